From an optimization exercise on the open Yosys and OpenROAD flow, aimed at small area, a short achievable clock period and few clock cycles per item; shortcuts taken in it are not production practice.
Where RTL was checked, it was by simulation tests only, not by an equivalence proof against the original.
Order is by start time. A run may have started before the one above it ended, and the first run may already hold edits.
The series may have gaps, and a smaller design here may also do less where the tests do not look.
Function not checked in runs 8 and 9: the RTL went through the layout flow alone.

==> design/flow/design.v <==
module bitcoin_hash (
  input  logic        clk, reset_n, start,
  input  logic [15:0] message_addr, output_addr,
  output logic        done, mem_clk, mem_we,
  output logic [15:0] mem_addr,
  output logic [31:0] mem_write_data,
  input  logic [31:0] mem_read_data
);
parameter int NUM_NONCES = 16;
assign mem_clk = 1'b0;
localparam logic [2047:0] KTAB = {
  32'h428a2f98,32'h71374491,32'hb5c0fbcf,32'he9b5dba5,32'h3956c25b,32'h59f111f1,32'h923f82a4,32'hab1c5ed5,
  32'hd807aa98,32'h12835b01,32'h243185be,32'h550c7dc3,32'h72be5d74,32'h80deb1fe,32'h9bdc06a7,32'hc19bf174,
  32'he49b69c1,32'hefbe4786,32'h0fc19dc6,32'h240ca1cc,32'h2de92c6f,32'h4a7484aa,32'h5cb0a9dc,32'h76f988da,
  32'h983e5152,32'ha831c66d,32'hb00327c8,32'hbf597fc7,32'hc6e00bf3,32'hd5a79147,32'h06ca6351,32'h14292967,
  32'h27b70a85,32'h2e1b2138,32'h4d2c6dfc,32'h53380d13,32'h650a7354,32'h766a0abb,32'h81c2c92e,32'h92722c85,
  32'ha2bfe8a1,32'ha81a664b,32'hc24b8b70,32'hc76c51a3,32'hd192e819,32'hd6990624,32'hf40e3585,32'h106aa070,
  32'h19a4c116,32'h1e376c08,32'h2748774c,32'h34b0bcb5,32'h391c0cb3,32'h4ed8aa4a,32'h5b9cca4f,32'h682e6ff3,
  32'h748f82ee,32'h78a5636f,32'h84c87814,32'h8cc70208,32'h90befffa,32'ha4506ceb,32'hbef9a3f7,32'hc67178f2
};
function automatic logic [31:0] kc(input logic [6:0] i);
  kc = KTAB[(7'd63 - i)*32 +: 32];
endfunction
localparam logic [31:0] H0C=32'h6a09e667, H1C=32'hbb67ae85, H2C=32'h3c6ef372, H3C=32'ha54ff53a,
                        H4C=32'h510e527f, H5C=32'h9b05688c, H6C=32'h1f83d9ab, H7C=32'h5be0cd19;
function automatic logic [31:0] ror(input logic [31:0] x, input logic [7:0] r);
  ror = (x >> r) | (x << (32-r));
endfunction
function automatic logic [255:0] sha256_op(
  input logic [31:0] a,b,c,d,e,f,g,h,
  input logic [31:0] w, kk
);
  logic [31:0] S1, S0, ch, maj, t1, t2;
  S1 = ror(e,6) ^ ror(e,11) ^ ror(e,25);
  ch = (e & f) ^ ((~e) & g);
  t1 = h + S1 + ch + kk + w;
  S0 = ror(a,2) ^ ror(a,13) ^ ror(a,22);
  maj = (a & b) ^ (a & c) ^ (b & c);
  t2 = S0 + maj;
  sha256_op = {t1 + t2, a, b, c, d + t1, e, f, g};
endfunction
function automatic logic [31:0] wt_next(
  input logic [31:0] w0,  
  input logic [31:0] w1,
  input logic [31:0] w9,  
  input logic [31:0] w14 
);
  logic [31:0] s0, s1;
  s0 = ror(w1,7)  ^ ror(w1,18) ^ (w1 >> 3);
  s1 = ror(w14,17)^ ror(w14,19)^ (w14 >> 10);
  wt_next = w0 + s0 + w9 + s1;
endfunction
typedef enum logic [3:0] {
  S_IDLE, S_READ,
  S_P1_LOAD, S_P1_RUN,
  S_P2_LOAD, S_P2_RUN,
  S_P3_LOAD, S_P3_RUN,
  S_WSET, S_WCOMMIT
} state_t;
state_t state;
logic cur_we;
logic [15:0] cur_addr;
logic [31:0] cur_wdata;
logic [15:0] offset;
assign mem_addr = cur_addr + offset;
assign mem_we = cur_we;
assign mem_write_data = cur_wdata;
logic [31:0] header[0:18];
logic [31:0] wwin[0:15];
logic [31:0] a,b,c,d,e,f,g,h;
logic [31:0] h0,h1,h2,h3,h4,h5,h6,h7;
logic [31:0] p1_0,p1_1,p1_2,p1_3,p1_4,p1_5,p1_6,p1_7;
logic [6:0]  t;
logic [4:0]  nonce;
assign done = (state == S_IDLE);
always_ff @(posedge clk, negedge reset_n) 
	begin
	  if (!reset_n) begin
		 state <= S_IDLE;
		 cur_we <= 1'b0;
		 cur_addr <= '0;
		 cur_wdata <= '0;
		 offset <= '0;
		 nonce <= '0;
		 t <= '0;
		 a<=0; b<=0; c<=0; d<=0; e<=0; f<=0; g<=0; h<=0;
		 h0<=0; h1<=0; h2<=0; h3<=0; h4<=0; h5<=0; h6<=0; h7<=0;
		 p1_0<=0; p1_1<=0; p1_2<=0; p1_3<=0; p1_4<=0; p1_5<=0; p1_6<=0; p1_7<=0;
	  end else begin
		 unique case (state)
			S_IDLE: begin
			  cur_we <= 1'b0;
			  if (start) begin
				 cur_addr <= message_addr;
				 offset <= 16'd0;
				 nonce <= 5'd0;
				 state <= S_READ;
			  end
			end
			S_READ: begin
			  cur_we <= 1'b0;
			  if (offset <= 16'd19) 
			  begin
					 if (offset != 0) header[offset-1] <= mem_read_data;
					 offset <= offset + 16'd1;
			  end else 
			  begin
					 offset <= 16'd0;
					 h0<=H0C; h1<=H1C; h2<=H2C; h3<=H3C; h4<=H4C; h5<=H5C; h6<=H6C; h7<=H7C;
					 a<=H0C; b<=H1C; c<=H2C; d<=H3C; e<=H4C; f<=H5C; g<=H6C; h<=H7C;
					 state <= S_P1_LOAD;
			  end
      end
      S_P1_LOAD: 
		begin
			  for (int i=0;i<16;i++) wwin[i] <= header[i];
			  t <= 7'd0;
			  state <= S_P1_RUN;
      end
      S_P1_RUN: 
		begin
			  logic [31:0] wt;
			  logic [31:0] na,nb,nc,nd,ne,nf,ng,nh;
			  if (t < 7'd16) wt = wwin[t];
			  else begin
				 wt = wt_next(wwin[0], wwin[1], wwin[9], wwin[14]);
				 for (int i=0;i<15;i++) wwin[i] <= wwin[i+1];
				 wwin[15] <= wt;
        end
        {na,nb,nc,nd,ne,nf,ng,nh} = sha256_op(a,b,c,d,e,f,g,h, wt, kc(t));
        if (t == 7'd63) 
		  begin
				 h0 <= h0 + na; h1 <= h1 + nb; h2 <= h2 + nc; h3 <= h3 + nd;
				 h4 <= h4 + ne; h5 <= h5 + nf; h6 <= h6 + ng; h7 <= h7 + nh;
				 p1_0 <= h0 + na; p1_1 <= h1 + nb; p1_2 <= h2 + nc; p1_3 <= h3 + nd;
				 p1_4 <= h4 + ne; p1_5 <= h5 + nf; p1_6 <= h6 + ng; p1_7 <= h7 + nh;
				 state <= S_P2_LOAD;
        end else 
		  begin
				 a<=na; b<=nb; c<=nc; d<=nd; e<=ne; f<=nf; g<=ng; h<=nh;
				 t <= t + 7'd1;
        end
      end
      S_P2_LOAD: begin
        wwin[0] <= header[16];
        wwin[1] <= header[17];
        wwin[2] <= header[18];
        wwin[3] <= {27'd0, nonce};
        wwin[4] <= 32'h80000000;
        for (int i=5;i<15;i++) wwin[i] <= 32'h00000000;
        wwin[15] <= 32'd640;
        h0<=p1_0; h1<=p1_1; h2<=p1_2; h3<=p1_3; h4<=p1_4; h5<=p1_5; h6<=p1_6; h7<=p1_7;
        a <=p1_0; b <=p1_1; c <=p1_2; d <=p1_3; e <=p1_4; f <=p1_5; g <=p1_6; h <=p1_7;
        t <= 7'd0;
        state <= S_P2_RUN;
      end
      S_P2_RUN: 
		begin
				  logic [31:0] wt;
				  logic [31:0] na,nb,nc,nd,ne,nf,ng,nh;
				  if (t < 7'd16) wt = wwin[t];
				  else begin
						 wt = wt_next(wwin[0], wwin[1], wwin[9], wwin[14]);
						 for (int i=0;i<15;i++) wwin[i] <= wwin[i+1];
						 wwin[15] <= wt;
				  end
				  {na,nb,nc,nd,ne,nf,ng,nh} = sha256_op(a,b,c,d,e,f,g,h, wt, kc(t));
				  if (t == 7'd63) 
				  begin
						 h0 <= h0 + na; h1 <= h1 + nb; h2 <= h2 + nc; h3 <= h3 + nd;
						 h4 <= h4 + ne; h5 <= h5 + nf; h6 <= h6 + ng; h7 <= h7 + nh;
						 state <= S_P3_LOAD;
				  end else 
				  begin
						 a<=na; b<=nb; c<=nc; d<=nd; e<=ne; f<=nf; g<=ng; h<=nh;
						 t <= t + 7'd1;
				  end
				end
				S_P3_LOAD: 
				begin
					  wwin[0]<=h0; wwin[1]<=h1; wwin[2]<=h2; wwin[3]<=h3;
					  wwin[4]<=h4; wwin[5]<=h5; wwin[6]<=h6; wwin[7]<=h7;
					  wwin[8]<=32'h80000000;
					  for (int i=9;i<15;i++) wwin[i] <= 32'h00000000;
					  wwin[15] <= 32'd256;
					  h0<=H0C; h1<=H1C; h2<=H2C; h3<=H3C; h4<=H4C; h5<=H5C; h6<=H6C; h7<=H7C;
					  a <=H0C; b <=H1C; c <=H2C; d <=H3C; e <=H4C; f <=H5C; g <=H6C; h <=H7C;
					  t <= 7'd0;
					  state <= S_P3_RUN;
				end
				S_P3_RUN: 
				begin
				  logic [31:0] wt;
				  logic [31:0] na,nb,nc,nd,ne,nf,ng,nh;
				  if (t < 7'd16) wt = wwin[t];
				  else 
				  begin
						 wt = wt_next(wwin[0], wwin[1], wwin[9], wwin[14]);
						 for (int i=0;i<15;i++) wwin[i] <= wwin[i+1];
						 wwin[15] <= wt;
				  end
				  {na,nb,nc,nd,ne,nf,ng,nh} = sha256_op(a,b,c,d,e,f,g,h, wt, kc(t));
				  if (t == 7'd63) 
				  begin
						 cur_we   <= 1'b0;
						 cur_addr <= output_addr;
						 offset   <= nonce;
						 cur_wdata<= H0C + na;
						 state    <= S_WSET;
				  end else 
				  begin
						 a<=na; b<=nb; c<=nc; d<=nd; e<=ne; f<=nf; g<=ng; h<=nh;
						 t <= t + 7'd1;
				  end
      end
      S_WSET: 
		begin
			  cur_we <= 1'b1;
			  state  <= S_WCOMMIT;
      end
      S_WCOMMIT: 
		begin
			  cur_we <= 1'b0;
			  if (nonce + 5'd1 < NUM_NONCES) 
			  begin
				 nonce <= nonce + 5'd1;
				 state <= S_P2_LOAD;
			  end else 
			  begin
				 state <= S_IDLE;
			  end
      end
      default: state <= S_IDLE;
    endcase
  end
end
endmodule
==> design/flow/run.sh <==
#!/bin/bash
# synth_recipe.tcl (not shown) runs the flow's synth.tcl, then flattens the netlist and writes it again
# the make line also repeats each setting of config.mk as NAME=value (left out here)
make -C /OpenROAD-flow-scripts/flow DESIGN_CONFIG=/design/flow/config.mk WORK_HOME=/design/flow/orfs CLKGATE_MAP_FILE= SYNTH_SCRIPT=/design/flow/synth_recipe.tcl finish
==> design/flow/config.mk <==
export PLATFORM = sky130hd
export DESIGN_NAME = bitcoin_hash
export DESIGN_NICKNAME = bitcoin_hash
export VERILOG_FILES = /design/flow/design.v
export SDC_FILE = /design/flow/constraint.sdc
export NUM_CORES = 4
export LEC_CHECK = 0
export CAP_MARGIN = 30
export CORE_MARGIN = 2
export CORE_UTILIZATION = 40
export PLACE_DENSITY = 0.55
export SLEW_MARGIN = 40
==> design/flow/constraint.sdc <==
create_clock -name core_clock -period 12.0 [get_ports {clk}]
set_input_delay 2.4000 -clock core_clock [delete_from_list [all_inputs] [get_ports {clk}]]
set_output_delay 2.4000 -clock core_clock [all_outputs]
set_load 0.01 [all_outputs]
==> flow_summary.yaml, run 1 <==
status:
  outcome: "complete, no violations"
yosys:
  synth_nets: 10600
  yosysWarnings: 3
  synth.distinct_cells: 99
  synth_edf_count: 1120
  yosysSeqAreaShare_pct: 50.8
  synthCells: 9975
  async_flop_share_pct: 43.1
  ys.flop_type: "edfxtp_1"
  syn_avg_cell_area_um2: 10.8
  ys_ff_latch: 1969
  netlist_area_um2: 108000
clock_tree:
  cts_root_buffer: "clkbuf_16"
  cts_tree: "done"
  htreeDepth: 4
  hold_buffers: 0
  clkSlewWorstSetupHoldPaths_ps: 60
  cts_buffers: 225
  clock_latency_ps: 960
  clockBufferDepth: 4
  clock-sinks: 1969
floorplan:
  initial_utilization_pct: 40.3
  core_um2: 268000
  rows: 190
  die_h_um: 524
  die_w_um: 524
  dieArea_um2: 274000
  io_pins: 118
placement:
  port-buffer-count: 116
  dp_hpwl_um: 354000
  place.gp.congestion: 1.03
  dp_cells: 13300
timing:
  tns_ps: 0
  hold_viol: 0
  setup_viol: 0
  fmax_mhz: 87.9
  slew_headroom_pct: 33.6
  whs_ps: 482
  worst_pin_slew_ps: 987
  fin_crit_sh_pct: 94.8
  rsz0062_at_grt: "no"
  fin_skew_ps: 81.6
  slew_violations: 0
  min_period_ps: 11380
worst_setup_path:
  required_ps: 12860
  critPathKind: "register to register"
  critPathArrivalTime_ps: 12240
  r2r_setup_slack_ps: 620
  cp_slowest_cell: "a2111oi_4"
  start_kind: "register"
  endpoint_kind: "register"
  cp_max_fo: 19
  worst_path_largest_cell_delay_ps: 520
final_layout:
  largest_reg_flops: 608
  reg.largest.list: "header (608), wwin (512)"
  final_cell_mix: "edfxtp_1 (1120), nor2_1 (892), dfrtp_1 (844)"
  regMostFlops: "header"
  synthToLayoutAreaGrowth_pct: 12.9
  fin_cells: 13700
  final_common_cell: "edfxtp_1"
  fin_nets: 10600
  drive_gt1_share_pct: 9.84
route:
  drt_iter0_markers: 13500
  detail_route.wl_per_cell_um: 35.9
  drc: 0
  vias: 89200
  drtPass1Iterations: 10
  detail-route-antenna-nets: 0
  vias_per_cell: 6.50
  wirelength_um: 493000
global_routing:
  grt_overflow: 0
  antenna_found_initial: 37
  gr-usage-all-layers_pct: 35.2
  grt_max_degree: 144
  grt_pass1_wl_um: 680000
  grt_pass1_vias: 83400
job:
  max_cap_violations: 0
worst_hold_path:
  min_path_type: "register to register"
## final timing paths
| check | end | depth (start not counted) | start |
|---|---|---|---|
| setup / recovery | h0[31]$_DFFE_PN0P_ | 48 | t[4]$_DFFE_PN0P_ |
| hold / removal | p1_3[31]$_DFFE_PN0P_ | 2 | p1_3[31]$_DFFE_PN0P_ |
| setup reg to reg | h0[31]$_DFFE_PN0P_ | 48 | t[4]$_DFFE_PN0P_ |
| hold reg to reg | p1_3[31]$_DFFE_PN0P_ | 2 | p1_3[31]$_DFFE_PN0P_ |
| max in group asynchronous | f[16]$_DFFE_PN0P_ | 6 | reset_n |
| min in group asynchronous | offset[8]$_DFFE_PN0P_ | 1 | reset_n |
## layout make-up
cell class / count / area [µm²]
Sequential cell: 1969 / 54900
Multi-Input combinational cell: 6921 / 49800
Clock inverter: 116 / 1280
Tap cell: 3552 / 4440
Antenna cell: 17 / 42.5
Inverter: 392 / 1470
Clock buffer: 303 / 6020
Timing Repair Buffer: 448 / 4170
Fill cell: 24700 / 146000
## layer usage
layer	share of wire (%)	global-route usage (%)	vias to the layer above
li1	-	-	37500
met1	40	48.4	45300
met2	42	50.6	5317
met3	10	6.97	1066
met4	7.7	22.4	18
met5	0.046	0	-
## worst max-delay path, delay by kind of cell (launching register included)
family | cells | cell delay [ps]
AO/OA/AOI/OAI | 20 | 4750
XOR/XNOR | 4 | 780
adder cells (fa/ha/maj) | 6 | 2370
buffers and inverters | 6 | 1090
flip-flops | 1 | 420
multiplexers | 1 | 210
AND/OR/NAND/NOR | 11 | 1660
## metrics by stage
stage | instance area, µm² | utilization [%] | setup slack (ps)
2_1_floorplan | 108000 | - | 313
3_3_place_gp | 114000 | 42.5 | 378
3_5_place_dp | 115000 | 42.7 | 400
4_1_cts | 122000 | 45.4 | 350
5_1_grt | 122000 | 45.5 | 7.68
6_report | 122000 | 45.5 | 621
## synthesized netlist by cell type (137+ instances only)
master | n | area share (%)
edfxtp_1 | 1120 | 31
nor2_1 | 919 | 3.2
dfrtp_1 | 849 | 20
nand2_1 | 788 | 2.7
clkbuf_1 | 665 | 2.3
o21ai_0 | 586 | 2.7
xnor2_1 | 526 | 4.3
a21oi_1 | 524 | 2.4
ha_1 | 465 | 5.4
inv_1 | 390 | 1.4
a22o_1 | 332 | 2.7
a22oi_1 | 283 | 2.0
a221oi_1 | 260 | 2.1
a222oi_1 | 198 | 1.8
mux2_2 | 188 | 2.0
a31oi_1 | 180 | 1.0
a21o_1 | 153 | 1.1
xor2_1 | 149 | 1.2
fa_1 | 137 | 2.5
## cell families (layout without fill, tap and decap cells)
logic type / Yosys count / in the layout / share of synthesized area [%]
AO/OA/AOI/OAI: 3182 / 3182 / 20.7
AND/OR/NAND/NOR: 2197 / 2197 / 8.67
flip-flops: 1969 / 1969 / 50.8
buffers and inverters: 1085 / 1259 / 3.77
XOR/XNOR: 677 / 677 / 5.50
adder cells (fa/ha/maj): 635 / 635 / 8.22
multiplexers: 229 / 229 / 2.34
other: 1 / 18 / 0.00347
## what timing repair did
item                       CTS  global route
setup endpoints to repair    0            15
gates resized for setup      0             9
buffers inserted             0             1
Testbench counts, summed over its fixed seeds: cycles 70,368, items 512.
Power of run 1 is left out: the tool's default activity adds up to more than one toggle a clock period on the data nets, which glitch-free logic cannot reach.
==> inputs of run 2 (changes only) <==
==> design/flow/design.v (replaced) <==
module bitcoin_hash (
  input  logic        clk, reset_n, start,
  input  logic [15:0] message_addr, output_addr,
  output logic        done, mem_clk, mem_we,
  output logic [15:0] mem_addr,
  output logic [31:0] mem_write_data,
  input  logic [31:0] mem_read_data
);
assign mem_clk = 1'b0;
localparam logic [2047:0] KTAB = {
  32'h428a2f98,32'h71374491,32'hb5c0fbcf,32'he9b5dba5,32'h3956c25b,32'h59f111f1,32'h923f82a4,32'hab1c5ed5,
  32'hd807aa98,32'h12835b01,32'h243185be,32'h550c7dc3,32'h72be5d74,32'h80deb1fe,32'h9bdc06a7,32'hc19bf174,
  32'he49b69c1,32'hefbe4786,32'h0fc19dc6,32'h240ca1cc,32'h2de92c6f,32'h4a7484aa,32'h5cb0a9dc,32'h76f988da,
  32'h983e5152,32'ha831c66d,32'hb00327c8,32'hbf597fc7,32'hc6e00bf3,32'hd5a79147,32'h06ca6351,32'h14292967,
  32'h27b70a85,32'h2e1b2138,32'h4d2c6dfc,32'h53380d13,32'h650a7354,32'h766a0abb,32'h81c2c92e,32'h92722c85,
  32'ha2bfe8a1,32'ha81a664b,32'hc24b8b70,32'hc76c51a3,32'hd192e819,32'hd6990624,32'hf40e3585,32'h106aa070,
  32'h19a4c116,32'h1e376c08,32'h2748774c,32'h34b0bcb5,32'h391c0cb3,32'h4ed8aa4a,32'h5b9cca4f,32'h682e6ff3,
  32'h748f82ee,32'h78a5636f,32'h84c87814,32'h8cc70208,32'h90befffa,32'ha4506ceb,32'hbef9a3f7,32'hc67178f2
};
localparam logic [255:0] IVTAB = {
  32'h6a09e667, 32'hbb67ae85, 32'h3c6ef372, 32'ha54ff53a,
  32'h510e527f, 32'h9b05688c, 32'h1f83d9ab, 32'h5be0cd19
};
function automatic logic [31:0] kc(input logic [5:0] i);
  kc = KTAB[(6'd63 - i)*32 +: 32];
endfunction
function automatic logic [31:0] ivc(input logic [2:0] i);
  ivc = IVTAB[(3'd7 - i)*32 +: 32];
endfunction
function automatic logic [31:0] ror(input logic [31:0] x, input int r);
  ror = (x >> r) | (x << (32-r));
endfunction
function automatic logic [63:0] csa(input logic [31:0] x, y, z);
  logic [31:0] s, c;
  s = x ^ y ^ z;
  c = ((x & y) | (x & z) | (y & z)) << 1;
  csa = {s, c};
endfunction
localparam logic [1:0] B_P1 = 2'd0, B_P2 = 2'd1, B_P3 = 2'd2;
localparam logic [2:0] PH_IDLE = 3'd0, PH_PRE = 3'd1, PH_RND = 3'd2,
                       PH_XFER = 3'd3, PH_FIN = 3'd4;
logic [2:0]  ph;
logic [1:0]  blk;
logic [6:0]  t;
logic [3:0]  nonce;
logic [31:0] a, b, c, d, e, f, g, hk;
logic [15:0][31:0] win;
logic [3:0][31:0] rp, rq;       
logic [15:0] ma;
logic        we;
assign done = (ph == PH_IDLE);
assign mem_addr = ma;
assign mem_we = we;
assign mem_write_data = a + ivc(3'd0);
wire rnd   = (ph == PH_RND);
wire init  = rnd && (t == 7'd0);
wire last  = rnd && (t == 7'd64);
wire is_p2 = (blk == B_P2);
wire is_p3 = (blk == B_P3);
logic [31:0] S0, S1, ch, maj, new_a, new_e;
logic [31:0] s1, c1, s2a, c2a, s3a, c3a, s2e, c2e;
always_comb begin
  S1  = ror(e,6) ^ ror(e,11) ^ ror(e,25);
  ch  = (e & f) ^ (~e & g);
  S0  = ror(a,2) ^ ror(a,13) ^ ror(a,22);
  maj = (a & b) | (a & c) | (b & c);
  {s1, c1}   = csa(hk, S1, ch);
  {s2e, c2e} = csa(s1, c1, d);
  {s2a, c2a} = csa(s1, c1, S0);
  {s3a, c3a} = csa(s2a, c2a, maj);
  new_e = s2e + c2e;
  new_a = s3a + c3a;
end
logic [31:0] fixop, wf;
always_comb begin
  fixop = 32'd0;
  if (ph == PH_XFER) fixop = ivc(t[2:0]);
  else if (rnd && is_p3 && t <= 7'd7) fixop = rq[t[2:1]];
  wf = win[8] + fixop;
end
logic [31:0] gsel, hk_next;
logic [31:0] hs, hc;
always_comb begin
  if (init) gsel = is_p2 ? rq[3] : ivc(3'd7);
  else      gsel = g;
  {hs, hc} = csa(gsel, kc(t[5:0]), wf);
  hk_next = hs + hc;
end
logic [31:0] sg0, sg1, sched, ss, sc;
always_comb begin
  sg0 = ror(win[1],7) ^ ror(win[1],18) ^ (win[1] >> 3);
  sg1 = ror(win[14],17) ^ ror(win[14],19) ^ (win[14] >> 10);
  {ss, sc} = csa(sg1, win[9], sg0);
  sched = ss + sc + win[0];
end
logic [31:0] ins;
logic [3:0]  nn;
always_comb begin
  nn  = (ph == PH_XFER) ? 4'd0 : nonce + 4'd1;
  ins = sched;
  case (ph)
    PH_PRE:  ins = mem_read_data;
    PH_XFER: case (t[2:0])
               3'd0, 3'd1, 3'd2: ins = mem_read_data;
               3'd3: ins = {28'd0, nn};
               3'd4: ins = 32'h80000000;
               default: ins = 32'd0;
             endcase
    PH_RND: begin
      if (t <= 7'd7) begin
        case (blk)
          B_P1: ins = mem_read_data;
          B_P2: ins = (t == 7'd7) ? 32'd640 : 32'd0;
          default: ins = (t == 7'd0) ? 32'h80000000 : (t == 7'd7) ? 32'd256 : 32'd0;
        endcase
      end else if (is_p3 && t >= 7'd57) begin
        case (t[2:0])
          3'd1, 3'd2, 3'd3: ins = mem_read_data;    
          3'd4: ins = {28'd0, nn};                   
          3'd5: ins = 32'h80000000;                  
          default: ins = 32'd0;
        endcase
      end
    end
    default: ;
  endcase
end
logic        ma_wr;
logic [4:0]  ma_off;
always_comb begin
  ma_wr  = 1'b0;
  ma_off = 5'd16;
  case (ph)
    PH_IDLE: ma_off = 5'd0;
    PH_PRE:  ma_off = t[4:0] + 5'd1;
    PH_XFER: ma_off = 5'd18;
    PH_RND: begin
      if (blk == B_P1) begin
        if (t <= 7'd5)       ma_off = t[4:0] + 5'd10;
        else if (t == 7'd64) ma_off = 5'd17;
        else                 ma_off = 5'd16;
      end else begin
        if (t == 7'd56)      ma_off = 5'd17;
        else if (t == 7'd57) ma_off = 5'd18;
        else                 ma_off = 5'd16;
        if (last) begin ma_wr = 1'b1; ma_off = {1'b0, nonce}; end
      end
    end
    default: ;
  endcase
end
always_ff @(posedge clk) begin
  if (init) begin
    if (is_p2) begin
      a <= rp[0]; b <= rq[0]; c <= rp[1]; d <= rq[1];
      e <= rp[2]; f <= rq[2]; g <= rp[3];
    end else begin
      a <= ivc(3'd0); b <= ivc(3'd1); c <= ivc(3'd2); d <= ivc(3'd3);
      e <= ivc(3'd4); f <= ivc(3'd5); g <= ivc(3'd6);
    end
  end else begin
    a <= new_a; b <= a; c <= b; d <= c;
    e <= new_e; f <= e; g <= f;
  end
  hk <= hk_next;
  for (int i = 0; i < 7; i++) win[i] <= win[i+1];
  win[7] <= wf;
  if (last && !is_p3) begin
    win[8]  <= new_a; win[9]  <= a; win[10] <= b; win[11] <= c;
    win[12] <= new_e; win[13] <= e; win[14] <= f; win[15] <= g;
  end else begin
    for (int i = 8; i < 15; i++) win[i] <= win[i+1];
    win[15] <= ins;
  end
  for (int j = 0; j < 4; j++) rp[j] <= rq[j];
  if (ph == PH_XFER) begin
    for (int j = 0; j < 3; j++) rq[j] <= rp[j+1];
    rq[3] <= wf;
  end else begin
    for (int j = 0; j < 4; j++) rq[j] <= rp[j];
  end
  ma <= (ma_wr ? output_addr : message_addr) + {11'd0, ma_off};
end
always_ff @(posedge clk, negedge reset_n) begin
  if (!reset_n) begin
    ph    <= PH_IDLE;
    blk   <= B_P1;
    t     <= 7'd0;
    nonce <= 4'd0;
    we    <= 1'b0;
  end else begin
    we <= rnd && is_p3 && (t == 7'd64);
    case (ph)
      PH_IDLE: if (start) begin
        ph <= PH_PRE; t <= 7'd0; blk <= B_P1; nonce <= 4'd0;
      end
      PH_PRE: begin
        if (t == 7'd8) begin ph <= PH_RND; t <= 7'd0; end
        else t <= t + 7'd1;
      end
      PH_XFER: begin
        if (t == 7'd7) begin ph <= PH_RND; blk <= B_P2; t <= 7'd0; end
        else t <= t + 7'd1;
      end
      PH_RND: begin
        if (t == 7'd64) begin
          t <= 7'd0;
          case (blk)
            B_P1: begin ph <= PH_XFER; end
            B_P2: begin blk <= B_P3; end
            default: begin
              nonce <= nonce + 4'd1;
              if (nonce == 4'd15) ph <= PH_FIN;
              else blk <= B_P2;
            end
          endcase
        end else t <= t + 7'd1;
      end
      PH_FIN: ph <= PH_IDLE;
      default: ph <= PH_IDLE;
    endcase
  end
end
endmodule
==> run 2 against run 1 <==
Net effect:
- count of clock-buffer cells in the layout down 157
- register-to-register slack improved by 2100 ps
- design area fell by 53%
- setup slack gained 2100 ps
- first-iteration DRC count decreased by 71%
- flip-flop and latch count shrank 912
- global-route usage is 3.8 points lower
- hold slack worse by 200 ps
- critical path depth down 16
- die area decreased by 53%
- critical path type unchanged
- cell count decreased by 47%
==> flow_summary.yaml, run 2 <==
timing:
  hold_viol: 0
  tns_ps: 0
  worst_slack_ps: 2750
  setup_viol: 0
  rsz0062_at_grt: "no"
  slew_headroom_pct: 34.1
  fmax_mhz: 108
  worst_pin_slew_ps: 984
  fin_crit_sh_pct: 77.0
  min_period_ps: 9250
  fin_skew_ps: 65.8
  slew_violations: 0
clock_tree:
  cts_root_buffer: "clkbuf_16"
  ctsResizeCount: 0
  post-cts-setup-buffer-count: 0
  clkSlewWorstSetupHoldPaths_ps: 70
  cts_tree: "done"
  clock-sinks: 1057
  htreeDepth: 3
  clock_latency_ps: 760
  hold_buffers: 0
  clockBufferDepth: 3
  cts_buffers: 110
route:
  drc: 0
  vias_per_cell: 5.65
  wirelength_um: 207000
  drt_iter0_markers: 3925
  detail_route.wl_per_cell_um: 28.6
  detail-route-antenna-nets: 0
  vias: 41000
  drtPass1Iterations: 6
yosys:
  ys_ff_latch: 1057
  yosysSeqAreaShare_pct: 41.7
  syn_avg_cell_area_um2: 9.25
  synth.distinct_cells: 94
  yosysWarnings: 1
  ys.flop_type: "dfxtp_1"
  synthTopCellsByArea: "dfxtp_1 (41%), fa_1 (8.6%), nand2_1 (8.2%)"
  synth_top_area_cell: "dfxtp_1"
  synth_top_area_share_pct: 40.9
  netlist_area_um2: 50900
  synth_nets: 5965
  synth_edf_count: 0
  synth_common_cells: "nand2_1 (1108), dfxtp_1 (1040), inv_1 (326)"
  synthCells: 5500
  async_flop_share_pct: 1.61
  synth_most_common_cell: "nand2_1"
floorplan:
  die_w_um: 361
  initial_utilization_pct: 40.4
  dieArea_um2: 130000
  core_um2: 126000
  rows: 130
  io_pins: 118
  die_h_um: 361
global_routing:
  grt_overflow: 0
  grt_pass1_wl_um: 293000
  antenna_found_initial: 3
  grt_pass1_vias: 39300
  gr-usage-all-layers_pct: 31.3
  grt_max_degree: 149
final_layout:
  design_area_um2: 57800
  regMostFlops: "win"
  final_common_cell: "nand2_1"
  fin_cells: 7254
  nFillCells: 12300
  final_cell_mix: "nand2_1 (1106), dfxtp_1 (1038), inv_1 (326)"
  reg.largest.list: "win (512), rp (128), rq (128)"
  synthToLayoutAreaGrowth_pct: 13.5
  seq_area_um2: 21300
  largest_reg_flops: 512
  drive_gt1_share_pct: 7.48
  fin_nets: 5968
  multi_input_area_um2: 27400
worst_setup_path:
  endpoint_kind: "register"
  path_common_cell: "buf_4"
  rr_endpoint: "hk[31]$_DFF_P_"
  critPathArrivalTime_ps: 9830
  reg2reg_depth: 32
  critPathKind: "register to register"
  required_ps: 12580
  r2r-start: "t[1]$_DFFE_PN0P_"
  start_kind: "register"
  worst_path_largest_cell_delay_ps: 640
  r2r_setup_slack_ps: 2750
  cp_slowest_cell: "dfrtp_4"
  cp_max_fo: 37
placement:
  place.gp.congestion: 1.01
  placed_cell_area_um2: 53800
  dp_hpwl_um: 160000
  dp_cells: 7040
  port-buffer-count: 116
  pre_cts_slack_ps: 3030
worst_hold_path:
  holdPathStages: 0
  min_from: "win[208]$_DFF_P_"
  min_path_type: "register to register"
  hold_path_end: "win[176]$_DFF_P_"
job:
  max_cap_violations: 0
status:
  outcome: "complete, no violations"
[run 2: cell count changes in the layout (fill, tap and decap cells not counted), moves of 233 or more]
cell	before	now
dfrtp_1	844	12
a22o_1	332	99
o21ai_0	584	181
edfxtp_1	1120	0
a21oi_1	521	276
ha_1	465	179
nor2_1	892	203
nand2_1	779	1106
a221oi_1	255	9
a22oi_1	282	20
dfxtp_1	0	1038
xnor2_1	519	271
[run 2: cell type report]
type | count | share of cell area, %
Clock inverter | 64 | 1.31
Tap cell | 1650 | 3.57
Sequential cell | 1057 | 36.8
Multi-Input combinational cell | 3801 | 47.4
Antenna cell | 3 | 0.0130
Inverter | 329 | 2.14
Timing Repair Buffer | 204 | 3.34
Clock buffer | 146 | 5.40
[run 2: layer usage]
layer  global-route usage [%]  vias up  part of all wire (%)
met4                     16.4        0                   5.9
met1                     42.0    20400                    43
met5                        0        -                     0
li1                         -    18600                     -
met2                     48.7     1604                    44
met3                     4.95      323                   6.8
[run 2: worst max path at each step]
stage                                end  slack [ps]  cells past startpoint        startpoint
after detailed placement  hk[31]$_DFF_P_        3030                     32  t[1]$_DFFE_PN0P_
after global placement    hk[31]$_DFF_P_        3110                     32  t[1]$_DFFE_PN0P_
final                     hk[31]$_DFF_P_        2750                     32  t[1]$_DFFE_PN0P_
after CTS                 hk[31]$_DFF_P_        2910                     32  t[1]$_DFFE_PN0P_
after floorplan           hk[31]$_DFF_P_        4790                     28  t[2]$_DFFE_PN0P_
after global routing      hk[31]$_DFF_P_        2290                     32  t[1]$_DFFE_PN0P_
[run 2: cell families (layout without fill, tap and decap cells)]
family	count (synthesis)	in the layout	synth area share, %
other	1	4	0.00737
and+or+nand+nor	1647	1647	13.6
buffers and inverters	642	743	4.75
muxes	116	116	3.21
AOI/OAI and AO/OA	1180	1180	15.7
DFF	1057	1057	41.7
xor gates and xnor gates	427	427	7.38
adders and majority gates	430	430	13.6
[run 2: critical path, delay by kind of cell (launching register included)]
kind            cells  cell delay (ps)
fa+ha+maj           4             1520
xor+xnor            2              770
compound gates     13             2880
simple gates        7             1380
flops               1              640
buf+inv             6             1720
[run 2: metrics by stage]
step	util (%)	hold WS [ps]
2_1_floorplan	-	310
3_3_place_gp	42.6	310
3_5_place_dp	42.7	312
4_1_cts	45.8	278
5_1_grt	45.9	295
6_report	45.9	278
Testbench counts for the RTL of run 2, summed over its fixed seeds: cycles 69,248, items 512.
Power of run 2 is left out for the same reason.
==> inputs of run 3 (changes only) <==
==> design/flow/design.v (replaced) <==
module bitcoin_hash (
  input  logic        clk, reset_n, start,
  input  logic [15:0] message_addr, output_addr,
  output logic        done, mem_clk, mem_we,
  output logic [15:0] mem_addr,
  output logic [31:0] mem_write_data,
  input  logic [31:0] mem_read_data
);
assign mem_clk = 1'b0;
localparam logic [2047:0] KTAB = {
  32'h428a2f98,32'h71374491,32'hb5c0fbcf,32'he9b5dba5,32'h3956c25b,32'h59f111f1,32'h923f82a4,32'hab1c5ed5,
  32'hd807aa98,32'h12835b01,32'h243185be,32'h550c7dc3,32'h72be5d74,32'h80deb1fe,32'h9bdc06a7,32'hc19bf174,
  32'he49b69c1,32'hefbe4786,32'h0fc19dc6,32'h240ca1cc,32'h2de92c6f,32'h4a7484aa,32'h5cb0a9dc,32'h76f988da,
  32'h983e5152,32'ha831c66d,32'hb00327c8,32'hbf597fc7,32'hc6e00bf3,32'hd5a79147,32'h06ca6351,32'h14292967,
  32'h27b70a85,32'h2e1b2138,32'h4d2c6dfc,32'h53380d13,32'h650a7354,32'h766a0abb,32'h81c2c92e,32'h92722c85,
  32'ha2bfe8a1,32'ha81a664b,32'hc24b8b70,32'hc76c51a3,32'hd192e819,32'hd6990624,32'hf40e3585,32'h106aa070,
  32'h19a4c116,32'h1e376c08,32'h2748774c,32'h34b0bcb5,32'h391c0cb3,32'h4ed8aa4a,32'h5b9cca4f,32'h682e6ff3,
  32'h748f82ee,32'h78a5636f,32'h84c87814,32'h8cc70208,32'h90befffa,32'ha4506ceb,32'hbef9a3f7,32'hc67178f2
};
localparam logic [255:0] IVTAB = {
  32'h6a09e667, 32'hbb67ae85, 32'h3c6ef372, 32'ha54ff53a,
  32'h510e527f, 32'h9b05688c, 32'h1f83d9ab, 32'h5be0cd19
};
function automatic logic [31:0] kc(input logic [5:0] i);
  kc = KTAB[(6'd63 - i)*32 +: 32];
endfunction
function automatic logic [31:0] ivc(input logic [2:0] i);
  ivc = IVTAB[(3'd7 - i)*32 +: 32];
endfunction
function automatic logic [31:0] ror(input logic [31:0] x, input int r);
  ror = (x >> r) | (x << (32-r));
endfunction
function automatic logic [63:0] csa(input logic [31:0] x, y, z);
  logic [31:0] s, c;
  s = x ^ y ^ z;
  c = ((x & y) | (x & z) | (y & z)) << 1;
  csa = {s, c};
endfunction
localparam logic [1:0] B_P1 = 2'd0, B_P2 = 2'd1, B_P3 = 2'd2;
localparam logic [2:0] PH_IDLE = 3'd0, PH_PRE = 3'd1, PH_RND = 3'd2,
                       PH_XFER = 3'd3, PH_FIN = 3'd4;
logic [2:0]  ph, ph_n;
logic [1:0]  blk, blk_n;
logic [6:0]  t, t_n;
logic [3:0]  nonce, nonce_n;
logic [31:0] a, b, c, d, e, f, g, hk;
logic [15:0][31:0] win;
logic [3:0][31:0] rp, rq;       
logic [15:0] ma;
logic        we;
logic [31:0] kr;                
logic        c_init, c_initp2, c_load, c_xfer;
logic [3:0]  c_fix;
logic        c_sched, c_mem, c_k80, c_k640, c_k256;
logic [3:0]  c_nn;
logic        c_wr;
logic [4:0]  c_off;
assign done = (ph == PH_IDLE);
assign mem_addr = ma;
assign mem_we = we;
assign mem_write_data = a + ivc(3'd0);
always_comb begin
  ph_n = ph; blk_n = blk; t_n = t + 7'd1; nonce_n = nonce;
  case (ph)
    PH_IDLE: begin
      t_n = 7'd0;
      if (start) begin ph_n = PH_PRE; blk_n = B_P1; nonce_n = 4'd0; end
    end
    PH_PRE:  if (t == 7'd8) begin ph_n = PH_RND; t_n = 7'd0; end
    PH_XFER: if (t == 7'd7) begin ph_n = PH_RND; blk_n = B_P2; t_n = 7'd0; end
    PH_RND:  if (t == 7'd64) begin
      t_n = 7'd0;
      case (blk)
        B_P1: ph_n = PH_XFER;
        B_P2: blk_n = B_P3;
        default: begin
          nonce_n = nonce + 4'd1;
          if (nonce == 4'd15) ph_n = PH_FIN;
          else blk_n = B_P2;
        end
      endcase
    end
    default: begin ph_n = PH_IDLE; t_n = 7'd0; end
  endcase
end
logic        d_init, d_initp2, d_load, d_xfer;
logic [3:0]  d_fix;
logic        d_sched, d_mem, d_k80, d_k640, d_k256;
logic [3:0]  d_nn;
logic        d_wr;
logic [4:0]  d_off;
always_comb begin
  logic rn;
  rn       = (ph_n == PH_RND);
  d_init   = rn && (t_n == 7'd0);
  d_initp2 = d_init && (blk_n == B_P2);
  d_load   = rn && (t_n == 7'd64) && (blk_n != B_P3);
  d_xfer   = (ph_n == PH_XFER);
  d_fix    = 4'd0;
  if (rn && blk_n == B_P3 && t_n <= 7'd7) d_fix[t_n[2:1]] = 1'b1;
  d_sched = 1'b0; d_mem = 1'b0; d_k80 = 1'b0; d_k640 = 1'b0; d_k256 = 1'b0;
  d_nn = 4'd0;
  case (ph_n)
    PH_PRE:  d_mem = 1'b1;
    PH_XFER: case (t_n[2:0])
               3'd0, 3'd1, 3'd2: d_mem = 1'b1;
               3'd3: d_nn = 4'd0;
               3'd4: d_k80 = 1'b1;
               default: ;
             endcase
    PH_RND: begin
      if (t_n <= 7'd7) begin
        case (blk_n)
          B_P1: d_mem = 1'b1;
          B_P2: d_k640 = (t_n == 7'd7);
          default: begin d_k80 = (t_n == 7'd0); d_k256 = (t_n == 7'd7); end
        endcase
      end else if (blk_n == B_P3 && t_n >= 7'd57) begin
        case (t_n[2:0])
          3'd1, 3'd2, 3'd3: d_mem = 1'b1;          
          3'd4: d_nn = nonce_n + 4'd1;              
          3'd5: d_k80 = 1'b1;                       
          default: ;
        endcase
      end else d_sched = 1'b1;
    end
    default: ;
  endcase
  d_wr  = 1'b0;
  d_off = 5'd16;
  case (ph_n)
    PH_IDLE: d_off = 5'd0;
    PH_PRE:  d_off = t_n[4:0] + 5'd1;
    PH_XFER: d_off = 5'd18;
    PH_RND: begin
      if (blk_n == B_P1) begin
        if (t_n <= 7'd5)       d_off = t_n[4:0] + 5'd10;
        else if (t_n == 7'd64) d_off = 5'd17;
        else                   d_off = 5'd16;
      end else begin
        if (t_n == 7'd56)      d_off = 5'd17;
        else if (t_n == 7'd57) d_off = 5'd18;
        else                   d_off = 5'd16;
        if (blk_n == B_P3 && t_n == 7'd64) begin d_wr = 1'b1; d_off = {1'b0, nonce_n}; end
      end
    end
    default: ;
  endcase
end
logic [31:0] S0, S1, ch, maj, new_a, new_e;
logic [31:0] s1, c1, s2a, c2a, s3a, c3a, s2e, c2e;
always_comb begin
  S1  = ror(e,6) ^ ror(e,11) ^ ror(e,25);
  ch  = (e & f) ^ (~e & g);
  S0  = ror(a,2) ^ ror(a,13) ^ ror(a,22);
  maj = (a & b) | (a & c) | (b & c);
  {s1, c1}   = csa(hk, S1, ch);
  {s2e, c2e} = csa(s1, c1, d);
  {s2a, c2a} = csa(s1, c1, S0);
  {s3a, c3a} = csa(s2a, c2a, maj);
  new_e = s2e + c2e;
  new_a = s3a + c3a;
end
logic [31:0] fixop, wf;
always_comb begin
  fixop = c_xfer ? ivc(t[2:0]) : 32'd0;
  for (int j = 0; j < 4; j++) fixop = fixop | (rq[j] & {32{c_fix[j]}});
  wf = win[8] + fixop;
end
logic [31:0] gsel, hk_next;
logic [31:0] hs, hc, hs2, hc2;
always_comb begin
  if (c_init) gsel = c_initp2 ? rq[3] : ivc(3'd7);
  else        gsel = g;
  {hs, hc}   = csa(gsel, kr, win[8]);
  {hs2, hc2} = csa(hs, hc, fixop);
  hk_next = hs2 + hc2;
end
logic [31:0] sg0, sg1, sched, ss, sc, ins;
always_comb begin
  sg0 = ror(win[1],7) ^ ror(win[1],18) ^ (win[1] >> 3);
  sg1 = ror(win[14],17) ^ ror(win[14],19) ^ (win[14] >> 10);
  {ss, sc} = csa(sg1, win[9], sg0);
  sched = ss + sc + win[0];
  if (c_sched)    ins = sched;
  else if (c_mem) ins = mem_read_data;
  else            ins = {c_k80, 21'd0, c_k640, c_k256, c_k640, 3'd0, c_nn};
end
always_ff @(posedge clk) begin
  if (c_init) begin
    if (c_initp2) begin
      a <= rp[0]; b <= rq[0]; c <= rp[1]; d <= rq[1];
      e <= rp[2]; f <= rq[2]; g <= rp[3];
    end else begin
      a <= ivc(3'd0); b <= ivc(3'd1); c <= ivc(3'd2); d <= ivc(3'd3);
      e <= ivc(3'd4); f <= ivc(3'd5); g <= ivc(3'd6);
    end
  end else begin
    a <= new_a; b <= a; c <= b; d <= c;
    e <= new_e; f <= e; g <= f;
  end
  hk <= hk_next;
  kr <= kc(t_n[5:0]);
  for (int i = 0; i < 7; i++) win[i] <= win[i+1];
  win[7] <= wf;
  if (c_load) begin
    win[8]  <= new_a; win[9]  <= a; win[10] <= b; win[11] <= c;
    win[12] <= new_e; win[13] <= e; win[14] <= f; win[15] <= g;
  end else begin
    for (int i = 8; i < 15; i++) win[i] <= win[i+1];
    win[15] <= ins;
  end
  for (int j = 0; j < 4; j++) rp[j] <= rq[j];
  if (c_xfer) begin
    for (int j = 0; j < 3; j++) rq[j] <= rp[j+1];
    rq[3] <= wf;
  end else begin
    for (int j = 0; j < 4; j++) rq[j] <= rp[j];
  end
  ma <= (c_wr ? output_addr : message_addr) + {11'd0, c_off};
end
always_ff @(posedge clk, negedge reset_n) begin
  if (!reset_n) begin
    ph <= PH_IDLE; blk <= B_P1; t <= 7'd0; nonce <= 4'd0; we <= 1'b0;
    c_init <= 1'b0; c_initp2 <= 1'b0; c_load <= 1'b0; c_xfer <= 1'b0; c_fix <= 4'd0;
    c_sched <= 1'b0; c_mem <= 1'b0; c_k80 <= 1'b0; c_k640 <= 1'b0; c_k256 <= 1'b0;
    c_nn <= 4'd0; c_wr <= 1'b0; c_off <= 5'd0;
  end else begin
    ph <= ph_n; blk <= blk_n; t <= t_n; nonce <= nonce_n;
    we <= (ph == PH_RND) && (blk == B_P3) && (t == 7'd64);
    c_init <= d_init; c_initp2 <= d_initp2; c_load <= d_load; c_xfer <= d_xfer; c_fix <= d_fix;
    c_sched <= d_sched; c_mem <= d_mem; c_k80 <= d_k80; c_k640 <= d_k640; c_k256 <= d_k256;
    c_nn <= d_nn; c_wr <= d_wr; c_off <= d_off;
  end
end
endmodule
==> run 3 against run 2 <==
Net effect:
- still clean
- core utilization shrank 0.38 points
- via count shrank 0.21%
- flip-flop and latch count grew 55
- cell count shrank 0.51%
- largest cell class unchanged
==> flow_summary.yaml, run 3 <==
final_layout:
  fin_nets: 5851
  drive_gt1_share_pct: 12.4
  design_area_um2: 60800
  final_common_cell: "dfxtp_1"
  final_cell_mix: "dfxtp_1 (1071), inv_1 (604), mux2_2 (329)"
  fin_cells: 7217
  regMostFlops: "win"
  synthToLayoutAreaGrowth_pct: 12.9
  largest_reg_flops: 512
  reg.largest.list: "win (512), rp (128), rq (128)"
clock_tree:
  clock_latency_ps: 770
  cts_buffers: 118
  clkSlewWorstSetupHoldPaths_ps: 60
  clockBufferDepth: 3
  hold_buffers: 0
  post-cts-setup-buffer-count: 0
  htreeDepth: 3
  ctsResizeCount: 0
  cts_tree: "done"
  clock-sinks: 1112
  cts_root_buffer: "clkbuf_16"
worst_setup_path:
  endpoint_kind: "output port"
  critPathKind: "register to output port"
  cp_max_fo: 7
  r2r_setup_slack_ps: 5600
  start_kind: "register"
  critPathArrivalTime_ps: 4530
  required_ps: 9600
global_routing:
  grt_busiest_layer: "met2"
  use_met2_pct: 45.7
  grt_overflow: 0
  grt_max_degree: 96
  antenna_found_initial: 19
  met1_usage_pct: 42.8
  met3_usage_pct: 5.13
  grt_pass1_vias: 39400
  gr-usage-all-layers_pct: 30.1
  grt_pass1_wl_um: 295000
yosys:
  yosysWarnings: 1
  synth.distinct_cells: 103
  synth_top_area_share_pct: 39.8
  synthCells: 5327
  syn_avg_cell_area_um2: 10.1
  async_flop_share_pct: 3.60
  synth_top_area_cell: "dfxtp_1"
  netlist_area_um2: 53900
  synth_nets: 5831
  ys.flop_type: "dfxtp_1"
  synth_edf_count: 0
  ys_ff_latch: 1112
  synth_most_common_cell: "dfxtp_1"
  synthTopCellsByArea: "dfxtp_1 (40%), fa_1 (9.3%), mux2_2 (6.9%)"
  yosysSeqAreaShare_pct: 41.7
  synth_common_cells: "dfxtp_1 (1072), inv_1 (606), mux2_2 (329)"
route:
  vias_per_cell: 5.67
  vias: 40900
  wirelength_um: 210000
  drt_iter0_markers: 4425
  detail-route-antenna-nets: 0
  detail_route.wl_per_cell_um: 29.1
  drc: 0
  drtPass1Iterations: 6
timing:
  worst_pin_slew_ps: 943
  tns_ps: 0
  slew_violations: 0
  fmax_mhz: 144
  hold_viol: 0
  rsz0062_at_grt: "no"
  fin_skew_ps: 61.4
  slew_headroom_pct: 37.1
  fin_crit_sh_pct: 57.7
  setup_viol: 0
  min_period_ps: 6930
placement:
  place.gp.congestion: 0.992
  dp_cells: 6995
  dp_hpwl_um: 163000
  placed_cell_area_um2: 56700
  port-buffer-count: 116
floorplan:
  die_h_um: 371
  rows: 134
  io_pins: 118
  dieArea_um2: 138000
  die_w_um: 371
  initial_utilization_pct: 40.3
  core_um2: 134000
worst_hold_path:
  min_path_type: "register to register"
job:
  max_cap_violations: 0
status:
  outcome: "complete, no violations"
-- run 3: per-stage QoR --
| step | setup slack [ps] | utilization [%] | hold slack [ps] |
|---|---|---|---|
| finish | 5070 | 45.5 | 309 |
| global route | 4790 | 45.5 | 311 |
| CTS | 4960 | 45.5 | 305 |
| detailed placement | 5700 | 42.5 | 312 |
| global placement | 5740 | 42.4 | 310 |
| floorplan | 6990 | - | 310 |
-- run 3: logic make-up (layout without fill, tap and decap cells) --
logic type / count (synthesis) / count (layout) / share of synthesized area (%)
buffers and inverters: 900 / 1017 / 6.41
AOI/OAI and AO/OA: 1272 / 1272 / 16.3
other: 1 / 6 / 0.00696
adders and majority gates: 467 / 467 / 14.2
DFF: 1112 / 1112 / 41.7
and+or+nand+nor: 774 / 774 / 6.76
xor gates and xnor gates: 435 / 435 / 7.10
muxes: 366 / 366 / 7.56
-- run 3: critical path, cell delays in order, from the launching register on --
cell and delay, ps:
dfxtp_1 460, inv_1 180, ha_1 200, nor2b_1 470, o21ai_1 230, a311oi_2 390, o21bai_1 170, a31o_2 320
a41oi_1 290, o21bai_1 130, a21oi_1 210, xor2_1 160, clkdlybuf4s50_1 550
-- run 3: final timing paths --
check	startpoint	to	cells after the start
max	a[1]$_DFF_P_	mem_write_data[30]	12
min	win[201]$_DFF_P_	win[169]$_DFF_P_	0
max reg2reg	c_init$_DFF_PN0_	hk[30]$_DFF_P_	18
min reg2reg	win[201]$_DFF_P_	win[169]$_DFF_P_	0
max in group asynchronous	reset_n	c_init$_DFF_PN0_	2
min in group asynchronous	reset_n	t[2]$_DFF_PN0_	2
-- run 3: layer usage --
| layer | part of all wire [%] | vias to the layer above |
|---|---|---|
| li1 | - | 18200 |
| met1 | 45 | 20400 |
| met2 | 43 | 1987 |
| met3 | 8.2 | 344 |
| met4 | 3.9 | 10 |
| met5 | 0.031 | - |
-- run 3: final cells by class --
type                       count  area (µm²)
inverter                     611        2300
clock buffer                 159        3320
timing repair buffer         189        1740
clock inverter                58         741
fill                       12700       72800
tap                         1768        2210
sequential                  1112       22500
antenna                        5        12.5
multi-input combinational   3315       28000
Testbench counts for the RTL of run 3, summed over its fixed seeds: cycles 69,248, items 512.
Power of run 3 is left out for the same reason.
==> inputs of run 4 (changes only) <==
--- a/design/flow/config.mk
+++ b/design/flow/config.mk
@@ -8,5 +8,6 @@
 export CAP_MARGIN = 30
 export CORE_MARGIN = 2
-export CORE_UTILIZATION = 40
-export PLACE_DENSITY = 0.55
+export CORE_UTILIZATION = 50
+export PLACE_DENSITY = 0.65
+export SETUP_SLACK_MARGIN = 5
 export SLEW_MARGIN = 40
==> run 4 against run 3 <==
Net effect:
- count of clock-buffer cells in the layout shrank 8
- register-to-register slack gained 90 ps
- global-route usage grew 4.9 points
- critical path depth is the same
- synthesized cell count is the same
- core utilization grew 11 points
- highest routed layer unchanged
==> flow_summary.yaml, run 4 <==
clock_tree:
  clkSlewWorstSetupHoldPaths_ps: 60
  cts_root_buffer: "clkbuf_16"
  cts_tree: "done"
  clock_latency_ps: 750
  cts_buffers: 110
  clockBufferDepth: 3
  htreeDepth: 3
  clock-sinks: 1112
  post-cts-setup-buffer-count: 0
route:
  wl_met3_um: 18700
  met2_length_um: 84200
  routed.top_layer: "met5"
  drt_iter0_markers: 4876
  wl_met1_um: 82800
  wirelength_um: 197000
  detail_route.wl_per_cell_um: 28.8
  drtPass1Iterations: 6
  drc: 0
  vias_per_cell: 6.01
  vias: 41100
  detail-route-antenna-nets: 0
timing:
  hold_viol: 0
  fin_crit_sh_pct: 55.5
  whs_ps: 293
  fin_skew_ps: 58.9
  slew_headroom_pct: 37.8
  tns_ps: 0
  rsz0062_at_grt: "no"
  min_period_ps: 6660
  worst_pin_slew_ps: 924
  slew_violations: 0
  fmax_mhz: 150
  setup_viol: 0
final_layout:
  drive_gt1_share_pct: 12.3
  largest_reg_flops: 512
  fin_nets: 5840
  regMostFlops: "win"
  final_common_cell: "dfxtp_1"
  reg.largest.list: "win (512), rp (128), rq (128)"
  synthToLayoutAreaGrowth_pct: 11.7
  final_cell_mix: "dfxtp_1 (1067), inv_1 (605), mux2_2 (329)"
  fin_util_pct: 56.3
floorplan:
  rows: 120
  die_w_um: 332
  initial_utilization_pct: 50.4
  dieArea_um2: 110000
  die_h_um: 332
  io_pins: 118
  core_um2: 107000
worst_setup_path:
  r2r-start: "e[26]$_DFF_P_"
  critPathKind: "register to output port"
  rr_endpoint: "a[31]$_DFF_P_"
  critPathArrivalTime_ps: 4260
  r2r_setup_slack_ps: 5690
  endpoint_kind: "output port"
  reg2reg_depth: 19
  crit_start: "a[0]$_DFF_P_"
  start_kind: "register"
  cp-endpoint: "mem_write_data[30]"
  required_ps: 9600
  cp_max_fo: 8
global_routing:
  grt_pass1_wl_um: 280000
  grt_overflow: 0
  grt_max_degree: 145
  antenna_found_initial: 13
  gr-usage-all-layers_pct: 35.1
  grt_pass1_vias: 39500
job:
  max_cap_violations: 0
yosys:
  netlist_area_um2: 53900
  synth_edf_count: 0
  synthCells: 5327
  synthTopCellsByArea: "dfxtp_1 (40%), fa_1 (9.3%), mux2_2 (6.9%)"
  ys_ff_latch: 1112
  yosysSeqAreaShare_pct: 41.7
  syn_avg_cell_area_um2: 10.1
  synth_top_area_cell: "dfxtp_1"
  synth.distinct_cells: 103
  yosysWarnings: 1
  synth_common_cells: "dfxtp_1 (1072), inv_1 (606), mux2_2 (329)"
  ys.flop_type: "dfxtp_1"
  async_flop_share_pct: 3.60
  synth_nets: 5831
  synth_most_common_cell: "dfxtp_1"
  synth_top_area_share_pct: 39.8
placement:
  place.gp.congestion: 1.02
  dp_hpwl_um: 150000
  port-buffer-count: 116
status:
  outcome: "complete, no violations"
worst_hold_path:
  min_path_type: "register to register"
-- run 4: cell count changes in the layout (fill, tap and decap cells not counted), sizes merged --
cell | previous run | this run
bufinv | 12 | 13
clkinv | 30 | 28
diode | 5 | 7
clkinvlp | 7 | 5
clkbuf | 159 | 151
buf | 74 | 71
inv | 620 | 618
-- run 4: final cells by class --
cell class / count / area [µm²]
repair buffers: 186 / 1700
inverters: 611 / 2300
clock inverters: 53 / 738
well taps: 1403 / 1760
multi-input cells: 3315 / 28000
diodes: 7 / 17.5
flip-flops and latches: 1112 / 22500
fillers: 9379 / 46700
clock buffers: 151 / 3160
-- run 4: cell families after synthesis --
group | count (synthesis) | synth area share [%]
AO/OA/AOI/OAI | 1272 | 16.3
XOR/XNOR | 435 | 7.10
adder cells (fa/ha/maj) | 467 | 14.2
buffers and inverters | 900 | 6.41
flip-flops | 1112 | 41.7
multiplexers | 366 | 7.56
other | 1 | 0.00696
AND/OR/NAND/NOR | 774 | 6.76
-- run 4: per-layer routing --
metal | vias up | GRT usage (%)
met5 | - | 0
met4 | 8 | 17.1
met3 | 443 | 6.77
met2 | 2175 | 52.7
met1 | 20200 | 48.4
li1 | 18200 | -
-- run 4: what timing repair did --
| action | CTS | global route |
|---|---|---|
| hold buffers | 0 | 0 |
| resized for setup | 0 | 3 |
| setup endpoints to repair | 0 | 2 |
-- run 4: critical path, stage by stage, from the launching register on --
cell,delay (ps)
dfxtp_2,410
inv_1,140
ha_1,220
nor2b_2,310
o21ai_1,200
a311oi_2,380
o21bai_1,210
a31o_2,320
a41oi_1,290
o21bai_1,130
a21oi_1,210
xor2_1,160
clkdlybuf4s50_1,550
-- run 4: how the worst min path moves through the flow --
stage          cells past startpoint  slack, ps          endpoint        startpoint
3_5_place_dp                       0        310  win[119]$_DFF_P_  win[151]$_DFF_P_
4_1_cts                            0        290  win[146]$_DFF_P_  win[178]$_DFF_P_
6_report                           0        290  win[146]$_DFF_P_  win[178]$_DFF_P_
3_3_place_gp                       0        310   win[69]$_DFF_P_  win[101]$_DFF_P_
5_1_grt                            0        290  win[146]$_DFF_P_  win[178]$_DFF_P_
2_1_floorplan                      0        310  win[100]$_DFF_P_  win[132]$_DFF_P_
-- run 4: stage by stage --
step | setup WS [ps] | instances | area, µm²
after floorplan | 6990 | 5327 | 53900
after global placement | 5820 | 6625 | 56200
after detailed placement | 5770 | 6626 | 56200
after CTS | 5000 | 6830 | 60100
after global routing | 5040 | 6831 | 60200
final | 5340 | 6838 | 60200
Power of run 4 is left out for the same reason.
==> inputs of run 5 (changes only) <==
--- a/design/flow/design.v
+++ b/design/flow/design.v
@@ -50,5 +50,5 @@
 logic        we;
 logic [31:0] kr;                
-logic        c_init, c_initp2, c_load, c_xfer;
+logic        c_init, c_initp2, c_load, c_xfer, c_iv0;
 logic [3:0]  c_fix;
 logic        c_sched, c_mem, c_k80, c_k640, c_k256;
@@ -59,5 +59,5 @@
 assign mem_addr = ma;
 assign mem_we = we;
-assign mem_write_data = a + ivc(3'd0);
+assign mem_write_data = a;    
 always_comb begin
   ph_n = ph; blk_n = blk; t_n = t + 7'd1; nonce_n = nonce;
@@ -84,5 +84,5 @@
   endcase
 end
-logic        d_init, d_initp2, d_load, d_xfer;
+logic        d_init, d_initp2, d_load, d_xfer, d_iv0;
 logic [3:0]  d_fix;
 logic        d_sched, d_mem, d_k80, d_k640, d_k256;
@@ -97,4 +97,5 @@
   d_load   = rn && (t_n == 7'd64) && (blk_n != B_P3);
   d_xfer   = (ph_n == PH_XFER);
+  d_iv0    = rn && (blk_n == B_P3) && (t_n == 7'd63);    
   d_fix    = 4'd0;
   if (rn && blk_n == B_P3 && t_n <= 7'd7) d_fix[t_n[2:1]] = 1'b1;
@@ -164,5 +165,5 @@
 logic [31:0] fixop, wf;
 always_comb begin
-  fixop = c_xfer ? ivc(t[2:0]) : 32'd0;
+  fixop = c_xfer ? ivc(t[2:0]) : c_iv0 ? ivc(3'd0) : 32'd0;
   for (int j = 0; j < 4; j++) fixop = fixop | (rq[j] & {32{c_fix[j]}});
   wf = win[8] + fixop;
@@ -177,10 +178,11 @@
   hk_next = hs2 + hc2;
 end
-logic [31:0] sg0, sg1, sched, ss, sc, ins;
+logic [31:0] sg0, sg1, sched, ss, sc, ss2, sc2, ins;
 always_comb begin
   sg0 = ror(win[1],7) ^ ror(win[1],18) ^ (win[1] >> 3);
   sg1 = ror(win[14],17) ^ ror(win[14],19) ^ (win[14] >> 10);
-  {ss, sc} = csa(sg1, win[9], sg0);
-  sched = ss + sc + win[0];
+  {ss, sc}   = csa(sg1, win[9], sg0);
+  {ss2, sc2} = csa(ss, sc, win[0]);
+  sched = ss2 + sc2;
   if (c_sched)    ins = sched;
   else if (c_mem) ins = mem_read_data;
@@ -223,5 +225,5 @@
   if (!reset_n) begin
     ph <= PH_IDLE; blk <= B_P1; t <= 7'd0; nonce <= 4'd0; we <= 1'b0;
-    c_init <= 1'b0; c_initp2 <= 1'b0; c_load <= 1'b0; c_xfer <= 1'b0; c_fix <= 4'd0;
+    c_init <= 1'b0; c_initp2 <= 1'b0; c_load <= 1'b0; c_xfer <= 1'b0; c_iv0 <= 1'b0; c_fix <= 4'd0;
     c_sched <= 1'b0; c_mem <= 1'b0; c_k80 <= 1'b0; c_k640 <= 1'b0; c_k256 <= 1'b0;
     c_nn <= 4'd0; c_wr <= 1'b0; c_off <= 5'd0;
@@ -229,5 +231,5 @@
     ph <= ph_n; blk <= blk_n; t <= t_n; nonce <= nonce_n;
     we <= (ph == PH_RND) && (blk == B_P3) && (t == 7'd64);
-    c_init <= d_init; c_initp2 <= d_initp2; c_load <= d_load; c_xfer <= d_xfer; c_fix <= d_fix;
+    c_init <= d_init; c_initp2 <= d_initp2; c_load <= d_load; c_xfer <= d_xfer; c_iv0 <= d_iv0; c_fix <= d_fix;
     c_sched <= d_sched; c_mem <= d_mem; c_k80 <= d_k80; c_k640 <= d_k640; c_k256 <= d_k256;
     c_nn <= d_nn; c_wr <= d_wr; c_off <= d_off;
--- a/design/flow/config.mk
+++ b/design/flow/config.mk
@@ -8,6 +8,5 @@
 export CAP_MARGIN = 30
 export CORE_MARGIN = 2
-export CORE_UTILIZATION = 50
-export PLACE_DENSITY = 0.65
-export SETUP_SLACK_MARGIN = 5
+export CORE_UTILIZATION = 40
+export PLACE_DENSITY = 0.55
 export SLEW_MARGIN = 40
==> run 5 against run 4 <==
Net effect:
- clock skew decreased by 13 ps
- highest routed layer unchanged
- first-iteration DRC count fell by 25%
- design area down 0.64%
- area after synthesis is 2.0% lower
- synthesized cell count decreased by 3.1%
- routed wire length increased by 5.7%
- hold slack better by 24 ps
- setup slack better by 52 ps
- via count shrank 3.5%
- sequential share of layout area up 0.27 points
- core utilization shrank 11 points
==> flow_summary.yaml, run 5 <==
status:
  outcome: "complete, no violations"
route:
  drt_iter0_markers: 3655
  detail_route.wl_per_cell_um: 29.6
  wirelength_um: 208000
  met2_length_um: 97100
  detail-route-antenna-nets: 0
  drc: 0
  routed.top_layer: "met5"
  vias_per_cell: 5.65
  wl_met1_um: 83700
  vias: 39700
  wl_met3_um: 14300
  drtPass1Iterations: 6
clock_tree:
  ctsResizeCount: 0
  clock-sinks: 1113
  post-cts-setup-buffer-count: 0
  cts_tree: "done"
  htreeDepth: 3
  hold_buffers: 0
  cts_buffers: 117
  clock_latency_ps: 780
  clkSlewWorstSetupHoldPaths_ps: 70
  clockBufferDepth: 3
  cts_root_buffer: "clkbuf_16"
final_layout:
  nFillCells: 12600
  synthToLayoutAreaGrowth_pct: 13.3
  drive_gt1_share_pct: 12.3
  largest_reg_flops: 512
  reg.largest.list: "win (512), rp (128), rq (128)"
  regMostFlops: "win"
  final_cell_mix: "dfxtp_1 (1072), inv_1 (482), mux2_2 (334)"
  final_common_cell: "dfxtp_1"
  fin_nets: 5675
  fin_cells: 7023
yosys:
  netlist_area_um2: 52800
  ys.flop_type: "dfxtp_1"
  synth.distinct_cells: 91
  synthTopCellsByArea: "dfxtp_1 (41%), fa_1 (9.4%), mux2_2 (7.1%)"
  synth_top_area_cell: "dfxtp_1"
  synth_common_cells: "dfxtp_1 (1072), inv_1 (484), mux2_2 (334)"
  synth_edf_count: 0
  yosysSeqAreaShare_pct: 42.6
  synth_most_common_cell: "dfxtp_1"
  syn_avg_cell_area_um2: 10.2
  synthCells: 5161
  yosysWarnings: 1
  synth_nets: 5664
  async_flop_share_pct: 3.68
  synth_top_area_share_pct: 40.7
  ys_ff_latch: 1113
placement:
  dp_cells: 6808
  port-buffer-count: 116
  dp_hpwl_um: 162000
  place.gp.congestion: 0.998
timing:
  slew_headroom_pct: 37.2
  slew_violations: 0
  fin_skew_ps: 46.3
  tns_ps: 0
  fmax_mhz: 151
  worst_pin_slew_ps: 932
  setup_viol: 0
  hold_viol: 0
  rsz0062_at_grt: "no"
  fin_crit_sh_pct: 55.1
  min_period_ps: 6610
global_routing:
  grt_pass1_wl_um: 293000
  antenna_found_initial: 7
  gr-usage-all-layers_pct: 30.3
  grt_max_degree: 70
  grt_overflow: 0
  grt_pass1_vias: 39200
worst_setup_path:
  start_kind: "register"
  endpoint_kind: "register"
  critPathArrivalTime_ps: 7270
  critPathKind: "register to register"
  cp_max_fo: 18
  required_ps: 12660
floorplan:
  initial_utilization_pct: 40.2
  io_pins: 118
  core_um2: 131000
  die_h_um: 367
  dieArea_um2: 135000
  die_w_um: 367
  rows: 133
job:
  max_cap_violations: 0
worst_hold_path:
  min_path_type: "register to register"
[run 5: cell count changes in the layout (fill, tap and decap cells not counted), sizes merged, moves of 18 or more]
cell / before / now
a21o: 104 / 73
a21oi: 240 / 261
inv: 618 / 491
nand2: 263 / 310
nor2: 190 / 171
xnor2: 305 / 287
[run 5: kinds of logic (layout without fill, tap and decap cells)]
kind of cell	count (synthesis)	after routing	synth area share [%]
xor gates and xnor gates	411	411	6.84
other	1	5	0.00711
DFF	1113	1113	42.6
muxes	358	358	7.58
adders and majority gates	466	466	14.4
buffers and inverters	781	884	5.63
AOI/OAI and AO/OA	1241	1241	16.0
and+or+nand+nor	790	790	6.93
[run 5: metal layers]
| metal | track usage [%] | up-vias |
|---|---|---|
| li1 | - | 17800 |
| met1 | 38.0 | 19900 |
| met2 | 49.7 | 1628 |
| met3 | 5.10 | 387 |
| met4 | 16.6 | 6 |
| met5 | 0 | - |
[run 5: path summary, 6_finish.rpt]
kind / start / end / slack (ps) / cells past startpoint
worst max-delay path: t[0]$_DFF_PN0_ / rq[124]$_DFF_P_ / 5390 / 14
worst min-delay path: win[184]$_DFF_P_ / win[152]$_DFF_P_ / 320 / 0
worst max register to register: t[0]$_DFF_PN0_ / rq[124]$_DFF_P_ / 5390 / 14
worst min register to register: win[184]$_DFF_P_ / win[152]$_DFF_P_ / 320 / 0
max in group asynchronous: reset_n / c_load$_DFF_PN0_ / 9760 / 2
min in group asynchronous: reset_n / c_off[3]$_DFF_PN0_ / 1750 / 2
[run 5: area by class of cell]
type	instances	area, µm²	share of cell area, %
multi-input combinational	3267	27400	45.8
sequential	1113	22500	37.6
clock buffer	163	3340	5.59
tap	1755	2200	3.67
inverter	489	1840	3.07
timing repair buffer	184	1700	2.84
clock inverter	48	806	1.35
antenna	4	10.0	0.0167
[run 5: worst max-delay path, cell delays in order, from the launching register on]
cell and delay (ps):
dfrtp_1 800, inv_1 510, ha_1 440, o311ai_2 770, nand3_1 310, fa_1 490
a21o_1 170, a21oi_1 270, o21ai_0 190, a211oi_1 720, o21ai_0 500, o31ai_1 640
a21oi_1 180, o21a_1 230, o31ai_1 260
[run 5: per-stage QoR]
stage,area (µm²),setup slack (ps),hold slack [ps],utilization (%)
finish,59800,5390,317,45.6
global route,59800,5250,318,45.6
CTS,59800,5760,317,45.6
detailed placement,55600,5800,312,42.4
global placement,55600,5590,310,42.4
floorplan,52800,6870,310,-
Testbench counts for the RTL of run 5, summed over its fixed seeds: cycles 69,248, items 512.
Power of run 5 is left out for the same reason.
==> inputs of run 6 (changes only) <==
==> design/flow/flow/run.sh (new file) <==
#!/bin/bash
set -euo pipefail
cd "$(dirname "$0")/.."
export SETUP_SLACK_MARGIN=${MARGIN:-6.5}
bash standard.sh > make.log 2>&1
==> design/flow/standard.sh (new file) <==
#!/bin/bash
# synth_recipe.tcl (not shown) runs the flow's synth.tcl, then flattens the netlist and writes it again
# the make line also repeats each setting of config.mk as NAME=value (left out here)
make -C /OpenROAD-flow-scripts/flow DESIGN_CONFIG=/design/flow/config.mk WORK_HOME=/design/flow/orfs CLKGATE_MAP_FILE= SYNTH_SCRIPT=/design/flow/synth_recipe.tcl "${@:-finish}"
removed: design/flow/run.sh
==> run 6 against run 5 <==
Net effect:
- hold slack is essentially flat
- synthesized cell count is the same
- clock skew fell by 1.3 ps
- global-route usage about the same
- critical path depth rose by 2
- area after synthesis did not move
- flip-flop and latch count stayed put
- count of clock-buffer cells in the layout stayed put
- critical endpoint is now win[287]$_DFF_P_
==> flow_summary.yaml, run 6 <==
timing:
  fin_skew_ps: 45.0
  slew_headroom_pct: 41.4
  whs_ps: 317
  tns_ps: 0
  hold_viol: 0
  slew_violations: 0
  fin_crit_sh_pct: 44.8
  min_period_ps: 5380
  fmax_mhz: 186
  worst_pin_slew_ps: 870
  rsz0062_at_grt: "no"
  setup_viol: 0
  worst_slack_ps: 6620
yosys:
  synth_top_family_by_area: "compound AO/OA/AOI/OAI gates"
  synth_compound_area_share_pct: 16.0
  synthCells: 5161
  syn_avg_cell_area_um2: 10.2
  ys.flop_type: "dfxtp_1"
  yosysWarnings: 1
  async_flop_share_pct: 3.68
  muxShareOfSynthArea_pct: 7.58
  synth_top_area_cell: "dfxtp_1"
  synth_edf_count: 0
  synthXorXnorAreaFrac_pct: 6.84
  synth_top_area_share_pct: 40.7
  netlist_area_um2: 52800
  synthTopCellsByArea: "dfxtp_1 (41%), fa_1 (9.4%), mux2_2 (7.1%)"
  synthAdderAreaFrac_pct: 14.4
  synth_common_cells: "dfxtp_1 (1072), inv_1 (484), mux2_2 (334)"
  synthSimpleGateAreaFrac_pct: 6.93
  synth.distinct_cells: 91
  synth_nets: 5664
  yosysSeqAreaShare_pct: 42.6
  ys_ff_latch: 1113
  synth_most_common_cell: "dfxtp_1"
floorplan:
  dieArea_um2: 135000
  initial_utilization_pct: 40.2
  io_pins: 118
  die_w_um: 367
  core_um2: 131000
  die_h_um: 367
  rows: 133
route:
  vias: 39800
  drtPass1Iterations: 5
  detail-route-antenna-nets: 0
  detail_route.wl_per_cell_um: 29.7
  drt_iter0_markers: 3588
  wirelength_um: 209000
  drc: 0
  vias_per_cell: 5.66
global_routing:
  grt_pass1_wl_um: 293000
  grt_busiest_layer: "met2"
  use_met2_pct: 49.4
  met3_usage_pct: 5.22
  grt_max_degree: 70
  grt_pass1_vias: 39200
  met1_usage_pct: 38.1
  gr-usage-all-layers_pct: 30.4
  grt_overflow: 0
  antenna_found_initial: 9
clock_tree:
  cts_buffers: 117
  clock_latency_ps: 780
  clockBufferDepth: 3
  htreeDepth: 3
  cts_tree: "done"
  cts_root_buffer: "clkbuf_16"
  clock-sinks: 1113
  hold_buffers: 0
  clkSlewWorstSetupHoldPaths_ps: 70
worst_setup_path:
  cp_slowest_cell: "dfxtp_1"
  cp_max_fo: 9
  start_kind: "register"
  critPathArrivalTime_ps: 6030
  crit_chain: "xnor2_1 -> xnor2_1 -> fa_1 -> inv_1 -> fa_1 -> inv_1 -> fa_1 -> ha_1 -> a21o_1 -> a21o_1 -> a21oi_1 -> a21bo_2 -> a221o_1 -> a31oi_1 -> xnor2_1 -> mux2_2"
  endpoint_kind: "register"
  reg2reg_depth: 16
  required_ps: 12650
  r2r_setup_slack_ps: 6620
  critPathKind: "register to register"
  worst_path_largest_cell_delay_ps: 710
final_layout:
  largest_reg_flops: 512
  final_common_cell: "dfxtp_1"
  multi_input_area_um2: 27600
  seq_area_um2: 22500
  reg.largest.list: "win (512), rp (128), rq (128)"
  nFillCells: 12600
  regMostFlops: "win"
  synthToLayoutAreaGrowth_pct: 14.1
  fin_nets: 5694
  fin_cells: 7041
  final_cell_mix: "dfxtp_1 (1055), inv_1 (478), mux2_2 (334)"
  drive_gt1_share_pct: 13.6
placement:
  port-buffer-count: 116
  dp_cells: 6808
  place.gp.congestion: 0.998
  dp_hpwl_um: 162000
  pre_cts_slack_ps: 5800
job:
  max_cap_violations: 0
status:
  outcome: "complete, no violations"
worst_hold_path:
  min_path_type: "register to register"
  holdPathStages: 0
## run 6: timing repair
action / in CTS / in global routing
setup endpoints to repair: 93 / 70
pin swaps: 1 / 4
resized for setup: 24 / 49
setup buffers: 5 / 14
## run 6: cell families (layout without fill, tap and decap cells)
group | Yosys count | count (layout)
XOR/XNOR | 411 | 411
multiplexers | 358 | 358
adder cells (fa/ha/maj) | 466 | 466
flip-flops | 1113 | 1113
AND/OR/NAND/NOR | 790 | 790
buffers and inverters | 781 | 903
AO/OA/AOI/OAI | 1241 | 1241
other | 1 | 4
## run 6: final timing paths
path | from | to
hold reg to reg | win[184]$_DFF_P_ | win[152]$_DFF_P_
max in group asynchronous | reset_n | c_load$_DFF_PN0_
hold / removal | win[184]$_DFF_P_ | win[152]$_DFF_P_
setup / recovery | e[30]$_DFF_P_ | win[287]$_DFF_P_
min in group asynchronous | reset_n | c_off[4]$_DFF_PN0_
setup reg to reg | e[30]$_DFF_P_ | win[287]$_DFF_P_
## run 6: critical path, delay by kind of cell (launching register included)
family,cells,cell delay (ps)
buffers and inverters,2,220
multiplexers,1,290
AO/OA/AOI/OAI,6,1480
flip-flops,1,710
adder cells (fa/ha/maj),4,1840
XOR/XNOR,3,730
## run 6: area by class of cell
class	instances	area share, %
Timing Repair Buffer	203	3.12
Clock inverter	48	1.34
Multi-Input combinational cell	3267	45.8
Antenna cell	3	0.0125
Tap cell	1755	3.65
Clock buffer	163	5.55
Inverter	489	3.11
Sequential cell	1113	37.4
## run 6: per-stage QoR
step	util (%)	area, µm²
3_3_place_gp	42.4	55600
5_1_grt	45.9	60200
2_1_floorplan	-	52800
4_1_cts	45.7	59900
3_5_place_dp	42.4	55600
6_report	45.9	60200
## run 6: metal layers
metal / share of wire (%) / up-vias
li1: - / 17800
met1: 40 / 19900
met2: 46 / 1659
met3: 6.7 / 399
met4: 6.5 / 8
met5: 0.025 / -
Power of run 6 is left out for the same reason.
==> inputs of run 7 (changes only) <==
--- a/design/flow/design.v
+++ b/design/flow/design.v
@@ -51,4 +51,5 @@
 logic [31:0] kr;                
 logic        c_init, c_initp2, c_load, c_xfer, c_iv0;
+logic        c_ginit, c_gp2, c_ring;    
 logic [3:0]  c_fix;
 logic        c_sched, c_mem, c_k80, c_k640, c_k256;
@@ -85,4 +86,5 @@
 end
 logic        d_init, d_initp2, d_load, d_xfer, d_iv0;
+logic        d_ginit, d_gp2, d_ring;
 logic [3:0]  d_fix;
 logic        d_sched, d_mem, d_k80, d_k640, d_k256;
@@ -97,4 +99,7 @@
   d_load   = rn && (t_n == 7'd64) && (blk_n != B_P3);
   d_xfer   = (ph_n == PH_XFER);
+  d_ginit  = d_init || d_xfer;
+  d_gp2    = d_initp2 || d_xfer;
+  d_ring   = d_xfer || (ph_n == PH_PRE) || (rn && blk_n == B_P1);
   d_iv0    = rn && (blk_n == B_P3) && (t_n == 7'd63);    
   d_fix    = 4'd0;
@@ -150,5 +155,5 @@
 end
 logic [31:0] S0, S1, ch, maj, new_a, new_e;
-logic [31:0] s1, c1, s2a, c2a, s3a, c3a, s2e, c2e;
+logic [31:0] s1, c1, s2a, c2a, s3a, c3a, s4a, c4a, s2e, c2e;
 always_comb begin
   S1  = ror(e,6) ^ ror(e,11) ^ ror(e,25);
@@ -156,10 +161,11 @@
   S0  = ror(a,2) ^ ror(a,13) ^ ror(a,22);
   maj = (a & b) | (a & c) | (b & c);
-  {s1, c1}   = csa(hk, S1, ch);
-  {s2e, c2e} = csa(s1, c1, d);
-  {s2a, c2a} = csa(s1, c1, S0);
-  {s3a, c3a} = csa(s2a, c2a, maj);
+  {s1, c1}   = csa(hk, ch, d);
+  {s2e, c2e} = csa(s1, c1, S1);
+  {s2a, c2a} = csa(hk, ch, maj);
+  {s3a, c3a} = csa(s2a, c2a, S1);
+  {s4a, c4a} = csa(s3a, c3a, S0);
   new_e = s2e + c2e;
-  new_a = s3a + c3a;
+  new_a = s4a + c4a;
 end
 logic [31:0] fixop, wf;
@@ -172,5 +178,5 @@
 logic [31:0] hs, hc, hs2, hc2;
 always_comb begin
-  if (c_init) gsel = c_initp2 ? rq[3] : ivc(3'd7);
+  if (c_ginit) gsel = c_gp2 ? rq[3] : ivc(3'd7);
   else        gsel = g;
   {hs, hc}   = csa(gsel, kr, win[8]);
@@ -214,5 +220,5 @@
   end
   for (int j = 0; j < 4; j++) rp[j] <= rq[j];
-  if (c_xfer) begin
+  if (c_ring) begin
     for (int j = 0; j < 3; j++) rq[j] <= rp[j+1];
     rq[3] <= wf;
@@ -226,4 +232,5 @@
     ph <= PH_IDLE; blk <= B_P1; t <= 7'd0; nonce <= 4'd0; we <= 1'b0;
     c_init <= 1'b0; c_initp2 <= 1'b0; c_load <= 1'b0; c_xfer <= 1'b0; c_iv0 <= 1'b0; c_fix <= 4'd0;
+    c_ginit <= 1'b0; c_gp2 <= 1'b0; c_ring <= 1'b0;
     c_sched <= 1'b0; c_mem <= 1'b0; c_k80 <= 1'b0; c_k640 <= 1'b0; c_k256 <= 1'b0;
     c_nn <= 4'd0; c_wr <= 1'b0; c_off <= 5'd0;
@@ -232,4 +239,5 @@
     we <= (ph == PH_RND) && (blk == B_P3) && (t == 7'd64);
     c_init <= d_init; c_initp2 <= d_initp2; c_load <= d_load; c_xfer <= d_xfer; c_iv0 <= d_iv0; c_fix <= d_fix;
+    c_ginit <= d_ginit; c_gp2 <= d_gp2; c_ring <= d_ring;
     c_sched <= d_sched; c_mem <= d_mem; c_k80 <= d_k80; c_k640 <= d_k640; c_k256 <= d_k256;
     c_nn <= d_nn; c_wr <= d_wr; c_off <= d_off;
==> design/flow/run.sh (new file) <==
#!/bin/bash
# synth_recipe.tcl (not shown) runs the flow's synth.tcl, then flattens the netlist and writes it again
# the make line also repeats each setting of config.mk as NAME=value (left out here)
make -C /OpenROAD-flow-scripts/flow DESIGN_CONFIG=/design/flow/config.mk WORK_HOME=/design/flow/orfs CLKGATE_MAP_FILE= SYNTH_SCRIPT=/design/flow/synth_recipe.tcl finish
--- a/design/flow/config.mk
+++ b/design/flow/config.mk
@@ -8,5 +8,6 @@
 export CAP_MARGIN = 30
 export CORE_MARGIN = 2
-export CORE_UTILIZATION = 40
-export PLACE_DENSITY = 0.55
+export CORE_UTILIZATION = 50
+export PLACE_DENSITY = 0.65
+export SETUP_SLACK_MARGIN = 5
 export SLEW_MARGIN = 40
removed: design/flow/flow/run.sh
removed: design/flow/standard.sh
==> run 7 against run 6 <==
Net effect:
- die area decreased by 18%
- design area increased by 0.65%
- cell count decreased by 1.6%
- core utilization increased by 11 points
- via count increased by 6.2%
- sequential share of layout area decreased by 0.18 points
- setup slack got worse by 1100 ps
- non-clock buffer count increased by 3
- synthesized cell count increased by 4.3%
- first-iteration DRC count increased by 34%
- flip-flop and latch count increased by 3
==> flow_summary.yaml, run 7 <==
worst_setup_path:
  start_kind: "register"
  reg2reg_depth: 20
  r2r-start: "t[1]$_DFF_PN0_"
  endpoint_kind: "register"
  r2r_setup_slack_ps: 5490
  path_common_cell: "inv_1"
  cp_max_fo: 12
  required_ps: 12590
  critPathArrivalTime_ps: 7100
  crit_chain: "inv_1 -> ha_1 -> o311ai_0 -> buf_4 -> nand3_1 -> inv_1 -> fa_1 -> inv_1 -> ha_1 -> inv_1 -> fa_1 -> nor2b_1 -> o31ai_1 -> a211oi_1 -> o211ai_1 -> a21oi_1 -> o41ai_1 -> a31oi_1 -> a21oi_1 -> xnor2_1"
  critPathKind: "register to register"
  worst_path_largest_cell_delay_ps: 780
  cp_slowest_cell: "o311ai_0"
  rr_endpoint: "hk[27]$_DFF_P_"
yosys:
  synth_edf_count: 0
  yosysWarnings: 1
  synth_top_area_share_pct: 39.9
  synthCells: 5383
  netlist_area_um2: 53800
  ys.flop_type: "dfxtp_1"
  yosysSeqAreaShare_pct: 41.9
  async_flop_share_pct: 3.94
  ys_ff_latch: 1116
  synth_top_area_cell: "dfxtp_1"
  syn_avg_cell_area_um2: 10.0
  synth.distinct_cells: 85
  synth_common_cells: "dfxtp_1 (1072), inv_1 (581), o21ai_0 (391)"
  synth_most_common_cell: "dfxtp_1"
  synthTopCellsByArea: "dfxtp_1 (40%), fa_1 (10%), mux2_2 (7.0%)"
  synth_nets: 5916
route:
  detail_route.wl_per_cell_um: 30.8
  vias: 42300
  detail-route-antenna-nets: 0
  vias_per_cell: 6.10
  drc: 0
  wirelength_um: 213000
  drt_iter0_markers: 4813
  drtPass1Iterations: 9
worst_hold_path:
  holdPathStages: 0
  min_path_type: "register to register"
  hold_path_end: "win[86]$_DFF_P_"
  min_from: "win[118]$_DFF_P_"
clock_tree:
  clockBufferDepth: 3
  htreeDepth: 3
  cts_buffers: 114
  post-cts-setup-buffer-count: 0
  hold_buffers: 0
  clock_latency_ps: 740
  cts_root_buffer: "clkbuf_16"
  clkSlewWorstSetupHoldPaths_ps: 70
  ctsResizeCount: 0
  clock-sinks: 1116
  cts_tree: "done"
timing:
  worst_slack_ps: 5490
  tns_ps: 0
  min_period_ps: 6510
  slew_headroom_pct: 38.1
  fin_crit_sh_pct: 54.3
  rsz0062_at_grt: "no"
  setup_viol: 0
  fin_skew_ps: 59.1
  hold_viol: 0
  worst_pin_slew_ps: 922
  slew_violations: 0
  fmax_mhz: 154
final_layout:
  regMostFlops: "win"
  drive_gt1_share_pct: 12.3
  largest_reg_flops: 512
  fin_util_pct: 56.7
  final_common_cell: "dfxtp_1"
  fin_nets: 5961
  synthToLayoutAreaGrowth_pct: 12.6
  reg.largest.list: "win (512), rp (128), rq (128)"
  final_cell_mix: "dfxtp_1 (1072), inv_1 (580), o21ai_0 (391)"
floorplan:
  core_um2: 107000
  die_h_um: 332
  die_w_um: 332
  io_pins: 118
  initial_utilization_pct: 50.4
  rows: 120
  dieArea_um2: 110000
placement:
  port-buffer-count: 116
  pre_cts_slack_ps: 5690
  dp_hpwl_um: 165000
  place.gp.congestion: 1.02
status:
  outcome: "complete, no violations"
global_routing:
  grt_overflow: 0
  grt_pass1_vias: 40700
  grt_max_degree: 201
  gr-usage-all-layers_pct: 38.0
  antenna_found_initial: 13
  grt_pass1_wl_um: 301000
job:
  max_cap_violations: 0
==> run 7: changes by cell type after synthesis, sizes merged, moves of 12 or more <==
cell and delta:
o21ai +134, inv +99, xnor2 +56, xor2 -55, o22a -52, a22o -46
nor2 +33, nand3 +32, fa +31, a21oi +23, nor3 +13, a21o -12
maj3 -12, o21a +12
==> run 7: how the worst max path moves through the flow <==
stage	slack [ps]	startpoint	end	cells past startpoint
floorplan	7350	a[14]$_DFF_P_	a[29]$_DFF_P_	17
global placement	5860	t[1]$_DFF_PN0_	hk[27]$_DFF_P_	20
detailed placement	5690	t[1]$_DFF_PN0_	hk[27]$_DFF_P_	20
CTS	5650	t[1]$_DFF_PN0_	hk[27]$_DFF_P_	20
global route	5320	t[1]$_DFF_PN0_	hk[27]$_DFF_P_	20
finish	5490	t[1]$_DFF_PN0_	hk[27]$_DFF_P_	20
==> run 7: area by class of cell <==
class | count | area [µm²]
clock buffers | 163 | 3350
multi-input cells | 3403 | 28200
clock inverters | 48 | 629
well taps | 1403 | 1760
diodes | 5 | 12.5
flip-flops and latches | 1116 | 22600
inverters | 587 | 2200
fillers | 9443 | 46300
repair buffers | 206 | 1900
==> run 7: layer usage <==
layer	track usage [%]	share of wire, %	up-vias
met5	0	0.030	-
met4	22.6	7.1	10
met3	8.35	9.6	532
li1	-	-	18500
met2	57.6	43	2277
met1	49.7	40	21000
==> run 7: metrics by stage <==
stage / area [µm²] / instances / hold WS [ps]
4_1_cts: 60500 / 6924 / 321
3_3_place_gp: 56400 / 6709 / 310
5_1_grt: 60600 / 6926 / 321
3_5_place_dp: 56600 / 6713 / 312
6_report: 60600 / 6931 / 319
2_1_floorplan: 53800 / 5383 / 310
==> run 7: critical path: cells and delay by family, from the launching register on <==
family / cells / cell delay, ps
compound gates: 8 / 2910
xor+xnor: 1 / 150
fa+ha+maj: 4 / 1410
buf+inv: 5 / 850
flops: 1 / 620
simple gates: 2 / 430
==> run 7: cells by family after synthesis <==
family / after synthesis / share of synthesized area, %
muxes: 354 / 7.40
other: 1 / 0.00697
DFF: 1116 / 41.9
adders and majority gates: 484 / 15.1
AOI/OAI and AO/OA: 1305 / 15.6
buffers and inverters: 864 / 6.07
and+or+nand+nor: 847 / 7.21
xor gates and xnor gates: 412 / 6.70
Testbench counts for the RTL of run 7, summed over its fixed seeds: cycles 69,248, items 512.
Power of run 7 is left out for the same reason.
==> inputs of run 8 (changes only) <==
--- a/design/flow/design.v
+++ b/design/flow/design.v
@@ -53,4 +53,5 @@
 logic        c_ginit, c_gp2, c_ring;    
 logic [3:0]  c_fix;
+logic [7:0]  c_iv;                
 logic        c_sched, c_mem, c_k80, c_k640, c_k256;
 logic [3:0]  c_nn;
@@ -85,7 +86,10 @@
   endcase
 end
+wire kz = (ph == PH_IDLE) || (ph == PH_FIN) || ((ph == PH_PRE) && (t == 7'd8)) ||
+          ((ph == PH_XFER) && (t == 7'd7)) || ((ph == PH_RND) && (t == 7'd64));
 logic        d_init, d_initp2, d_load, d_xfer, d_iv0;
 logic        d_ginit, d_gp2, d_ring;
 logic [3:0]  d_fix;
+logic [7:0]  d_iv;
 logic        d_sched, d_mem, d_k80, d_k640, d_k256;
 logic [3:0]  d_nn;
@@ -103,4 +107,7 @@
   d_ring   = d_xfer || (ph_n == PH_PRE) || (rn && blk_n == B_P1);
   d_iv0    = rn && (blk_n == B_P3) && (t_n == 7'd63);    
+  d_iv     = 8'd0;
+  if (d_xfer) d_iv[t_n[2:0]] = 1'b1;
+  if (d_iv0)  d_iv[0] = 1'b1;
   d_fix    = 4'd0;
   if (rn && blk_n == B_P3 && t_n <= 7'd7) d_fix[t_n[2:1]] = 1'b1;
@@ -125,5 +132,5 @@
         case (t_n[2:0])
           3'd1, 3'd2, 3'd3: d_mem = 1'b1;          
-          3'd4: d_nn = nonce_n + 4'd1;              
+          3'd4: d_nn = nonce + 4'd1;                
           3'd5: d_k80 = 1'b1;                       
           default: ;
@@ -171,5 +178,6 @@
 logic [31:0] fixop, wf;
 always_comb begin
-  fixop = c_xfer ? ivc(t[2:0]) : c_iv0 ? ivc(3'd0) : 32'd0;
+  fixop = 32'd0;
+  for (int k = 0; k < 8; k++) fixop = fixop | (ivc(3'(k)) & {32{c_iv[k]}});
   for (int j = 0; j < 4; j++) fixop = fixop | (rq[j] & {32{c_fix[j]}});
   wf = win[8] + fixop;
@@ -209,5 +217,5 @@
   end
   hk <= hk_next;
-  kr <= kc(t_n[5:0]);
+  kr <= kz ? kc(6'd0) : kc(t[5:0] + 6'd1);    
   for (int i = 0; i < 7; i++) win[i] <= win[i+1];
   win[7] <= wf;
@@ -231,5 +239,5 @@
   if (!reset_n) begin
     ph <= PH_IDLE; blk <= B_P1; t <= 7'd0; nonce <= 4'd0; we <= 1'b0;
-    c_init <= 1'b0; c_initp2 <= 1'b0; c_load <= 1'b0; c_xfer <= 1'b0; c_iv0 <= 1'b0; c_fix <= 4'd0;
+    c_init <= 1'b0; c_initp2 <= 1'b0; c_load <= 1'b0; c_xfer <= 1'b0; c_iv0 <= 1'b0; c_fix <= 4'd0; c_iv <= 8'd0;
     c_ginit <= 1'b0; c_gp2 <= 1'b0; c_ring <= 1'b0;
     c_sched <= 1'b0; c_mem <= 1'b0; c_k80 <= 1'b0; c_k640 <= 1'b0; c_k256 <= 1'b0;
@@ -238,5 +246,5 @@
     ph <= ph_n; blk <= blk_n; t <= t_n; nonce <= nonce_n;
     we <= (ph == PH_RND) && (blk == B_P3) && (t == 7'd64);
-    c_init <= d_init; c_initp2 <= d_initp2; c_load <= d_load; c_xfer <= d_xfer; c_iv0 <= d_iv0; c_fix <= d_fix;
+    c_init <= d_init; c_initp2 <= d_initp2; c_load <= d_load; c_xfer <= d_xfer; c_iv0 <= d_iv0; c_fix <= d_fix; c_iv <= d_iv;
     c_ginit <= d_ginit; c_gp2 <= d_gp2; c_ring <= d_ring;
     c_sched <= d_sched; c_mem <= d_mem; c_k80 <= d_k80; c_k640 <= d_k640; c_k256 <= d_k256;
==> design/flow/flow/run.sh (new file) <==
#!/bin/bash
set -euo pipefail
cd "$(dirname "$0")/.."
export SETUP_SLACK_MARGIN=8
bash standard.sh > make.log 2>&1
==> design/flow/standard.sh (new file) <==
#!/bin/bash
# synth_recipe.tcl (not shown) runs the flow's synth.tcl, then flattens the netlist and writes it again
# the make line also repeats each setting of config.mk as NAME=value (left out here)
make -C /OpenROAD-flow-scripts/flow DESIGN_CONFIG=/design/flow/config.mk WORK_HOME=/design/flow/orfs CLKGATE_MAP_FILE= SYNTH_SCRIPT=/design/flow/synth_recipe.tcl "${@:-finish}"
--- a/design/flow/config.mk
+++ b/design/flow/config.mk
@@ -8,6 +8,5 @@
 export CAP_MARGIN = 30
 export CORE_MARGIN = 2
-export CORE_UTILIZATION = 50
-export PLACE_DENSITY = 0.65
-export SETUP_SLACK_MARGIN = 5
+export CORE_UTILIZATION = 40
+export PLACE_DENSITY = 0.55
 export SLEW_MARGIN = 40
removed: design/flow/run.sh
==> run 8 against run 7 <==
Net effect:
- still clean
- register-to-register slack better by 1600 ps
- via count up 0.87%
- non-clock buffer count increased by 237
==> flow_summary.yaml, run 8 <==
worst_setup_path:
  endpoint_kind: "register"
  start_kind: "register"
  reg2reg_depth: 18
  rr_endpoint: "win[284]$_DFF_P_"
  cp_max_fo: 4
  required_ps: 12640
  crit_start: "e[11]$_DFF_P_"
  cp-endpoint: "win[284]$_DFF_P_"
  critPathKind: "register to register"
  r2r-start: "e[11]$_DFF_P_"
  critPathArrivalTime_ps: 5530
  r2r_setup_slack_ps: 7110
yosys:
  muxShareOfSynthArea_pct: 8.11
  ys.flop_type: "dfxtp_1"
  ys_ff_latch: 1122
  syn_avg_cell_area_um2: 10.1
  synthXorXnorAreaFrac_pct: 6.88
  synthSimpleGateAreaFrac_pct: 7.42
  synth_compound_area_share_pct: 14.3
  synth_top_area_cell: "dfxtp_1"
  synth_most_common_cell: "dfxtp_1"
  synthCells: 5356
  async_flop_share_pct: 4.46
  synthAdderAreaFrac_pct: 15.1
  synth_edf_count: 0
  synth_top_area_share_pct: 39.8
  yosysWarnings: 1
  synth_top_family_by_area: "adder cells"
  yosysSeqAreaShare_pct: 42.1
  netlist_area_um2: 54000
  synthTopCellsByArea: "dfxtp_1 (40%), fa_1 (10%), mux2_2 (7.2%)"
  synth_common_cells: "dfxtp_1 (1072), inv_1 (594), o21ai_0 (357)"
  synth.distinct_cells: 90
  synth_nets: 5894
final_layout:
  regMostFlops: "win"
  largest_reg_flops: 512
  synthToLayoutAreaGrowth_pct: 24.8
  fin_nets: 6183
  final_cell_mix: "dfxtp_1 (986), inv_1 (573), mux2_2 (322)"
  reg.largest.list: "win (512), rp (128), rq (128)"
  drive_gt1_share_pct: 25.8
  final_common_cell: "dfxtp_1"
floorplan:
  core_um2: 134000
  dieArea_um2: 138000
  die_h_um: 371
  io_pins: 118
  rows: 134
  die_w_um: 371
  initial_utilization_pct: 40.4
timing:
  slew_headroom_pct: 36.8
  fin_crit_sh_pct: 40.8
  rsz0062_at_grt: "yes"
  tns_ps: 0
  hold_viol: 0
  min_period_ps: 4890
  worst_slack_ps: 7110
  setup_viol: 0
  fin_skew_ps: 66.8
  slew_violations: 0
  worst_pin_slew_ps: 947
  fmax_mhz: 204
worst_hold_path:
  min_path_type: "register to register"
  holdPathStages: 0
  min_from: "win[144]$_DFF_P_"
job:
  max_cap_violations: 0
placement:
  dp_hpwl_um: 161000
  port-buffer-count: 116
  pre_cts_slack_ps: 5950
  place.gp.congestion: 1.02
route:
  detail_route.wl_per_cell_um: 29.0
  detail-route-antenna-nets: 0
  wirelength_um: 218000
  drtPass1Iterations: 9
  drt_iter0_markers: 4642
  vias: 42700
  vias_per_cell: 5.68
  drc: 0
clock_tree:
  cts_root_buffer: "clkbuf_16"
  cts_tree: "done"
  hold_buffers: 0
  htreeDepth: 3
  clock-sinks: 1122
  clkSlewWorstSetupHoldPaths_ps: 70
  clock_latency_ps: 770
  clockBufferDepth: 3
  cts_buffers: 118
global_routing:
  gr-usage-all-layers_pct: 30.9
  grt_pass1_vias: 41300
  grt_overflow: 0
  grt_max_degree: 124
  grt_pass1_wl_um: 304000
  antenna_found_initial: 14
status:
  outcome: "complete, no violations"
run 8: timing repair:
action | CTS | global route
gates resized for setup | 622 | 297
pin swaps | 184 | 171
setup buffers | 152 | 95
cloned | 4 | 0
setup endpoints to repair | 282 | 199
run 8: how the worst min path moves through the flow:
stage | to
after floorplan | win[40]$_DFF_P_
final | win[112]$_DFF_P_
after global placement | win[186]$_DFF_P_
after detailed placement | win[40]$_DFF_P_
after CTS | win[112]$_DFF_P_
after global routing | win[112]$_DFF_P_
run 8: cells by family after synthesis:
logic type | count (synthesis)
buffers and inverters | 873
AOI/OAI and AO/OA | 1193
DFF | 1122
other | 1
and+or+nand+nor | 861
adders and majority gates | 488
xor gates and xnor gates | 424
muxes | 394
run 8: metal layers:
metal	routed length, µm	global-route usage [%]
met1	90100	41.7
met4	14000	15.9
met3	19600	6.15
met2	94000	47.0
met5	54	0
run 8: layout make-up:
| type | instances | area (µm²) |
|---|---|---|
| Fill cell | 12000 | 66300 |
| Multi-Input combinational cell | 3361 | 31600 |
| Sequential cell | 1122 | 23000 |
| Timing Repair Buffer | 443 | 4230 |
| Clock buffer | 162 | 3420 |
| Inverter | 599 | 2270 |
| Tap cell | 1768 | 2210 |
| Clock inverter | 47 | 609 |
| Antenna cell | 6 | 15.0 |
run 8: metrics by stage:
step	hold slack (ps)	area [µm²]	utilization, %	cells
after floorplan	310	54500	-	5356
after global placement	310	57400	42.9	7038
after detailed placement	312	57500	43.0	7040
after CTS	297	65200	48.8	7405
after global routing	301	67300	50.4	7504
final	283	67400	50.4	7508
run 8: critical path: stages (launching register included):
cell and delay, ps:
dfxtp_4 370, mux2_4 320, fa_1 500, inv_1 50, fa_1 470, inv_1 50
fa_1 530, ha_4 220, a211o_1 310, a21oi_4 260, or2_4 150, a21o_1 100
o211ai_1 80, buf_4 170, o31a_1 380, a211o_1 320, a21oi_2 160, xor2_1 240
mux2i_1 110
Power of run 8 is left out for the same reason.
==> inputs of run 9 (changes only) <==
==> design/flow/flow/run.sh (replaced) <==
#!/bin/bash
set -euo pipefail
cd "$(dirname "$0")/.."
export SETUP_SLACK_MARGIN=7
bash standard.sh > make.log 2>&1
==> run 9 against run 8 <==
Net effect:
- still clean
- via count fell by 2.6%
- critical path type unchanged
- register-to-register slack worse by 240 ps
- core utilization fell by 3.9 points
- critical endpoint unchanged
- largest cell class unchanged
==> flow_summary.yaml, run 9 <==
yosys:
  synth.distinct_cells: 90
  synthTopCellsByArea: "dfxtp_1 (40%), fa_1 (10%), mux2_2 (7.2%)"
  synth_top_area_cell: "dfxtp_1"
  yosysWarnings: 1
  syn_avg_cell_area_um2: 10.1
  ys.flop_type: "dfxtp_1"
  synth_edf_count: 0
  netlist_area_um2: 54000
  synthCells: 5356
  async_flop_share_pct: 4.46
  synth_common_cells: "dfxtp_1 (1072), inv_1 (594), o21ai_0 (357)"
  yosysSeqAreaShare_pct: 42.1
  synth_nets: 5894
  synth_most_common_cell: "dfxtp_1"
  synth_top_area_share_pct: 39.8
  ys_ff_latch: 1122
final_layout:
  synthToLayoutAreaGrowth_pct: 15.0
  final_cell_mix: "dfxtp_1 (1025), inv_1 (588), o21ai_0 (344)"
  largest_reg_flops: 512
  regMostFlops: "win"
  drive_gt1_share_pct: 15.4
  nFillCells: 12500
  fin_nets: 5957
  design_area_um2: 62100
  reg.largest.list: "win (512), rp (128), rq (128)"
  final_common_cell: "dfxtp_1"
floorplan:
  die_w_um: 371
  initial_utilization_pct: 40.4
  dieArea_um2: 138000
  die_h_um: 371
  io_pins: 118
  rows: 134
  core_um2: 134000
worst_hold_path:
  holdPathStages: 0
  min_path_type: "register to register"
timing:
  fmax_mhz: 195
  min_period_ps: 5130
  setup_viol: 0
  worst_pin_slew_ps: 888
  rsz0062_at_grt: "yes"
  fin_crit_sh_pct: 42.8
  slew_headroom_pct: 40.4
  fin_skew_ps: 47.8
  hold_viol: 0
  tns_ps: 0
  slew_violations: 0
clock_tree:
  clock-sinks: 1122
  clkSlewWorstSetupHoldPaths_ps: 70
  hold_buffers: 0
  cts_buffers: 115
  cts_tree: "done"
  htreeDepth: 3
  clockBufferDepth: 3
  cts_root_buffer: "clkbuf_16"
  clock_latency_ps: 770
job:
  max_cap_violations: 0
worst_setup_path:
  reg2reg_depth: 18
  start_kind: "register"
  critPathArrivalTime_ps: 5720
  required_ps: 12590
  cp_max_fo: 5
  critPathKind: "register to register"
  endpoint_kind: "register"
global_routing:
  grt_pass1_wl_um: 295000
  grt_pass1_vias: 39700
  grt_max_degree: 100
  grt_overflow: 0
  gr-usage-all-layers_pct: 30.1
  antenna_found_initial: 17
route:
  detail_route.wl_per_cell_um: 28.8
  vias: 41600
  wirelength_um: 210000
  vias_per_cell: 5.70
  detail-route-antenna-nets: 0
  drt_iter0_markers: 4707
  drtPass1Iterations: 8
  drc: 0
placement:
  dp_hpwl_um: 163000
  placed_cell_area_um2: 57200
  port-buffer-count: 116
  place.gp.congestion: 1.03
status:
  outcome: "complete, no violations"
==> run 9: cell counts after synthesis <==
No cell type changed its count.
==> run 9: kinds of logic (layout without fill, tap and decap cells) <==
family / after synthesis / count (layout) / synth area share [%]
compound gates: 1193 / 1193 / 14.3
xor+xnor: 424 / 424 / 6.88
fa+ha+maj: 488 / 488 / 15.1
buf+inv: 873 / 1036 / 6.10
flops: 1122 / 1122 / 42.1
mux: 394 / 394 / 8.11
other cells: 1 / 7 / 0.00695
simple gates: 861 / 861 / 7.42
==> run 9: stage by stage <==
stage          utilization [%]  setup slack, ps  cells  hold WS, ps
6_report                  46.5             6870   7293          311
5_1_grt                   46.5             6810   7287          315
3_3_place_gp              42.7             6290   7048          310
2_1_floorplan                -             7300   5356          310
4_1_cts                   46.2             6990   7276          309
3_5_place_dp              42.8             6240   7051          312
==> run 9: repair_timing <==
item / 4_1_cts / 5_1_grt
endpoints found under the setup margin: 62 / 67
setup buffers: 8 / 11
gates resized for setup: 128 / 80
pin swaps: 23 / 44
==> run 9: critical path, cell delays in order (launching register included) <==
cell and delay (ps):
dfxtp_1 510, inv_1 160, xnor2_1 620, fa_1 510
inv_1 90, fa_1 460, ha_4 280, o21a_1 190
o211ai_1 250, nand2_1 150, nand2_2 160, o211ai_1 120
buf_4 180, o31a_1 250, buf_6 140, a211o_1 270
a21oi_2 190, xor2_2 300, mux2i_1 120
==> run 9: final cells by class <==
type	count	area, µm²	share of cell area, %
Antenna cell	6	15.0	0.0242
Clock buffer	161	3280	5.29
Clock inverter	56	723	1.16
Inverter	599	2250	3.63
Multi-Input combinational cell	3361	28800	46.3
Sequential cell	1122	22800	36.8
Tap cell	1768	2210	3.56
Timing Repair Buffer	220	2020	3.25
==> run 9: final timing paths <==
path                                   from  slack (ps)                to
setup reg to reg              e[31]$_DFF_P_        6870  win[284]$_DFF_P_
setup / recovery              e[31]$_DFF_P_        6870  win[284]$_DFF_P_
min in group asynchronous           reset_n        1670    c_wr$_DFF_PN0_
hold reg to reg            win[145]$_DFF_P_         310  win[113]$_DFF_P_
hold / removal             win[145]$_DFF_P_         310  win[113]$_DFF_P_
max in group asynchronous           reset_n        9730  c_ring$_DFF_PN0_
==> run 9: metal layers <==
metal	share of wire (%)	GRT usage [%]
met5	0.012	0
met4	6.0	15.1
met3	8.4	4.71
met2	43	45.3
met1	43	42.0
Power of run 9 is left out for the same reason.
==> inputs of run 10 (changes only) <==
==> design/flow/design.v: back to that of run 5 <==
--- a/design/flow/config.mk
+++ b/design/flow/config.mk
@@ -9,4 +9,6 @@
 export CORE_MARGIN = 2
 export CORE_UTILIZATION = 40
+export CTS_BUF_LIST = sky130_fd_sc_hd__clkbuf_8
+export CTS_CLUSTER_SIZE = 30
 export PLACE_DENSITY = 0.55
 export SLEW_MARGIN = 40
==> run 10 against run 9 <==
Net effect:
- still clean
- clock skew grew 16 ps
- synthesized cell count shrank 3.6%
- design area shrank 1.7%
- die area shrank 2.2%
- via count shrank 1.4%
- core utilization grew 0.094 points
- critical path depth shrank 2
- sequential share of layout area grew 0.25 points
- non-clock buffer count grew 14
- flip-flop and latch count shrank 9
- hold slack lost 0.51 ps
- count of clock-buffer cells in the layout grew 78
- largest cell class unchanged
==> flow_summary.yaml, run 10 <==
status:
  outcome: "complete, no violations"
route:
  drt_iter0_markers: 4053
  detail_route.wl_per_cell_um: 29.7
  detail-route-antenna-nets: 0
  drtPass1Iterations: 6
  wirelength_um: 214000
  vias: 41000
  drc: 0
  vias_per_cell: 5.69
timing:
  min_period_ps: 5050
  worst_pin_slew_ps: 940
  setup_viol: 0
  rsz0062_at_grt: "yes"
  fmax_mhz: 198
  slew_violations: 0
  hold_viol: 0
  fin_crit_sh_pct: 42.1
  tns_ps: 0
  fin_skew_ps: 63.8
  slew_headroom_pct: 36.9
worst_setup_path:
  required_ps: 12830
  crit_chain: "buf_4 -> buf_4 -> nand2_1 -> nand4_1 -> inv_1 -> fa_1 -> inv_1 -> ha_1 -> o21ai_0 -> a21oi_1 -> nand4_1 -> a31o_4 -> o311ai_1 -> a31o_2 -> a21oi_2 -> xnor2_1"
  rr_endpoint: "hk[31]$_DFF_P_"
  r2r-start: "c_xfer$_DFF_PN0_"
  critPathKind: "register to register"
  cp_top_family: "compound AO/OA/AOI/OAI gates"
  cp_max_fo: 38
  start_kind: "register"
  endpoint_kind: "register"
  r2r_setup_slack_ps: 6950
  critPathBufInv: 4
  worst_path_largest_cell_delay_ps: 540
  cp_slowest_cell: "buf_4"
  reg2reg_depth: 16
  crit_start: "c_xfer$_DFF_PN0_"
  critPathArrivalTime_ps: 5880
floorplan:
  die_w_um: 367
  initial_utilization_pct: 40.2
  die_h_um: 367
  dieArea_um2: 135000
  rows: 133
  io_pins: 118
  core_um2: 131000
yosys:
  synth.distinct_cells: 91
  yosysSeqAreaShare_pct: 42.6
  synth_edf_count: 0
  async_flop_share_pct: 3.68
  synth_top_area_share_pct: 40.7
  netlist_area_um2: 52800
  synth_common_cells: "dfxtp_1 (1072), inv_1 (484), mux2_2 (334)"
  synthCells: 5161
  ys_ff_latch: 1113
  synth_most_common_cell: "dfxtp_1"
  ys.flop_type: "dfxtp_1"
  syn_avg_cell_area_um2: 10.2
  synthTopCellsByArea: "dfxtp_1 (41%), fa_1 (9.4%), mux2_2 (7.1%)"
  yosysWarnings: 1
  synth_nets: 5664
  synth_top_area_cell: "dfxtp_1"
final_layout:
  fin_nets: 5798
  regMostFlops: "win"
  largest_reg_flops: 512
  drive_gt1_share_pct: 17.0
  reg.largest.list: "win (512), rp (128), rq (128)"
  final_cell_mix: "dfxtp_1 (1035), inv_1 (532), mux2_2 (334)"
  synthToLayoutAreaGrowth_pct: 15.7
  final_common_cell: "dfxtp_1"
clock_tree:
  htreeDepth: 4
  hold_buffers: 0
  cts_tree: "done"
  cts_buffers: 189
  cts_root_buffer: "clkbuf_8"
  clkSlewWorstSetupHoldPaths_ps: 60
  clock-sinks: 1113
  clockBufferDepth: 3
  clock_latency_ps: 970
worst_hold_path:
  min_from: "win[116]$_DFF_P_"
  hold_path_end: "win[84]$_DFF_P_"
  holdPathStages: 0
  min_path_type: "register to register"
job:
  max_cap_violations: 0
placement:
  dp_hpwl_um: 163000
  place.gp.congestion: 1.01
  port-buffer-count: 116
global_routing:
  grt_overflow: 0
  grt_max_degree: 71
  grt_pass1_wl_um: 297000
  antenna_found_initial: 8
  gr-usage-all-layers_pct: 31.0
  grt_pass1_vias: 40200
run 10: cell count changes after synthesis, moves of 40 or more:
cell | before | now
nor2_1 | 224 | 170
xor2_1 | 74 | 124
o21ai_0 | 357 | 262
nand3_1 | 121 | 81
xnor2_1 | 350 | 286
a22o_1 | 26 | 76
inv_1 | 594 | 484
nand2_1 | 262 | 310
o22a_1 | 63 | 113
run 10: metal layers:
metal	global-route usage, %	wire [µm]
met2	49.4	96600
met5	0	28
met1	37.5	83200
met4	21.4	17300
met3	6.60	16900
run 10: final cells by class:
| type | count | area [µm²] |
|---|---|---|
| Tap cell | 1755 | 2200 |
| Clock inverter | 97 | 769 |
| Clock buffer | 239 | 3290 |
| Sequential cell | 1113 | 22600 |
| Fill cell | 12600 | 70100 |
| Multi-Input combinational cell | 3268 | 28100 |
| Antenna cell | 7 | 17.5 |
| Timing Repair Buffer | 234 | 2250 |
| Inverter | 489 | 1870 |
run 10: kinds of logic (layout without fill, tap and decap cells):
family	Yosys count	in the layout	synth area share (%)
xor gates and xnor gates	411	411	6.84
other	1	8	0.00711
buffers and inverters	781	1059	5.63
and+or+nand+nor	790	791	6.93
DFF	1113	1113	42.6
AOI/OAI and AO/OA	1241	1241	16.0
muxes	358	358	7.58
adders and majority gates	466	466	14.4
run 10: worst max path at each step:
| stage | end | depth (start not counted) |
|---|---|---|
| floorplan | a[25]$_DFF_P_ | 19 |
| global placement | hk[30]$_DFF_P_ | 17 |
| detailed placement | hk[31]$_DFF_P_ | 17 |
| CTS | hk[31]$_DFF_P_ | 21 |
| finish | hk[31]$_DFF_P_ | 16 |
| global route | hk[31]$_DFF_P_ | 21 |
run 10: timing repair:
action | in CTS | in global routing
gates cloned | 0 | 2
setup buffers | 22 | 22
endpoints found under the setup margin | 146 | 112
pin swaps | 8 | 36
gates resized for setup | 93 | 119
run 10: through the flow:
stage	utilization, %	setup WS [ps]	hold slack (ps)	area, µm²	cells
global route	46.6	6840	313	61100	7200
CTS	46.0	6790	311	60300	7170
global placement	42.4	6030	310	55600	6811
detailed placement	42.4	6040	312	55600	6812
finish	46.6	6950	311	61100	7202
floorplan	-	7010	310	52800	5161
run 10: worst reg2reg max path: stages, from the launching register on:
cell,delay (ps)
dfrtp_4,440
buf_4,240
buf_4,540
nand2_1,380
nand4_1,220
inv_1,80
fa_1,540
inv_1,50
ha_1,370
o21ai_0,130
a21oi_1,400
nand4_1,370
a31o_4,370
o311ai_1,380
a31o_2,230
a21oi_2,60
xnor2_1,120
Testbench counts for the RTL of run 10, summed over its fixed seeds: cycles 69,248, items 512.
Power of run 10 is left out for the same reason.
==> inputs of run 11 (changes only) <==
==> design/flow/flow/run.sh (replaced) <==
#!/bin/bash
set -euo pipefail
cd "$(dirname "$0")/.."
export SETUP_SLACK_MARGIN=8
bash standard.sh > make.log 2>&1
--- a/design/flow/config.mk
+++ b/design/flow/config.mk
@@ -9,6 +9,4 @@
 export CORE_MARGIN = 2
 export CORE_UTILIZATION = 40
-export CTS_BUF_LIST = sky130_fd_sc_hd__clkbuf_8
-export CTS_CLUSTER_SIZE = 30
 export PLACE_DENSITY = 0.55
 export SLEW_MARGIN = 40
==> run 11 against run 10 <==
Net effect:
- register-to-register slack improved by 240 ps
- via count rose by 5.2%
- first-iteration DRC count increased by 15%
- critical path depth increased by 1
- still clean
- area after synthesis unchanged
- core utilization grew 5.8 points
==> flow_summary.yaml, run 11 <==
clock_tree:
  clock-sinks: 1113
  cts_root_buffer: "clkbuf_16"
  clkSlewWorstSetupHoldPaths_ps: 60
  clock_latency_ps: 770
  clockBufferDepth: 3
  htreeDepth: 3
  cts_buffers: 116
  cts_tree: "done"
  hold_buffers: 0
yosys:
  synth_compound_area_share_pct: 16.0
  netlist_area_um2: 52800
  synth_common_cells: "dfxtp_1 (1072), inv_1 (484), mux2_2 (334)"
  synth_most_common_cell: "dfxtp_1"
  ys_ff_latch: 1113
  synthXorXnorAreaFrac_pct: 6.84
  synth_top_area_cell: "dfxtp_1"
  synth_nets: 5664
  synth_top_area_share_pct: 40.7
  synthAdderAreaFrac_pct: 14.4
  synthTopCellsByArea: "dfxtp_1 (41%), fa_1 (9.4%), mux2_2 (7.1%)"
  synth_edf_count: 0
  ys.flop_type: "dfxtp_1"
  syn_avg_cell_area_um2: 10.2
  async_flop_share_pct: 3.68
  synth.distinct_cells: 91
  yosysWarnings: 1
  synthCells: 5161
  synthSimpleGateAreaFrac_pct: 6.93
  synth_top_family_by_area: "compound AO/OA/AOI/OAI gates"
  yosysSeqAreaShare_pct: 42.6
  muxShareOfSynthArea_pct: 7.58
timing:
  worst_pin_slew_ps: 931
  worst_slack_ps: 7190
  rsz0062_at_grt: "yes"
  fin_skew_ps: 55.3
  slew_headroom_pct: 37.5
  slew_violations: 0
  fmax_mhz: 208
  fin_crit_sh_pct: 40.1
  hold_viol: 0
  setup_viol: 0
  min_period_ps: 4810
  tns_ps: 0
floorplan:
  dieArea_um2: 135000
  initial_utilization_pct: 40.2
  die_h_um: 367
  core_um2: 131000
  die_w_um: 367
  io_pins: 118
  rows: 133
route:
  wirelength_um: 228000
  drc: 0
  vias: 43100
  drtPass1Iterations: 6
  drt_iter0_markers: 4651
  detail_route.wl_per_cell_um: 30.8
  vias_per_cell: 5.83
  detail-route-antenna-nets: 0
placement:
  port-buffer-count: 116
  dp_hpwl_um: 161000
  place.gp.congestion: 1.03
  pre_cts_slack_ps: 5850
  dp_cells: 6807
final_layout:
  final_common_cell: "dfxtp_1"
  fin_util_pct: 52.3
  reg.largest.list: "win (512), rp (128), rq (128)"
  synthToLayoutAreaGrowth_pct: 30.0
  regMostFlops: "win"
  fin_cells: 7392
  drive_gt1_share_pct: 30.5
  fin_nets: 6034
  largest_reg_flops: 512
  final_cell_mix: "dfxtp_1 (974), inv_1 (450), mux2_2 (314)"
worst_setup_path:
  crit_start: "e[12]$_DFF_P_"
  required_ps: 12630
  critPathArrivalTime_ps: 5440
  r2r-start: "e[12]$_DFF_P_"
  critPathKind: "register to register"
  start_kind: "register"
  cp_max_fo: 6
  endpoint_kind: "register"
worst_hold_path:
  min_path_type: "register to register"
  min_from: "win[86]$_DFF_P_"
job:
  max_cap_violations: 0
global_routing:
  gr-usage-all-layers_pct: 32.6
  grt_pass1_wl_um: 314000
  antenna_found_initial: 15
  grt_max_degree: 141
  grt_pass1_vias: 41500
  grt_overflow: 0
status:
  outcome: "complete, no violations"
-- run 11: metrics by stage --
stage	hold WS (ps)	cell area, µm²
finish	323	68600
global placement	310	55900
detailed placement	312	56000
global route	328	68600
CTS	322	65400
floorplan	310	53200
-- run 11: repair_timing --
action	in CTS	in global routing
hold endpoints to repair	0	0
buffers inserted	204	136
pin swaps	221	276
setup endpoints to repair	321	229
gates resized for setup	851	414
cloned	17	3
-- run 11: path summary, 6_finish.rpt --
path | to | slack (ps) | cells after the start
worst min-delay path | win[54]$_DFF_P_ | 320 | 0
worst max-delay path | win[286]$_DFF_P_ | 7190 | 17
min in group asynchronous | t[0]$_DFF_PN0_ | 1650 | 1
worst min register to register | win[54]$_DFF_P_ | 320 | 0
worst max register to register | win[286]$_DFF_P_ | 7190 | 17
max in group asynchronous | c_load$_DFF_PN0_ | 9900 | 1
-- run 11: worst max-delay path, cell delays in order (launching register included) --
cell	delay, ps
dfxtp_4	400
xnor2_2	170
xnor2_2	310
fa_1	490
inv_2	90
fa_1	420
inv_2	70
fa_1	450
ha_4	290
a21oi_2	120
o211ai_1	150
a221o_2	460
a221oi_4	290
buf_12	170
nor4_4	50
o31ai_2	290
xnor2_2	160
mux2_4	280
-- run 11: layout make-up --
type | count | area (µm²)
Multi-Input combinational cell | 3268 | 31900
Fill cell | 11700 | 62500
Inverter | 489 | 1900
Clock inverter | 59 | 782
Clock buffer | 158 | 3330
Sequential cell | 1113 | 22800
Antenna cell | 7 | 17.5
Tap cell | 1755 | 2200
Timing Repair Buffer | 541 | 5660
Timing Repair inverter | 2 | 17.5
-- run 11: layer usage --
metal	share of wire [%]	up-vias	track usage (%)
li1	-	18500	-
met1	39	21500	40.5
met2	44	2346	51.2
met3	8.4	746	6.03
met4	9.1	10	22.5
met5	0.030	-	0
-- run 11: logic make-up (layout without fill, tap and decap cells) --
| family | Yosys count | in the layout |
|---|---|---|
| compound gates | 1241 | 1241 |
| flops | 1113 | 1113 |
| simple gates | 790 | 791 |
| buf+inv | 781 | 1249 |
| fa+ha+maj | 466 | 466 |
| xor+xnor | 411 | 411 |
| mux | 358 | 358 |
| other cells | 1 | 8 |
Power of run 11 is left out for the same reason.
==> inputs of run 12 (changes only) <==
==> design/flow/flow/run.sh (replaced) <==
#!/bin/bash
set -euo pipefail
cd "$(dirname "$0")/.."
export SETUP_SLACK_MARGIN=7
bash standard.sh > make.log 2>&1
==> run 12 against run 11 <==
Net effect:
- core utilization shrank 5.8 points
- critical endpoint is now hk[31]$_DFF_P_
- critical path depth grew 1
- hold slack lost 27 ps
- highest routed layer unchanged
- maximum frequency shrank 3.9%
- register-to-register slack lost 200 ps
==> flow_summary.yaml, run 12 <==
status:
  outcome: "complete, no violations"
route:
  vias: 40400
  vias_per_cell: 5.71
  wirelength_um: 212000
  drt_iter0_markers: 4087
  detail-route-antenna-nets: 0
  drc: 0
  detail_route.wl_per_cell_um: 29.9
  drtPass1Iterations: 7
clock_tree:
  clock-sinks: 1113
  cts_tree: "done"
  clock_latency_ps: 760
  clockBufferDepth: 3
  cts_buffers: 116
  hold_buffers: 0
  cts_root_buffer: "clkbuf_16"
  clkSlewWorstSetupHoldPaths_ps: 60
  htreeDepth: 3
yosys:
  async_flop_share_pct: 3.68
  syn_avg_cell_area_um2: 10.2
  synthCells: 5161
  synth_top_area_share_pct: 40.7
  ys_ff_latch: 1113
  synth_nets: 5664
  synth_most_common_cell: "dfxtp_1"
  ys.flop_type: "dfxtp_1"
  synth.distinct_cells: 91
  yosysWarnings: 1
  synthTopCellsByArea: "dfxtp_1 (41%), fa_1 (9.4%), mux2_2 (7.1%)"
  synth_edf_count: 0
  synth_common_cells: "dfxtp_1 (1072), inv_1 (484), mux2_2 (334)"
  yosysSeqAreaShare_pct: 42.6
  netlist_area_um2: 52800
  synth_top_area_cell: "dfxtp_1"
timing:
  fin_skew_ps: 52.7
  slew_violations: 0
  setup_viol: 0
  fmax_mhz: 200
  tns_ps: 0
  min_period_ps: 5010
  worst_pin_slew_ps: 973
  slew_headroom_pct: 34.7
  fin_crit_sh_pct: 41.7
  rsz0062_at_grt: "yes"
  hold_viol: 0
global_routing:
  use_met2_pct: 49.2
  gr-usage-all-layers_pct: 30.8
  antenna_found_initial: 6
  met3_usage_pct: 5.85
  met1_usage_pct: 37.5
  grt_pass1_wl_um: 296000
  grt_busiest_layer: "met2"
  grt_overflow: 0
  grt_pass1_vias: 39600
  grt_max_degree: 71
worst_hold_path:
  holdPathStages: 0
  min_from: "win[222]$_DFF_P_"
  min_path_type: "register to register"
  hold_path_end: "win[190]$_DFF_P_"
placement:
  dp_hpwl_um: 163000
  place.gp.congestion: 1.01
  placed_cell_area_um2: 55600
  port-buffer-count: 116
worst_setup_path:
  critPathBufInv: 4
  cp_max_fo: 21
  critPathArrivalTime_ps: 5680
  reg2reg_depth: 18
  critPathKind: "register to register"
  crit_chain: "buf_4 -> buf_4 -> a22oi_1 -> nand3_2 -> inv_1 -> fa_1 -> inv_1 -> ha_1 -> fa_1 -> a21o_1 -> a311o_1 -> a211o_1 -> nand4_1 -> a31o_2 -> o311ai_1 -> a31o_2 -> a21oi_2 -> xnor2_1"
  worst_path_largest_cell_delay_ps: 540
  cp_top_family: "compound AO/OA/AOI/OAI gates"
  rr_endpoint: "hk[31]$_DFF_P_"
  cp_slowest_cell: "fa_1"
  r2r_setup_slack_ps: 6990
  crit_cells: 18
  required_ps: 12670
  r2r-start: "c_fix[1]$_DFF_PN0_"
  endpoint_kind: "register"
  start_kind: "register"
final_layout:
  fin_util_pct: 46.5
  nFillCells: 12500
  final_common_cell: "dfxtp_1"
  fin_nets: 5724
  design_area_um2: 61000
  reg.largest.list: "win (512), rp (128), rq (128)"
  final_cell_mix: "dfxtp_1 (1036), inv_1 (476), mux2_2 (333)"
  synthToLayoutAreaGrowth_pct: 15.6
  drive_gt1_share_pct: 15.6
  regMostFlops: "win"
  largest_reg_flops: 512
floorplan:
  die_w_um: 367
  io_pins: 118
  initial_utilization_pct: 40.2
  die_h_um: 367
  dieArea_um2: 135000
  rows: 133
  core_um2: 131000
job:
  max_cap_violations: 0
==> run 12: cell type report <==
| class | instances | area [µm²] | area share (%) |
|---|---|---|---|
| multi-input combinational | 3267 | 28000 | 45.9 |
| sequential | 1113 | 22600 | 37.1 |
| clock buffer | 160 | 3300 | 5.41 |
| timing repair buffer | 234 | 2230 | 3.65 |
| tap | 1755 | 2200 | 3.60 |
| inverter | 489 | 1870 | 3.07 |
| clock inverter | 54 | 785 | 1.29 |
| antenna | 3 | 7.51 | 0.0123 |
==> run 12: metal layers <==
layer,wire [µm],vias to the layer above
met2,95800,1852
met3,15800,506
met4,17000,2
li1,-,17900
met1,83100,20100
met5,12,-
==> run 12: cells by family (layout without fill, tap and decap cells) <==
group / after synthesis / count (layout) / synth area share [%]
AOI/OAI and AO/OA: 1241 / 1241 / 16.0
xor gates and xnor gates: 411 / 411 / 6.84
adders and majority gates: 466 / 466 / 14.4
buffers and inverters: 781 / 937 / 5.63
DFF: 1113 / 1113 / 42.6
muxes: 358 / 358 / 7.58
other: 1 / 4 / 0.00711
and+or+nand+nor: 790 / 790 / 6.93
==> run 12: how the worst max path moves through the flow <==
stage                                   from             end
after global routing      c_fix[1]$_DFF_PN0_  hk[31]$_DFF_P_
after floorplan                 e[1]$_DFF_P_   a[25]$_DFF_P_
final                     c_fix[1]$_DFF_PN0_  hk[31]$_DFF_P_
after global placement    c_initp2$_DFF_PN0_  hk[30]$_DFF_P_
after detailed placement  c_initp2$_DFF_PN0_  hk[31]$_DFF_P_
after CTS                   c_xfer$_DFF_PN0_  hk[31]$_DFF_P_
==> run 12: what timing repair did <==
item / 4_1_cts / 5_1_grt
pin swaps: 9 / 27
buffers inserted: 24 / 20
endpoints found under the setup margin: 149 / 108
endpoints found under the hold margin: 0 / 0
resized for setup: 97 / 104
==> run 12: through the flow <==
step,setup slack [ps],instances,hold slack (ps)
global route,6850,7072,318
floorplan,7010,5161,310
global placement,6030,6811,310
detailed placement,6040,6812,312
finish,6990,7075,296
CTS,6870,7050,309
Power of run 12 is left out for the same reason.
==> inputs of run 13 (changes only) <==
==> design/flow/flow/run.sh (replaced) <==
#!/bin/bash
set -euo pipefail
cd "$(dirname "$0")/.."
export SETUP_SLACK_MARGIN=8
bash standard.sh > make.log 2>&1
--- a/design/flow/config.mk
+++ b/design/flow/config.mk
@@ -11,2 +11,3 @@
 export PLACE_DENSITY = 0.55
 export SLEW_MARGIN = 40
+export TNS_END_PERCENT = 5
==> run 13 against run 12 <==
Net effect:
- area after synthesis did not move
- count of clock-buffer cells in the layout rose by 10
- setup slack improved by 93 ps
- sequential share of layout area fell by 1.5 points
- maximum frequency rose by 1.9%
- global-route usage rose by 0.85 points
- flip-flop and latch count did not move
- die area did not move
- non-clock buffer count rose by 107
- synthesized cell count did not move
- critical path type unchanged
==> flow_summary.yaml, run 13 <==
route:
  wirelength_um: 218000
  drc: 0
  drtPass1Iterations: 7
  detail_route.wl_per_cell_um: 30.3
  vias: 41100
  vias_per_cell: 5.71
  drt_iter0_markers: 4519
  detail-route-antenna-nets: 0
yosys:
  netlist_area_um2: 52800
  async_flop_share_pct: 3.68
  synthCells: 5161
  yosysSeqAreaShare_pct: 42.6
  synth_most_common_cell: "dfxtp_1"
  ys_ff_latch: 1113
  synth_edf_count: 0
  ys.flop_type: "dfxtp_1"
  synthTopCellsByArea: "dfxtp_1 (41%), fa_1 (9.4%), mux2_2 (7.1%)"
  synth_common_cells: "dfxtp_1 (1072), inv_1 (484), mux2_2 (334)"
  synth_top_area_cell: "dfxtp_1"
  syn_avg_cell_area_um2: 10.2
  synth.distinct_cells: 91
  yosysWarnings: 1
  synth_nets: 5664
  synth_top_area_share_pct: 40.7
placement:
  pre_cts_slack_ps: 5830
  place.gp.congestion: 0.990
  port-buffer-count: 116
  dp_hpwl_um: 162000
worst_setup_path:
  required_ps: 12670
  rr_endpoint: "win[287]$_DFF_P_"
  crit_chain: "mux2_4 -> fa_1 -> inv_2 -> fa_1 -> inv_1 -> fa_1 -> ha_4 -> a21o_1 -> a221oi_4 -> o21a_1 -> o31ai_4 -> buf_12 -> buf_4 -> a221o_1 -> a31oi_4 -> xnor2_2 -> mux2_2"
  start_kind: "register"
  critPathKind: "register to register"
  cp_max_fo: 5
  endpoint_kind: "register"
  r2r_setup_slack_ps: 7090
  reg2reg_depth: 17
  critPathArrivalTime_ps: 5580
  r2r-start: "e[15]$_DFF_P_"
  path_common_cell: "fa_1"
  cp_slowest_cell: "fa_1"
  cp_top_family: "adder cells"
  worst_path_largest_cell_delay_ps: 610
  critPathBufInv: 4
floorplan:
  dieArea_um2: 135000
  io_pins: 118
  die_w_um: 367
  rows: 133
  core_um2: 131000
  initial_utilization_pct: 40.2
  die_h_um: 367
final_layout:
  drive_gt1_share_pct: 21.1
  largest_reg_flops: 512
  reg.largest.list: "win (512), rp (128), rq (128)"
  final_cell_mix: "dfxtp_1 (996), inv_1 (471), mux2_2 (328)"
  fin_nets: 5835
  final_common_cell: "dfxtp_1"
  regMostFlops: "win"
  synthToLayoutAreaGrowth_pct: 20.8
timing:
  min_period_ps: 4910
  rsz0062_at_grt: "yes"
  slew_violations: 0
  fin_crit_sh_pct: 40.9
  hold_viol: 0
  worst_slack_ps: 7090
  slew_headroom_pct: 38.9
  whs_ps: 323
  worst_pin_slew_ps: 917
  tns_ps: 0
  fin_skew_ps: 71.1
  fmax_mhz: 204
  setup_viol: 0
job:
  max_cap_violations: 0
global_routing:
  grt_overflow: 0
  gr-usage-all-layers_pct: 31.6
  grt_pass1_wl_um: 304000
  antenna_found_initial: 12
  grt_max_degree: 64
  grt_pass1_vias: 40300
clock_tree:
  clkSlewWorstSetupHoldPaths_ps: 60
  cts_buffers: 117
  cts_tree: "done"
  clock-sinks: 1113
  clockBufferDepth: 3
  htreeDepth: 3
  cts_root_buffer: "clkbuf_16"
  hold_buffers: 0
  clock_latency_ps: 800
worst_hold_path:
  holdPathStages: 0
  hold_path_end: "win[111]$_DFF_P_"
  min_path_type: "register to register"
  min_from: "win[143]$_DFF_P_"
status:
  outcome: "complete, no violations"
run 13: cell types whose count changed in the layout (fill, tap and decap cells not counted), moves of 17 or more:
cell,change
dfxtp_4,+19
dfxtp_2,+21
buf_4,+74
xnor2_1,-21
dfxtp_1,-40
o21ai_0,-19
ha_1,-44
a21oi_1,-21
ha_4,+27
ha_2,+17
run 13: cell type report:
type	count	area, µm²
timing repair buffer	341	3410
inverter	489	1880
clock buffer	170	3400
multi-input combinational	3268	29400
tap	1755	2200
sequential	1113	22700
timing repair inverter	2	17.5
antenna	4	10.0
clock inverter	51	741
fill	12200	67400
run 13: logic make-up after synthesis:
logic type / Yosys count / share of synthesized area (%)
DFF: 1113 / 42.6
buffers and inverters: 781 / 5.63
xor gates and xnor gates: 411 / 6.84
AOI/OAI and AO/OA: 1241 / 16.0
adders and majority gates: 466 / 14.4
and+or+nand+nor: 790 / 6.93
muxes: 358 / 7.58
other: 1 / 0.00711
run 13: per-layer routing:
| metal | track usage [%] | share of wire [%] | routed length (µm) | vias to the layer above |
|---|---|---|---|---|
| met1 | 39.0 | 39 | 85400 | 20500 |
| met3 | 6.25 | 8.0 | 17500 | 492 |
| met2 | 50.9 | 46 | 99300 | 1873 |
| met5 | 0 | 0.026 | 57 | - |
| met4 | 19.2 | 7.1 | 15500 | 10 |
| li1 | - | - | - | 18100 |
run 13: worst max path at each step:
stage / slack [ps] / depth (start not counted) / to / startpoint
CTS: 7130 / 21 / win[287]$_DFF_P_ / e[26]$_DFF_P_
global route: 6960 / 18 / win[280]$_DFF_P_ / e[9]$_DFF_P_
floorplan: 7380 / 19 / a[25]$_DFF_P_ / e[1]$_DFF_P_
global placement: 5620 / 16 / win[252]$_DFF_P_ / c_xfer$_DFF_PN0_
detailed placement: 5830 / 16 / win[252]$_DFF_P_ / c_xfer$_DFF_PN0_
finish: 7090 / 17 / win[287]$_DFF_P_ / e[15]$_DFF_P_
run 13: repair_timing:
action,CTS,global route
endpoints found under the hold margin,0,0
endpoints found under the setup margin,321,286
resized for setup,323,209
pin swaps,97,89
cloned,12,0
setup buffers,112,34
run 13: per-stage QoR:
step / area [µm²] / cells / util (%)
CTS: 62500 / 7155 / 47.7
detailed placement: 55700 / 6810 / 42.5
floorplan: 52900 / 5161 / -
finish: 63700 / 7193 / 48.6
global route: 63700 / 7189 / 48.6
global placement: 55700 / 6808 / 42.4
run 13: worst register-to-register path, cell delays in order (launching register included):
cell and delay, ps:
dfxtp_4 390, mux2_4 320, fa_1 610, inv_2 70
fa_1 480, inv_1 50, fa_1 560, ha_4 230
a21o_1 190, a221oi_4 340, o21a_1 220, o31ai_4 90
buf_12 150, buf_4 150, a221o_1 360, a31oi_4 200
xnor2_2 90, mux2_2 270
Power of run 13 is left out for the same reason.
==> inputs of run 14 (changes only) <==
==> design/flow/flow/run.sh (replaced) <==
#!/bin/bash
set -euo pipefail
cd "$(dirname "$0")/.."
export SETUP_SLACK_MARGIN=7
bash standard.sh > make.log 2>&1
--- a/design/flow/config.mk
+++ b/design/flow/config.mk
@@ -8,6 +8,5 @@
 export CAP_MARGIN = 30
 export CORE_MARGIN = 2
-export CORE_UTILIZATION = 40
-export PLACE_DENSITY = 0.55
+export CORE_UTILIZATION = 50
+export PLACE_DENSITY = 0.65
 export SLEW_MARGIN = 40
-export TNS_END_PERCENT = 5
==> run 14 against run 13 <==
Net effect:
- still clean on timing, DRC and antenna
- clock skew shrank 24 ps
- setup slack got worse by 81 ps
- register-to-register slack worse by 80 ps
- area after synthesis stayed put
- synthesized cell count did not move
- critical path depth stayed put
- count of clock-buffer cells in the layout shrank 28
- hold slack got worse by 15 ps
- cell count decreased by 6.9%
- global-route usage grew 4.5 points
- design area shrank 4.7%
- critical endpoint is now hk[31]$_DFF_P_
==> flow_summary.yaml, run 14 <==
route:
  drc: 0
  vias_per_cell: 6.08
  drt_iter0_markers: 4745
  detail_route.wl_per_cell_um: 29.6
  vias: 40700
  wirelength_um: 198000
  drtPass1Iterations: 6
  detail-route-antenna-nets: 0
global_routing:
  gr-usage-all-layers_pct: 36.1
  grt_pass1_vias: 39600
  grt_pass1_wl_um: 280000
  antenna_found_initial: 9
  grt_overflow: 0
  grt_max_degree: 133
yosys:
  yosysSeqAreaShare_pct: 42.6
  synth_top_area_share_pct: 40.7
  async_flop_share_pct: 3.68
  synth_nets: 5664
  synth_most_common_cell: "dfxtp_1"
  yosysWarnings: 1
  ys_ff_latch: 1113
  synthTopCellsByArea: "dfxtp_1 (41%), fa_1 (9.4%), mux2_2 (7.1%)"
  synth_top_area_cell: "dfxtp_1"
  synthCells: 5161
  ys.flop_type: "dfxtp_1"
  netlist_area_um2: 52800
  synth.distinct_cells: 91
  syn_avg_cell_area_um2: 10.2
  synth_common_cells: "dfxtp_1 (1072), inv_1 (484), mux2_2 (334)"
  synth_edf_count: 0
timing:
  setup_viol: 0
  fin_crit_sh_pct: 41.6
  min_period_ps: 4990
  fmax_mhz: 200
  whs_ps: 309
  fin_skew_ps: 46.8
  slew_violations: 0
  rsz0062_at_grt: "yes"
  slew_headroom_pct: 39.7
  worst_pin_slew_ps: 904
  tns_ps: 0
  hold_viol: 0
worst_hold_path:
  holdPathStages: 0
  min_path_type: "register to register"
  min_from: "win[139]$_DFF_P_"
final_layout:
  final_common_cell: "dfxtp_1"
  drive_gt1_share_pct: 15.8
  synthToLayoutAreaGrowth_pct: 15.1
  regMostFlops: "win"
  reg.largest.list: "win (512), rp (128), rq (128)"
  fin_nets: 5706
  nFillCells: 9060
  final_cell_mix: "dfxtp_1 (1029), inv_1 (474), mux2_2 (331)"
  design_area_um2: 60800
  largest_reg_flops: 512
placement:
  placed_cell_area_um2: 55100
  place.gp.congestion: 1.06
  port-buffer-count: 116
  dp_hpwl_um: 150000
floorplan:
  die_h_um: 329
  io_pins: 118
  die_w_um: 329
  core_um2: 105000
  dieArea_um2: 108000
  initial_utilization_pct: 50.3
  rows: 119
worst_setup_path:
  start_kind: "register"
  required_ps: 12660
  critPathArrivalTime_ps: 5660
  cp_max_fo: 9
  r2r-start: "c_initp2$_DFF_PN0_"
  reg2reg_depth: 17
  crit_start: "c_initp2$_DFF_PN0_"
  critPathKind: "register to register"
  endpoint_kind: "register"
clock_tree:
  hold_buffers: 0
  htreeDepth: 3
  cts_tree: "done"
  clock_latency_ps: 740
  clockBufferDepth: 3
  clkSlewWorstSetupHoldPaths_ps: 70
  clock-sinks: 1113
  cts_root_buffer: "clkbuf_16"
  cts_buffers: 112
status:
  outcome: "complete, no violations"
job:
  max_cap_violations: 0
[run 14: cell counts after synthesis]
Identical to the previous run, type by type.
[run 14: repair_timing]
item / CTS / global route
cloned: 2 / 2
buffers inserted: 21 / 16
resized for setup: 121 / 110
pin swaps: 13 / 31
setup endpoints to repair: 187 / 97
[run 14: cells by family (layout without fill, tap and decap cells)]
family | count (synthesis) | count (layout) | synth area share (%)
muxes | 358 | 358 | 7.58
other | 1 | 4 | 0.00711
DFF | 1113 | 1113 | 42.6
adders and majority gates | 466 | 466 | 14.4
and+or+nand+nor | 790 | 790 | 6.93
buffers and inverters | 781 | 922 | 5.63
AOI/OAI and AO/OA | 1241 | 1241 | 16.0
xor gates and xnor gates | 411 | 411 | 6.84
[run 14: layer usage]
layer  GRT usage, %  up-vias  share of wire, %
met5              0        -             0.018
met4           25.2        6               8.4
met3           7.00      590               8.7
met2           56.8     2193                45
met1           44.8    20100                38
li1               -    17900                 -
[run 14: path summary, 6_finish.rpt]
| kind | slack [ps] | to |
|---|---|---|
| worst min-delay path | 310 | win[107]$_DFF_P_ |
| min in group asynchronous | 1760 | nonce[0]$_DFF_PN0_ |
| worst max register to register | 7010 | hk[31]$_DFF_P_ |
| worst min register to register | 310 | win[107]$_DFF_P_ |
| worst max-delay path | 7010 | hk[31]$_DFF_P_ |
| max in group asynchronous | 9790 | c_init$_DFF_PN0_ |
[run 14: critical path: stages, from the launching register on]
cell and delay (ps):
dfrtp_4 610, inv_8 220, or3_1 150, o21ai_0 120
fa_1 440, fa_1 530, inv_1 40, ha_1 250
fa_1 470, a21o_1 200, a311o_1 370, a211o_1 340
nand4_1 200, a31o_4 240, o311ai_1 130, a31o_2 260
a21oi_1 200, xnor2_1 140
[run 14: cell type report]
type,instances,area (µm²),area share (%)
multi-input cells,3267,28100,46.2
flip-flops and latches,1113,22600,37.2
clock buffers,142,3120,5.14
repair buffers,220,2240,3.68
inverters,489,1860,3.06
well taps,1391,1740,2.86
clock inverters,71,1090,1.80
diodes,3,7.51,0.0124
[run 14: through the flow]
stage                     std cells  setup slack [ps]  util, %
final                          6696              7010     57.9
after global routing           6694              6870     57.9
after CTS                      6673              6920     57.2
after detailed placement       6437              5850     52.5
after global placement         6436              5690     52.5
after floorplan                5161              7010        -
Power of run 14 is left out for the same reason.
==> inputs of run 15 (changes only) <==
--- a/design/flow/config.mk
+++ b/design/flow/config.mk
@@ -8,5 +8,6 @@
 export CAP_MARGIN = 30
 export CORE_MARGIN = 2
-export CORE_UTILIZATION = 50
-export PLACE_DENSITY = 0.65
+export CORE_UTILIZATION = 40
+export PLACE_DENSITY = 0.55
 export SLEW_MARGIN = 40
+export TNS_END_PERCENT = 5
==> run 15 against run 14 <==
Net effect:
- count of clock-buffer cells in the layout rose by 18
- critical path type unchanged
- maximum frequency decreased by 2.0%
- sequential share of layout area increased by 0.084 points
- first-iteration DRC count shrank 17%
- setup slack worse by 100 ps
- flip-flop and latch count unchanged
- global-route usage shrank 5.4 points
- critical path depth decreased by 4
- hold slack got worse by 11 ps
- cell count is 5.5% higher
- routed wire length rose by 6.4%
- critical endpoint is now rq[121]$_DFF_P_
- non-clock buffer count fell by 2
==> flow_summary.yaml, run 15 <==
status:
  outcome: "complete, no violations"
yosys:
  synth_top_area_share_pct: 40.7
  async_flop_share_pct: 3.68
  synth_most_common_cell: "dfxtp_1"
  syn_avg_cell_area_um2: 10.2
  synth_edf_count: 0
  synth_nets: 5664
  yosysSeqAreaShare_pct: 42.6
  synthTopCellsByArea: "dfxtp_1 (41%), fa_1 (9.4%), mux2_2 (7.1%)"
  ys_ff_latch: 1113
  synth_top_area_cell: "dfxtp_1"
  synth.distinct_cells: 91
  synthCells: 5161
  synth_common_cells: "dfxtp_1 (1072), inv_1 (484), mux2_2 (334)"
  yosysWarnings: 1
  ys.flop_type: "dfxtp_1"
  netlist_area_um2: 52800
route:
  vias_per_cell: 5.69
  detail_route.wl_per_cell_um: 29.9
  drtPass1Iterations: 8
  drc: 0
  wirelength_um: 211000
  vias: 40200
  drt_iter0_markers: 3915
  detail-route-antenna-nets: 0
clock_tree:
  cts_root_buffer: "clkbuf_16"
  clock-sinks: 1113
  clkSlewWorstSetupHoldPaths_ps: 70
  htreeDepth: 3
  clock_latency_ps: 760
  cts_tree: "done"
  cts_buffers: 116
  clockBufferDepth: 3
  hold_buffers: 0
floorplan:
  rows: 133
  die_w_um: 367
  dieArea_um2: 135000
  initial_utilization_pct: 40.2
  io_pins: 118
  core_um2: 131000
  die_h_um: 367
global_routing:
  gr-usage-all-layers_pct: 30.7
  grt_overflow: 0
  grt_pass1_vias: 39600
  grt_max_degree: 71
  grt_pass1_wl_um: 296000
  antenna_found_initial: 11
timing:
  min_period_ps: 5090
  slew_violations: 0
  tns_ps: 0
  setup_viol: 0
  hold_viol: 0
  rsz0062_at_grt: "yes"
  fmax_mhz: 196
  fin_crit_sh_pct: 42.4
  fin_skew_ps: 49.6
  worst_pin_slew_ps: 888
  slew_headroom_pct: 40.1
placement:
  port-buffer-count: 116
  place.gp.congestion: 1.01
  dp_cells: 6812
  dp_hpwl_um: 163000
worst_setup_path:
  start_kind: "register"
  required_ps: 12690
  cp_slowest_cell: "dfrtp_2"
  endpoint_kind: "register"
  cp_max_fo: 22
  critPathArrivalTime_ps: 5780
  critPathBufInv: 1
  critPathKind: "register to register"
  crit_chain: "clkinvlp_4 -> nand2_1 -> nand2_1 -> o21ai_1 -> nand3_1 -> ha_1 -> a211o_1 -> o2111ai_1 -> a211oi_1 -> or2_2 -> a211o_1 -> xnor2_1 -> mux2_2"
  cp_top_family: "compound AO/OA/AOI/OAI gates"
  worst_path_largest_cell_delay_ps: 650
job:
  max_cap_violations: 0
final_layout:
  regMostFlops: "win"
  reg.largest.list: "win (512), rp (128), rq (128)"
  drive_gt1_share_pct: 14.5
  final_cell_mix: "dfxtp_1 (1047), inv_1 (479), mux2_2 (334)"
  final_common_cell: "dfxtp_1"
  fin_util_pct: 46.2
  largest_reg_flops: 512
  fin_cells: 7061
  fin_nets: 5708
  synthToLayoutAreaGrowth_pct: 14.7
worst_hold_path:
  min_path_type: "register to register"
run 15: layout make-up:
cell class                 count  area (µm²)
clock buffer                 160        3300
fill                       12500       70600
clock inverter                54         785
timing repair buffer         218        2060
multi-input combinational   3267       27700
tap                         1755        2200
sequential                  1113       22600
antenna                        5        12.5
inverter                     489        1870
run 15: worst register-to-register path, cell delays in order, from the launching register on:
cell and delay, ps:
dfrtp_2 650, clkinvlp_4 340, nand2_1 150, nand2_1 60, o21ai_1 590, nand3_1 210, ha_1 380, a211o_1 330
o2111ai_1 400, a211oi_1 230, or2_2 410, a211o_1 330, xnor2_1 660, mux2_2 290
run 15: path summary, 6_finish.rpt:
check	from	cells past startpoint	slack (ps)	to
worst max-delay path	t[2]$_DFF_PN0_	13	6910	rq[121]$_DFF_P_
worst min-delay path	win[222]$_DFF_P_	0	300	win[190]$_DFF_P_
worst max register to register	t[2]$_DFF_PN0_	13	6910	rq[121]$_DFF_P_
worst min register to register	win[222]$_DFF_P_	0	300	win[190]$_DFF_P_
max in group asynchronous	reset_n	2	9730	c_init$_DFF_PN0_
min in group asynchronous	reset_n	2	1770	t[5]$_DFF_PN0_
run 15: stage by stage:
step | area (µm²) | worst slack, ps | hold slack (ps)
floorplan | 52800 | 7010 | 310
global placement | 55600 | 6030 | 310
detailed placement | 55600 | 6040 | 312
CTS | 60100 | 6860 | 309
global route | 60500 | 6810 | 318
finish | 60500 | 6910 | 297
run 15: cells by family after synthesis:
family	after synthesis	share of synthesized area [%]
xor gates and xnor gates	411	6.84
other	1	0.00711
DFF	1113	42.6
and+or+nand+nor	790	6.93
adders and majority gates	466	14.4
muxes	358	7.58
AOI/OAI and AO/OA	1241	16.0
buffers and inverters	781	5.63
run 15: layer usage:
metal | vias up | part of all wire, % | wire (µm) | global-route usage [%]
met4 | 6 | 8.1 | 17200 | 20.9
met3 | 532 | 7.5 | 15800 | 5.84
met5 | - | 0.018 | 39 | 0
li1 | 17900 | - | - | -
met1 | 19900 | 39 | 82600 | 37.4
met2 | 1864 | 45 | 95500 | 49.3
run 15: timing repair:
item	in CTS	in global routing
buffers inserted	17	11
gates resized for setup	67	66
pin swaps	5	17
endpoints found under the setup margin	149	134
Power of run 15 is left out for the same reason.
==> inputs of run 16 (changes only) <==
--- a/design/flow/config.mk
+++ b/design/flow/config.mk
@@ -6,8 +6,7 @@
 export NUM_CORES = 4
 export LEC_CHECK = 0
-export CAP_MARGIN = 30
+export CAP_MARGIN = 10
 export CORE_MARGIN = 2
 export CORE_UTILIZATION = 40
 export PLACE_DENSITY = 0.55
-export SLEW_MARGIN = 40
-export TNS_END_PERCENT = 5
+export SLEW_MARGIN = 10
==> run 16 against run 15 <==
Net effect:
- synthesized cell count stayed put
- area after synthesis stayed put
- critical path type unchanged
- setup slack improved by 78 ps
- global-route usage increased by 0.13 points
- critical path depth increased by 4
- via count grew 0.45%
- critical endpoint is now hk[31]$_DFF_P_
- routed wire length grew 1.1%
- non-clock buffer count grew 14
==> flow_summary.yaml, run 16 <==
yosys:
  synth_top_area_cell: "dfxtp_1"
  synth_compound_area_share_pct: 16.0
  synth_edf_count: 0
  synth_top_area_share_pct: 40.7
  synth_top_family_by_area: "compound AO/OA/AOI/OAI gates"
  syn_avg_cell_area_um2: 10.2
  synth_nets: 5664
  netlist_area_um2: 52800
  async_flop_share_pct: 3.68
  ys.flop_type: "dfxtp_1"
  synthSimpleGateAreaFrac_pct: 6.93
  synth_most_common_cell: "dfxtp_1"
  synthTopCellsByArea: "dfxtp_1 (41%), fa_1 (9.4%), mux2_2 (7.1%)"
  yosysWarnings: 1
  synth.distinct_cells: 91
  synth_common_cells: "dfxtp_1 (1072), inv_1 (484), mux2_2 (334)"
  yosysSeqAreaShare_pct: 42.6
  synthCells: 5161
  synthAdderAreaFrac_pct: 14.4
  muxShareOfSynthArea_pct: 7.58
  ys_ff_latch: 1113
  synthXorXnorAreaFrac_pct: 6.84
placement:
  place.gp.congestion: 1.01
  dp_hpwl_um: 163000
  pre_cts_slack_ps: 6060
  port-buffer-count: 116
clock_tree:
  cts_root_buffer: "clkbuf_16"
  clock_latency_ps: 750
  clkSlewWorstSetupHoldPaths_ps: 70
  clockBufferDepth: 3
  cts_tree: "done"
  htreeDepth: 3
  cts_buffers: 117
  clock-sinks: 1113
worst_setup_path:
  worst_path_largest_cell_delay_ps: 510
  required_ps: 12670
  critPathKind: "register to register"
  path_common_cell: "fa_1"
  critPathArrivalTime_ps: 5690
  cp_slowest_cell: "dfrtp_4"
  cp_max_fo: 45
  endpoint_kind: "register"
  r2r-start: "c_init$_DFF_PN0_"
  start_kind: "register"
  crit_start: "c_init$_DFF_PN0_"
  crit_chain: "clkinv_8 -> nor2_4 -> a22oi_1 -> fa_1 -> fa_1 -> inv_1 -> ha_1 -> fa_2 -> a21o_1 -> a311o_1 -> a211o_1 -> nand4_1 -> a31o_4 -> o311ai_2 -> a31o_2 -> a21oi_2 -> xnor2_1"
route:
  vias: 40400
  drc: 0
  vias_per_cell: 5.71
  drtPass1Iterations: 5
  detail-route-antenna-nets: 0
  detail_route.wl_per_cell_um: 30.2
  drt_iter0_markers: 3941
  wirelength_um: 213000
global_routing:
  grt_max_degree: 71
  gr-usage-all-layers_pct: 30.9
  grt_pass1_wl_um: 297000
  antenna_found_initial: 10
  grt_overflow: 0
  grt_pass1_vias: 39700
final_layout:
  synthToLayoutAreaGrowth_pct: 15.4
  nFillCells: 12500
  fin_nets: 5724
  largest_reg_flops: 512
  final_common_cell: "dfxtp_1"
  regMostFlops: "win"
  drive_gt1_share_pct: 15.6
  reg.largest.list: "win (512), rp (128), rq (128)"
  final_cell_mix: "dfxtp_1 (1035), inv_1 (475), mux2_2 (334)"
timing:
  fmax_mhz: 199
  slew_violations: 0
  tns_ps: 0
  worst_pin_slew_ps: 1090
  min_period_ps: 5020
  hold_viol: 0
  worst_slack_ps: 6980
  setup_viol: 0
  rsz0062_at_grt: "yes"
  slew_headroom_pct: 27.5
  fin_crit_sh_pct: 41.8
  fin_skew_ps: 40.5
floorplan:
  die_w_um: 367
  rows: 133
  initial_utilization_pct: 40.2
  dieArea_um2: 135000
  io_pins: 118
  die_h_um: 367
  core_um2: 131000
job:
  max_cap_violations: 0
worst_hold_path:
  min_from: "win[176]$_DFF_P_"
  min_path_type: "register to register"
status:
  outcome: "complete, no violations"
run 16: cell counts after synthesis:
Identical to the previous run, type by type.
run 16: final cells by class:
type | count | area, µm² | share of cell area, %
clock buffers | 157 | 3320 | 5.45
flip-flops and latches | 1113 | 22600 | 37.1
repair buffers | 232 | 2240 | 3.68
inverters | 489 | 1870 | 3.07
well taps | 1755 | 2200 | 3.61
clock inverters | 57 | 704 | 1.16
diodes | 2 | 5.00 | 0.00822
multi-input cells | 3268 | 28000 | 45.9
run 16: timing repair:
action,CTS,global route
setup endpoints to repair,146,108
pin swaps,9,31
hold endpoints to repair,0,0
resized for setup,96,112
gates cloned,0,2
buffers inserted,20,24
hold buffers,0,0
run 16: per-layer routing:
layer	GRT usage (%)	part of all wire (%)
met4	21.6	8.4
met5	0	0.022
met1	38.0	39
met3	5.38	7.3
met2	49.1	45
run 16: critical path, delay by kind of cell, from the launching register on:
kind / cells / cell delay (ps)
adders and majority gates: 4 / 1610
xor gates and xnor gates: 1 / 130
AOI/OAI and AO/OA: 8 / 1840
buffers and inverters: 2 / 300
and+or+nand+nor: 2 / 490
DFF: 1 / 510
run 16: final timing paths:
path / endpoint / slack, ps / cells after the start
max: hk[31]$_DFF_P_ / 6980 / 17
min: win[144]$_DFF_P_ / 320 / 0
max reg2reg: hk[31]$_DFF_P_ / 6980 / 17
min reg2reg: win[144]$_DFF_P_ / 320 / 0
max in group asynchronous: c_initp2$_DFF_PN0_ / 9730 / 2
min in group asynchronous: t[3]$_DFF_PN0_ / 1750 / 2
run 16: kinds of logic after synthesis:
kind of cell             Yosys count
AO/OA/AOI/OAI                   1241
flip-flops                      1113
AND/OR/NAND/NOR                  790
buffers and inverters            781
adder cells (fa/ha/maj)          466
XOR/XNOR                         411
multiplexers                     358
other                              1
run 16: stage by stage:
step	hold slack, ps	cell area [µm²]	std cells	util [%]
3_3_place_gp	310	55600	6811	42.4
5_1_grt	328	60900	7071	46.4
6_report	319	60900	7073	46.4
2_1_floorplan	310	52800	5161	-
4_1_cts	318	60200	7045	45.9
3_5_place_dp	312	55600	6811	42.4
Power of run 16 is left out for the same reason.
==> inputs of run 17 (changes only) <==
--- a/design/flow/design.v
+++ b/design/flow/design.v
@@ -50,5 +50,7 @@
 logic        we;
 logic [31:0] kr;                
-logic        c_init, c_initp2, c_load, c_xfer, c_iv0;
+logic        c_init, c_initp2, c_load;
+logic        c_ginit, c_gp2, c_ring;    
+logic [7:0]  c_iv;                     
 logic [3:0]  c_fix;
 logic        c_sched, c_mem, c_k80, c_k640, c_k256;
@@ -85,4 +87,6 @@
 end
 logic        d_init, d_initp2, d_load, d_xfer, d_iv0;
+logic        d_ginit, d_gp2, d_ring;
+logic [7:0]  d_iv;
 logic [3:0]  d_fix;
 logic        d_sched, d_mem, d_k80, d_k640, d_k256;
@@ -97,5 +101,11 @@
   d_load   = rn && (t_n == 7'd64) && (blk_n != B_P3);
   d_xfer   = (ph_n == PH_XFER);
+  d_ginit  = d_init || d_xfer;
+  d_gp2    = d_initp2 || d_xfer;
+  d_ring   = d_xfer || (ph_n == PH_PRE) || (rn && blk_n == B_P1);
   d_iv0    = rn && (blk_n == B_P3) && (t_n == 7'd63);    
+  d_iv     = 8'd0;
+  if (d_xfer) d_iv[t_n[2:0]] = 1'b1;
+  if (d_iv0)  d_iv[0] = 1'b1;
   d_fix    = 4'd0;
   if (rn && blk_n == B_P3 && t_n <= 7'd7) d_fix[t_n[2:1]] = 1'b1;
@@ -165,5 +175,6 @@
 logic [31:0] fixop, wf;
 always_comb begin
-  fixop = c_xfer ? ivc(t[2:0]) : c_iv0 ? ivc(3'd0) : 32'd0;
+  fixop = 32'd0;
+  for (int k = 0; k < 8; k++) fixop = fixop | (ivc(3'(k)) & {32{c_iv[k]}});
   for (int j = 0; j < 4; j++) fixop = fixop | (rq[j] & {32{c_fix[j]}});
   wf = win[8] + fixop;
@@ -172,5 +183,5 @@
 logic [31:0] hs, hc, hs2, hc2;
 always_comb begin
-  if (c_init) gsel = c_initp2 ? rq[3] : ivc(3'd7);
+  if (c_ginit) gsel = c_gp2 ? rq[3] : ivc(3'd7);
   else        gsel = g;
   {hs, hc}   = csa(gsel, kr, win[8]);
@@ -214,5 +225,5 @@
   end
   for (int j = 0; j < 4; j++) rp[j] <= rq[j];
-  if (c_xfer) begin
+  if (c_ring) begin
     for (int j = 0; j < 3; j++) rq[j] <= rp[j+1];
     rq[3] <= wf;
@@ -225,14 +236,14 @@
   if (!reset_n) begin
     ph <= PH_IDLE; blk <= B_P1; t <= 7'd0; nonce <= 4'd0; we <= 1'b0;
-    c_init <= 1'b0; c_initp2 <= 1'b0; c_load <= 1'b0; c_xfer <= 1'b0; c_iv0 <= 1'b0; c_fix <= 4'd0;
-    c_sched <= 1'b0; c_mem <= 1'b0; c_k80 <= 1'b0; c_k640 <= 1'b0; c_k256 <= 1'b0;
-    c_nn <= 4'd0; c_wr <= 1'b0; c_off <= 5'd0;
   end else begin
     ph <= ph_n; blk <= blk_n; t <= t_n; nonce <= nonce_n;
     we <= (ph == PH_RND) && (blk == B_P3) && (t == 7'd64);
-    c_init <= d_init; c_initp2 <= d_initp2; c_load <= d_load; c_xfer <= d_xfer; c_iv0 <= d_iv0; c_fix <= d_fix;
+  end
+end
+always_ff @(posedge clk) begin
+    c_init <= d_init; c_initp2 <= d_initp2; c_load <= d_load; c_fix <= d_fix;
+    c_ginit <= d_ginit; c_gp2 <= d_gp2; c_ring <= d_ring; c_iv <= d_iv;
     c_sched <= d_sched; c_mem <= d_mem; c_k80 <= d_k80; c_k640 <= d_k640; c_k256 <= d_k256;
     c_nn <= d_nn; c_wr <= d_wr; c_off <= d_off;
-  end
 end
 endmodule
--- a/design/flow/config.mk
+++ b/design/flow/config.mk
@@ -6,7 +6,7 @@
 export NUM_CORES = 4
 export LEC_CHECK = 0
-export CAP_MARGIN = 10
+export CAP_MARGIN = 30
 export CORE_MARGIN = 2
 export CORE_UTILIZATION = 40
 export PLACE_DENSITY = 0.55
-export SLEW_MARGIN = 10
+export SLEW_MARGIN = 40
==> run 17 against run 16 <==
Net effect:
- critical path type unchanged
- cell count is 1.2% higher
- global-route usage decreased by 1.2 points
- sequential share of layout area grew 0.097 points
- clock skew increased by 30 ps
- still clean
- core utilization hardly changed
- routed wire length is 3.9% lower
- synthesized cell count rose by 1.6%
==> flow_summary.yaml, run 17 <==
floorplan:
  die_h_um: 367
  initial_utilization_pct: 40.2
  dieArea_um2: 135000
  rows: 133
  io_pins: 118
  core_um2: 131000
  die_w_um: 367
timing:
  setup_viol: 0
  fin_crit_sh_pct: 42.0
  worst_slack_ps: 6960
  min_period_ps: 5040
  hold_viol: 0
  fmax_mhz: 198
  worst_pin_slew_ps: 976
  slew_violations: 0
  fin_skew_ps: 70.6
  slew_headroom_pct: 34.9
  tns_ps: 0
  rsz0062_at_grt: "yes"
yosys:
  async_flop_share_pct: 1.52
  synth_most_common_cell: "dfxtp_1"
  synth_nets: 5745
  synthCells: 5245
  synth_common_cells: "dfxtp_1 (1105), inv_1 (515), o21ai_0 (379)"
  synthTopCellsByArea: "dfxtp_1 (42%), fa_1 (9.4%), mux2_2 (7.1%)"
  synth_top_area_cell: "dfxtp_1"
  yosysSeqAreaShare_pct: 42.7
  ys_ff_latch: 1122
  synth_edf_count: 0
  netlist_area_um2: 52800
  syn_avg_cell_area_um2: 10.1
  yosysWarnings: 1
  synth.distinct_cells: 105
  ys.flop_type: "dfxtp_1"
  synth_top_area_share_pct: 41.9
final_layout:
  drive_gt1_share_pct: 15.7
  regMostFlops: "win"
  final_cell_mix: "dfxtp_1 (1044), inv_1 (509), o21ai_0 (363)"
  final_common_cell: "dfxtp_1"
  reg.largest.list: "win (512), rp (128), rq (128)"
  nFillCells: 12400
  synthToLayoutAreaGrowth_pct: 15.3
  largest_reg_flops: 512
  fin_nets: 5804
global_routing:
  antenna_found_initial: 21
  grt_pass1_vias: 38900
  grt_max_degree: 102
  grt_overflow: 0
  gr-usage-all-layers_pct: 29.7
  grt_pass1_wl_um: 289000
worst_setup_path:
  cp_max_fo: 7
  critPathKind: "register to register"
  cp_top_family: "adder cells"
  start_kind: "register"
  crit_cells: 15
  required_ps: 12600
  r2r-start: "a[22]$_DFF_P_"
  critPathBufInv: 2
  cp-endpoint: "a[30]$_DFF_P_"
  r2r_setup_slack_ps: 6960
  cp_slowest_cell: "dfxtp_1"
  worst_path_largest_cell_delay_ps: 760
  critPathArrivalTime_ps: 5640
  crit_chain: "xnor2_1 -> xnor2_1 -> fa_1 -> inv_1 -> fa_1 -> ha_1 -> nand3_1 -> nor2_1 -> and2_1 -> a221oi_4 -> buf_6 -> o211ai_1 -> a31oi_2 -> xor2_2 -> o21ai_1"
  crit_start: "a[22]$_DFF_P_"
  reg2reg_depth: 15
  endpoint_kind: "register"
  rr_endpoint: "a[30]$_DFF_P_"
route:
  detail-route-antenna-nets: 0
  vias_per_cell: 5.67
  drt_iter0_markers: 4307
  wirelength_um: 205000
  vias: 40600
  drc: 0
  drtPass1Iterations: 6
  detail_route.wl_per_cell_um: 28.6
placement:
  pre_cts_slack_ps: 5950
  dp_hpwl_um: 157000
  place.gp.congestion: 1.01
  port-buffer-count: 116
clock_tree:
  cts_tree: "done"
  clkSlewWorstSetupHoldPaths_ps: 60
  clock-sinks: 1122
  clockBufferDepth: 3
  htreeDepth: 3
  cts_root_buffer: "clkbuf_16"
  clock_latency_ps: 790
  cts_buffers: 118
  hold_buffers: 0
job:
  max_cap_violations: 0
status:
  outcome: "complete, no violations"
worst_hold_path:
  min_path_type: "register to register"
-- run 17: cell count changes after synthesis, sizes merged, moves of 33 or more --
cell and change:
o21ai +122, nand3 +54, xnor2 +52, o22a -51, a22o -49, xor2 -47, nor2 +37, nand2 -34
dfxtp +33, inv +33
-- run 17: cells by family (layout without fill, tap and decap cells) --
logic type               after synthesis  in the layout  synth area share, %
AND/OR/NAND/NOR                      889            889                 8.06
buffers and inverters                793            948                 5.79
multiplexers                         355            355                 7.51
other                                  1              4              0.00710
flip-flops                          1122           1122                 42.7
XOR/XNOR                             416            416                 6.91
AO/OA/AOI/OAI                       1217           1217                 14.9
adder cells (fa/ha/maj)              452            452                 14.2
-- run 17: final cells by class --
class / count / area (µm²) / area share, %
Clock inverter: 54 / 658 / 1.08
Timing Repair Buffer: 208 / 2000 / 3.28
Clock buffer: 162 / 3400 / 5.58
Multi-Input combinational cell: 3330 / 28000 / 46.0
Antenna cell: 3 / 7.51 / 0.0123
Sequential cell: 1122 / 22700 / 37.2
Tap cell: 1755 / 2200 / 3.60
Inverter: 524 / 1970 / 3.23
-- run 17: how the worst min path moves through the flow --
| stage | start | to | slack, ps | cells past startpoint |
|---|---|---|---|---|
| floorplan | win[132]$_DFF_P_ | win[100]$_DFF_P_ | 310 | 0 |
| global placement | win[194]$_DFF_P_ | win[162]$_DFF_P_ | 310 | 0 |
| detailed placement | win[135]$_DFF_P_ | win[103]$_DFF_P_ | 310 | 0 |
| CTS | win[227]$_DFF_P_ | win[195]$_DFF_P_ | 300 | 0 |
| global route | win[227]$_DFF_P_ | win[195]$_DFF_P_ | 300 | 0 |
| finish | win[227]$_DFF_P_ | win[195]$_DFF_P_ | 300 | 0 |
-- run 17: through the flow --
step	util (%)	hold WS, ps	instance area, µm²	instances
2_1_floorplan	-	310	52800	5245
3_3_place_gp	42.4	310	55600	6904
3_5_place_dp	42.5	312	55700	6909
4_1_cts	45.9	295	60300	7137
5_1_grt	46.4	300	60900	7155
6_report	46.4	296	60900	7158
-- run 17: metal layers --
metal	track usage [%]	share of wire (%)	vias up
li1	-	-	18100
met1	40.8	43	20100
met2	45.6	44	1973
met3	6.02	8.9	394
met4	12.0	4.7	4
met5	0	0.013	-
-- run 17: worst register-to-register path, stage by stage, from the launching register on --
cell      delay, ps
dfxtp_1         760
xnor2_1         200
xnor2_1         670
fa_1            520
inv_1            70
fa_1            420
ha_1            410
nand3_1         130
nor2_1          380
and2_1          250
a221oi_4         90
buf_6           170
o211ai_1        350
a31oi_2         190
xor2_2          200
o21ai_1          80
-- run 17: repair_timing --
| action | CTS | global route |
|---|---|---|
| gates cloned | 0 | 1 |
| pin swaps | 18 | 36 |
| setup buffers | 12 | 17 |
| endpoints found under the setup margin | 77 | 48 |
| gates resized for setup | 117 | 93 |
Testbench counts for the RTL of run 17, summed over its fixed seeds: cycles 69,248, items 512.
Power of run 17 is left out for the same reason.
==> inputs of run 18 (changes only) <==
==> design/flow/flow/run.sh (replaced) <==
#!/bin/bash
set -euo pipefail
cd "$(dirname "$0")/.."
export SETUP_SLACK_MARGIN=7.5
bash standard.sh > make.log 2>&1
==> run 18 against run 17 <==
Net effect:
- via count is 1.6% higher
- critical path depth is 4 higher
- setup slack better by 120 ps
- flip-flop and latch count stayed put
- cell count is 1.6% higher
- synthesized cell count stayed put
- critical path type unchanged
- critical endpoint is now win[286]$_DFF_P_
- largest cell class unchanged
==> flow_summary.yaml, run 18 <==
placement:
  port-buffer-count: 116
  pre_cts_slack_ps: 5890
  placed_cell_area_um2: 55800
  dp_hpwl_um: 160000
  place.gp.congestion: 0.997
yosys:
  yosysSeqAreaShare_pct: 42.7
  synth_top_area_cell: "dfxtp_1"
  netlist_area_um2: 52800
  synthTopCellsByArea: "dfxtp_1 (42%), fa_1 (9.4%), mux2_2 (7.1%)"
  ys_ff_latch: 1122
  ys.flop_type: "dfxtp_1"
  synth.distinct_cells: 105
  async_flop_share_pct: 1.52
  synth_top_area_share_pct: 41.9
  yosysWarnings: 1
  synth_common_cells: "dfxtp_1 (1105), inv_1 (515), o21ai_0 (379)"
  syn_avg_cell_area_um2: 10.1
  synth_edf_count: 0
  synth_nets: 5745
  synthCells: 5245
  synth_most_common_cell: "dfxtp_1"
floorplan:
  core_um2: 131000
  initial_utilization_pct: 40.2
  rows: 133
  die_w_um: 367
  io_pins: 118
  die_h_um: 367
  dieArea_um2: 135000
route:
  drc: 0
  detail-route-antenna-nets: 0
  detail_route.wl_per_cell_um: 29.1
  vias_per_cell: 5.67
  wirelength_um: 211000
  drt_iter0_markers: 4801
  drtPass1Iterations: 8
  vias: 41200
final_layout:
  drive_gt1_share_pct: 21.8
  reg.largest.list: "win (512), rp (128), rq (128)"
  largest_reg_flops: 512
  regMostFlops: "win"
  final_cell_mix: "dfxtp_1 (1000), inv_1 (500), o21ai_0 (327)"
  design_area_um2: 63600
  fin_nets: 5909
  final_common_cell: "dfxtp_1"
  synthToLayoutAreaGrowth_pct: 20.4
worst_setup_path:
  critPathArrivalTime_ps: 5560
  reg2reg_depth: 19
  worst_path_largest_cell_delay_ps: 490
  crit_chain: "xnor2_4 -> xnor2_2 -> fa_1 -> inv_2 -> fa_1 -> inv_1 -> fa_1 -> ha_1 -> a21oi_2 -> o211ai_1 -> nor3_2 -> o221ai_1 -> buf_4 -> a221oi_4 -> buf_6 -> o211ai_1 -> a31oi_2 -> xor2_2 -> o21ai_1"
  endpoint_kind: "register"
  critPathKind: "register to register"
  path_common_cell: "fa_1"
  required_ps: 12630
  crit_cells: 19
  crit_start: "e[27]$_DFF_P_"
  cp_max_fo: 3
  cp_slowest_cell: "fa_1"
  r2r-start: "e[27]$_DFF_P_"
  critPathBufInv: 4
  start_kind: "register"
  cp_top_family: "adder cells"
worst_hold_path:
  min_path_type: "register to register"
  min_from: "win[219]$_DFF_P_"
  holdPathStages: 0
global_routing:
  antenna_found_initial: 19
  grt_max_degree: 83
  met3_usage_pct: 6.26
  use_met2_pct: 46.6
  grt_pass1_vias: 39800
  grt_busiest_layer: "met2"
  grt_overflow: 0
  gr-usage-all-layers_pct: 30.6
  grt_pass1_wl_um: 297000
  met1_usage_pct: 41.9
job:
  max_cap_violations: 0
clock_tree:
  htreeDepth: 3
  clock_latency_ps: 790
  clockBufferDepth: 3
  hold_buffers: 0
  clock-sinks: 1122
  cts_tree: "done"
  cts_root_buffer: "clkbuf_16"
  cts_buffers: 120
  clkSlewWorstSetupHoldPaths_ps: 70
timing:
  fin_crit_sh_pct: 41.0
  setup_viol: 0
  worst_slack_ps: 7080
  fmax_mhz: 203
  hold_viol: 0
  min_period_ps: 4920
  tns_ps: 0
  slew_headroom_pct: 38.0
  rsz0062_at_grt: "yes"
  fin_skew_ps: 50.0
  worst_pin_slew_ps: 924
  slew_violations: 0
status:
  outcome: "complete, no violations"
## run 18: worst paths after layout
kind	endpoint	slack (ps)
min	win[187]$_DFF_P_	280
min in group asynchronous	blk[1]$_DFF_PN0_	1560
max in group asynchronous	ph[0]$_DFF_PN0_	10120
max	win[286]$_DFF_P_	7080
max reg2reg	win[286]$_DFF_P_	7080
min reg2reg	win[187]$_DFF_P_	280
## run 18: layer usage
metal | share of wire [%] | vias to the layer above
li1 | - | 18300
met1 | 42 | 20500
met2 | 43 | 2025
met3 | 9.1 | 415
met4 | 5.4 | 6
met5 | 0.017 | -
## run 18: repair_timing
item / 4_1_cts / 5_1_grt
gates resized for setup: 415 / 198
endpoints found under the setup margin: 203 / 109
pin swaps: 149 / 122
cloned: 3 / 0
buffers inserted: 91 / 30
## run 18: kinds of logic after synthesis
family / after synthesis / synth area share [%]
compound gates: 1217 / 14.9
other cells: 1 / 0.00710
mux: 355 / 7.51
buf+inv: 793 / 5.79
xor+xnor: 416 / 6.91
fa+ha+maj: 452 / 14.2
simple gates: 889 / 8.06
flops: 1122 / 42.7
## run 18: cell type report
class,count,area [µm²]
Inverter,524,1980
Fill cell,12100,67700
Clock inverter,63,764
Tap cell,1755,2200
Multi-Input combinational cell,3330,29500
Sequential cell,1122,22800
Timing Repair Buffer,311,2930
Clock buffer,161,3420
Antenna cell,3,7.51
## run 18: stage by stage
step           hold WS, ps  util (%)  std cells
3_3_place_gp           310      42.4       6911
3_5_place_dp           312      42.5       6917
4_1_cts                287      47.6       7235
6_report               281      48.5       7269
2_1_floorplan          310         -       5245
5_1_grt                298      48.5       7266
Power of run 18 is left out for the same reason.
==> inputs of run 19 (changes only) <==
==> design/flow/flow/run.sh (replaced) <==
#!/bin/bash
set -euo pipefail
cd "$(dirname "$0")/.."
export SETUP_SLACK_MARGIN=7
bash standard.sh > make.log 2>&1
--- a/design/flow/config.mk
+++ b/design/flow/config.mk
@@ -6,4 +6,5 @@
 export NUM_CORES = 4
 export LEC_CHECK = 0
+export ABC_AREA = 1
 export CAP_MARGIN = 30
 export CORE_MARGIN = 2
==> run 19 against run 18 <==
Net effect:
- cell count increased by 19%
- global-route usage increased by 5.3 points
- area after synthesis increased by 2.9%
- critical path depth decreased by 1
- maximum frequency decreased by 0.91%
- non-clock buffer count decreased by 133
- sequential share of layout area increased by 0.65 points
- die area increased by 2.9%
- core utilization decreased by 2.7 points
- critical endpoint is now win[277]$_DFF_P_
==> flow_summary.yaml, run 19 <==
status:
  outcome: "complete, no violations"
worst_hold_path:
  holdPathStages: 0
  min_path_type: "register to register"
timing:
  worst_pin_slew_ps: 926
  min_period_ps: 4970
  slew_violations: 0
  worst_slack_ps: 7030
  fin_crit_sh_pct: 41.4
  fin_skew_ps: 67.1
  fmax_mhz: 201
  hold_viol: 0
  tns_ps: 0
  rsz0062_at_grt: "yes"
  slew_headroom_pct: 38.2
  setup_viol: 0
route:
  vias_per_cell: 5.44
  detail-route-antenna-nets: 0
  drc: 0
  detail_route.wl_per_cell_um: 29.6
  drtPass1Iterations: 6
  vias: 47100
  wirelength_um: 257000
  drt_iter0_markers: 5326
yosys:
  synth_common_cells: "nand2_1 (1446), dfxtp_1 (1105), inv_1 (1004)"
  synthCells: 6713
  synthTopCellsByArea: "dfxtp_1 (41%), nand2_1 (10%), fa_1 (9.2%)"
  yosysSeqAreaShare_pct: 41.5
  synth_nets: 7213
  async_flop_share_pct: 1.52
  synth_most_common_cell: "nand2_1"
  ys.flop_type: "dfxtp_1"
  synth.distinct_cells: 62
  yosysWarnings: 1
  syn_avg_cell_area_um2: 8.10
  netlist_area_um2: 54400
  ys_ff_latch: 1122
  synth_edf_count: 0
  synth_top_area_share_pct: 40.7
  synth_top_area_cell: "dfxtp_1"
worst_setup_path:
  required_ps: 12670
  reg2reg_depth: 18
  critPathArrivalTime_ps: 5640
  critPathKind: "register to register"
  start_kind: "register"
  cp_max_fo: 5
  endpoint_kind: "register"
global_routing:
  grt_pass1_wl_um: 351000
  grt_pass1_vias: 45200
  gr-usage-all-layers_pct: 36.0
  antenna_found_initial: 7
  grt_overflow: 0
  grt_max_degree: 194
clock_tree:
  hold_buffers: 0
  clock-sinks: 1122
  cts_buffers: 117
  clockBufferDepth: 3
  clock_latency_ps: 800
  cts_tree: "done"
  cts_root_buffer: "clkbuf_16"
  htreeDepth: 3
  clkSlewWorstSetupHoldPaths_ps: 60
final_layout:
  fin_nets: 7272
  final_cell_mix: "nand2_1 (1442), dfxtp_1 (1078), inv_1 (1001)"
  nFillCells: 13700
  drive_gt1_share_pct: 5.95
  synthToLayoutAreaGrowth_pct: 13.8
  largest_reg_flops: 512
  fin_cells: 8657
  reg.largest.list: "win (512), rp (128), rq (128)"
  regMostFlops: "win"
  seq_area_um2: 22600
  multi_input_area_um2: 27300
  fin_util_pct: 45.8
  final_common_cell: "nand2_1"
floorplan:
  die_w_um: 373
  die_h_um: 373
  io_pins: 118
  dieArea_um2: 139000
  rows: 135
  core_um2: 135000
  initial_utilization_pct: 40.2
placement:
  dp_cells: 8424
  dp_hpwl_um: 209000
  place.gp.congestion: 1.09
  port-buffer-count: 116
  pre_cts_slack_ps: 6050
job:
  max_cap_violations: 0
run 19: cell types whose count changed after synthesis, sizes merged, moves of 42 or more:
| cell | previous run | this run |
|---|---|---|
| nand2 | 276 | 1459 |
| inv | 521 | 1011 |
| mux2 | 331 | 4 |
| nand3 | 135 | 332 |
| o21ai | 395 | 583 |
| xnor2 | 339 | 156 |
| nor2 | 208 | 385 |
| xor2 | 77 | 207 |
| a21oi | 263 | 318 |
| a21o | 60 | 15 |
| o22a | 62 | 20 |
run 19: final cells by class:
class / instances / area share [%]
Antenna cell: 4 / 0.0162
Clock buffer: 167 / 5.49
Clock inverter: 52 / 1.30
Inverter: 1015 / 6.19
Multi-Input combinational cell: 4338 / 44.2
Sequential cell: 1122 / 36.5
Tap cell: 1781 / 3.60
Timing Repair Buffer: 178 / 2.71
run 19: final timing paths:
path / to / startpoint / slack [ps]
setup / recovery: win[277]$_DFF_P_ / e[4]$_DFF_P_ / 7030
hold / removal: win[120]$_DFF_P_ / win[152]$_DFF_P_ / 320
setup reg to reg: win[277]$_DFF_P_ / e[4]$_DFF_P_ / 7030
hold reg to reg: win[120]$_DFF_P_ / win[152]$_DFF_P_ / 320
max in group asynchronous: ph[1]$_DFF_PN0_ / reset_n / 10200
min in group asynchronous: ph[2]$_DFF_PN0_ / reset_n / 1520
run 19: per-layer routing:
| layer | GRT usage, % | vias up | routed length (µm) |
|---|---|---|---|
| met5 | 0 | - | 69 |
| met4 | 20.6 | 10 | 17300 |
| met3 | 6.80 | 484 | 20400 |
| met2 | 55.7 | 2083 | 112000 |
| met1 | 47.0 | 23000 | 106000 |
| li1 | - | 21500 | - |
run 19: kinds of logic after synthesis:
logic type,Yosys count,share of synthesized area (%)
mux,11,0.212
buf+inv,1253,8.80
simple gates,2328,17.8
other cells,1,0.00690
compound gates,1194,12.4
fa+ha+maj,441,13.5
flops,1122,41.5
xor+xnor,363,5.85
run 19: repair_timing:
action / in CTS / in global routing
pin swaps: 3 / 6
buffers inserted: 3 / 6
endpoints found under the setup margin: 91 / 61
resized for setup: 33 / 52
run 19: worst max-delay path, cell delays in order, from the launching register on:
cell	delay (ps)
dfxtp_2	500
xnor2_1	220
xor2_1	210
inv_1	110
fa_1	490
inv_1	100
fa_1	500
inv_1	50
fa_1	440
ha_1	410
nand2_1	230
nor2_1	80
nor2_1	430
nand2_1	210
a21oi_1	170
nand2_1	100
or2_2	290
nand3_1	210
nand2_1	100
run 19: stage by stage:
step / area [µm²] / hold WS, ps
floorplan: 54400 / 310
global placement: 57200 / 310
detailed placement: 57300 / 312
CTS: 61600 / 318
global route: 61900 / 329
finish: 61900 / 319
Power of run 19 is left out for the same reason.
==> inputs of run 20 (changes only) <==
--- a/design/flow/config.mk
+++ b/design/flow/config.mk
@@ -6,8 +6,10 @@
 export NUM_CORES = 4
 export LEC_CHECK = 0
-export ABC_AREA = 1
 export CAP_MARGIN = 30
 export CORE_MARGIN = 2
 export CORE_UTILIZATION = 40
+export CTS_BUF_LIST = sky130_fd_sc_hd__clkbuf_4 sky130_fd_sc_hd__clkbuf_8 sky130_fd_sc_hd__clkbuf_16
+export CTS_CLUSTER_DIAMETER = 100
+export CTS_CLUSTER_SIZE = 30
 export PLACE_DENSITY = 0.55
 export SLEW_MARGIN = 40
==> run 20 against run 19 <==
Net effect:
- sequential share of layout area is 2.3 points higher
- design area is 5.5% lower
- clock skew is 16 ps lower
- register-to-register slack worse by 70 ps
- via count is 15% lower
- non-clock buffer count is 28 higher
- core utilization is 1.2 points lower
- cell count is 19% lower
- synthesized cell count is 22% lower
- die area is 2.8% lower
- highest routed layer unchanged
==> flow_summary.yaml, run 20 <==
status:
  outcome: "complete, no violations"
worst_setup_path:
  critPathKind: "register to register"
  critPathArrivalTime_ps: 5730
  crit_start: "c_fix[3]$_SDFF_PN0_"
  rr_endpoint: "rq[126]$_DFF_P_"
  r2r_setup_slack_ps: 6960
  start_kind: "register"
  r2r-start: "c_fix[3]$_SDFF_PN0_"
  cp-endpoint: "rq[126]$_DFF_P_"
  reg2reg_depth: 13
  cp_max_fo: 32
  endpoint_kind: "register"
  required_ps: 12690
placement:
  dp_hpwl_um: 157000
  port-buffer-count: 116
  place.gp.congestion: 1.01
floorplan:
  initial_utilization_pct: 40.2
  io_pins: 118
  rows: 133
  die_h_um: 367
  dieArea_um2: 135000
  core_um2: 131000
  die_w_um: 367
clock_tree:
  clkSlewWorstSetupHoldPaths_ps: 120
  clockBufferDepth: 3
  cts_root_buffer: "clkbuf_16"
  clock-sinks: 1122
  htreeDepth: 2
  cts_tree: "done"
  clock_latency_ps: 730
  hold_buffers: 0
  cts_buffers: 52
yosys:
  synth_top_area_cell: "dfxtp_1"
  synth_nets: 5745
  async_flop_share_pct: 1.52
  ys_ff_latch: 1122
  synth.distinct_cells: 105
  yosysWarnings: 1
  netlist_area_um2: 52800
  synthCells: 5245
  synth_most_common_cell: "dfxtp_1"
  synth_common_cells: "dfxtp_1 (1105), inv_1 (515), o21ai_0 (379)"
  ys.flop_type: "dfxtp_1"
  synth_top_area_share_pct: 41.9
  synth_edf_count: 0
  synthTopCellsByArea: "dfxtp_1 (42%), fa_1 (9.4%), mux2_2 (7.1%)"
  syn_avg_cell_area_um2: 10.1
  yosysSeqAreaShare_pct: 42.7
timing:
  worst_pin_slew_ps: 951
  slew_violations: 0
  tns_ps: 0
  hold_viol: 0
  fmax_mhz: 198
  rsz0062_at_grt: "yes"
  slew_headroom_pct: 36.3
  min_period_ps: 5040
  setup_viol: 0
  fin_skew_ps: 50.7
  fin_crit_sh_pct: 42.0
global_routing:
  grt_overflow: 0
  grt_max_degree: 102
  grt_pass1_vias: 38200
  gr-usage-all-layers_pct: 29.4
  grt_pass1_wl_um: 286000
  antenna_found_initial: 19
route:
  wirelength_um: 203000
  detail-route-antenna-nets: 0
  drc: 0
  vias_per_cell: 5.68
  drtPass1Iterations: 6
  vias: 39900
  detail_route.wl_per_cell_um: 28.9
  drt_iter0_markers: 4588
final_layout:
  largest_reg_flops: 512
  regMostFlops: "win"
  synthToLayoutAreaGrowth_pct: 10.7
  final_common_cell: "dfxtp_1"
  drive_gt1_share_pct: 13.8
  final_cell_mix: "dfxtp_1 (1041), inv_1 (509), o21ai_0 (363)"
  fin_nets: 5736
  reg.largest.list: "win (512), rp (128), rq (128)"
worst_hold_path:
  min_from: "win[227]$_DFF_P_"
  min_path_type: "register to register"
job:
  max_cap_violations: 0
-- run 20: changes by cell type after synthesis, moves of 36 or more --
cell / previous run / this run
nor2_1: 368 / 202
clkbuf_1: 185 / 221
a21o_1: 15 / 60
a21oi_1: 316 / 261
xor2_1: 207 / 77
a211oi_1: 3 / 40
mux2_2: 4 / 331
nor2b_1: 0 / 39
o22a_1: 20 / 62
nand2_1: 1446 / 274
nand3_1: 326 / 134
inv_1: 1004 / 515
o21ai_0: 565 / 379
xnor2_1: 156 / 338
-- run 20: what timing repair did --
action | in CTS | in global routing
setup endpoints to repair | 77 | 51
hold endpoints to repair | 0 | 0
pin swaps | 14 | 44
gates resized for setup | 116 | 94
setup buffers | 10 | 17
gates cloned | 1 | 0
-- run 20: kinds of logic (layout without fill, tap and decap cells) --
kind of cell | after synthesis | in the layout | synth area share, %
xor gates and xnor gates | 416 | 416 | 6.91
buffers and inverters | 793 | 808 | 5.79
muxes | 355 | 355 | 7.51
AOI/OAI and AO/OA | 1217 | 1217 | 14.9
DFF | 1122 | 1122 | 42.7
and+or+nand+nor | 889 | 889 | 8.06
other | 1 | 6 | 0.00710
adders and majority gates | 452 | 452 | 14.2
-- run 20: metal layers --
metal	wire [µm]	up-vias	GRT usage, %
met5	8	-	0
met1	88200	19800	41.5
met2	88400	1852	45.3
li1	-	17900	-
met3	17300	341	4.49
met4	9030	2	10.7
-- run 20: worst max-delay path, cell delays in order, from the launching register on --
cell	delay [ps]
dfxtp_2	330
buf_6	260
a222oi_1	900
nand3_1	260
buf_4	230
ha_1	410
nand4_1	110
nor3_1	510
and4bb_2	370
o31ai_1	510
a21oi_1	240
o21ai_0	280
xor2_1	330
mux2_2	210
-- run 20: metrics by stage --
step / instance area (µm²) / std cells / setup WS [ps] / util, % / hold WS (ps)
2_1_floorplan: 52800 / 5245 / 7320 / - / 310
3_3_place_gp: 55600 / 6904 / 5940 / 42.4 / 310
3_5_place_dp: 55700 / 6909 / 5950 / 42.5 / 312
4_1_cts: 57900 / 6998 / 6910 / 44.1 / 323
5_1_grt: 58500 / 7015 / 6930 / 44.6 / 333
6_report: 58500 / 7020 / 6960 / 44.6 / 324
-- run 20: how the worst min path moves through the flow --
stage | endpoint | slack (ps) | cells after the start
2_1_floorplan | win[100]$_DFF_P_ | 310 | 0
4_1_cts | win[195]$_DFF_P_ | 320 | 0
5_1_grt | win[195]$_DFF_P_ | 330 | 0
6_report | win[195]$_DFF_P_ | 320 | 0
3_5_place_dp | win[103]$_DFF_P_ | 310 | 0
3_3_place_gp | win[162]$_DFF_P_ | 310 | 0
-- run 20: layout make-up --
class,instances,area (µm²)
diodes,5,12.5
clock buffers,54,1320
clock inverters,24,380
fillers,12600,72800
inverters,524,1970
multi-input cells,3330,28000
flip-flops and latches,1122,22700
well taps,1755,2200
repair buffers,206,1960
Power of run 20 is left out for the same reason.
==> inputs of run 21 (changes only) <==
--- a/design/flow/config.mk
+++ b/design/flow/config.mk
@@ -10,5 +10,5 @@
 export CORE_UTILIZATION = 40
 export CTS_BUF_LIST = sky130_fd_sc_hd__clkbuf_4 sky130_fd_sc_hd__clkbuf_8 sky130_fd_sc_hd__clkbuf_16
-export CTS_CLUSTER_DIAMETER = 100
+export CTS_CLUSTER_DIAMETER = 70
 export CTS_CLUSTER_SIZE = 30
 export PLACE_DENSITY = 0.55
==> run 21 against run 20 <==
Net effect:
- hold slack got worse by 6.9 ps
- design area grew 3.1%
- area after synthesis did not move
- maximum frequency increased by 1.4%
- core utilization grew 1.4 points
- synthesized cell count unchanged
- die area unchanged
- critical path depth rose by 4
- sequential share of layout area down 1.2 points
- cell count grew 1.1%
==> flow_summary.yaml, run 21 <==
yosys:
  synthAdderAreaFrac_pct: 14.2
  synth_top_area_cell: "dfxtp_1"
  yosysWarnings: 1
  synth.distinct_cells: 105
  syn_avg_cell_area_um2: 10.1
  synthCells: 5245
  synth_edf_count: 0
  ys.flop_type: "dfxtp_1"
  synthXorXnorAreaFrac_pct: 6.91
  synth_common_cells: "dfxtp_1 (1105), inv_1 (515), o21ai_0 (379)"
  muxShareOfSynthArea_pct: 7.51
  netlist_area_um2: 52800
  ys_ff_latch: 1122
  synth_nets: 5745
  synthSimpleGateAreaFrac_pct: 8.06
  async_flop_share_pct: 1.52
  synth_top_area_share_pct: 41.9
  synth_compound_area_share_pct: 14.9
  synthTopCellsByArea: "dfxtp_1 (42%), fa_1 (9.4%), mux2_2 (7.1%)"
  synth_top_family_by_area: "compound AO/OA/AOI/OAI gates"
  synth_most_common_cell: "dfxtp_1"
  yosysSeqAreaShare_pct: 42.7
worst_setup_path:
  required_ps: 12600
  rr_endpoint: "a[30]$_DFF_P_"
  start_kind: "register"
  cp_slowest_cell: "xnor2_1"
  worst_path_largest_cell_delay_ps: 710
  cp_max_fo: 7
  r2r_setup_slack_ps: 7030
  reg2reg_depth: 17
  crit_chain: "buf_4 -> xnor2_1 -> xnor2_1 -> fa_1 -> inv_1 -> fa_1 -> ha_1 -> o21a_1 -> o2111ai_2 -> o221ai_1 -> buf_4 -> a221oi_4 -> buf_6 -> o211ai_1 -> a31oi_2 -> xor2_2 -> o21ai_1"
  r2r-start: "a[29]$_DFF_P_"
  critPathKind: "register to register"
  endpoint_kind: "register"
  critPathArrivalTime_ps: 5570
route:
  drc: 0
  drtPass1Iterations: 6
  wirelength_um: 204000
  vias: 40400
  drt_iter0_markers: 4790
  detail-route-antenna-nets: 0
  vias_per_cell: 5.69
  detail_route.wl_per_cell_um: 28.8
clock_tree:
  clockBufferDepth: 3
  hold_buffers: 0
  cts_buffers: 82
  clkSlewWorstSetupHoldPaths_ps: 110
  clock_latency_ps: 760
  cts_root_buffer: "clkbuf_16"
  htreeDepth: 3
  clock-sinks: 1122
  cts_tree: "done"
global_routing:
  grt_max_degree: 102
  antenna_found_initial: 19
  grt_overflow: 0
  gr-usage-all-layers_pct: 29.6
  grt_pass1_wl_um: 288000
  grt_pass1_vias: 38600
placement:
  placed_cell_area_um2: 55700
  place.gp.congestion: 1.01
  dp_hpwl_um: 157000
  pre_cts_slack_ps: 5950
  port-buffer-count: 116
worst_hold_path:
  min_from: "win[192]$_DFF_P_"
  hold_path_end: "win[160]$_DFF_P_"
  holdPathStages: 0
  min_path_type: "register to register"
final_layout:
  design_area_um2: 60300
  largest_reg_flops: 512
  fin_nets: 5772
  final_cell_mix: "dfxtp_1 (1043), inv_1 (510), o21ai_0 (369)"
  regMostFlops: "win"
  synthToLayoutAreaGrowth_pct: 14.2
  final_common_cell: "dfxtp_1"
  reg.largest.list: "win (512), rp (128), rq (128)"
  nFillCells: 12400
  drive_gt1_share_pct: 15.3
timing:
  fin_skew_ps: 66.2
  slew_headroom_pct: 34.0
  hold_viol: 0
  rsz0062_at_grt: "yes"
  tns_ps: 0
  worst_pin_slew_ps: 990
  slew_violations: 0
  fin_crit_sh_pct: 41.4
  setup_viol: 0
  fmax_mhz: 201
  min_period_ps: 4970
  worst_slack_ps: 7030
floorplan:
  die_w_um: 367
  initial_utilization_pct: 40.2
  io_pins: 118
  rows: 133
  die_h_um: 367
  dieArea_um2: 135000
  core_um2: 131000
job:
  max_cap_violations: 0
status:
  outcome: "complete, no violations"
==> run 21: cell counts after synthesis <==
Identical to the previous run, type by type.
==> run 21: worst max-delay path by stage <==
stage,startpoint,end,cells past startpoint
detailed placement,c_ginit$_DFF_P_,hk[21]$_DFF_P_,16
global placement,c_ginit$_DFF_P_,hk[20]$_DFF_P_,16
floorplan,e[18]$_DFF_P_,win[285]$_DFF_P_,17
global route,e[26]$_DFF_P_,win[282]$_DFF_P_,19
finish,a[29]$_DFF_P_,a[30]$_DFF_P_,17
CTS,e[24]$_DFF_P_,a[31]$_DFF_P_,18
==> run 21: layer usage <==
layer / GRT usage [%] / part of all wire [%]
met5: 0 / 0
met4: 11.1 / 4.4
met3: 4.89 / 8.4
met2: 45.7 / 44
met1: 41.5 / 43
==> run 21: through the flow <==
| step | hold slack [ps] | std cells | utilization [%] |
|---|---|---|---|
| after floorplan | 310 | 5245 | - |
| after global placement | 310 | 6904 | 42.4 |
| after detailed placement | 312 | 6909 | 42.5 |
| after CTS | 322 | 7077 | 45.4 |
| after global routing | 319 | 7097 | 45.9 |
| final | 317 | 7099 | 45.9 |
==> run 21: kinds of logic (layout without fill, tap and decap cells) <==
group           Yosys count  in the layout
buf+inv                 793            890
fa+ha+maj               452            452
other cells               1              3
compound gates         1217           1217
mux                     355            355
xor+xnor                416            416
simple gates            889            889
flops                  1122           1122
==> run 21: critical path, delay by kind of cell (launching register included) <==
kind                     cells  cell delay (ps)
buffers and inverters        4              630
adder cells (fa/ha/maj)      3             1350
AO/OA/AOI/OAI                7             1370
flip-flops                   1              320
XOR/XNOR                     3             1130
==> run 21: area by class of cell <==
type                       count  area (µm²)  area share [%]
multi-input combinational   3330       28100            46.6
clock buffer                  88        2130            3.54
clock inverter                66        1220            2.02
sequential                  1122       22700            37.6
antenna                        2        5.00         0.00830
inverter                     524        1970            3.26
timing repair buffer         212        2020            3.34
tap                         1755        2200            3.64
==> run 21: what timing repair did <==
| item | in CTS | in global routing |
|---|---|---|
| buffers inserted | 13 | 20 |
| gates resized for setup | 122 | 93 |
| pin swaps | 15 | 39 |
| cloned | 1 | 0 |
| endpoints found under the setup margin | 75 | 44 |
Power of run 21 is left out for the same reason.
==> inputs of run 22 (changes only) <==
--- a/design/flow/config.mk
+++ b/design/flow/config.mk
@@ -10,6 +10,6 @@
 export CORE_UTILIZATION = 40
 export CTS_BUF_LIST = sky130_fd_sc_hd__clkbuf_4 sky130_fd_sc_hd__clkbuf_8 sky130_fd_sc_hd__clkbuf_16
-export CTS_CLUSTER_DIAMETER = 70
-export CTS_CLUSTER_SIZE = 30
+export CTS_CLUSTER_DIAMETER = 100
+export CTS_CLUSTER_SIZE = 24
 export PLACE_DENSITY = 0.55
 export SLEW_MARGIN = 40
==> run 22 against run 21 <==
Net effect:
- routed wire length shrank 0.69%
- die area stayed put
- synthesized cell count did not move
- highest routed layer is now met5
==> flow_summary.yaml, run 22 <==
yosys:
  synth.distinct_cells: 105
  synth_top_area_share_pct: 41.9
  synth_top_area_cell: "dfxtp_1"
  syn_avg_cell_area_um2: 10.1
  ys.flop_type: "dfxtp_1"
  synth_edf_count: 0
  synth_nets: 5745
  yosysWarnings: 1
  ys_ff_latch: 1122
  netlist_area_um2: 52800
  synthTopCellsByArea: "dfxtp_1 (42%), fa_1 (9.4%), mux2_2 (7.1%)"
  synthCells: 5245
  synth_common_cells: "dfxtp_1 (1105), inv_1 (515), o21ai_0 (379)"
  synth_most_common_cell: "dfxtp_1"
  yosysSeqAreaShare_pct: 42.7
  async_flop_share_pct: 1.52
placement:
  dp_hpwl_um: 157000
  port-buffer-count: 116
  place.gp.congestion: 1.01
final_layout:
  nFillCells: 12600
  fin_nets: 5740
  largest_reg_flops: 512
  synthToLayoutAreaGrowth_pct: 11.1
  seq_area_um2: 22700
  reg.largest.list: "win (512), rp (128), rq (128)"
  regMostFlops: "win"
  final_common_cell: "dfxtp_1"
  final_cell_mix: "dfxtp_1 (1043), inv_1 (508), o21ai_0 (364)"
  multi_input_area_um2: 28000
  drive_gt1_share_pct: 14.0
route:
  vias_per_cell: 5.68
  drc: 0
  drtPass1Iterations: 7
  detail_route.wl_per_cell_um: 28.9
  drt_iter0_markers: 4571
  wirelength_um: 203000
  detail-route-antenna-nets: 0
  vias: 39900
timing:
  slew_headroom_pct: 35.4
  slew_violations: 0
  setup_viol: 0
  tns_ps: 0
  fin_crit_sh_pct: 41.3
  rsz0062_at_grt: "yes"
  fmax_mhz: 202
  fin_skew_ps: 54.8
  hold_viol: 0
  worst_pin_slew_ps: 953
  min_period_ps: 4950
global_routing:
  grt_max_degree: 102
  grt_pass1_vias: 38200
  grt_pass1_wl_um: 286000
  gr-usage-all-layers_pct: 29.4
  antenna_found_initial: 18
  grt_overflow: 0
clock_tree:
  cts_tree: "done"
  clockBufferDepth: 3
  clock_latency_ps: 740
  hold_buffers: 0
  clkSlewWorstSetupHoldPaths_ps: 110
  cts_buffers: 58
  cts_root_buffer: "clkbuf_16"
  htreeDepth: 2
  clock-sinks: 1122
status:
  outcome: "complete, no violations"
worst_setup_path:
  critPathBufInv: 2
  crit_chain: "xnor2_1 -> xnor2_1 -> fa_1 -> inv_1 -> fa_1 -> ha_1 -> nand3_1 -> nor2_1 -> and2_1 -> a221oi_4 -> buf_6 -> o211ai_1 -> a31oi_2 -> xor2_2 -> o21ai_1"
  critPathKind: "register to register"
  required_ps: 12610
  cp_top_family: "adder cells"
  critPathArrivalTime_ps: 5560
  cp_max_fo: 7
  worst_path_largest_cell_delay_ps: 750
  crit_cells: 15
  reg2reg_depth: 15
  endpoint_kind: "register"
  start_kind: "register"
  cp_slowest_cell: "dfxtp_1"
floorplan:
  die_h_um: 367
  core_um2: 131000
  initial_utilization_pct: 40.2
  die_w_um: 367
  io_pins: 118
  dieArea_um2: 135000
  rows: 133
worst_hold_path:
  holdPathStages: 0
  min_path_type: "register to register"
job:
  max_cap_violations: 0
## run 22: cell count changes in the layout (fill, tap and decap cells not counted), sizes merged
cell,previous run,this run
clkinv,33,8
inv,553,528
clkbuf,88,65
buf,96,88
bufinv,0,4
clkinvlp,4,2
diode,2,3
## run 22: logic make-up after synthesis
family                     Yosys count  synth area share, %
AOI/OAI and AO/OA                 1217                 14.9
DFF                               1122                 42.7
and+or+nand+nor                    889                 8.06
buffers and inverters              793                 5.79
adders and majority gates          452                 14.2
xor gates and xnor gates           416                 6.91
muxes                              355                 7.51
other                                1              0.00710
## run 22: worst paths after layout
kind / start / to / slack [ps]
setup / recovery: a[22]$_DFF_P_ / a[30]$_DFF_P_ / 7050
hold / removal: win[227]$_DFF_P_ / win[195]$_DFF_P_ / 310
setup reg to reg: a[22]$_DFF_P_ / a[30]$_DFF_P_ / 7050
hold reg to reg: win[227]$_DFF_P_ / win[195]$_DFF_P_ / 310
max in group asynchronous: reset_n / t[0]$_DFF_PN0_ / 10040
min in group asynchronous: reset_n / ph[0]$_DFF_PN0_ / 1600
## run 22: worst register-to-register path: cells and delay by family, from the launching register on
family	cells	cell delay, ps
xor gates and xnor gates	3	1060
DFF	1	750
buffers and inverters	2	230
adders and majority gates	3	1390
AOI/OAI and AO/OA	4	690
and+or+nand+nor	3	720
## run 22: routing by layer
| metal | global-route usage [%] | share of wire, % | vias to the layer above |
|---|---|---|---|
| li1 | - | - | 17900 |
| met1 | 41.5 | 44 | 19900 |
| met2 | 45.6 | 44 | 1796 |
| met3 | 4.19 | 8.2 | 303 |
| met4 | 10.5 | 4.3 | 4 |
| met5 | 0 | 0.013 | - |
## run 22: final cells by class
class,count,share of cell area [%]
inverters,524,3.35
repair buffers,204,3.31
flip-flops and latches,1122,38.6
multi-input cells,3330,47.8
clock buffers,65,2.61
diodes,3,0.0128
well taps,1755,3.74
clock inverters,18,0.559
## run 22: stage by stage
stage                     instances  setup WS (ps)  cell area [µm²]  utilization (%)  hold slack [ps]
after global routing           7018           6950            58700             44.7              321
after floorplan                5245           7320            52800                -              310
after detailed placement       6909           5950            55700             42.5              312
final                          7021           7050            58700             44.7              306
after global placement         6904           5940            55600             42.4              310
after CTS                      7002           6960            58100             44.3              310
## run 22: repair_timing
item / in CTS / in global routing
pin swaps: 13 / 43
cloned: 1 / 0
setup buffers: 9 / 16
endpoints found under the setup margin: 77 / 45
gates resized for setup: 116 / 96
endpoints found under the hold margin: 0 / 0
Power of run 22 is left out for the same reason.
==> inputs of run 23 (changes only) <==
--- a/design/flow/config.mk
+++ b/design/flow/config.mk
@@ -10,6 +10,6 @@
 export CORE_UTILIZATION = 40
 export CTS_BUF_LIST = sky130_fd_sc_hd__clkbuf_4 sky130_fd_sc_hd__clkbuf_8 sky130_fd_sc_hd__clkbuf_16
-export CTS_CLUSTER_DIAMETER = 100
-export CTS_CLUSTER_SIZE = 24
+export CTS_CLUSTER_DIAMETER = 120
+export CTS_CLUSTER_SIZE = 20
 export PLACE_DENSITY = 0.55
 export SLEW_MARGIN = 40
==> run 23 against run 22 <==
Net effect:
- sequential share of layout area barely moved
- design area barely moved
- non-clock buffer count rose by 1
- highest routed layer unchanged
==> flow_summary.yaml, run 23 <==
status:
  outcome: "complete, no violations"
clock_tree:
  cts_tree: "done"
  clock_latency_ps: 720
  clock-sinks: 1122
  cts_root_buffer: "clkbuf_16"
  cts_buffers: 67
  clockBufferDepth: 3
  clkSlewWorstSetupHoldPaths_ps: 100
  hold_buffers: 0
  htreeDepth: 3
worst_hold_path:
  min_from: "win[188]$_DFF_P_"
  min_path_type: "register to register"
  holdPathStages: 0
  hold_path_end: "win[156]$_DFF_P_"
yosys:
  synth_top_area_cell: "dfxtp_1"
  yosysSeqAreaShare_pct: 42.7
  yosysWarnings: 1
  synth_top_area_share_pct: 41.9
  synth_nets: 5745
  synth_edf_count: 0
  ys_ff_latch: 1122
  ys.flop_type: "dfxtp_1"
  synth_most_common_cell: "dfxtp_1"
  synthTopCellsByArea: "dfxtp_1 (42%), fa_1 (9.4%), mux2_2 (7.1%)"
  synth_common_cells: "dfxtp_1 (1105), inv_1 (515), o21ai_0 (379)"
  synth.distinct_cells: 105
  synthCells: 5245
  netlist_area_um2: 52800
  async_flop_share_pct: 1.52
  syn_avg_cell_area_um2: 10.1
worst_setup_path:
  r2r_setup_slack_ps: 7000
  reg2reg_depth: 15
  critPathKind: "register to register"
  required_ps: 12560
  cp_max_fo: 7
  r2r-start: "a[22]$_DFF_P_"
  critPathArrivalTime_ps: 5550
  endpoint_kind: "register"
  start_kind: "register"
  rr_endpoint: "a[30]$_DFF_P_"
global_routing:
  antenna_found_initial: 18
  grt_pass1_wl_um: 287000
  grt_overflow: 0
  grt_pass1_vias: 38300
  grt_max_degree: 102
  gr-usage-all-layers_pct: 29.6
timing:
  setup_viol: 0
  worst_pin_slew_ps: 917
  worst_slack_ps: 7000
  slew_headroom_pct: 38.5
  fmax_mhz: 200
  fin_crit_sh_pct: 41.6
  hold_viol: 0
  tns_ps: 0
  rsz0062_at_grt: "yes"
  fin_skew_ps: 51.4
  slew_violations: 0
  min_period_ps: 5000
final_layout:
  largest_reg_flops: 512
  regMostFlops: "win"
  reg.largest.list: "win (512), rp (128), rq (128)"
  drive_gt1_share_pct: 13.8
  final_common_cell: "dfxtp_1"
  synthToLayoutAreaGrowth_pct: 11.1
  nFillCells: 12600
  fin_nets: 5750
  final_cell_mix: "dfxtp_1 (1044), inv_1 (509), o21ai_0 (365)"
route:
  detail-route-antenna-nets: 0
  wirelength_um: 204000
  drt_iter0_markers: 4657
  drtPass1Iterations: 6
  vias_per_cell: 5.70
  detail_route.wl_per_cell_um: 29.0
  vias: 40000
  drc: 0
floorplan:
  initial_utilization_pct: 40.2
  die_h_um: 367
  rows: 133
  dieArea_um2: 135000
  core_um2: 131000
  io_pins: 118
  die_w_um: 367
placement:
  place.gp.congestion: 1.01
  pre_cts_slack_ps: 5950
  dp_hpwl_um: 157000
  port-buffer-count: 116
job:
  max_cap_violations: 0
## run 23: cell counts after synthesis
Identical to the previous run, type by type.
## run 23: repair_timing
| action | in CTS | in global routing |
|---|---|---|
| gates resized for setup | 116 | 85 |
| setup buffers | 10 | 16 |
| pin swaps | 15 | 44 |
| setup endpoints to repair | 75 | 42 |
| cloned | 1 | 0 |
| endpoints found under the hold margin | 0 | 0 |
## run 23: logic make-up after synthesis
group                    synth area share, %
AO/OA/AOI/OAI                           14.9
flip-flops                              42.7
AND/OR/NAND/NOR                         8.06
buffers and inverters                   5.79
adder cells (fa/ha/maj)                 14.2
XOR/XNOR                                6.91
multiplexers                            7.51
other                                0.00710
## run 23: layer usage
layer | vias up | wire length (µm) | track usage, %
met3 | 338 | 18000 | 4.88
met4 | 2 | 8860 | 11.2
met5 | - | 13 | 0
met1 | 19900 | 87500 | 41.5
li1 | 17900 | - | -
met2 | 1869 | 89400 | 45.5
## run 23: stage by stage
stage | cell area, µm² | hold WS (ps) | std cells | utilization, %
6_report | 58700 | 293 | 7022 | 44.7
5_1_grt | 58700 | 312 | 7019 | 44.7
4_1_cts | 58200 | 303 | 7003 | 44.3
3_5_place_dp | 55700 | 312 | 6909 | 42.5
3_3_place_gp | 55600 | 310 | 6904 | 42.4
2_1_floorplan | 52800 | 310 | 5245 | -
## run 23: area by class of cell
| type | count | area [µm²] | area share, % |
|---|---|---|---|
| sequential | 1122 | 22700 | 38.6 |
| multi-input combinational | 3330 | 28000 | 47.7 |
| clock inverter | 7 | 95.1 | 0.162 |
| timing repair buffer | 205 | 1970 | 3.36 |
| tap | 1755 | 2200 | 3.74 |
| inverter | 524 | 1970 | 3.35 |
| clock buffer | 76 | 1800 | 3.06 |
| antenna | 3 | 7.51 | 0.0128 |
## run 23: critical path, cell delays in order, from the launching register on
cell,delay (ps)
dfxtp_1,750
xnor2_1,190
xnor2_1,660
fa_1,510
inv_1,70
fa_1,420
ha_1,410
nand3_1,140
nor2_1,370
and2_1,240
a221oi_4,90
buf_6,160
o211ai_1,340
a31oi_2,190
xor2_2,210
o21ai_1,80
## run 23: worst max-delay path by stage
stage,start,to,cells after the start,slack [ps]
6_report,a[22]$_DFF_P_,a[30]$_DFF_P_,15,7000
5_1_grt,e[27]$_DFF_P_,a[30]$_DFF_P_,19,6920
4_1_cts,e[0]$_DFF_P_,win[285]$_DFF_P_,16,6960
3_5_place_dp,c_ginit$_DFF_P_,hk[21]$_DFF_P_,16,5950
3_3_place_gp,c_ginit$_DFF_P_,hk[20]$_DFF_P_,16,5940
2_1_floorplan,e[18]$_DFF_P_,win[285]$_DFF_P_,17,7320
Power of run 23 is left out for the same reason.
==> inputs of run 24 (changes only) <==
--- a/design/flow/config.mk
+++ b/design/flow/config.mk
@@ -8,8 +8,8 @@
 export CAP_MARGIN = 30
 export CORE_MARGIN = 2
-export CORE_UTILIZATION = 40
+export CORE_UTILIZATION = 50
 export CTS_BUF_LIST = sky130_fd_sc_hd__clkbuf_4 sky130_fd_sc_hd__clkbuf_8 sky130_fd_sc_hd__clkbuf_16
-export CTS_CLUSTER_DIAMETER = 120
-export CTS_CLUSTER_SIZE = 20
-export PLACE_DENSITY = 0.55
+export CTS_CLUSTER_DIAMETER = 100
+export CTS_CLUSTER_SIZE = 24
+export PLACE_DENSITY = 0.65
 export SLEW_MARGIN = 40
==> run 24 against run 23 <==
Net effect:
- flip-flop and latch count unchanged
- sequential share of layout area up 0.68 points
- routed wire length is 1.4% lower
- design area decreased by 1.7%
- core utilization up 10 points
- count of clock-buffer cells in the layout decreased by 15
- area after synthesis unchanged
- non-clock buffer count fell by 8
- critical path depth fell by 2
- die area fell by 20%
- hold slack better by 33 ps
==> flow_summary.yaml, run 24 <==
status:
  outcome: "complete, no violations"
final_layout:
  fin_cells: 6640
  synthToLayoutAreaGrowth_pct: 9.17
  regMostFlops: "win"
  reg.largest.list: "win (512), rp (128), rq (128)"
  largest_reg_flops: 512
  final_cell_mix: "dfxtp_1 (1044), inv_1 (512), o21ai_0 (370)"
  fin_util_pct: 54.9
  drive_gt1_share_pct: 13.0
  fin_nets: 5731
  final_common_cell: "dfxtp_1"
worst_setup_path:
  cp_slowest_cell: "a22oi_1"
  endpoint_kind: "register"
  r2r-start: "c_fix[1]$_SDFF_PN0_"
  path_common_cell: "nand3_1"
  r2r_setup_slack_ps: 6990
  rr_endpoint: "rq[125]$_DFF_P_"
  critPathBufInv: 1
  cp_top_family: "compound AO/OA/AOI/OAI gates"
  worst_path_largest_cell_delay_ps: 660
  critPathKind: "register to register"
  start_kind: "register"
  required_ps: 12650
  crit_start: "c_fix[1]$_SDFF_PN0_"
  cp_max_fo: 20
  crit_chain: "buf_6 -> a22oi_1 -> nand4_1 -> ha_1 -> and2_1 -> a221oi_1 -> o221ai_1 -> nor3_2 -> a311o_1 -> a211o_1 -> nand3_1 -> a2111o_1 -> nand3_1"
  crit_cells: 13
  reg2reg_depth: 13
  cp-endpoint: "rq[125]$_DFF_P_"
  critPathArrivalTime_ps: 5670
floorplan:
  core_um2: 105000
  io_pins: 118
  die_w_um: 329
  die_h_um: 329
  dieArea_um2: 108000
  rows: 119
  initial_utilization_pct: 50.3
worst_hold_path:
  min_path_type: "register to register"
route:
  wirelength_um: 201000
  vias_per_cell: 6.11
  vias: 40600
  drt_iter0_markers: 5318
  detail-route-antenna-nets: 0
  drtPass1Iterations: 7
  drc: 0
  detail_route.wl_per_cell_um: 30.2
placement:
  place.gp.congestion: 1.03
  dp_cells: 6545
  dp_hpwl_um: 157000
  port-buffer-count: 116
timing:
  fin_crit_sh_pct: 41.8
  fmax_mhz: 199
  rsz0062_at_grt: "yes"
  fin_skew_ps: 49.0
  worst_pin_slew_ps: 927
  slew_headroom_pct: 38.2
  min_period_ps: 5010
  hold_viol: 0
  setup_viol: 0
  tns_ps: 0
  slew_violations: 0
yosys:
  synthCells: 5245
  synth_edf_count: 0
  synthTopCellsByArea: "dfxtp_1 (42%), fa_1 (9.4%), mux2_2 (7.1%)"
  netlist_area_um2: 52800
  synth_common_cells: "dfxtp_1 (1105), inv_1 (515), o21ai_0 (379)"
  yosysSeqAreaShare_pct: 42.7
  ys_ff_latch: 1122
  synth_top_area_cell: "dfxtp_1"
  yosysWarnings: 1
  synth.distinct_cells: 105
  synth_top_area_share_pct: 41.9
  synth_most_common_cell: "dfxtp_1"
  ys.flop_type: "dfxtp_1"
  synth_nets: 5745
  async_flop_share_pct: 1.52
  syn_avg_cell_area_um2: 10.1
clock_tree:
  clockBufferDepth: 3
  clock-sinks: 1122
  cts_tree: "done"
  cts_root_buffer: "clkbuf_16"
  cts_buffers: 56
  clkSlewWorstSetupHoldPaths_ps: 90
  hold_buffers: 0
  htreeDepth: 2
  clock_latency_ps: 720
global_routing:
  grt_overflow: 0
  grt_max_degree: 90
  grt_pass1_wl_um: 282000
  antenna_found_initial: 10
  grt_pass1_vias: 38200
  gr-usage-all-layers_pct: 36.4
job:
  max_cap_violations: 0
run 24: repair_timing:
| action | CTS | global route |
|---|---|---|
| buffers inserted | 7 | 9 |
| gates cloned | 0 | 0 |
| endpoints found under the hold margin | 0 | 0 |
| resized for setup | 79 | 75 |
| pin swaps | 12 | 32 |
| setup endpoints to repair | 81 | 54 |
run 24: cells by family after synthesis:
group                    after synthesis  synth area share [%]
other                                  1               0.00710
AND/OR/NAND/NOR                      889                  8.06
flip-flops                          1122                  42.7
AO/OA/AOI/OAI                       1217                  14.9
XOR/XNOR                             416                  6.91
buffers and inverters                793                  5.79
adder cells (fa/ha/maj)              452                  14.2
multiplexers                         355                  7.51
run 24: worst min path at each step:
stage / start / to / slack, ps / depth (start not counted)
final: win[139]$_DFF_P_ / win[107]$_DFF_P_ / 330 / 0
after global routing: win[166]$_DFF_P_ / win[134]$_DFF_P_ / 330 / 0
after CTS: win[80]$_DFF_P_ / win[48]$_DFF_P_ / 330 / 0
after detailed placement: win[158]$_DFF_P_ / win[126]$_DFF_P_ / 310 / 0
after global placement: win[182]$_DFF_P_ / win[150]$_DFF_P_ / 310 / 0
after floorplan: win[132]$_DFF_P_ / win[100]$_DFF_P_ / 310 / 0
run 24: worst register-to-register path: cells and delay by family, from the launching register on:
kind | cells | cell delay, ps
adders and majority gates | 1 | 430
AOI/OAI and AO/OA | 6 | 2380
and+or+nand+nor | 5 | 1440
DFF | 1 | 450
buffers and inverters | 1 | 260
run 24: per-layer routing:
metal	share of wire (%)	GRT usage [%]	vias up
met5	0.013	0	-
met4	5.5	16.2	6
met3	10	7.65	431
met2	43	54.7	2261
met1	41	50.5	20100
li1	-	-	17800
run 24: area by class of cell:
type / count / area, µm²
repair buffers: 197 / 1820
flip-flops and latches: 1122 / 22700
fillers: 9451 / 47400
diodes: 3 / 7.51
clock buffers: 61 / 1470
clock inverters: 12 / 220
multi-input cells: 3330 / 27800
inverters: 524 / 1970
well taps: 1391 / 1740
run 24: per-stage QoR:
stage | hold slack [ps] | cell area, µm² | worst slack, ps
5_1_grt | 330 | 57700 | 6960
2_1_floorplan | 310 | 52800 | 7320
3_3_place_gp | 310 | 55200 | 5850
3_5_place_dp | 312 | 55300 | 5780
6_report | 326 | 57700 | 6990
4_1_cts | 329 | 57300 | 7010
Power of run 24 is left out for the same reason.
==> inputs of run 25 (changes only) <==
==> design/flow/flow/run.sh (replaced) <==
#!/bin/bash
set -euo pipefail
cd "$(dirname "$0")/.."
export SETUP_SLACK_MARGIN=7.5
bash standard.sh > make.log 2>&1
--- a/design/flow/config.mk
+++ b/design/flow/config.mk
@@ -8,8 +8,8 @@
 export CAP_MARGIN = 30
 export CORE_MARGIN = 2
-export CORE_UTILIZATION = 50
+export CORE_UTILIZATION = 40
 export CTS_BUF_LIST = sky130_fd_sc_hd__clkbuf_4 sky130_fd_sc_hd__clkbuf_8 sky130_fd_sc_hd__clkbuf_16
 export CTS_CLUSTER_DIAMETER = 100
 export CTS_CLUSTER_SIZE = 24
-export PLACE_DENSITY = 0.65
+export PLACE_DENSITY = 0.55
 export SLEW_MARGIN = 40
==> run 25 against run 24 <==
Net effect:
- register-to-register slack better by 70 ps
- non-clock buffer count is 117 higher
- design area is 6.1% higher
- sequential share of layout area is 2.0 points lower
- routed wire length is 3.9% higher
- core utilization is 8.3 points lower
- maximum frequency is 1.4% higher
- die area is 25% higher
- area after synthesis stayed put
- critical endpoint is now win[283]$_DFF_P_
- setup slack better by 67 ps
- critical path type unchanged
- synthesized cell count stayed put
- first-iteration DRC count is 17% lower
- still clean on timing, DRC and antenna
==> flow_summary.yaml, run 25 <==
worst_setup_path:
  reg2reg_depth: 15
  r2r-start: "a[10]$_DFF_P_"
  worst_path_largest_cell_delay_ps: 710
  cp_slowest_cell: "xnor2_1"
  start_kind: "register"
  critPathArrivalTime_ps: 5570
  critPathKind: "register to register"
  required_ps: 12630
  rr_endpoint: "win[283]$_DFF_P_"
  r2r_setup_slack_ps: 7050
  cp_max_fo: 5
  endpoint_kind: "register"
  crit_chain: "inv_1 -> xnor2_1 -> fa_1 -> inv_1 -> fa_1 -> ha_1 -> nand3_1 -> nor2_2 -> o21ai_4 -> a21oi_4 -> o41ai_4 -> buf_6 -> buf_6 -> xnor2_4 -> mux2_4"
clock_tree:
  clkSlewWorstSetupHoldPaths_ps: 100
  hold_buffers: 0
  cts_tree: "done"
  cts_buffers: 59
  cts_root_buffer: "clkbuf_16"
  clock-sinks: 1122
  clockBufferDepth: 3
  clock_latency_ps: 740
  htreeDepth: 2
final_layout:
  synthToLayoutAreaGrowth_pct: 15.8
  fin_nets: 5851
  drive_gt1_share_pct: 19.8
  final_common_cell: "dfxtp_1"
  nFillCells: 12300
  fin_cells: 7133
  final_cell_mix: "dfxtp_1 (1001), inv_1 (502), mux2_2 (323)"
  regMostFlops: "win"
  largest_reg_flops: 512
  fin_util_pct: 46.6
  seq_area_um2: 22800
  multi_input_area_um2: 29400
  reg.largest.list: "win (512), rp (128), rq (128)"
placement:
  port-buffer-count: 116
  dp_hpwl_um: 160000
  pre_cts_slack_ps: 5890
  dp_cells: 6917
  place.gp.congestion: 0.997
yosys:
  synth_top_area_share_pct: 41.9
  synth_most_common_cell: "dfxtp_1"
  synth_top_area_cell: "dfxtp_1"
  async_flop_share_pct: 1.52
  ys.flop_type: "dfxtp_1"
  yosysWarnings: 1
  synth.distinct_cells: 105
  synth_nets: 5745
  ys_ff_latch: 1122
  synth_edf_count: 0
  synthTopCellsByArea: "dfxtp_1 (42%), fa_1 (9.4%), mux2_2 (7.1%)"
  netlist_area_um2: 52800
  yosysSeqAreaShare_pct: 42.7
  synth_common_cells: "dfxtp_1 (1105), inv_1 (515), o21ai_0 (379)"
  syn_avg_cell_area_um2: 10.1
  synthCells: 5245
status:
  outcome: "complete, no violations"
timing:
  setup_viol: 0
  min_period_ps: 4950
  fmax_mhz: 202
  worst_slack_ps: 7050
  rsz0062_at_grt: "yes"
  fin_skew_ps: 63.3
  slew_headroom_pct: 35.6
  worst_pin_slew_ps: 966
  slew_violations: 0
  tns_ps: 0
  hold_viol: 0
  fin_crit_sh_pct: 41.2
route:
  detail_route.wl_per_cell_um: 29.3
  drc: 0
  vias_per_cell: 5.69
  detail-route-antenna-nets: 0
  drt_iter0_markers: 4416
  wirelength_um: 209000
  drtPass1Iterations: 6
  vias: 40600
floorplan:
  io_pins: 118
  rows: 133
  die_w_um: 367
  dieArea_um2: 135000
  initial_utilization_pct: 40.2
  core_um2: 131000
  die_h_um: 367
job:
  max_cap_violations: 0
global_routing:
  antenna_found_initial: 16
  grt_max_degree: 83
  gr-usage-all-layers_pct: 30.2
  grt_overflow: 0
  grt_pass1_wl_um: 293000
  grt_pass1_vias: 39100
worst_hold_path:
  hold_path_end: "win[84]$_DFF_P_"
  holdPathStages: 0
  min_from: "win[116]$_DFF_P_"
  min_path_type: "register to register"
## run 25: cell counts after synthesis
Identical to the previous run, type by type.
## run 25: per-stage QoR
step	hold slack [ps]	area [µm²]
5_1_grt	334	61200
4_1_cts	328	59900
6_report	321	61200
3_5_place_dp	312	55800
2_1_floorplan	310	52900
3_3_place_gp	310	55700
## run 25: layout make-up
class | count | area share (%)
antenna | 4 | 0.0164
multi-input combinational | 3330 | 48.1
clock inverter | 19 | 0.432
inverter | 524 | 3.24
clock buffer | 65 | 2.53
timing repair buffer | 314 | 4.78
sequential | 1122 | 37.3
tap | 1755 | 3.59
## run 25: worst max-delay path by stage
stage | from | to | slack (ps) | cells after the start
finish | a[10]$_DFF_P_ | win[283]$_DFF_P_ | 7050 | 15
global route | e[27]$_DFF_P_ | a[30]$_DFF_P_ | 6950 | 19
CTS | e[26]$_DFF_P_ | win[285]$_DFF_P_ | 7090 | 20
detailed placement | e[26]$_DFF_P_ | a[31]$_DFF_P_ | 5890 | 20
global placement | e[26]$_DFF_P_ | a[31]$_DFF_P_ | 5920 | 20
floorplan | e[18]$_DFF_P_ | win[285]$_DFF_P_ | 7480 | 17
## run 25: per-layer routing
metal,vias to the layer above,global-route usage (%),share of wire (%)
met1,20200,41.8,43
met3,367,5.16,8.9
met4,4,12.7,4.9
met2,1908,46.3,44
li1,18100,-,-
met5,-,0,0.015
## run 25: logic make-up after synthesis
group	after synthesis	synth area share, %
AND/OR/NAND/NOR	889	8.06
buffers and inverters	793	5.79
other	1	0.00710
adder cells (fa/ha/maj)	452	14.2
AO/OA/AOI/OAI	1217	14.9
multiplexers	355	7.51
XOR/XNOR	416	6.91
flip-flops	1122	42.7
## run 25: worst max-delay path, delay by kind of cell (launching register included)
family / cells / cell delay [ps]
flops: 1 / 640
simple gates: 2 / 490
mux: 1 / 260
buf+inv: 4 / 640
fa+ha+maj: 3 / 1380
compound gates: 3 / 580
xor+xnor: 2 / 830
## run 25: timing repair
item / CTS / global route
pin swaps: 144 / 126
endpoints found under the setup margin: 198 / 119
resized for setup: 381 / 213
buffers inserted: 84 / 41
cloned: 2 / 0
Power of run 25 is left out for the same reason.
==> inputs of run 26 (changes only) <==
==> design/flow/flow/run.sh (replaced) <==
#!/bin/bash
set -euo pipefail
cd "$(dirname "$0")/.."
export SETUP_SLACK_MARGIN=7
bash standard.sh > make.log 2>&1
--- a/design/flow/config.mk
+++ b/design/flow/config.mk
@@ -8,8 +8,8 @@
 export CAP_MARGIN = 30
 export CORE_MARGIN = 2
-export CORE_UTILIZATION = 40
+export CORE_UTILIZATION = 60
 export CTS_BUF_LIST = sky130_fd_sc_hd__clkbuf_4 sky130_fd_sc_hd__clkbuf_8 sky130_fd_sc_hd__clkbuf_16
 export CTS_CLUSTER_DIAMETER = 100
 export CTS_CLUSTER_SIZE = 24
-export PLACE_DENSITY = 0.55
+export PLACE_DENSITY = 0.75
 export SLEW_MARGIN = 40
==> run 26 against run 25 <==
Net effect:
- register-to-register slack worse by 70 ps
- die area is 33% lower
- hold slack better by 2.8 ps
- design area is 6.3% lower
- clock skew is 32 ps lower
- flip-flop and latch count stayed put
- first-iteration DRC count is 32% higher
- sequential share of layout area is 2.2 points higher
- count of clock-buffer cells in the layout is 4 lower
- setup slack worse by 70 ps
- maximum frequency is 1.4% lower
- non-clock buffer count is 121 lower
- critical path type unchanged
==> flow_summary.yaml, run 26 <==
status:
  outcome: "complete, no violations"
clock_tree:
  clkSlewWorstSetupHoldPaths_ps: 90
  clock-sinks: 1122
  cts_tree: "done"
  clockBufferDepth: 3
  htreeDepth: 2
  clock_latency_ps: 680
  cts_buffers: 56
  hold_buffers: 0
  cts_root_buffer: "clkbuf_16"
placement:
  place.gp.congestion: 1.05
  dp_hpwl_um: 149000
  pre_cts_slack_ps: 5900
  dp_cells: 6304
  port-buffer-count: 116
timing:
  worst_slack_ps: 6980
  fin_crit_sh_pct: 41.8
  fmax_mhz: 199
  slew_violations: 0
  rsz0062_at_grt: "yes"
  hold_viol: 0
  slew_headroom_pct: 35.9
  worst_pin_slew_ps: 958
  tns_ps: 0
  setup_viol: 0
  fin_skew_ps: 31.3
  min_period_ps: 5020
yosys:
  synthTopCellsByArea: "dfxtp_1 (42%), fa_1 (9.4%), mux2_2 (7.1%)"
  netlist_area_um2: 52800
  ys.flop_type: "dfxtp_1"
  synth_nets: 5745
  syn_avg_cell_area_um2: 10.1
  yosysSeqAreaShare_pct: 42.7
  synth_common_cells: "dfxtp_1 (1105), inv_1 (515), o21ai_0 (379)"
  async_flop_share_pct: 1.52
  synthCells: 5245
  ys_ff_latch: 1122
  synth_top_area_share_pct: 41.9
  synth_most_common_cell: "dfxtp_1"
  synth_edf_count: 0
  yosysWarnings: 1
  synth.distinct_cells: 105
  synth_top_area_cell: "dfxtp_1"
worst_setup_path:
  endpoint_kind: "register"
  cp_max_fo: 16
  critPathKind: "register to register"
  start_kind: "register"
  required_ps: 12610
  critPathArrivalTime_ps: 5620
floorplan:
  die_h_um: 301
  die_w_um: 301
  io_pins: 118
  initial_utilization_pct: 60.7
  core_um2: 87000
  dieArea_um2: 90500
  rows: 108
route:
  drtPass1Iterations: 8
  vias: 41100
  detail_route.wl_per_cell_um: 30.3
  drt_iter0_markers: 5829
  detail-route-antenna-nets: 0
  drc: 0
  wirelength_um: 194000
  vias_per_cell: 6.42
final_layout:
  fin_nets: 5727
  regMostFlops: "win"
  drive_gt1_share_pct: 12.7
  final_cell_mix: "dfxtp_1 (1061), inv_1 (510), o21ai_0 (366)"
  largest_reg_flops: 512
  synthToLayoutAreaGrowth_pct: 8.46
  final_common_cell: "dfxtp_1"
  fin_util_pct: 65.9
  fin_cells: 6403
  reg.largest.list: "win (512), rp (128), rq (128)"
global_routing:
  gr-usage-all-layers_pct: 42.2
  grt_pass1_wl_um: 275000
  grt_max_degree: 218
  grt_pass1_vias: 38800
  grt_overflow: 0
  antenna_found_initial: 20
worst_hold_path:
  min_path_type: "register to register"
job:
  max_cap_violations: 0
run 26: worst paths after layout:
check | from | cells past startpoint | end | slack (ps)
max | t[0]$_DFF_PN0_ | 16 | kr[12]$_DFF_P_ | 6980
min | win[97]$_DFF_P_ | 0 | win[65]$_DFF_P_ | 320
max reg2reg | t[0]$_DFF_PN0_ | 16 | kr[12]$_DFF_P_ | 6980
min reg2reg | win[97]$_DFF_P_ | 0 | win[65]$_DFF_P_ | 320
max in group asynchronous | reset_n | 1 | t[0]$_DFF_PN0_ | 10040
min in group asynchronous | reset_n | 1 | we$_DFF_PN0_ | 1640
run 26: logic make-up after synthesis:
logic type,after synthesis,synth area share (%)
multiplexers,355,7.51
buffers and inverters,793,5.79
AO/OA/AOI/OAI,1217,14.9
other,1,0.00710
AND/OR/NAND/NOR,889,8.06
XOR/XNOR,416,6.91
adder cells (fa/ha/maj),452,14.2
flip-flops,1122,42.7
run 26: critical path: stages (launching register included):
cell and delay [ps]:
dfrtp_1 370, clkinv_1 370, ha_1 420, nand3b_1 180, o21ai_2 90, a21o_1 270, nor2_1 100, buf_4 220
nand2_1 420, inv_2 530, ha_2 560, nor2_1 240, nor3b_1 290, a21oi_1 60, o21ai_0 530, a22oi_1 190
nand2_1 130
run 26: cell type report:
type,instances,area [µm²]
Antenna cell,8,20.0
Clock buffer,61,1480
Clock inverter,10,150
Fill cell,7077,29700
Inverter,524,1970
Multi-Input combinational cell,3330,27800
Sequential cell,1122,22600
Tap cell,1155,1450
Timing Repair Buffer,193,1820
run 26: stage by stage:
stage	instance area (µm²)	hold slack, ps
after floorplan	52800	310
after global placement	54900	310
after detailed placement	54900	312
after CTS	56900	321
after global routing	57300	322
final	57300	324
run 26: per-layer routing:
metal  vias up  track usage (%)  share of wire (%)  wire length (µm)
met4        20             21.9                6.6             12900
met2      2614             62.4                 42             81300
met3       587             12.0                 13             24500
met5         -                0              0.056               108
li1      17800                -                  -                 -
met1     20100             56.3                 39             75100
run 26: timing repair:
item	in CTS	in global routing
gates resized for setup	73	75
buffers inserted	5	11
pin swaps	16	28
setup endpoints to repair	58	65
Power of run 26 is left out for the same reason.
==> inputs of run 27 (changes only) <==
==> design/flow/flow/run.sh (replaced) <==
#!/bin/bash
set -euo pipefail
cd "$(dirname "$0")/.."
export SETUP_SLACK_MARGIN=6.75
bash standard.sh > make.log 2>&1
--- a/design/flow/config.mk
+++ b/design/flow/config.mk
@@ -8,8 +8,8 @@
 export CAP_MARGIN = 30
 export CORE_MARGIN = 2
-export CORE_UTILIZATION = 60
+export CORE_UTILIZATION = 40
 export CTS_BUF_LIST = sky130_fd_sc_hd__clkbuf_4 sky130_fd_sc_hd__clkbuf_8 sky130_fd_sc_hd__clkbuf_16
 export CTS_CLUSTER_DIAMETER = 100
 export CTS_CLUSTER_SIZE = 24
-export PLACE_DENSITY = 0.75
+export PLACE_DENSITY = 0.55
 export SLEW_MARGIN = 40
==> run 27 against run 26 <==
Net effect:
- flip-flop and latch count unchanged
- area after synthesis unchanged
- critical path type unchanged
- largest cell class unchanged
- cell count increased by 9.4%
- die area increased by 49%
- still clean on timing, DRC and antenna
==> flow_summary.yaml, run 27 <==
status:
  outcome: "complete, no violations"
yosys:
  synthTopCellsByArea: "dfxtp_1 (42%), fa_1 (9.4%), mux2_2 (7.1%)"
  synth.distinct_cells: 105
  ys.flop_type: "dfxtp_1"
  synthCells: 5245
  yosysSeqAreaShare_pct: 42.7
  synth_edf_count: 0
  synth_most_common_cell: "dfxtp_1"
  synth_top_area_share_pct: 41.9
  synth_nets: 5745
  yosysWarnings: 1
  netlist_area_um2: 52800
  synth_common_cells: "dfxtp_1 (1105), inv_1 (515), o21ai_0 (379)"
  ys_ff_latch: 1122
  synth_top_area_cell: "dfxtp_1"
  async_flop_share_pct: 1.52
  syn_avg_cell_area_um2: 10.1
timing:
  fmax_mhz: 190
  slew_violations: 0
  fin_crit_sh_pct: 43.7
  fin_skew_ps: 58.2
  tns_ps: 0
  min_period_ps: 5250
  setup_viol: 0
  hold_viol: 0
  slew_headroom_pct: 39.1
  rsz0062_at_grt: "yes"
  worst_pin_slew_ps: 909
final_layout:
  final_common_cell: "dfxtp_1"
  regMostFlops: "win"
  largest_reg_flops: 512
  fin_nets: 5722
  synthToLayoutAreaGrowth_pct: 9.84
  final_cell_mix: "dfxtp_1 (1055), inv_1 (512), o21ai_0 (374)"
  reg.largest.list: "win (512), rp (128), rq (128)"
  drive_gt1_share_pct: 12.4
worst_hold_path:
  min_path_type: "register to register"
route:
  drt_iter0_markers: 4443
  drtPass1Iterations: 9
  wirelength_um: 202000
  vias_per_cell: 5.69
  drc: 0
  vias: 39900
  detail_route.wl_per_cell_um: 28.8
  detail-route-antenna-nets: 0
clock_tree:
  clock-sinks: 1122
  cts_buffers: 58
  cts_root_buffer: "clkbuf_16"
  clockBufferDepth: 3
  htreeDepth: 2
  cts_tree: "done"
  clock_latency_ps: 740
  hold_buffers: 0
  clkSlewWorstSetupHoldPaths_ps: 100
job:
  max_cap_violations: 0
global_routing:
  grt_pass1_vias: 38100
  grt_max_degree: 102
  grt_pass1_wl_um: 285000
  gr-usage-all-layers_pct: 29.3
  antenna_found_initial: 17
  grt_overflow: 0
worst_setup_path:
  critPathArrivalTime_ps: 5870
  endpoint_kind: "register"
  start_kind: "register"
  critPathKind: "register to register"
  cp_max_fo: 6
  required_ps: 12620
floorplan:
  die_h_um: 367
  io_pins: 118
  die_w_um: 367
  dieArea_um2: 135000
  core_um2: 131000
  rows: 133
  initial_utilization_pct: 40.2
placement:
  port-buffer-count: 116
  dp_hpwl_um: 157000
  place.gp.congestion: 1.01
==> run 27: per-layer routing <==
metal  global-route usage [%]  routed length, µm
met1                     41.3              88600
met5                        0                 13
met4                     10.7               8650
met2                     45.4              88600
met3                     4.23              16100
==> run 27: cell families (layout without fill, tap and decap cells) <==
kind of cell	Yosys count	after routing	synth area share (%)
AOI/OAI and AO/OA	1217	1217	14.9
DFF	1122	1122	42.7
and+or+nand+nor	889	889	8.06
buffers and inverters	793	793	5.79
adders and majority gates	452	452	14.2
xor gates and xnor gates	416	416	6.91
muxes	355	355	7.51
other	1	4	0.00710
==> run 27: stage by stage <==
| step | worst slack [ps] | instances | hold WS, ps | cell area, µm² | util (%) |
|---|---|---|---|---|---|
| final | 6750 | 7003 | 300 | 58000 | 44.2 |
| after floorplan | 7320 | 5245 | 310 | 52800 | - |
| after global routing | 6740 | 7000 | 321 | 58000 | 44.2 |
| after CTS | 6750 | 6992 | 310 | 57800 | 44.0 |
| after global placement | 5940 | 6904 | 310 | 55600 | 42.4 |
| after detailed placement | 5950 | 6909 | 312 | 55700 | 42.5 |
==> run 27: repair_timing <==
| action | CTS | global route |
|---|---|---|
| setup endpoints to repair | 51 | 33 |
| buffers inserted | 0 | 8 |
| pin swaps | 1 | 12 |
| hold endpoints to repair | 0 | 0 |
| gates resized for setup | 50 | 49 |
==> run 27: worst paths after layout <==
check	from	to	slack [ps]	depth (start not counted)
setup reg to reg	e[19]$_DFF_P_	win[415]$_DFF_P_	6750	15
hold / removal	win[227]$_DFF_P_	win[195]$_DFF_P_	300	0
setup / recovery	e[19]$_DFF_P_	win[415]$_DFF_P_	6750	15
max in group asynchronous	reset_n	t[0]$_DFF_PN0_	10040	1
min in group asynchronous	reset_n	ph[0]$_DFF_PN0_	1600	1
hold reg to reg	win[227]$_DFF_P_	win[195]$_DFF_P_	300	0
==> run 27: area by class of cell <==
cell class	instances	area, µm²
inverter	524	1970
fill	12700	73300
sequential	1122	22600
antenna	3	7.51
multi-input combinational	3330	27600
clock inverter	18	328
tap	1755	2200
timing repair buffer	186	1750
clock buffer	65	1530
==> run 27: critical path, stage by stage, from the launching register on <==
cell      delay (ps)
dfxtp_1          610
xnor2_1          160
xnor2_1          240
fa_1             520
inv_1             70
fa_1             510
inv_1             50
ha_1             220
or4_1            540
o21ai_2          350
o21bai_4         170
a211oi_1         720
o311ai_1         320
a21oi_1          270
xor2_1           120
mux2_2           270
Power of run 27 is left out for the same reason.

==> separate check: timing with driven ports <==
In the flow no input, the clock included, has a driving cell. The finished layouts below were timed again as built, in two steps. Step 1 (the two cells are an assumption about what drives the block):
set clk [get_ports {clk}]
set_driving_cell -lib_cell sky130_fd_sc_hd__clkbuf_16 $clk
set_driving_cell -lib_cell sky130_fd_sc_hd__buf_2 [delete_from_list [all_inputs] $clk]
Step 2 times the ports against the registers' clock, not the clock port: input delays grow and output delays shrink by t, the midpoint of the rising clock arrivals with the driver on. Slacks: ideal / step 1 / step 2; pairs: ideal / step 1.
run	shift t [ns]	slack for setup (ns)	pins driven straight from the clock port
run 1	1.042	0.621 / 0.621 / 0.621	1
run 2	0.800	2.754 / 2.754 / 2.754	1
run 3	0.820	5.072 / 4.992 / 5.604	1
run 4	0.793	5.336 / 5.261 / 5.693	1
run 5	0.838	5.388 / 5.388 / 5.388	1
run 6	0.837	6.620 / 6.620 / 6.620	1
run 7	0.783	5.487 / 5.487 / 5.487	1
run 8	0.814	7.105 / 7.105 / 7.105	1
run 9	0.823	6.867 / 6.867 / 6.596	1
run 10	1.008	6.947 / 6.947 / 6.740	1
run 11	0.826	7.192 / 7.192 / 7.192	1
run 12	0.816	6.995 / 6.995 / 6.716	1
run 13	0.839	7.088 / 7.088 / 6.698	1
run 14	0.788	7.007 / 7.007 / 6.794	1
run 15	0.818	6.907 / 6.907 / 6.717	1
run 16	0.812	6.984 / 6.984 / 6.727	1
run 17	0.834	6.960 / 6.960 / 6.573	1
run 18	0.843	7.075 / 7.075 / 6.881	1
run 19	0.846	7.030 / 7.030 / 7.018	1
run 20	0.791	6.959 / 6.959 / 6.609	1
run 21	0.811	7.030 / 7.030 / 6.589	1
run 22	0.791	7.049 / 7.049 / 6.590	1
run 23	0.770	7.005 / 7.005 / 6.572	1
run 24	0.775	6.987 / 6.987 / 6.682	1
run 25	0.790	7.054 / 7.054 / 6.939	1
run 26	0.740	6.984 / 6.984 / 6.605	1
run 27	0.792	6.750 / 6.750 / 6.589	1
After both steps setup and hold are still met in every run listed. The setup slack of run 22, which loses most, moves by 0.000 ns with the drivers and by -0.459 ns with both steps.
